This is an optimization exercise on Yosys and OpenROAD, whose aim is small area, not a production implementation. At most, simulation tests tie the RTL to the original design; equivalence was not proved. The runs stand in the order in which they began. Some may have run side by side, so a run need not build on the results above it, and the first need not be the original design. Not every run is shown, and edits may drop behaviour that the tests do not exercise. No functional check of the RTL was part of runs 4 to 10, 14 to 16 and 21. In runs 11 to 23 the design's own scripts or RTL, not TritonCTS, make the clock network. The clock port is modelled as an ideal driver, which makes a skipped or thinned clock tree look cheaper than it is; a real chip needs a root buffer or a tree. Power is estimated from default activity; no workload was simulated.

--- flow/config.mk ---
export PLATFORM = sky130hd
export DESIGN_NAME = qspi_fsm
export DESIGN_NICKNAME = qspi_fsm
export VERILOG_FILES = /design/flow/design.v
export SDC_FILE = /design/flow/constraint.sdc
export NUM_CORES = 4
export LEC_CHECK = 0
export CAP_MARGIN = 20
export CORE_MARGIN = 2
export CORE_UTILIZATION = 40
export PLACE_DENSITY = 0.6
export SLEW_MARGIN = 20
--- flow/constraint.sdc ---
create_clock -name core_clock -period 5.0 [get_ports {clk}]
set_input_delay 1.0000 -clock core_clock [delete_from_list [all_inputs] [get_ports {clk}]]
set_output_delay 1.0000 -clock core_clock [all_outputs]
set_load 0.01 [all_outputs]
--- flow/design.v ---
module qspi_fsm #( 
  parameter ADDR_W = 32 )
(
  input               clk,
  input               rst_n,
  input      [2:0]    clk_div,     
  input               cs_auto,     
  input               cs_level,    
  input               quad_en,     
  input               cpol,        
  input               cpha,        
  input               lsb_first,   
  input               start,
  input      [15:0]   cmd_cfg,     
  input      [15:0]   cmd_op,      
  input      [ADDR_W-1:0] cmd_addr,
  input      [7:0]    cmd_dummy,
  input      [31:0]   cmd_len,
  output              done,
  input               tx_ren,           
  input      [7:0]    tx_data_fifo,
  output reg          tx_empty,
  output reg          rx_wen,
  output reg [7:0]    rx_data_fifo,
  input               rx_full,
  output              sclk,
  output reg          cs_n,
  output reg [3:0]    io_o,        
  output reg [3:0]    io_oe,       
  input      [3:0]    io_i         
);
  wire [7:0] opcode    = cmd_op[7:0];
  wire [7:0] mode_bits = cmd_op[15:8];
  wire is_cmd_wrdi = (opcode == 8'h04);  
  wire is_cmd_rdsr = (opcode == 8'h05);  
  wire is_cmd_rdid = (opcode == 8'h9F);  
  wire [1:0] cmd_lanes_raw  = cmd_cfg[1:0];
  wire [1:0] addr_lanes_raw = cmd_cfg[3:2];
  wire [1:0] data_lanes_raw = cmd_cfg[5:4];
  wire [1:0] eff_cmd_lanes  = (is_cmd_wrdi|is_cmd_rdsr|is_cmd_rdid) ? 2'd0 : cmd_lanes_raw;
  wire [1:0] eff_addr_lanes = (is_cmd_wrdi|is_cmd_rdsr|is_cmd_rdid) ? 2'd0
                           : (quad_en ? 2'd2 : addr_lanes_raw);
  wire [1:0] eff_data_lanes = (is_cmd_wrdi|is_cmd_rdsr|is_cmd_rdid) ? 2'd0
                           : (quad_en ? 2'd2 : data_lanes_raw);
  function [2:0] lane_w; input [1:0] code; begin
    case (code)
      2'd0: lane_w = 3'd1;
      2'd1: lane_w = 3'd2;
      default: lane_w = 3'd4;
    endcase
  end endfunction
  wire [2:0] w_cmd  = lane_w(eff_cmd_lanes);
  wire [2:0] w_addr = lane_w(eff_addr_lanes);
  wire [2:0] w_data = lane_w(eff_data_lanes);
  wire [2:0] w_mode = w_addr;  
  wire [1:0] addr_bytes_sel = cmd_cfg[7:6];
  reg  [2:0] addr_bytes_raw;
  always @(*) begin
    case (addr_bytes_sel)
      2'd1: addr_bytes_raw = 3'd3;
      2'd2: addr_bytes_raw = 3'd4;
      default: addr_bytes_raw = 3'd0;
    endcase
  end
  wire [2:0] addr_bytes = (is_cmd_wrdi|is_cmd_rdsr|is_cmd_rdid) ? 3'd0 : addr_bytes_raw;
  wire       mode_en_raw   = cmd_cfg[8];
  wire [3:0] dummy_cfg     = cmd_cfg[12:9];
  wire       dir_read_raw  = cmd_cfg[13];
  wire       mode_en   = (is_cmd_wrdi|is_cmd_rdsr|is_cmd_rdid) ? 1'b0 : mode_en_raw;
  wire [7:0] total_dummy_raw = {4'b0, dummy_cfg} + cmd_dummy;
  wire [7:0] total_dummy = (is_cmd_wrdi|is_cmd_rdsr|is_cmd_rdid) ? 8'd0 : total_dummy_raw;
  wire       dir_read = is_cmd_rdid ? 1'b1 :
                        is_cmd_rdsr ? 1'b1 :
                        dir_read_raw;
  wire [31:0] cmd_len_eff =
      is_cmd_wrdi ? 32'd0 :
      is_cmd_rdid ? ((cmd_len==32'd0) ? 32'd3 : cmd_len) :
      is_cmd_rdsr ? ((cmd_len==32'd0) ? 32'd1 : cmd_len) :
                    cmd_len;
  reg [7:0] div_cnt;
  reg       sclk_int, sclk_en;
  wire [7:0] div_mask = (clk_div==3'd0) ? 8'd1 : (8'd1 << clk_div);
  always @(posedge clk or negedge rst_n) begin
    if (!rst_n) begin
      div_cnt  <= 8'd0;
      sclk_int <= 1'b0;
    end else if (sclk_en) begin
      div_cnt <= div_cnt + 8'd1;
      if (div_cnt == (div_mask - 1)) begin
        div_cnt  <= 8'd0;
        sclk_int <= ~sclk_int;
      end
    end else begin
      div_cnt  <= 8'd0;
      sclk_int <= 1'b0;
    end
  end
  assign sclk = sclk_en ? (cpol ^ sclk_int) : cpol;
  reg sclk_int_d;
  always @(posedge clk or negedge rst_n) begin
    if (!rst_n) sclk_int_d <= 1'b0;
    else        sclk_int_d <= sclk_int;
  end
  wire sclk_rise =  sclk_int & ~sclk_int_d;
  wire sclk_fall = ~sclk_int &  sclk_int_d;
  wire strobe_shift  = cpha ? sclk_rise : sclk_fall;
  wire strobe_sample = cpha ? sclk_fall : sclk_rise;
  localparam ST_IDLE   = 4'd0,
             ST_CS_ON  = 4'd1,
             ST_OPCODE = 4'd2,
             ST_ADDR   = 4'd3,
             ST_MODE   = 4'd4,
             ST_DUMMY  = 4'd5,
             ST_DATA_W = 4'd6,
             ST_DATA_R = 4'd7,
             ST_CS_OFF = 4'd8,
             ST_DONE   = 4'd9;
  reg [3:0] state, nstate;
  reg [7:0] out_byte, in_byte;
  reg [2:0] group_ptr;            
  reg [31:0] bytes_left;
  reg [2:0] addr_idx;
  reg [7:0] dummy_left;
  reg       done_r; assign done = done_r;
  reg       lsb_first_q;
  reg       have_tx;
  reg [7:0] tx_lat;
  reg start_d; always @(posedge clk or negedge rst_n) if (!rst_n) start_d<=1'b0; else start_d<=start;
  wire start_pulse = start & ~start_d;
  function group_done; input [2:0] w; reg [2:0] thr; begin
    if (w==3'd1) thr = 3'd7;      
    else if (w==3'd2) thr = 3'd6;  
    else thr = 3'd4;              
    group_done = (group_ptr >= thr);
  end endfunction
  always @(posedge clk or negedge rst_n) begin
    if (!rst_n) state <= ST_IDLE;
    else        state <= nstate;
  end
  always @(*) begin
    nstate = state;
    case (state)
      ST_IDLE   : nstate = start_pulse ? ST_CS_ON : ST_IDLE;
      ST_CS_ON  : nstate = ST_OPCODE;
      ST_OPCODE : if (strobe_shift && group_done(w_cmd)) begin
                    if (addr_bytes!=0)                    nstate = ST_ADDR;
                    else if (mode_en)                     nstate = ST_MODE;
                    else if (total_dummy!=0)              nstate = ST_DUMMY;
                    else if (cmd_len_eff!=0 && !dir_read) nstate = ST_DATA_W;
                    else if (cmd_len_eff!=0 &&  dir_read) nstate = ST_DATA_R;
                    else                                  nstate = ST_CS_OFF;
                  end
      ST_ADDR   : if (strobe_shift && group_done(w_addr)) begin
                    if (addr_idx == (addr_bytes-1)) begin
                      if (mode_en)                         nstate = ST_MODE;
                      else if (total_dummy!=0)             nstate = ST_DUMMY;
                      else if (cmd_len_eff!=0 && !dir_read)nstate = ST_DATA_W;
                      else if (cmd_len_eff!=0 &&  dir_read)nstate = ST_DATA_R;
                      else                                 nstate = ST_CS_OFF;
                    end
                  end
      ST_MODE   : if (strobe_shift && group_done(w_mode)) begin
                    if (total_dummy!=0)                    nstate = ST_DUMMY;
                    else if (cmd_len_eff!=0 && !dir_read)  nstate = ST_DATA_W;
                    else if (cmd_len_eff!=0 &&  dir_read)  nstate = ST_DATA_R;
                    else                                   nstate = ST_CS_OFF;
                  end
      ST_DUMMY  : if (strobe_sample && (dummy_left==8'd0))
                    nstate = (cmd_len_eff!=0) ? (dir_read ? ST_DATA_R : ST_DATA_W) : ST_CS_OFF;
      ST_DATA_W : if (strobe_shift && group_done(w_data)) begin
                    if (bytes_left==32'd1) nstate = ST_CS_OFF;
                  end
      ST_DATA_R : if (strobe_shift && group_done(w_data)) begin
                    if (bytes_left==32'd1) nstate = ST_CS_OFF;
                  end
      ST_CS_OFF : nstate = ST_DONE;
      ST_DONE   : nstate = ST_IDLE;
      default   : nstate = ST_IDLE;
    endcase
  end
  always @(posedge clk or negedge rst_n) begin
    if (!rst_n) begin
      sclk_en<=1'b0; cs_n<=1'b1; io_oe<=4'b0000; io_o<=4'b0000;
      out_byte<=8'h00; in_byte<=8'h00; group_ptr<=3'd0; bytes_left<=32'd0;
      addr_idx<=3'd0; dummy_left<=8'd0; have_tx<=1'b0; tx_lat<=8'h00;
      tx_empty<=1'b1; rx_wen<=1'b0; rx_data_fifo<=8'h00; done_r<=1'b0;
      lsb_first_q<=1'b0;
    end else begin
      rx_wen<=1'b0; done_r<=1'b0;
      case (state)
        ST_IDLE:   begin sclk_en<=1'b0; cs_n <= (cs_auto ? 1'b1 : cs_level); end
        ST_CS_ON,
        ST_OPCODE, ST_ADDR, ST_MODE, ST_DUMMY, ST_DATA_W, ST_DATA_R:
                   begin sclk_en<=1'b1; cs_n<=1'b0; end
        ST_CS_OFF: begin sclk_en<=1'b1; cs_n <= (cs_auto ? 1'b1 : cs_level); end
        ST_DONE:   begin sclk_en<=1'b0; cs_n <= (cs_auto ? 1'b1 : cs_level); done_r<=1'b1; end
      endcase
      if (state==ST_IDLE && start_pulse) begin
        lsb_first_q <= lsb_first;                
        group_ptr   <= 3'd0;
        out_byte    <= opcode;
        bytes_left  <= cmd_len_eff;
        addr_idx    <= 3'd0;
        dummy_left  <= total_dummy;
        tx_empty    <= (cmd_len_eff==0) || dir_read;
        have_tx     <= 1'b0;
      end
      if (state==ST_CS_ON && nstate==ST_OPCODE) begin
        out_byte  <= opcode; group_ptr <= 3'd0;
      end
      else if (state==ST_OPCODE && strobe_shift && group_done(w_cmd)) begin
        group_ptr <= 3'd0;
        if (addr_bytes!=0)        out_byte <= pick_addr_byte(cmd_addr, addr_bytes, 3'd0);
        else if (mode_en)         out_byte <= mode_bits;    
      end
      else if (state==ST_ADDR && strobe_shift && group_done(w_addr)) begin
        group_ptr <= 3'd0;
        if (addr_idx < addr_bytes-1) out_byte <= pick_addr_byte(cmd_addr, addr_bytes, addr_idx+1);
        else if (mode_en)            out_byte <= mode_bits;  
      end
      else if (state==ST_MODE && strobe_shift && group_done(w_mode)) begin
        group_ptr <= 3'd0;
      end
      else if (state==ST_DATA_W && strobe_shift && group_done(w_data)) begin
        group_ptr <= 3'd0;
      end
      else if (state==ST_DATA_R && strobe_shift && group_done(w_data)) begin
        group_ptr <= 3'd0;
      end
      if (state==ST_ADDR && strobe_shift && group_done(w_addr))
        addr_idx <= addr_idx + 3'd1;
      if ((state==ST_OPCODE && nstate==ST_DUMMY) ||
          (state==ST_ADDR   && nstate==ST_DUMMY) ||
          (state==ST_MODE   && nstate==ST_DUMMY)) begin
        dummy_left <= total_dummy;
      end else if (state==ST_DUMMY && strobe_sample && dummy_left!=8'd0) begin
        dummy_left <= dummy_left - 8'd1;
      end
      if (tx_ren) begin tx_lat <= tx_data_fifo; have_tx <= 1'b0; have_tx <= 1'b1; end
      if (state==ST_DATA_W && strobe_shift && group_done(w_data)) begin
        if (bytes_left!=0) bytes_left <= bytes_left - 32'd1;
        tx_empty <= (bytes_left<=32'd1);
        have_tx  <= 1'b0;
      end
      if (state==ST_DATA_R && strobe_shift && group_done(w_data))
        if (bytes_left!=0) bytes_left <= bytes_left - 32'd1;
      io_oe <= 4'b0000; io_o <= 4'b0000;
      if (state==ST_OPCODE)      {io_oe, io_o} <= drive_group(w_cmd , out_byte, group_ptr, lsb_first_q);
      else if (state==ST_ADDR)   {io_oe, io_o} <= drive_group(w_addr, out_byte, group_ptr, lsb_first_q);
      else if (state==ST_MODE)   {io_oe, io_o} <= drive_group(w_mode, out_byte, group_ptr, lsb_first_q);
      else if (state==ST_DATA_W) {io_oe, io_o} <= drive_group(w_data, (have_tx ? tx_lat : 8'h00), group_ptr, lsb_first_q);
      if (strobe_shift) begin
        if (state==ST_OPCODE)      group_ptr <= group_ptr + w_cmd;
        else if (state==ST_ADDR)   group_ptr <= group_ptr + w_addr;
        else if (state==ST_MODE)   group_ptr <= group_ptr + w_mode;
        else if (state==ST_DATA_W || state==ST_DATA_R)
                                   group_ptr <= group_ptr + w_data;
      end
      if (state==ST_DATA_R && strobe_sample)
        in_byte <= sample_group(w_data, in_byte, lsb_first_q, io_i);  
      if (state==ST_DATA_R && strobe_shift && group_done(w_data)) begin
        if (!rx_full) begin rx_data_fifo <= in_byte; rx_wen <= 1'b1; end
        in_byte <= 8'h00;
      end
    end
  end
  function [7:0] pick_addr_byte;
    input [31:0] a; input [2:0] nbytes; input [2:0] idx;
    begin
      if (nbytes==3) begin
        case (idx)
          3'd0: pick_addr_byte = a[23:16];
          3'd1: pick_addr_byte = a[15:8];
          default: pick_addr_byte = a[7:0];
        endcase
      end else begin
        case (idx)
          3'd0: pick_addr_byte = a[31:24];
          3'd1: pick_addr_byte = a[23:16];
          3'd2: pick_addr_byte = a[15:8];
          default: pick_addr_byte = a[7:0];
        endcase
      end
    end
  endfunction
  function [7:0] drive_group;
    input  [2:0] w;               
    input  [7:0] byte_val;
    input  [2:0] ptr;             
    input        lsb_first_t;
    reg [3:0] oe_r, o_r;
    reg b0,b1,b2,b3;
    integer idx;
    begin
      oe_r = 4'b0000; o_r = 4'b0000;
      case (w)
        3'd1: begin
          oe_r = 4'b0001;
          idx  = lsb_first_t ? ptr : (7 - ptr);
          b0   = byte_val[idx];
          o_r  = {3'b000, b0};                  
        end
        3'd2: begin
          oe_r = 4'b0011;
          if (lsb_first_t) begin
            b1 = byte_val[ptr+1]; b0 = byte_val[ptr];
          end else begin
            b1 = byte_val[7 - ptr    ];
            b0 = byte_val[7 - (ptr+1)];
          end
          o_r = {2'b00, b1, b0};                
        end
        default: begin  
          oe_r = 4'b1111;
          if (lsb_first_t) begin
            b3 = byte_val[ptr+3];
            b2 = byte_val[ptr+2];
            b1 = byte_val[ptr+1];
            b0 = byte_val[ptr  ];
          end else begin
            b3 = byte_val[7 - ptr    ];
            b2 = byte_val[7 - (ptr+1)];
            b1 = byte_val[7 - (ptr+2)];
            b0 = byte_val[7 - (ptr+3)];
          end
          o_r = {b3,b2,b1,b0};                  
        end
      endcase
      drive_group = {oe_r, o_r};
    end
  endfunction
  function [7:0] sample_group;
    input  [2:0] w;
    input  [7:0] byte_accum;
    input        lsb_first_t;
    input  [3:0] lanes_in;  
    reg b0,b1,b2,b3;
    begin
      b0 = lanes_in[0]; b1 = lanes_in[1]; b2 = lanes_in[2]; b3 = lanes_in[3];
      case (w)
        3'd1: begin
          if (!lsb_first_t)  sample_group = {byte_accum[6:0], b1};
          else               sample_group = {b1, byte_accum[7:1]};
        end
        3'd2: begin
          if (!lsb_first_t)  sample_group = {byte_accum[5:0], b1, b0};
          else               sample_group = {b1, b0, byte_accum[7:2]};
        end
        default: begin  
          if (!lsb_first_t)  sample_group = {byte_accum[3:0], b3, b2, b1, b0};
          else               sample_group = {b3, b2, b1, b0, byte_accum[7:4]};
        end
      endcase
    end
  endfunction
endmodule
--- flow/run.sh ---
#!/bin/bash
# synth_recipe.tcl (not shown) runs the flow's synth.tcl, then flattens the netlist and writes it again
# the make line also repeats each setting of config.mk as NAME=value (left out here)
make -C /OpenROAD-flow-scripts/flow DESIGN_CONFIG=/design/flow/config.mk WORK_HOME=/design/flow/orfs CLKGATE_MAP_FILE= SYNTH_SCRIPT=/design/flow/synth_recipe.tcl finish
==> summary.md, run 1 <==
| Metric | Value |
|---|---|
| Post-Synthesis Cells | roughly 1100 |
| Avg Vias per Cell | ~6.0 |
| Worst min path class | reg -> reg |
| TritonCTS Buffers | 9 |
| H-tree levels | 3 |
| Most Crowded Layer GR | met2 |
| Max Slew Vio Count | 0 |
| Final Power | around 5100 uW |
| Cell taking the most area after synthesis | dfrtp_1 |
| Area contributors post-synth | dfrtp_1, a21oi_1, nand2_1 |
| CP Cell Sequence | clkdlybuf4s50_1 -> nor4_1 -> buf_4 -> a21o_1 -> nand2_1 -> buf_12 -> o21ai_1 -> nand2_1 -> inv_1 -> ha_1 -> nand2b_1 -> a21oi_1 -> nor2_2 -> buf_4 -> nand2_1 -> a21o_1 -> nand2_1 -> buf_4 -> a21oi_1 -> a311oi_1 |
| Die X-Extent | 153.5 um |
| #FFs+latches synth | 107 |
| Setup crit start | cmd_op[4] |
| CP top delay family | buffers and inverters |
| Root buf cell | clkbuf_16 |
| Worst setup SP type | input port |
| Post-Route WL | 27.07 mm |
| Rel. slew slack | 28.84% |
| All-Layer GR Usage | 22.85% |
| CP max stage delay | 0.48 ns |
| Register area share after synthesis | 30.00% |
| WHS Endpoint | bytes_left[12]$_DFF_PN0_ |
| Vias in the first global route | 8616 |
| Commonest cells after routing, fill and taps aside | clkdlybuf4s50_1, nand2_1, a21oi_1 |
| Synth top area share | between 20% and 30% |
| Mux contribution to synthesized area | 8.556% |
| Area of the die | 23550 um^2 |
| Placement Rows | 54 |
| Status | complete, no violations |
| Worst Tran Pin Value | ~1.1 ns |
| Post-synth EDFFs | 0 |
| Ys async rst share | 100.0% |
| DP Worst Slack | -0.01711 ns |
| Final hold vios | 0 |
| Share of layout cells above drive strength 1 | 9.539% |
| Slowest cell on crit path | clkdlybuf4s50_1 |
| Reg2reg path depth | 10 |
| WL per Instance | 17.84 um |
| Fin nets | 1398 |
| VDD IR max | 0.1747 mV |
| CP required | approximately 5.2 ns |
| Arrival @ worst endpoint | slightly below 5 ns |
| Mean post-synth cell area | 8.160 um^2 |
| Synth Area in XOR/XNOR | between 2 and 2.5% |
| Port bufs | 148 |
| Vias | about 9000 |
| CTS tree | done |
| Synth-to-Final Area Change | 24.83% |
| First-pass GRT wire length | 44.64 mm |
| GR Layer Usage met2 | a little under two fifths |
| Reported max-cap violation count | 0 |
| Routed Antenna Nets | 0 |
| CORE AREA | 21890 um^2 |
| Deepest clock path buffer count | 2 |
| Synth Area in Simple Gates | 22.48% |
| Final Worst Setup Slack | 0.3075 ns |
| Synth warnings | 1 |
| Top_reg_cell synth | dfrtp_1 |
| CP Buf/Inv Count | 6 |
| Fin crit share | between 90% and 100% |
| Commonest non-fill, non-tap cell in the layout | clkdlybuf4s50_1 |
| R2r endpoint | dummy_left[0]$_DFFE_PN0P_ |
| Clock sinks | 107 |
| Residual DRC count | 0 |
| Chip Height | approximately 150 um |
| FMAX | between 200 and 250 MHz |
| Clock slew at reported path FFs | 0.08 ns |
| Largest family of logic cells by synthesized area | compound AO/OA/AOI/OAI gates |
| Synth Area in Adders | under 10% |
| Final HPWL DP | between 20 and 25 mm |
| DR pass1 iterations | 5 |
| Syn nets | 1261 |
| Routability Congestion | 0.8885 |
| Setup bufs post-CTS | 0 |
| R2R setup slack | 1.76 ns |
| Initial Util | 40.82% |
| Most frequent CP cell | nand2_1 |
| Grt met3 use | 3.771% |
| M1 GR Usage | 32.65% |
| # IOs | 151 |
| Reg2reg start | bytes_left[16]$_DFF_PN0_ |
| Overflow after GRT | 0 |
| Final instance area | 11150 um^2 |
| Initial antenna violation count | 0 |
| LEAKAGE | 0.004338 uW |
| Post-synthesis compound-gate area fraction | 27.15% |
| Number of diodes | 0 |
| Min-Delay Path Depth | 1 |
| RSZ-0062 raised after global routing | no |
| Largest net degree at the start of global routing | 51 |
| Syn Std Cell Area | 8935 um^2 |
| Placed Instance Area | 10830 um^2 |
| Setup Skew | 0.009596 ns |
| Fin crit period | 4.693 ns |
| Final setup fails | 0 |
| Endpoint type of the worst setup path | flop |
| Hold path startpoint | bytes_left[12]$_DFF_PN0_ |
| Setup Crit Path Kind | in -> reg |
| Worst-Skew Late Latency | between 0.3 and 0.4 ns |
| Power Dens Cells | 461.0 nW/um^2 |
| Synth unique cells | 77 |
| CP max FO | 19 |
| Detailed Route Iter0 Violations | 561 |
layout make-up:
| type | instances | area, um^2 |
|---|---|---|
| fill | 2163 | 10740 |
| multi-input combinational | 890 | 5891 |
| sequential | 107 | 2680 |
| timing repair buffer | 186 | 1777 |
| tap | 280 | 350.3 |
| clock buffer | 10 | 229.0 |
| inverter | 38 | 142.6 |
| clock inverter | 6 | 83.83 |
worst register-to-register path: stages (launching register included):
cell      delay, ns
dfrtp_1        0.47
nor4_1         0.47
nand3_1        0.37
nor4_4         0.39
nand2_1        0.15
a311oi_1       0.29
o221a_2        0.24
nor3_2         0.06
buf_4          0.18
or4_1          0.46
o221ai_1       0.08
metal layers:
metal | part of all wire (%) | vias up
met5 | 0 | -
met4 | 0.71 | 0
met3 | 6.1 | 15
met2 | 46 | 298
met1 | 47 | 4300
li1 | - | 4433
how the worst max path moves through the flow:
stage | cells past startpoint | slack, ns | end
after floorplan | 16 | 0.49 | dummy_left[5]$_DFFE_PN0P_
after global placement | 21 | 0.06 | bytes_left[20]$_DFF_PN0_
after detailed placement | 17 | -0.02 | dummy_left[0]$_DFFE_PN0P_
after CTS | 17 | 0.35 | dummy_left[0]$_DFFE_PN0P_
after global routing | 20 | 0.02 | bytes_left[22]$_DFF_PN0_
final | 20 | 0.31 | bytes_left[14]$_DFF_PN0_
logic make-up (layout without fill, tap and decap cells):
logic type | Yosys count | count (layout)
AND/OR/NAND/NOR | 400 | 400
flip-flops | 107 | 107
buffers and inverters | 98 | 240
AO/OA/AOI/OAI | 373 | 373
multiplexers | 59 | 59
XOR/XNOR | 22 | 22
adder cells (fa/ha/maj) | 36 | 36
what timing repair did:
action / CTS / global route
hold buffers: 0 / 0
setup endpoints to repair: 0 / 3
gates resized for setup: 0 / 2
through the flow:
| stage | cells | hold slack (ns) | TNS (ns) | utilization [%] |
|---|---|---|---|---|
| global placement | 1501 | 0.4778 | 0 | 49.45 |
| detailed placement | 1501 | 0.4796 | -0.01711 | 49.45 |
| finish | 1517 | 0.4924 | 0 | 50.95 |
| CTS | 1517 | 0.4930 | 0 | 50.88 |
| floorplan | 1095 | 0.4509 | 0 | - |
| global route | 1517 | 0.5064 | 0 | 50.95 |
registers in the layout (all words and copies together) (netlist names), 4 cells and up:
signal / count
bytes_left: 32
div_cnt: 8
dummy_left: 8
in_byte: 8
io_o: 4
out_byte: 8
rx_data_fifo: 8
state: 4
tx_lat: 8
power by group:
group,internal (uW),total [uW],switching [uW]
clock,401,769,368
sequential,1170,1580,414
combinational,1320,2790,1470
total,2890,5140,2250
synthesized netlist by cell type, drive strengths merged (5+ instances only):
master / count
a21o: 6
mux4: 11
nand4: 5
ha: 32
a32o: 5
nor2: 89
dfrtp: 105
nand3b: 8
and2: 9
and3: 8
or3: 13
inv: 36
a222oi: 8
nand2: 116
or2: 9
o21ai: 68
nand2b: 29
o31ai: 11
xnor2: 14
o22ai: 18
xor2: 8
a31oi: 20
mux2: 29
nand3: 35
mux2i: 19
a211oi: 19
clkbuf: 51
a22oi: 12
nor4: 19
o221ai: 7
a221oi: 11
buf: 9
nor2b: 8
a21oi: 117
nor3: 31
nor3b: 8
a311oi: 24
o211ai: 17
==> run 2, diff against run 1 <==
==> flow/design.v (replaced) <==
module qspi_fsm #(
  parameter ADDR_W = 32 )
(
  input               clk,
  input               rst_n,
  input      [2:0]    clk_div,
  input               cs_auto,
  input               cs_level,
  input               quad_en,
  input               cpol,
  input               cpha,
  input               lsb_first,
  input               start,
  input      [15:0]   cmd_cfg,
  input      [15:0]   cmd_op,
  input      [ADDR_W-1:0] cmd_addr,
  input      [7:0]    cmd_dummy,
  input      [31:0]   cmd_len,
  output              done,
  input               tx_ren,
  input      [7:0]    tx_data_fifo,
  output reg          tx_empty,
  output reg          rx_wen,
  output     [7:0]    rx_data_fifo,
  input               rx_full,
  output              sclk,
  output reg          cs_n,
  output reg [3:0]    io_o,
  output reg [3:0]    io_oe,
  input      [3:0]    io_i
);
  wire [7:0] opcode  = cmd_op[7:0];
  wire is_wrdi = (opcode == 8'h04);
  wire is_rdsr = (opcode == 8'h05);
  wire is_rdid = (opcode == 8'h9F);
  wire special = is_wrdi | is_rdsr | is_rdid;
  wire [1:0] cl = special ? 2'd0 : cmd_cfg[1:0];
  wire [1:0] al = special ? 2'd0 : (quad_en ? 2'd2 : cmd_cfg[3:2]);
  wire [1:0] dl = special ? 2'd0 : (quad_en ? 2'd2 : cmd_cfg[5:4]);
  wire       has_addr  = ~special & (cmd_cfg[7] ^ cmd_cfg[6]);
  wire       nb4       = cmd_cfg[7];
  wire       mode_en   = ~special & cmd_cfg[8];
  wire [7:0] td        = {4'd0, cmd_cfg[12:9]} + cmd_dummy;
  wire       has_dummy = ~special & (td != 8'd0);
  wire       rd        = is_rdid | is_rdsr | cmd_cfg[13];
  wire       len_zero  = (cmd_len == 32'd0);
  wire       has_data  = ~is_wrdi & (~len_zero | is_rdid | is_rdsr);
  wire [31:0] len_eff  = {cmd_len[31:2],
                          cmd_len[1] | (len_zero & is_rdid),
                          cmd_len[0] | (len_zero & (is_rdid | is_rdsr))};
  localparam S_IDLE  = 4'b0000,
             S_IDLED = 4'b0001,    
             S_CSOFF = 4'b0100,
             S_DONE  = 4'b0101,
             S_CSON  = 4'b0110,
             S_DUMMY = 4'b0111,
             S_OP    = 4'b1000,
             S_DATA  = 4'b1001,
             S_ADDR  = 4'b1010,
             S_MODE  = 4'b1011;
  reg  [3:0] state, nstate;
  wire idle      = (state[3:1] == 3'b000);
  wire byte_ph   = state[3];
  wire in_dummy  = (state == S_DUMMY);
  wire in_data   = (state == S_DATA);
  wire sclk_en   = byte_ph | in_dummy | (state == S_CSOFF) | (state == S_DONE);
  assign done = (state == S_IDLED);
  reg [6:0] div_cnt;
  reg       sclk_int, sclk_int_d;
  wire [6:0] div_care = ~(7'h7f << clk_div);
  wire       tick = &(div_cnt | ~div_care);
  always @(posedge clk) begin
    div_cnt    <= sclk_en ? div_cnt + 7'd1 : 7'd0;
    sclk_int   <= sclk_en & (sclk_int ^ tick);
    sclk_int_d <= sclk_int;
  end
  assign sclk = cpol ^ (sclk_en & sclk_int);
  wire sedge  = sclk_int ^ sclk_int_d;
  wire shift  = sedge & (sclk_int ~^ cpha);
  wire sample = sedge & (sclk_int ^ cpha);
  reg  [1:0] pl;
  always @(*) begin
    case (state)
      S_OP:          pl = cl;
      S_ADDR, S_MODE: pl = al;
      default:       pl = dl;
    endcase
  end
  wire w2 = (pl == 2'd1);
  wire w4 = pl[1];
  reg  [2:0] ptr;
  wire gd       = ptr[2] & (w4 | (ptr[1] & (w2 | ptr[0])));
  wire byte_end = byte_ph & shift & gd;
  always @(posedge clk)
    ptr <= byte_ph ? ptr + ({w4, w2, ~(w2 | w4)} & {3{shift}}) : 3'd0;
  reg  [31:0] cnt;
  wire addr_last  = (cnt[1:0] == 2'd0);
  wire dummy_last = (cnt[7:0] == 8'd0);
  wire data_last  = (cnt == 32'd1);
  wire [3:0] after_dummy = has_data  ? S_DATA  : S_CSOFF;
  wire [3:0] after_mode  = has_dummy ? S_DUMMY : after_dummy;
  wire [3:0] after_addr  = mode_en   ? S_MODE  : after_mode;
  wire [3:0] after_op    = has_addr  ? S_ADDR  : after_addr;
  reg start_d;
  wire start_pulse = start & ~start_d;
  always @(*) begin
    nstate = state;
    case (state)
      S_IDLE, S_IDLED: nstate = start_pulse ? S_CSON : S_IDLE;
      S_CSON:  nstate = S_OP;
      S_OP:    if (byte_end) nstate = after_op;
      S_ADDR:  if (byte_end & addr_last) nstate = after_addr;
      S_MODE:  if (byte_end) nstate = after_mode;
      S_DUMMY: if (sample & dummy_last) nstate = after_dummy;
      S_DATA:  if (byte_end & data_last) nstate = S_CSOFF;
      S_CSOFF: nstate = S_DONE;
      S_DONE:  nstate = S_IDLED;
      default: nstate = S_IDLE;
    endcase
  end
  always @(posedge clk or negedge rst_n) begin
    if (!rst_n) begin
      state   <= S_IDLE;
      start_d <= 1'b0;
    end else begin
      state   <= nstate;
      start_d <= start;
    end
  end
  wire enter  = (nstate != state);
  wire ld_addr  = enter & (nstate == S_ADDR);
  wire ld_dummy = enter & (nstate == S_DUMMY);
  wire ld_data  = enter & (nstate == S_DATA);
  wire dec      = byte_end | (in_dummy & sample);
  wire [31:0] cnt_dec = cnt - {31'd0, dec};
  always @(posedge clk) begin
    cnt[31:8] <= ld_data ? len_eff[31:8] : cnt_dec[31:8];
    cnt[7:2]  <= ld_data ? len_eff[7:2] : ld_dummy ? td[7:2] : cnt_dec[7:2];
    cnt[1:0]  <= ld_data ? len_eff[1:0] : ld_dummy ? td[1:0] :
                 ld_addr ? {1'b1, nb4} : cnt_dec[1:0];
  end
  reg [7:0] rb;
  assign rx_data_fifo = rb;
  reg [7:0] rb_smp;
  always @(*) begin
    if (dl == 2'd0)
      rb_smp = lsb_first ? {io_i[1], rb[7:1]} : {rb[6:0], io_i[1]};
    else if (dl == 2'd1)
      rb_smp = lsb_first ? {io_i[1:0], rb[7:2]} : {rb[5:0], io_i[1:0]};
    else
      rb_smp = lsb_first ? {io_i, rb[7:4]} : {rb[3:0], io_i};
  end
  always @(posedge clk) begin
    if (rd) begin
      if (in_data) begin
        if (sample) rb <= rb_smp;
      end else
        rb <= 8'h00;
    end else begin
      if (tx_ren & ~(in_data & byte_end)) rb <= tx_data_fifo;
      else if (idle | (in_data & byte_end)) rb <= 8'h00;
    end
  end
  reg [7:0] bv;
  always @(*) begin
    case (state)
      S_OP:   bv = cmd_op[7:0];
      S_MODE: bv = cmd_op[15:8];
      S_ADDR: case (cnt[1:0])
                2'd0: bv = cmd_addr[7:0];
                2'd1: bv = cmd_addr[15:8];
                2'd2: bv = cmd_addr[23:16];
                default: bv = cmd_addr[31:24];
              endcase
      default: bv = rb;
    endcase
  end
  wire [2:0] inv = {3{~lsb_first}};
  wire [1:0] wm1 = {w4, w4 | w2};           
  wire [2:0] i0 = (ptr | {1'b0, lsb_first ? 2'd0 : wm1}) ^ inv;
  wire [2:0] i1 = (ptr | {1'b0, lsb_first ? 2'd1 : (w4 ? 2'd2 : 2'd0)}) ^ inv;
  wire [2:0] i2 = (ptr | {1'b0, lsb_first ? 2'd2 : 2'd1}) ^ inv;
  wire [2:0] i3 = (ptr | {1'b0, lsb_first ? 2'd3 : 2'd0}) ^ inv;
  wire drive = byte_ph & ~(in_data & rd);
  always @(posedge clk) io_o <= {bv[i3], bv[i2], bv[i1], bv[i0]};
  always @(posedge clk or negedge rst_n) begin
    if (!rst_n) begin
      io_oe    <= 4'b0000;
      cs_n     <= 1'b1;
      rx_wen   <= 1'b0;
      tx_empty <= 1'b1;
    end else begin
      io_oe    <= {w4, w4, w4 | w2, 1'b1} & {4{drive}};
      cs_n     <= (~byte_ph & ~(state[2] & state[1])) & (cs_auto | cs_level);
      rx_wen   <= in_data & rd & byte_end & ~rx_full;
      if (idle & start_pulse)
        tx_empty <= ~has_data | rd;
      else if (in_data & ~rd & byte_end & data_last)
        tx_empty <= 1'b1;
    end
  end
endmodule
==> run 2 against run 1 <==
  * Synthesized cell count down 42%
  * Setup slack better by 0.097 ns
  * Sequential power down 35%
  * Clock skew about the same
  * Routed wire length down 38%
  * Critical endpoint is now cnt[8]$_DFF_P_
  * Maximum frequency up 2.1%
  * Count of clock-buffer cells in the layout up 4
==> summary.md, run 2 <==
| Metric | Value |
|---|---|
| Status | complete, no violations (unchanged) |
| Setup Skew | 0.009225 ns (was 0.009596 ns) |
| Reg2reg start | state[3]$_DFF_PN0_ (was bytes_left[16]$_DFF_PN0_) |
| Top_reg_cell synth | dfxtp_1 (was dfrtp_1) |
| Synth warnings | 1 (unchanged) |
| Residual DRC count | 0 (unchanged) |
| Root buf cell | clkbuf_16 (unchanged) |
| Deepest clock path buffer count | 2 (unchanged) |
| Grt met3 use | 3.897% (was 3.771%) |
| Fillers | 1184 (was 2163) |
| CTS tree | done (unchanged) |
| Final Power | 3063 uW (was 5142 uW) |
| Max FFs per register | 32 (unchanged) |
| Port bufs | 148 (unchanged) |
| FF/Latch Area | 1479 um^2 (was 2680 um^2) |
| Final hold vios | 0 (unchanged) |
| M1 GR Usage | 32.09% (was 32.65%) |
| Clock slew at reported path FFs | 0.05 ns (was 0.08 ns) |
| Area contributors post-synth | dfxtp_1, mux4_2, nand2_1 (was dfrtp_1, a21oi_1, nand2_1) |
| Endpoint type of the worst setup path | flop (unchanged) |
| Area of the die | 14290 um^2 (was 23550 um^2) |
| Vias in the first global route | 5223 (was 8616) |
| Worst min path class | reg -> reg (unchanged) |
| WL per Instance | 17.61 um (was 17.84 um) |
| Die X-Extent | 119.5 um (was 153.5 um) |
| Synth top cells by count | nand2_1, nor2_1, dfxtp_1, a21oi_1, o21ai_0 (was a21oi_1, nand2_1, dfrtp_1, nor2_1, o21ai_0) |
| Synth top area share | 18.00% (was 29.41%) |
| Post-route setup TNS | 0 ns (unchanged) |
| Area of the multi-input gates | 3657 um^2 (was 5891 um^2) |
| Post-Synthesis Cells | 630 (was 1095) |
| Fin crit period | 4.596 ns (was 4.693 ns) |
| Cts hold-fix bufs | 0 (unchanged) |
| Fin nets | 916 (was 1398) |
| TritonCTS Buffers | 9 (unchanged) |
| All-Layer GR Usage | 23.64% (was 22.85%) |
| Avg Vias per Cell | 5.685 (was 5.963) |
| Reg2reg path depth | 12 (was 10) |
| CP max FO | 16 (was 19) |
| Power Dens Cells | 420.1 nW/um^2 (was 461.0 nW/um^2) |
| Rel. slew slack | 37.74% (was 28.84%) |
| First-pass GRT wire length | 27.08 mm (was 44.64 mm) |
| GR Layer Usage met2 | 38.50% (was 37.10%) |
| Most Crowded Layer GR | met2 (unchanged) |
| Post-synth EDFFs | 8 (was 0) |
| Ys async rst share | 16.42% (was 100.0%) |
| Worst-Skew Late Latency | 0.34 ns (was 0.36 ns) |
| Mean post-synth cell area | 8.474 um^2 (was 8.160 um^2) |
| Syn Std Cell Area | 5339 um^2 (was 8935 um^2) |
| Synth unique cells | 78 (was 77) |
| Final HPWL DP | 13.02 mm (was 20.26 mm) |
| Clock sinks | 67 (was 107) |
| DR pass1 iterations | 5 (unchanged) |
| Reported max-cap violation count | 0 (unchanged) |
| Largest net degree at the start of global routing | 33 (was 51) |
| Worst setup SP type | input port (unchanged) |
| Final setup fails | 0 (unchanged) |
| Overflow after GRT | 0 (unchanged) |
| Cts repair resizes | 0 (unchanged) |
| Routability Congestion | 0.9889 (was 0.8885) |
| Post-route core utilization | 55.50% (was 50.95%) |
| Min-Delay Path Depth | 0 (was 1) |
| Setup Crit Path Kind | in -> reg (unchanged) |
| LEAKAGE | 0.002822 uW (was 0.004338 uW) |
| Commonest non-fill, non-tap cell in the layout | clkdlybuf4s50_1 (unchanged) |
| Register area share after synthesis | 27.70% (was 30.00%) |
| Share of layout cells above drive strength 1 | 10.24% (was 9.539%) |
| Setup bufs post-CTS | 0 (unchanged) |
| Largest regs | cnt: 32 flops, rb: 8 flops, div_cnt: 7 flops |
| Post-Route WL | 16.86 mm (was 27.07 mm) |
| CP required | 5.22 ns (was 5.23 ns) |
| R2R setup slack | 1.02 ns (was 1.76 ns) |
| Arrival @ worst endpoint | 4.81 ns (was 4.92 ns) |
| Synth-to-Final Area Change | 36.56% (was 24.83%) |
| WHS Endpoint | sclk_int_d$_DFF_P_ (was bytes_left[12]$_DFF_PN0_) |
| RSZ-0062 raised after global routing | no (unchanged) |
| FMAX | 217.6 MHz (was 213.1 MHz) |
| Chip Height | 119.5 um (was 153.5 um) |
| Max Slew Vio Count | 0 (unchanged) |
| Count leader, synth | nand2_1 (was a21oi_1) |
| H-tree levels | 3 (unchanged) |
| Register name with the most flops | cnt (was bytes_left) |
| Number of diodes | 0 (unchanged) |
| Commonest cells after routing, fill and taps aside | clkdlybuf4s50_1, nand2_1, nor2_1 (was clkdlybuf4s50_1, nand2_1, a21oi_1) |
| Worst Tran Pin Value | 0.9339 ns (was 1.065 ns) |
| # IOs | 151 (unchanged) |
| Hold path startpoint | sclk_int$_DFF_P_ (was bytes_left[12]$_DFF_PN0_) |
| Syn nets | 770 (was 1261) |
| R2r endpoint | cnt[8]$_DFF_P_ (was dummy_left[0]$_DFFE_PN0P_) |
| VDD IR max | 0.2117 mV (was 0.1747 mV) |
| Cell taking the most area after synthesis | dfxtp_1 (was dfrtp_1) |
| Fin crit share | 91.92% (was 93.85%) |
| Initial Util | 40.64% (was 40.82%) |
| Vias | 5441 (was 9046) |
| #FFs+latches synth | 67 (was 107) |
| Placement Rows | 42 (was 54) |
| Initial antenna violation count | 0 (unchanged) |
| Detailed Route Iter0 Violations | 442 (was 561) |
| Routed Antenna Nets | 0 (unchanged) |
| CORE AREA | 13140 um^2 (was 21890 um^2) |
==> run 2: changes by cell type after synthesis, sizes merged, moves of 33 or more <==
cell,change
o21ai,-37
a21oi,-82
nor2,-33
dfxtp,+48
clkbuf,-33
nand2,-46
dfrtp,-96
==> run 2: cells by family after synthesis <==
group	Yosys count	share of synthesized area, %
simple gates	266	25.08
fa+ha+maj	10	2.625
flops	67	27.70
xor+xnor	45	7.382
compound gates	147	18.94
mux	49	14.25
buf+inv	46	4.031
==> run 2: through the flow <==
stage / setup slack (ns) / cells / area (um^2) / hold slack, ns
after global placement: 0.1080 / 940 / 6994 / 0.4188
after CTS: 0.3773 / 956 / 7278 / 0.4448
after floorplan: 0.6168 / 630 / 5339 / 0.3950
after global routing: 0.03922 / 957 / 7291 / 0.4533
final: 0.4040 / 957 / 7291 / 0.4374
after detailed placement: 0.06777 / 940 / 6994 / 0.4414
==> run 2: how the worst max path moves through the flow <==
| stage | start | end | cells past startpoint |
|---|---|---|---|
| floorplan | cmd_cfg[10] | cnt[10]$_DFF_P_ | 14 |
| finish | cmd_cfg[9] | cnt[8]$_DFF_P_ | 13 |
| detailed placement | cmd_cfg[10] | cnt[8]$_DFF_P_ | 13 |
| CTS | cmd_cfg[10] | cnt[8]$_DFF_P_ | 13 |
| global placement | cmd_cfg[10] | cnt[9]$_DFF_P_ | 13 |
| global route | cmd_cfg[9] | cnt[9]$_DFF_P_ | 13 |
==> run 2: layout make-up <==
| type | instances | area share [%] |
|---|---|---|
| Tap cell | 176 | 3.020 |
| Timing Repair Buffer | 161 | 21.66 |
| Inverter | 19 | 0.9782 |
| Sequential cell | 67 | 20.28 |
| Multi-Input combinational cell | 518 | 50.16 |
| Clock inverter | 2 | 0.1373 |
| Clock buffer | 14 | 3.758 |
==> run 2: metal layers <==
metal  up-vias  part of all wire [%]  wire [um]
met5         -                     0          0
met4         0                   1.7        281
li1       2663                     -          -
met3        20                   6.4       1078
met2       192                    46       7676
met1      2566                    46       7820
==> run 2: critical path, cell delays in order <==
cell and delay [ns]:
clkdlybuf4s50_1 0.40, ha_1 0.25, fa_1 0.43, xor2_1 0.19, nor3_1 0.19, o221ai_1 0.21
nor3_1 0.42, o2111ai_1 0.19, a21oi_1 0.35, a21o_1 0.19, o31a_1 0.23, and2_4 0.38
mux2_2 0.37
==> run 2: power breakdown <==
group | internal (uW) | total, uW | switching, uW
combinational | 742 | 1440 | 697
clock | 375 | 606 | 232
sequential | 757 | 1020 | 261
==> run 3, diff against run 2 <==
==> flow/flow/run.sh (new file) <==
#!/bin/bash
# Standard ORFS layout, with the I/O port buffers made of the smallest buffer cell.
set -euo pipefail
bash standard.sh synth > synth.log 2>&1
bash standard.sh "BUFFER_PORTS_ARGS=-buffer_cell sky130_fd_sc_hd__buf_1" finish > layout.log 2>&1
==> flow/standard.sh (new file) <==
#!/bin/bash
# synth_recipe.tcl (not shown) runs the flow's synth.tcl, then flattens the netlist and writes it again
# the make line also repeats each setting of config.mk as NAME=value (left out here)
make -C /OpenROAD-flow-scripts/flow DESIGN_CONFIG=/design/flow/config.mk WORK_HOME=/design/flow/orfs CLKGATE_MAP_FILE= SYNTH_SCRIPT=/design/flow/synth_recipe.tcl "${@:-finish}"
--- a/flow/config.mk
+++ b/flow/config.mk
@@ -8,5 +8,6 @@
 export CAP_MARGIN = 20
 export CORE_MARGIN = 2
 export CORE_UTILIZATION = 40
+export CTS_BUF_LIST = sky130_fd_sc_hd__clkbuf_4
 export PLACE_DENSITY = 0.6
 export SLEW_MARGIN = 20
removed: flow/run.sh
==> run 3 against run 2 <==
  * Still clean
  * Count of clock-buffer cells in the layout shrank 3
  * Global-route usage shrank 1.0 points
  * Sequential share of layout area grew 3.6 points
==> summary.md, run 3 <==
| Metric | Value |
|---|---|
| Most Crowded Layer GR | met2 (unchanged) |
| Reported max-cap violation count | 0 (unchanged) |
| Fin nets | 916 (unchanged) |
| #FFs+latches synth | 67 (unchanged) |
| Ys async rst share | 16.42% (unchanged) |
| Placement Rows | 42 (unchanged) |
| Register area share after synthesis | 27.70% (unchanged) |
| Detailed Route Iter0 Violations | 461 (was 442) |
| Worst-Skew Late Latency | 0.45 ns (was 0.34 ns) |
| Grt met3 use | 3.992% (was 3.897%) |
| Synth top cells by count | nand2_1, nor2_1, dfxtp_1, a21oi_1, o21ai_0 (unchanged) |
| Max Slew Vio Count | 0 (unchanged) |
| Setup Skew | 0.02643 ns (was 0.009225 ns) |
| Count leader, synth | nand2_1 (unchanged) |
| # IOs | 151 (unchanged) |
| RSZ-0062 raised after global routing | no (unchanged) |
| Routed Antenna Nets | 0 (unchanged) |
| Layout Cells excl Fill | 957 (unchanged) |
| Cts repair resizes | 0 (unchanged) |
| Mean post-synth cell area | 8.474 um^2 (unchanged) |
| Share of layout cells above drive strength 1 | 9.987% (was 10.24%) |
| Worst setup SP type | input port (unchanged) |
| Vias | 5483 (was 5441) |
| Arrival @ worst endpoint | 4.44 ns (was 4.81 ns) |
| Overflow after GRT | 0 (unchanged) |
| CP max FO | 32 (was 16) |
| Post-Synthesis Cells | 630 (unchanged) |
| Max FFs per register | 32 (unchanged) |
| Chip Height | 119.5 um (unchanged) |
| Worst Tran Pin Value | 0.9808 ns (was 0.9339 ns) |
| Root buf cell | clkbuf_4 (was clkbuf_16) |
| CP required | 5.34 ns (was 5.22 ns) |
| Largest regs | cnt: 32 flops, rb: 8 flops, div_cnt: 7 flops (unchanged) |
| Post-Route WL | 16.16 mm (was 16.86 mm) |
| Synth top area share | 18.00% (unchanged) |
| Fin Hold WS | 0.4334 ns (was 0.4374 ns) |
| Final hold vios | 0 (unchanged) |
| GR Layer Usage met2 | 38.04% (was 38.50%) |
| Routability Congestion | 0.9370 (was 0.9889) |
| M1 GR Usage | 29.25% (was 32.09%) |
| Port bufs | 148 (unchanged) |
| Commonest non-fill, non-tap cell in the layout | buf_1 (was clkdlybuf4s50_1) |
| Deepest clock path buffer count | 2 (unchanged) |
| Area of the die | 14290 um^2 (unchanged) |
| Area contributors post-synth | dfxtp_1, mux4_2, nand2_1 (unchanged) |
| Setup Crit Path Kind | in -> reg (unchanged) |
| Post-synth EDFFs | 8 (unchanged) |
| LEAKAGE | 0.002345 uW (was 0.002822 uW) |
| Syn Std Cell Area | 5339 um^2 (unchanged) |
| Rel. slew slack | 34.62% (was 37.74%) |
| Synth-to-Final Area Change | 15.75% (was 36.56%) |
| Setup bufs post-CTS | 0 (unchanged) |
| Top_reg_cell synth | dfxtp_1 (unchanged) |
| Fin crit share | 82.04% (was 91.92%) |
| CTS tree | done (unchanged) |
| TritonCTS Buffers | 9 (unchanged) |
| VDD IR max | 0.1537 mV (was 0.2117 mV) |
| Die X-Extent | 119.5 um (unchanged) |
| Largest net degree at the start of global routing | 33 (unchanged) |
| DR pass1 iterations | 6 (was 5) |
| Endpoint type of the worst setup path | flop (unchanged) |
| WL per Instance | 16.89 um (was 17.61 um) |
| Final Worst Setup Slack | 0.8979 ns (was 0.4040 ns) |
| Avg Vias per Cell | 5.729 (was 5.685) |
| Status | complete, no violations (unchanged) |
| Post-route core utilization | 47.04% (was 55.50%) |
| Commonest cells after routing, fill and taps aside | buf_1, nand2_1, nor2_1 (was clkdlybuf4s50_1, nand2_1, nor2_1) |
| Vias in the first global route | 5272 (was 5223) |
| Synth warnings | 1 (unchanged) |
| Post-route setup TNS | 0 ns (unchanged) |
| Final HPWL DP | 12.61 mm (was 13.02 mm) |
| Power Dens Cells | 425.8 nW/um^2 (was 420.1 nW/um^2) |
| Placed cells | 941 (was 940) |
| All-Layer GR Usage | 22.61% (was 23.64%) |
| H-tree levels | 3 (unchanged) |
| Cts hold-fix bufs | 0 (unchanged) |
| Register name with the most flops | cnt (unchanged) |
| Syn nets | 770 (unchanged) |
| CORE AREA | 13140 um^2 (unchanged) |
| Synth unique cells | 78 (unchanged) |
| Initial antenna violation count | 0 (unchanged) |
| Worst min path class | reg -> reg (unchanged) |
| Initial Util | 40.64% (unchanged) |
| Clock sinks | 67 (unchanged) |
| Number of diodes | 0 (unchanged) |
| FMAX | 243.8 MHz (was 217.6 MHz) |
| Clock slew at reported path FFs | 0.11 ns (was 0.05 ns) |
| Residual DRC count | 0 (unchanged) |
| First-pass GRT wire length | 25.89 mm (was 27.08 mm) |
| Final setup fails | 0 (unchanged) |
| DP Worst Slack | 0.4640 ns (was 0.06777 ns) |
| Fin crit period | 4.102 ns (was 4.596 ns) |
| Cell taking the most area after synthesis | dfxtp_1 (unchanged) |
run 3: cell counts after synthesis:
Identical to the previous run, type by type.
run 3: power by group:
part           total [uW]  leakage [uW]  internal [uW]  switching (uW)
registers             984      0.000631            755             229
logic                1330       0.00165            624             710
clock network         313     0.0000631            107             206
run 3: critical path, cell delays in order:
cell,delay [ns]
buf_1,0.11
ha_1,0.31
a211oi_1,0.34
nor2_1,0.15
o311ai_0,0.40
buf_4,0.21
o21ai_0,0.12
a21oi_1,0.20
a22oi_1,0.16
a211oi_1,0.36
o31a_1,0.21
and2_4,0.45
mux2_2,0.39
run 3: layout make-up:
type,instances,area [um^2]
multi-input cells,517,3645
clock inverters,5,21.27
flip-flops and latches,67,1479
inverters,19,71.32
clock buffers,11,82.58
well taps,176,220.2
fillers,1392,6958
repair buffers,162,660.6
run 3: cells by family after synthesis:
| group | count (synthesis) | share of synthesized area (%) |
|---|---|---|
| mux | 49 | 14.25 |
| buf+inv | 46 | 4.031 |
| simple gates | 266 | 25.08 |
| flops | 67 | 27.70 |
| compound gates | 147 | 18.94 |
| xor+xnor | 45 | 7.382 |
| fa+ha+maj | 10 | 2.625 |
run 3: worst paths after layout:
check,startpoint,end,slack (ns),cells after the start
max in group asynchronous,rst_n,state[2]$_DFF_PN0_,4.08,1
min,sclk_int$_DFF_P_,sclk_int_d$_DFF_P_,0.43,0
max reg2reg,state[0]$_DFF_PN0_,cnt[12]$_DFF_P_,1.00,12
max,cmd_cfg[10],cnt[8]$_DFF_P_,0.90,13
min in group asynchronous,rst_n,io_oe[0]$_DFF_PN0_,0.50,1
min reg2reg,sclk_int$_DFF_P_,sclk_int_d$_DFF_P_,0.43,0
run 3: stage by stage:
step	power (uW)	area (um^2)
6_report	2631	6180
3_5_place_dp	2319	6076
2_1_floorplan	1962	5339
4_1_cts	2642	6180
3_3_place_gp	2289	6076
5_1_grt	2848	6180
run 3: metal layers:
metal / up-vias / share of wire [%]
met3: 27 / 6.1
li1: 2658 / -
met4: 0 / 1.9
met5: - / 0
met1: 2600 / 44
met2: 198 / 47
==> run 4, diff against run 3 <==
--- a/flow/design.v
+++ b/flow/design.v
@@ -175,14 +175,16 @@
       default: bv = rb;
     endcase
   end
-  wire [2:0] inv = {3{~lsb_first}};
-  wire [1:0] wm1 = {w4, w4 | w2};           
-  wire [2:0] i0 = (ptr | {1'b0, lsb_first ? 2'd0 : wm1}) ^ inv;
-  wire [2:0] i1 = (ptr | {1'b0, lsb_first ? 2'd1 : (w4 ? 2'd2 : 2'd0)}) ^ inv;
-  wire [2:0] i2 = (ptr | {1'b0, lsb_first ? 2'd2 : 2'd1}) ^ inv;
-  wire [2:0] i3 = (ptr | {1'b0, lsb_first ? 2'd3 : 2'd0}) ^ inv;
+  wire [2:0] idx = ptr ^ {3{~lsb_first}};
+  wire [2:0] s0  = {idx[2], idx[1] & ~w4, idx[0] & ~(w4 | w2)};
+  wire [1:0] s1  = {idx[2], idx[1] & ~w4};
+  wire [3:0] lane;
+  assign lane[0] = bv[s0];
+  assign lane[1] = bv[{s1, 1'b1}];
+  assign lane[2] = bv[{idx[2], 2'b10}];
+  assign lane[3] = bv[{idx[2], 2'b11}];
   wire drive = byte_ph & ~(in_data & rd);
-  always @(posedge clk) io_o <= {bv[i3], bv[i2], bv[i1], bv[i0]};
+  always @(posedge clk) io_o <= lane;
   always @(posedge clk or negedge rst_n) begin
     if (!rst_n) begin
       io_oe    <= 4'b0000;
==> flow/flow/run.sh (replaced) <==
#!/bin/bash
# Standard ORFS synthesis, then an area-oriented re-mapping of its combinational
# logic (flip-flops untouched), then the standard ORFS layout with the I/O port
# buffers made of the smallest buffer cell.
set -euo pipefail
here=$(pwd)
res=$here/orfs/results/$FLOW_PLATFORM/qspi_fsm/base
bash standard.sh synth > synth.log 2>&1
cp $res/1_2_yosys.v $here/standard_synth.v
REABC_IN=$here/standard_synth.v REABC_OUT=$res/1_2_yosys.v REABC_SCRIPT=$here/flow/area.abc \
  yosys -c $here/flow/reabc.tcl > reabc.log 2>&1
rm -f $res/1_synth.odb $res/1_synth.sdc
bash standard.sh "BUFFER_PORTS_ARGS=-buffer_cell sky130_fd_sc_hd__buf_1" finish > layout.log 2>&1
==> flow/flow/area.abc (new file) <==
strash
&get -n
&st
&syn2
&dch -f
&nf -a
&put
==> flow/flow/reabc.tcl (new file) <==
# Re-map the combinational logic of the standard synthesis netlist for area.
# The flip-flops are kept as they are (same instances, names and cells).
yosys -import
set lib $::env(FLOW_HOME)/platforms/sky130hd/lib/sky130_fd_sc_hd__tt_025C_1v80.lib
read_liberty -ignore_miss_func $lib
read_verilog $::env(REABC_IN)
hierarchy -top $::env(FLOW_TOP)
setattr -mod -set keep_hierarchy 1 sky130_fd_sc_hd__df* sky130_fd_sc_hd__edf*
flatten
opt_clean -purge
abc -liberty $lib -dont_use sky130_fd_sc_hd__probe_p_8 -dont_use sky130_fd_sc_hd__probec_p_8 -dont_use sky130_fd_sc_hd__lpflow_bleeder_1 -dont_use sky130_fd_sc_hd__lpflow_clkbufkapwr_1 -dont_use sky130_fd_sc_hd__lpflow_clkbufkapwr_16 -dont_use sky130_fd_sc_hd__lpflow_clkbufkapwr_2 -dont_use sky130_fd_sc_hd__lpflow_clkbufkapwr_4 -dont_use sky130_fd_sc_hd__lpflow_clkbufkapwr_8 -dont_use sky130_fd_sc_hd__lpflow_clkinvkapwr_1 -dont_use sky130_fd_sc_hd__lpflow_clkinvkapwr_16 -dont_use sky130_fd_sc_hd__lpflow_clkinvkapwr_2 -dont_use sky130_fd_sc_hd__lpflow_clkinvkapwr_4 -dont_use sky130_fd_sc_hd__lpflow_clkinvkapwr_8 -dont_use sky130_fd_sc_hd__lpflow_decapkapwr_12 -dont_use sky130_fd_sc_hd__lpflow_decapkapwr_3 -dont_use sky130_fd_sc_hd__lpflow_decapkapwr_4 -dont_use sky130_fd_sc_hd__lpflow_decapkapwr_6 -dont_use sky130_fd_sc_hd__lpflow_decapkapwr_8 -dont_use sky130_fd_sc_hd__lpflow_inputiso0n_1 -dont_use sky130_fd_sc_hd__lpflow_inputiso0p_1 -dont_use sky130_fd_sc_hd__lpflow_inputiso1n_1 -dont_use sky130_fd_sc_hd__lpflow_inputiso1p_1 -dont_use sky130_fd_sc_hd__lpflow_inputisolatch_1 -dont_use sky130_fd_sc_hd__lpflow_isobufsrc_1 -dont_use sky130_fd_sc_hd__lpflow_isobufsrc_16 -dont_use sky130_fd_sc_hd__lpflow_isobufsrc_2 -dont_use sky130_fd_sc_hd__lpflow_isobufsrc_4 -dont_use sky130_fd_sc_hd__lpflow_isobufsrc_8 -dont_use sky130_fd_sc_hd__lpflow_isobufsrckapwr_16 -dont_use sky130_fd_sc_hd__lpflow_lsbuf_lh_hl_isowell_tap_1 -dont_use sky130_fd_sc_hd__lpflow_lsbuf_lh_hl_isowell_tap_2 -dont_use sky130_fd_sc_hd__lpflow_lsbuf_lh_hl_isowell_tap_4 -dont_use sky130_fd_sc_hd__lpflow_lsbuf_lh_isowell_4 -dont_use sky130_fd_sc_hd__lpflow_lsbuf_lh_isowell_tap_1 -dont_use sky130_fd_sc_hd__lpflow_lsbuf_lh_isowell_tap_2 -dont_use sky130_fd_sc_hd__lpflow_lsbuf_lh_isowell_tap_4  -script $::env(REABC_SCRIPT) -D 5000
opt_clean -purge
hilomap -singleton -hicell sky130_fd_sc_hd__conb_1 HI -locell sky130_fd_sc_hd__conb_1 LO
insbuf -buf sky130_fd_sc_hd__buf_4 A X
splitnets
opt_clean -purge
select $::env(FLOW_TOP)
stat -liberty $lib
write_verilog -noattr -noexpr -nohex -nodec -selected $::env(REABC_OUT)
--- a/flow/config.mk
+++ b/flow/config.mk
@@ -8,6 +8,6 @@
 export CAP_MARGIN = 20
 export CORE_MARGIN = 2
 export CORE_UTILIZATION = 40
-export CTS_BUF_LIST = sky130_fd_sc_hd__clkbuf_4
+export CTS_BUF_LIST = sky130_fd_sc_hd__clkbuf_4 sky130_fd_sc_hd__clkbuf_8
 export PLACE_DENSITY = 0.6
 export SLEW_MARGIN = 20
==> run 4 against run 3 <==
  * First-iteration DRC count decreased by 36%
  * Synthesized cell count decreased by 10%
  * Critical path depth decreased by 2
==> summary.md, run 4 <==
| Metric | Value |
|---|---|
| Status | complete, no violations (unchanged) |
| Reg2reg start | state[1]$_DFF_PN0_ (was state[0]$_DFF_PN0_) |
| TritonCTS Buffers | 9 (unchanged) |
| Commonest cells after routing, fill and taps aside | buf_1, nor2_1, nand2_1 (was buf_1, nand2_1, nor2_1) |
| Routability Congestion | 0.8952 (was 0.9370) |
| Commonest non-fill, non-tap cell in the layout | buf_1 (unchanged) |
| DR pass1 iterations | 5 (was 6) |
| CP required | 5.23 ns (was 5.34 ns) |
| Worst-Skew Late Latency | 0.35 ns (was 0.45 ns) |
| Largest regs | cnt: 32 flops, rb: 8 flops, div_cnt: 7 flops (unchanged) |
| Largest net degree at the start of global routing | 40 (was 33) |
| Register name with the most flops | cnt (unchanged) |
| Reg2reg path depth | 11 (was 12) |
| All-Layer GR Usage | 22.59% (was 22.61%) |
| Final hold vios | 0 (unchanged) |
| CORE AREA | 10980 um^2 (was 13140 um^2) |
| Power Dens Cells | 501.0 nW/um^2 (was 425.8 nW/um^2) |
| Routed Antenna Nets | 0 (unchanged) |
| Detailed Route Iter0 Violations | 296 (was 461) |
| Clock sinks | 67 (unchanged) |
| Residual DRC count | 0 (unchanged) |
| # IOs | 151 (unchanged) |
| Reported max-cap violation count | 0 (unchanged) |
| Post-Route WL | 13.81 mm (was 16.16 mm) |
| Clock slew at reported path FFs | 0.07 ns (was 0.11 ns) |
| RSZ-0062 raised after global routing | no (unchanged) |
| Fin nets | 860 (was 916) |
| Fin crit share | 90.23% (was 82.04%) |
| Final Worst Setup Slack | 0.4887 ns (was 0.8979 ns) |
| Post-route setup TNS | 0 ns (unchanged) |
| Final HPWL DP | 10.89 mm (was 12.61 mm) |
| CTS tree | done (unchanged) |
| Fin crit period | 4.511 ns (was 4.102 ns) |
| Avg Vias per Cell | 5.695 (was 5.729) |
| Mean post-synth cell area | 8.065 um^2 (was 8.474 um^2) |
| Overflow after GRT | 0 (unchanged) |
| Port bufs | 148 (unchanged) |
| R2R setup slack | 0.49 ns (was 1.00 ns) |
| Syn nets | 695 (was 770) |
| Area of the die | 12260 um^2 (was 14290 um^2) |
| Synth-to-Final Area Change | 21.39% (was 15.75%) |
| Final setup fails | 0 (unchanged) |
| Number of diodes | 0 (unchanged) |
| Endpoint type of the worst setup path | flop (unchanged) |
| Post-Synthesis Cells | 565 (was 630) |
| Vias | 4983 (was 5483) |
| Initial antenna violation count | 0 (unchanged) |
| Cts hold-fix bufs | 0 (unchanged) |
| Fillers | 1084 (was 1392) |
| First-pass GRT wire length | 22.91 mm (was 25.89 mm) |
| LEAKAGE | 0.001939 uW (was 0.002345 uW) |
| Fin Hold WS | 0.4490 ns (was 0.4334 ns) |
| Area of the multi-input gates | 3009 um^2 (was 3645 um^2) |
| Share of layout cells above drive strength 1 | 5.442% (was 9.987%) |
| R2r endpoint | cnt[1]$_DFF_P_ (was cnt[12]$_DFF_P_) |
| Hold path startpoint | sclk_int$_DFF_P_ (unchanged) |
| CP max FO | 25 (was 32) |
| Root buf cell | clkbuf_8 (was clkbuf_4) |
| Setup Crit Path Kind | reg -> reg (was in -> reg) |
| H-tree levels | 3 (unchanged) |
| Setup bufs post-CTS | 0 (unchanged) |
| Max FFs per register | 32 (unchanged) |
| Worst min path class | reg -> reg (unchanged) |
| DP Worst Slack | 0.4641 ns (was 0.4640 ns) |
| Synth warnings | 1 (unchanged) |
| WL per Instance | 15.78 um (was 16.89 um) |
| VDD IR max | 0.2526 mV (was 0.1537 mV) |
| Die X-Extent | 110.7 um (was 119.5 um) |
| Cts repair resizes | 0 (unchanged) |
| Chip Height | 110.7 um (was 119.5 um) |
| Placed cells | 859 (was 941) |
| WHS Endpoint | sclk_int_d$_DFF_P_ (unchanged) |
| Setup Skew | 0.008697 ns (was 0.02643 ns) |
| Initial Util | 41.49% (was 40.64%) |
| FMAX | 221.7 MHz (was 243.8 MHz) |
| Deepest clock path buffer count | 2 (unchanged) |
| Vias in the first global route | 4729 (was 5272) |
| Worst setup SP type | flop (was input port) |
| Arrival @ worst endpoint | 4.74 ns (was 4.44 ns) |
| Worst Tran Pin Value | 0.8694 ns (was 0.9808 ns) |
| Rel. slew slack | 40.54% (was 34.62%) |
| Max Slew Vio Count | 0 (unchanged) |
| Placement Rows | 38 (was 42) |
| FF/Latch Area | 1479 um^2 (unchanged) |
| Layout Cells excl Fill | 875 (was 957) |
| Min-Delay Path Depth | 0 (unchanged) |
| Syn Std Cell Area | 4557 um^2 (was 5339 um^2) |
==> run 4: through the flow <==
stage / instance area (um^2) / total power [uW] / util, %
after floorplan: 4572 / 1940 / -
after global placement: 5348 / 2318 / 48.69
after detailed placement: 5348 / 2355 / 48.69
after CTS: 5525 / 2781 / 50.31
after global routing: 5532 / 3010 / 50.36
final: 5532 / 2771 / 50.36
==> run 4: per-layer routing <==
| layer | vias to the layer above | part of all wire (%) | global-route usage, % | routed length [um] |
|---|---|---|---|---|
| met3 | 27 | 8.1 | 5.030 | 1119 |
| met5 | - | 0 | 0 | 0 |
| met4 | 0 | 1.9 | 8.083 | 269 |
| li1 | 2468 | - | - | - |
| met2 | 218 | 46 | 37.59 | 6326 |
| met1 | 2270 | 44 | 28.84 | 6096 |
==> run 4: cell type report <==
type                       instances  share of cell area (%)
inverter                           4                  0.2714
timing repair buffer             164                   12.21
multi-input combinational        484                   54.40
clock buffer                      12                   2.760
tap                              140                   3.167
clock inverter                     4                  0.4524
sequential                        67                   26.74
==> run 4: power by group <==
group,switching [uW],total (uW),leakage (uW),internal (uW)
clock network,209,413,0.0000975,204
registers,237,1030,0.000620,792
logic,750,1330,0.00122,579
total,1200,2770,0.00194,1580
==> run 4: worst max path at each step <==
stage / cells past startpoint / start / end / slack [ns]
after floorplan: 9 / cmd_op[6] / cnt[0]$_DFF_P_ / 0.39
final: 11 / state[1]$_DFF_PN0_ / cnt[1]$_DFF_P_ / 0.49
after CTS: 11 / state[1]$_DFF_PN0_ / cnt[1]$_DFF_P_ / 0.56
after detailed placement: 12 / cmd_op[3] / cnt[1]$_DFF_P_ / 0.46
after global placement: 12 / cmd_op[3] / cnt[1]$_DFF_P_ / 0.51
after global routing: 11 / state[1]$_DFF_PN0_ / cnt[1]$_DFF_P_ / 0.07
==> run 4: worst max-delay path, stage by stage, from the launching register on <==
cell and delay (ns):
dfrtp_1 0.59, or2_0 0.56, nor3_1 0.13, a2111oi_0 0.80, o2111ai_1 0.23, or2_0 0.39
o311ai_0 0.59, buf_4 0.23, or4b_1 0.44, buf_4 0.23, o22ai_1 0.13, a31oi_1 0.05
==> run 5, diff against run 4 <==
--- a/flow/design.v
+++ b/flow/design.v
@@ -141,19 +141,19 @@
   end
   reg [7:0] rb;
   assign rx_data_fifo = rb;
-  reg [7:0] rb_smp;
-  always @(*) begin
-    if (dl == 2'd0)
-      rb_smp = lsb_first ? {io_i[1], rb[7:1]} : {rb[6:0], io_i[1]};
-    else if (dl == 2'd1)
-      rb_smp = lsb_first ? {io_i[1:0], rb[7:2]} : {rb[5:0], io_i[1:0]};
-    else
-      rb_smp = lsb_first ? {io_i, rb[7:4]} : {rb[3:0], io_i};
-  end
+  wire [2:0] idx = ptr ^ {3{~lsb_first}};
+  wire w1 = ~(w4 | w2);
+  wire [7:0] hit;
+  wire [7:0] din;
+  genvar k;
+  generate for (k = 0; k < 8; k = k + 1) begin : g_rx
+    assign hit[k] = (idx[2] == k[2]) & (w4 | ((idx[1] == k[1]) & (w2 | (idx[0] == k[0]))));
+    assign din[k] = w1 ? io_i[1] : w2 ? io_i[k % 2] : io_i[k % 4];
+  end endgenerate
   always @(posedge clk) begin
     if (rd) begin
       if (in_data) begin
-        if (sample) rb <= rb_smp;
+        if (sample) rb <= (din & hit) | (rb & ~hit);
       end else
         rb <= 8'h00;
     end else begin
@@ -175,7 +175,6 @@
       default: bv = rb;
     endcase
   end
-  wire [2:0] idx = ptr ^ {3{~lsb_first}};
   wire [2:0] s0  = {idx[2], idx[1] & ~w4, idx[0] & ~(w4 | w2)};
   wire [1:0] s1  = {idx[2], idx[1] & ~w4};
   wire [3:0] lane;
==> flow/flow/area.abc (replaced) <==
strash
&get -n
&st
&deepsyn -T 60
&dch -f
&nf -a -R 1000
&put
mfs3 -a
strash
&get -n
&st
&dc2
&syn2
&dch -f
&nf -a -R 1000
&put
mfs3 -a
==> run 5 against run 4 <==
  * Sequential power barely moved
  * Clock power rose by 25%
  * Critical path depth rose by 7
  * Flip-flop and latch count did not move
  * Sequential share of layout area rose by 2.7 points
  * Utilization rose by 1.3 points
  * Clock skew rose by 0.0050 ns
  * Power rose by 4.7%
  * Register-to-register slack improved by 0.13 ns
  * Synthesized cell count fell by 9.7%
  * Largest cell class unchanged
==> summary.md, run 5 <==
| Metric | Value |
|---|---|
| Setup crit start | cmd_op[2] (was state[1]$_DFF_PN0_) |
| FMAX | 226.7 MHz (was 221.7 MHz) |
| Fin crit period | 4.410 ns (was 4.511 ns) |
| Placement Rows | 36 (was 38) |
| RSZ-0062 raised after global routing | no (unchanged) |
| Initial Util | 41.18% (was 41.49%) |
| Reg2reg path depth | 20 (was 11) |
| Status | complete, no violations (unchanged) |
| Largest regs | cnt: 32 flops, rb: 8 flops, div_cnt: 7 flops (unchanged) |
| Overflow after GRT | 0 (unchanged) |
| Cts repair resizes | 0 (unchanged) |
| CORE AREA | 9729 um^2 (was 10980 um^2) |
| All-Layer GR Usage | 23.18% (was 22.59%) |
| Post-Route WL | 12.76 mm (was 13.81 mm) |
| Commonest cells after routing, fill and taps aside | buf_1, nor2_1, a21oi_1 (was buf_1, nor2_1, nand2_1) |
| Power Dens Cells | 576.9 nW/um^2 (was 501.0 nW/um^2) |
| Detailed Route Iter0 Violations | 265 (was 296) |
| Avg Vias per Cell | 5.457 (was 5.695) |
| Setup Crit Path Kind | in -> reg (was reg -> reg) |
| Final setup fails | 0 (unchanged) |
| Vias | 4442 (was 4983) |
| Clock sinks | 67 (unchanged) |
| Routed Antenna Nets | 0 (unchanged) |
| Arrival @ worst endpoint | 4.70 ns (was 4.74 ns) |
| LEAKAGE | 0.001825 uW (was 0.001939 uW) |
| Clock slew at reported path FFs | 0.08 ns (was 0.07 ns) |
| First-pass GRT wire length | 20.36 mm (was 22.91 mm) |
| Placed cells | 798 (was 859) |
| VDD IR max | 0.1854 mV (was 0.2526 mV) |
| Worst setup SP type | input port (was flop) |
| Fin nets | 806 (was 860) |
| TritonCTS Buffers | 9 (unchanged) |
| Largest net degree at the start of global routing | 52 (was 40) |
| Worst Tran Pin Value | 0.9861 ns (was 0.8694 ns) |
| Root buf cell | clkbuf_8 (unchanged) |
| Rel. slew slack | 33.96% (was 40.54%) |
| Worst min path class | reg -> reg (unchanged) |
| Reg2reg start | state[2]$_DFF_PN0_ (was state[1]$_DFF_PN0_) |
| # IOs | 151 (unchanged) |
| Endpoint type of the worst setup path | flop (unchanged) |
| Crit path to | cnt[31]$_DFF_P_ (was cnt[1]$_DFF_P_) |
| Setup Skew | 0.01367 ns (was 0.008697 ns) |
| Post-route setup TNS | 0 ns (unchanged) |
| Final HPWL DP | 10.18 mm (was 10.89 mm) |
| CTS tree | done (unchanged) |
| Initial antenna violation count | 0 (unchanged) |
| Post-Synthesis Cells | 510 (was 565) |
| Syn nets | 640 (was 695) |
| H-tree levels | 3 (unchanged) |
| Commonest non-fill, non-tap cell in the layout | buf_1 (unchanged) |
| Residual DRC count | 0 (unchanged) |
| Final instance area | 5029 um^2 (was 5532 um^2) |
| CP max FO | 8 (was 25) |
| R2r endpoint | cnt[31]$_DFF_P_ (was cnt[1]$_DFF_P_) |
| Area of the die | 10830 um^2 (was 12260 um^2) |
| Vias in the first global route | 4242 (was 4729) |
| Fillers | 1024 (was 1084) |
| WL per Instance | 15.67 um (was 15.78 um) |
| Cts hold-fix bufs | 0 (unchanged) |
| Register name with the most flops | cnt (unchanged) |
| Die X-Extent | 104.1 um (was 110.7 um) |
| Synth warnings | 1 (unchanged) |
| Number of diodes | 0 (unchanged) |
| Setup bufs post-CTS | 0 (unchanged) |
| Worst-Skew Late Latency | 0.36 ns (was 0.35 ns) |
| Synth-to-Final Area Change | 25.52% (was 21.39%) |
| Syn Std Cell Area | 4006 um^2 (was 4557 um^2) |
| Routability Congestion | 0.9064 (was 0.8952) |
| Min-Delay Path Depth | 0 (unchanged) |
| Fin crit share | 88.21% (was 90.23%) |
| CP required | 5.29 ns (was 5.23 ns) |
| Deepest clock path buffer count | 2 (unchanged) |
| Max FFs per register | 32 (unchanged) |
| Share of layout cells above drive strength 1 | 5.580% (was 5.442%) |
| Final hold vios | 0 (unchanged) |
| Port bufs | 148 (unchanged) |
| Chip Height | 104.1 um (was 110.7 um) |
| R2R setup slack | 0.62 ns (was 0.49 ns) |
| Max Slew Vio Count | 0 (unchanged) |
| Reported max-cap violation count | 0 (unchanged) |
| Post-route core utilization | 51.68% (was 50.36%) |
| DR pass1 iterations | 6 (was 5) |
| Mean post-synth cell area | 7.856 um^2 (was 8.065 um^2) |
| Final Power | 2901 uW (was 2771 uW) |
| Layout Cells excl Fill | 814 (was 875) |
| Placed Instance Area | 4802 um^2 (was 5348 um^2) |
[run 5: per-stage QoR]
step           hold WS [ns]  setup slack [ns]
2_1_floorplan        0.4072          0.005962
3_3_place_gp         0.4264            0.3516
3_5_place_dp         0.4412            0.2592
4_1_cts              0.4522            0.6088
5_1_grt              0.4645            0.2344
6_report             0.4461            0.5896
[run 5: worst min-delay path by stage]
stage	start	end
detailed placement	sclk_int$_DFF_P_	sclk_int_d$_DFF_P_
finish	sclk_int$_DFF_P_	sclk_int_d$_DFF_P_
floorplan	sclk_int$_DFF_P_	sclk_int_d$_DFF_P_
global route	sclk_int$_DFF_P_	sclk_int_d$_DFF_P_
global placement	sclk_int$_DFF_P_	sclk_int_d$_DFF_P_
CTS	sclk_int$_DFF_P_	sclk_int_d$_DFF_P_
[run 5: final cells by class]
class | count | area [um^2] | share of cell area (%)
clock buffer | 10 | 137.6 | 2.737
clock inverter | 6 | 88.84 | 1.767
inverter | 16 | 61.31 | 1.219
multi-input combinational | 417 | 2400 | 47.72
sequential | 67 | 1479 | 29.41
tap | 133 | 166.4 | 3.309
timing repair buffer | 165 | 695.7 | 13.83
[run 5: worst max-delay path, stage by stage]
cell and delay [ns]:
buf_1 0.08, nor3b_1 0.16, nand3_1 0.08, and4b_1 0.23
a21o_1 0.20, or3_1 0.37, a21oi_1 0.18, and2_1 0.17
a22o_1 0.23, nand3_1 0.11, or3_1 0.34, or3_1 0.34
nor3_1 0.21, nand2b_1 0.11, or2_0 0.36, nand2b_1 0.23
xor2_1 0.16, a21oi_1 0.13
[run 5: power by group]
part / total (uW) / leakage [uW] / internal (uW) / switching (uW)
registers: 1030 / 0.000614 / 821 / 208
clock network: 518 / 0.000108 / 294 / 224
logic: 1350 / 0.00110 / 559 / 796
total: 2900 / 0.00183 / 1670 / 1230
[run 5: metal layers]
metal  share of wire, %  up-vias  wire length (um)  global-route usage (%)
li1                   -     2198                 -                       -
met3                6.4       12               816                   4.825
met4                1.3        0               167                   6.564
met5                  0        -                 0                       0
met1                 45     2078              5740                   30.30
met2                 47      154              6034                   38.77
==> run 6, diff against run 5 <==
--- a/flow/config.mk
+++ b/flow/config.mk
@@ -7,7 +7,7 @@
 export LEC_CHECK = 0
 export CAP_MARGIN = 20
 export CORE_MARGIN = 2
-export CORE_UTILIZATION = 40
-export CTS_BUF_LIST = sky130_fd_sc_hd__clkbuf_4 sky130_fd_sc_hd__clkbuf_8
-export PLACE_DENSITY = 0.6
+export CORE_UTILIZATION = 60
+export CTS_BUF_LIST = sky130_fd_sc_hd__clkbuf_4
+export PLACE_DENSITY = 0.7
 export SLEW_MARGIN = 20
==> run 6 against run 5 <==
  * Power down 6.5%
  * Die area down 32%
  * Synthesized area unchanged
  * Via count up 0.14%
  * Hold slack better by 0.0017 ns
  * Combinational power down 4%
  * Clock skew up 0.0025 ns
  * Critical path type is now reg -> reg
  * Highest routed layer unchanged
==> summary.md, run 6 <==
| Metric | Value |
|---|---|
| Clock share of power | 13.4% (was 17.9%) |
| R2R setup slack | 0.50 ns (was 0.62 ns) |
| Port bufs | 148 (unchanged) |
| Final HPWL DP | 9.325 mm (was 10.18 mm) |
| Fin nets | 798 (was 806) |
| Fin Hold WS | 0.4479 ns (was 0.4461 ns) |
| Reported max-cap violation count | 0 (unchanged) |
| CORE AREA | 6386 um^2 (was 9729 um^2) |
| Rel. slew slack | 36.20% (was 33.96%) |
| CP Cell Sequence | nand2b_1 -> clkinv_1 -> nand2_1 -> o21ai_0 -> nand2b_1 -> a21oi_1 -> o21ai_0 -> a21oi_1 -> and2_1 -> a22o_1 -> nand3_1 -> or3_1 -> or3_1 -> nor3_1 -> nand2b_1 -> or2_0 -> nand2b_1 -> xor2_1 -> a21oi_1 (was buf_1 -> nor3b_1 -> nand3_1 -> and4b_1 -> a21o_1 -> or3_1 -> a21oi_1 -> and2_1 -> a22o_1 -> nand3_1 -> or3_1 -> or3_1 -> nor3_1 -> nand2b_1 -> or2_0 -> nand2b_1 -> xor2_1 -> a21oi_1) |
| Syn nets | 640 (unchanged) |
| WHS Endpoint | sclk_int_d$_DFF_P_ (unchanged) |
| Overflow after GRT | 0 (unchanged) |
| Placement Rows | 29 (was 36) |
| Critical Path Stages | 19 (was 18) |
| # IOs | 151 (unchanged) |
| Endpoint type of the worst setup path | flop (unchanged) |
| Max Slew Vio Count | 0 (unchanged) |
| Post-route core utilization | 75.29% (was 51.68%) |
| Worst Tran Pin Value | 0.9538 ns (was 0.9861 ns) |
| Clock sinks | 67 (unchanged) |
| Register name with the most flops | cnt (unchanged) |
| Syn Std Cell Area | 4006 um^2 (unchanged) |
| DR pass1 iterations | 6 (unchanged) |
| Setup bufs post-CTS | 0 (unchanged) |
| Vias | 4448 (was 4442) |
| Reg2reg path depth | 19 (was 20) |
| Fin crit share | 89.90% (was 88.21%) |
| Number of diodes | 0 (unchanged) |
| Commonest cells after routing, fill and taps aside | buf_1, nor2_1, a21oi_1 (unchanged) |
| Residual DRC count | 0 (unchanged) |
| Worst-Skew Late Latency | 0.44 ns (was 0.36 ns) |
| TritonCTS Buffers | 9 (unchanged) |
| Chip Height | 85.72 um (was 104.1 um) |
| CP required | 5.37 ns (was 5.29 ns) |
| Status | complete, no violations (unchanged) |
| Routability Congestion | 0.9992 (was 0.9064) |
| Final setup fails | 0 (unchanged) |
| Hold path startpoint | sclk_int$_DFF_P_ (unchanged) |
| Min-Delay Path Depth | 0 (unchanged) |
| H-tree levels | 3 (unchanged) |
| Worst min path class | reg -> reg (unchanged) |
| Initial antenna violation count | 0 (unchanged) |
| Clock slew at reported path FFs | 0.11 ns (was 0.08 ns) |
| Routed Antenna Nets | 0 (unchanged) |
| Gate power share | 47.9% (was 46.7%) |
| Die X-Extent | 85.72 um (was 104.1 um) |
| Switch share | 44.04% (was 42.31%) |
| Final instance area | 4808 um^2 (was 5029 um^2) |
| Cts repair resizes | 0 (unchanged) |
| CP top delay family | simple AND/OR/NAND/NOR gates (unchanged) |
| Commonest non-fill, non-tap cell in the layout | buf_1 (unchanged) |
| Switch Pwr | 1195 uW (was 1228 uW) |
| CP max FO | 10 (was 8) |
| Post-Route WL | 11.81 mm (was 12.76 mm) |
| Vias in the first global route | 3947 (was 4242) |
| First-pass GRT wire length | 18.41 mm (was 20.36 mm) |
| Arrival @ worst endpoint | 4.86 ns (was 4.70 ns) |
| CTS tree | done (unchanged) |
| Avg Vias per Cell | 5.931 (was 5.457) |
| Fin crit period | 4.495 ns (was 4.410 ns) |
| CP max stage delay | 0.51 ns (was 0.37 ns) |
| R2r endpoint | cnt[31]$_DFF_P_ (unchanged) |
| FMAX | 222.5 MHz (was 226.7 MHz) |
| Synth warnings | 1 (unchanged) |
| Detailed Route Iter0 Violations | 267 (was 265) |
| Reg2reg start | state[3]$_DFF_PN0_ (was state[2]$_DFF_PN0_) |
| RSZ-0062 raised after global routing | no (unchanged) |
| Reg power frac | 38.7% (was 35.4%) |
| Power Dens Cells | 564.4 nW/um^2 (was 576.9 nW/um^2) |
| Share of layout cells above drive strength 1 | 4.458% (was 5.580%) |
| Setup Crit Path Kind | reg -> reg (was in -> reg) |
| Placed Instance Area | 4672 um^2 (was 4802 um^2) |
| Mean post-synth cell area | 7.856 um^2 (unchanged) |
| Initial Util | 62.74% (was 41.18%) |
| Max FFs per register | 32 (unchanged) |
| Most frequent CP cell | nand2b_1 (was or3_1) |
| Worst setup SP type | flop (was input port) |
| Power Internal | 1519 uW (was 1674 uW) |
| Root buf cell | clkbuf_4 (was clkbuf_8) |
| Slowest cell on crit path | dfrtp_1 (was or3_1) |
| VDD IR max | 0.3897 mV (was 0.1854 mV) |
| Synth-to-Final Area Change | 20.02% (was 25.52%) |
| CP Buf/Inv Count | 1 (unchanged) |
| Deepest clock path buffer count | 2 (unchanged) |
| Post-route setup TNS | 0 ns (unchanged) |
| Setup Skew | 0.01619 ns (was 0.01367 ns) |
| LEAKAGE | 0.001760 uW (was 0.001825 uW) |
| Area of the die | 7347 um^2 (was 10830 um^2) |
| Largest net degree at the start of global routing | 52 (unchanged) |
| Final hold vios | 0 (unchanged) |
| WL per Instance | 15.74 um (was 15.67 um) |
| Cts hold-fix bufs | 0 (unchanged) |
| All-Layer GR Usage | 31.86% (was 23.18%) |
| Post-Synthesis Cells | 510 (unchanged) |
| Largest regs | cnt: 32 flops, rb: 8 flops, div_cnt: 7 flops (unchanged) |
[run 6: worst register-to-register path, delay by kind of cell (launching register included)]
kind,cells,cell delay [ns]
simple gates,11,2.48
compound gates,6,1.18
flops,1,0.51
xor+xnor,1,0.15
buf+inv,1,0.13
[run 6: layout make-up]
class | instances | area [um^2]
Tap cell | 77 | 96.34
Timing Repair Buffer | 157 | 635.6
Fill cell | 526 | 1578
Inverter | 16 | 61.31
Multi-Input combinational cell | 417 | 2400
Sequential cell | 67 | 1479
Clock buffer | 11 | 82.58
Clock inverter | 5 | 53.80
[run 6: worst max-delay path by stage]
| stage | startpoint | endpoint | slack [ns] |
|---|---|---|---|
| floorplan | cmd_op[2] | cnt[7]$_DFF_P_ | 0.006 |
| global placement | cmd_op[2] | cnt[30]$_DFF_P_ | 0.25 |
| CTS | state[3]$_DFF_PN0_ | cnt[31]$_DFF_P_ | 0.54 |
| detailed placement | cmd_op[2] | cnt[28]$_DFF_P_ | 0.15 |
| finish | state[3]$_DFF_PN0_ | cnt[31]$_DFF_P_ | 0.50 |
| global route | state[3]$_DFF_PN0_ | cnt[31]$_DFF_P_ | 0.06 |
[run 6: power groups by stage]
| stage | clock network [uW] | registers [uW] | logic [uW] |
|---|---|---|---|
| detailed placement | 0 | 1060 | 1280 |
| global placement | 0 | 1040 | 1250 |
| floorplan | 0 | 1010 | 966 |
| CTS | 365 | 1040 | 1290 |
| finish | 363 | 1050 | 1300 |
| global route | 392 | 1080 | 1440 |
[run 6: metrics by stage]
| stage | power [uW] | worst slack [ns] | std cells |
|---|---|---|---|
| after CTS | 2700 | 0.5361 | 750 |
| final | 2714 | 0.5048 | 750 |
| after global placement | 2287 | 0.2490 | 734 |
| after floorplan | 1976 | 0.005962 | 510 |
| after detailed placement | 2332 | 0.1510 | 734 |
| after global routing | 2912 | 0.05962 | 750 |
[run 6: per-layer routing]
layer | part of all wire [%] | wire, um | global-route usage, %
met1 | 42 | 4966 | 41.68
met2 | 47 | 5576 | 52.49
met3 | 9.2 | 1081 | 7.315
met4 | 1.6 | 184 | 10.10
met5 | 0 | 0 | 0
==> run 7, diff against run 6 <==
==> flow/flow/area.abc (replaced) <==
strash
&get -n
&st
&dc2
&syn2
&dch -f
&nf -a -R 1000
&put
mfs3 -a
strash
&get -n
&st
&dc2
&syn2
&dch -f
&nf -a -R 1000
&put
mfs3 -a
--- a/flow/config.mk
+++ b/flow/config.mk
@@ -8,6 +8,7 @@
 export CAP_MARGIN = 20
 export CORE_MARGIN = 2
 export CORE_UTILIZATION = 60
-export CTS_BUF_LIST = sky130_fd_sc_hd__clkbuf_4
+export CTS_BUF_LIST = sky130_fd_sc_hd__clkbuf_4 sky130_fd_sc_hd__clkbuf_8
+export CTS_CLUSTER_SIZE = 20
 export PLACE_DENSITY = 0.7
 export SLEW_MARGIN = 20
==> run 7 against run 6 <==
  * Still clean
  * Final area up 4.4%
  * Synthesized cell count is 2.4% higher
  * Utilization shrank 0.56 points
  * Count of clock-buffer cells in the layout rose by 1
  * Synthesized area up 2.8%
  * Critical path depth increased by 3
  * Largest power group unchanged
==> summary.md, run 7 <==
| Metric | Value |
|---|---|
| Status | complete, no violations (unchanged) |
| All-Layer GR Usage | 32.79% (was 31.86%) |
| TritonCTS Buffers | 9 (unchanged) |
| Final instance area | 5021 um^2 (was 4808 um^2) |
| Reported max-cap violation count | 0 (unchanged) |
| RSZ-0062 raised after global routing | no (unchanged) |
| Cts hold-fix bufs | 0 (unchanged) |
| Max FFs per register | 32 (unchanged) |
| Hold path startpoint | sclk_int$_DFF_P_ (unchanged) |
| Fillers | 580 (was 526) |
| Clock sinks | 67 (unchanged) |
| # IOs | 151 (unchanged) |
| Setup Crit Path Kind | in -> reg (was reg -> reg) |
| Final HPWL DP | 9.661 mm (was 9.325 mm) |
| Reg power frac | 37.1% (was 38.7%) |
| Worst min path class | reg -> reg (unchanged) |
| Area of the die | 7546 um^2 (was 7347 um^2) |
| Endpoint type of the worst setup path | flop (unchanged) |
| Commonest cells after routing, fill and taps aside | buf_1, nand2_1, nor2_1 (was buf_1, nor2_1, a21oi_1) |
| Die X-Extent | 86.87 um (was 85.72 um) |
| Power Dens Cells | 540.1 nW/um^2 (was 564.4 nW/um^2) |
| Arrival @ worst endpoint | 4.95 ns (was 4.86 ns) |
| Register name with the most flops | cnt (unchanged) |
| Vias in the first global route | 4332 (was 3947) |
| LEAKAGE | 0.001839 uW (was 0.001760 uW) |
| Fin crit period | 4.674 ns (was 4.495 ns) |
| WL per Instance | 16.24 um (was 15.74 um) |
| Grt met3 use | 5.877% (was 7.315%) |
| Final setup fails | 0 (unchanged) |
| Placed Instance Area | 4812 um^2 (was 4672 um^2) |
| M1 GR Usage | 40.65% (was 41.68%) |
| Synth warnings | 1 (unchanged) |
| Min-Delay Path Depth | 0 (unchanged) |
| Root buf cell | clkbuf_8 (was clkbuf_4) |
| Placed cells | 753 (was 734) |
| R2R setup slack | 0.46 ns (was 0.50 ns) |
| Final hold vios | 0 (unchanged) |
| Placement Rows | 30 (was 29) |
| FF/Latch Area | 1479 um^2 (unchanged) |
| Syn nets | 652 (was 640) |
| Detailed Route Iter0 Violations | 345 (was 267) |
| Overflow after GRT | 0 (unchanged) |
| Fin nets | 814 (was 798) |
| Initial antenna violation count | 0 (unchanged) |
| H-tree levels | 3 (unchanged) |
| First-pass GRT wire length | 19.62 mm (was 18.41 mm) |
| Chip Height | 86.87 um (was 85.72 um) |
| Reg2reg path depth | 21 (was 19) |
| Routed Antenna Nets | 0 (unchanged) |
| Largest regs | cnt: 32 flops, rb: 8 flops, div_cnt: 7 flops (unchanged) |
| Post-Synthesis Cells | 522 (was 510) |
| Switch share | 41.67% (was 44.04%) |
| Most Crowded Layer GR | met2 (unchanged) |
| Area of the multi-input gates | 2511 um^2 (was 2400 um^2) |
| Commonest non-fill, non-tap cell in the layout | buf_1 (unchanged) |
| Gate power share | 45.8% (was 47.9%) |
| Worst setup SP type | input port (was flop) |
| Max Slew Vio Count | 0 (unchanged) |
| Mean post-synth cell area | 7.893 um^2 (was 7.856 um^2) |
| WHS Endpoint | sclk_int_d$_DFF_P_ (unchanged) |
| Worst-Skew Late Latency | 0.34 ns (was 0.44 ns) |
| Power Internal | 1582 uW (was 1519 uW) |
| CORE AREA | 6719 um^2 (was 6386 um^2) |
| Switch Pwr | 1130 uW (was 1195 uW) |
| Deepest clock path buffer count | 2 (unchanged) |
| Share of layout cells above drive strength 1 | 6.096% (was 4.458%) |
| GR Layer Usage met2 | 57.04% (was 52.49%) |
| CP max FO | 11 (was 10) |
| CP required | 5.27 ns (was 5.37 ns) |
| Clock share of power | 17.1% (was 13.4%) |
| Rel. slew slack | 39.66% (was 36.20%) |
| Fin crit share | 93.47% (was 89.90%) |
| Initial Util | 61.32% (was 62.74%) |
| Avg Vias per Cell | 6.029 (was 5.931) |
| Port bufs | 148 (unchanged) |
| R2r endpoint | cnt[3]$_DFF_P_ (was cnt[31]$_DFF_P_) |
| Post-Route WL | 12.49 mm (was 11.81 mm) |
| Routability Congestion | 0.9950 (was 0.9992) |
| Number of diodes | 0 (unchanged) |
| Reg2reg start | state[2]$_DFF_PN0_ (was state[3]$_DFF_PN0_) |
| VDD IR max | 0.3337 mV (was 0.3897 mV) |
| Setup Skew | 0.01049 ns (was 0.01619 ns) |
| DR pass1 iterations | 5 (was 6) |
| FMAX | 214.0 MHz (was 222.5 MHz) |
| Post-route setup TNS | 0 ns (unchanged) |
| Synth-to-Final Area Change | 21.86% (was 20.02%) |
| CTS tree | done (unchanged) |
| Layout Cells excl Fill | 769 (was 750) |
| Largest net degree at the start of global routing | 38 (was 52) |
| Residual DRC count | 0 (unchanged) |
| Clock slew at reported path FFs | 0.08 ns (was 0.11 ns) |
| Worst Tran Pin Value | 0.9008 ns (was 0.9538 ns) |
| Vias | 4636 (was 4448) |
| Syn Std Cell Area | 4120 um^2 (was 4006 um^2) |
## run 7: changes by cell type in the layout (fill, tap and decap cells not counted), moves of 9 or more
cell	change
clkbuf_4	-9
o21ai_0	+33
nor2_1	-20
clkbuf_8	+10
nand2_1	+28
a21oi_1	-34
## run 7: through the flow
stage	total power (uW)	utilization [%]	hold slack (ns)	setup WS [ns]
after global placement	2173	71.62	0.4045	0.08217
final	2712	74.73	0.4489	0.3263
after floorplan	1826	-	0.3894	0.09393
after global routing	2915	74.73	0.4817	0.04880
after detailed placement	2223	71.62	0.4269	-0.04413
after CTS	2695	74.62	0.4529	0.2079
## run 7: how the worst max path moves through the flow
stage                           endpoint  cells past startpoint         start  slack, ns
after floorplan           cnt[2]$_DFF_P_                     18   cmd_cfg[10]       0.09
after CTS                 cnt[3]$_DFF_P_                     22   cmd_cfg[10]       0.21
after global routing      cnt[3]$_DFF_P_                     22   cmd_cfg[10]       0.05
final                     cnt[3]$_DFF_P_                     22  cmd_dummy[1]       0.33
after detailed placement  cnt[3]$_DFF_P_                     22   cmd_cfg[10]      -0.04
after global placement    cnt[3]$_DFF_P_                     22   cmd_cfg[10]       0.08
## run 7: layer usage
layer  vias to the layer above  wire (um)
met5                         -          0
met4                         0        320
met3                        37       1090
met2                       267       6091
met1                      2102       4985
li1                       2230          -
## run 7: area by class of cell
class	count	share of cell area (%)
inverters	17	1.271
clock buffers	12	3.040
well taps	80	1.994
flip-flops and latches	67	29.45
repair buffers	161	13.26
multi-input cells	428	50.01
clock inverters	4	0.9718
## run 7: repair_timing
item	CTS	global route
setup buffers	0	0
setup endpoints to repair	0	7
resized for setup	0	2
hold endpoints to repair	0	0
## run 7: worst max-delay path, stage by stage
cell	delay, ns
buf_1	0.10
nor2_1	0.06
a21oi_1	0.16
a21oi_1	0.13
maj3_1	0.41
maj3_1	0.42
and2_0	0.21
nand3_1	0.14
o41ai_1	0.11
nand3_1	0.14
nand2_1	0.08
and2_0	0.16
o31ai_1	0.27
nand3_1	0.14
a211oi_2	0.30
o311a_1	0.22
and2_0	0.23
nand2_2	0.17
buf_4	0.21
nand3_1	0.07
o21ai_0	0.08
o21ai_0	0.14
## run 7: power groups by stage
| stage | Clock, uW | Combinational (uW) | Sequential (uW) |
|---|---|---|---|
| after floorplan | 0 | 849 | 977 |
| after global placement | 0 | 1180 | 996 |
| after detailed placement | 0 | 1210 | 1010 |
| after CTS | 467 | 1230 | 1000 |
| after global routing | 484 | 1390 | 1040 |
| final | 464 | 1240 | 1010 |
==> run 8, diff against run 7 <==
--- a/flow/config.mk
+++ b/flow/config.mk
@@ -8,7 +8,8 @@
 export CAP_MARGIN = 20
 export CORE_MARGIN = 2
 export CORE_UTILIZATION = 60
-export CTS_BUF_LIST = sky130_fd_sc_hd__clkbuf_4 sky130_fd_sc_hd__clkbuf_8
-export CTS_CLUSTER_SIZE = 20
+export CTS_BUF_LIST = sky130_fd_sc_hd__clkbuf_8
+export CTS_CLUSTER_DIAMETER = 100
+export CTS_CLUSTER_SIZE = 30
 export PLACE_DENSITY = 0.7
 export SLEW_MARGIN = 20
==> run 8 against run 7 <==
  * Global-route usage fell by 0.11 points
  * Sequential share of layout area barely moved
  * Routed wire length fell by 0.61%
  * Final area fell by 0.15%
  * Maximum frequency rose by 0.13%
  * Die area did not move
  * Synthesized area did not move
  * Flip-flop and latch count did not move
  * First-iteration DRC count rose by 2.6%
  * Clock power fell by 3%
  * Critical endpoint unchanged
==> summary.md, run 8 <==
| Metric | Value |
|---|---|
| Fillers | 579 (was 580) |
| VDD IR max | 0.3477 mV (was 0.3337 mV) |
| Clock slew at reported path FFs | 0.08 ns (about the same) |
| RSZ-0062 raised after global routing | no (unchanged) |
| Power Dens Cells | 538.6 nW/um^2 (was 540.1 nW/um^2) |
| Avg Vias per Cell | 6.018 (was 6.029) |
| DR pass1 iterations | 5 (unchanged) |
| Largest net degree at the start of global routing | 38 (unchanged) |
| FMAX | 214.2 MHz (was 214.0 MHz) |
| Register name with the most flops | cnt (unchanged) |
| CTS tree | done (unchanged) |
| Placement Rows | 30 (unchanged) |
| Post-Route WL | 12.41 mm (was 12.49 mm) |
| Deepest clock path buffer count | 2 (unchanged) |
| Final Power | 2700 uW (was 2712 uW) |
| WL per Instance | 16.14 um (was 16.24 um) |
| Number of diodes | 0 (unchanged) |
| Max Slew Vio Count | 0 (unchanged) |
| TritonCTS Buffers | 9 (unchanged) |
| Syn nets | 652 (unchanged) |
| Min-Delay Path Depth | 0 (unchanged) |
| Endpoint type of the worst setup path | flop (unchanged) |
| Worst-Skew Late Latency | 0.34 ns (about the same) |
| Commonest non-fill, non-tap cell in the layout | buf_1 (unchanged) |
| Reg2reg path depth | 21 (unchanged) |
| Final Worst Setup Slack | 0.3323 ns (was 0.3263 ns) |
| Worst Tran Pin Value | 0.9040 ns (was 0.9008 ns) |
| CORE AREA | 6719 um^2 (unchanged) |
| Rel. slew slack | 39.45% (was 39.66%) |
| Fin nets | 814 (unchanged) |
| DP Worst Slack | -0.04413 ns (unchanged) |
| Setup Skew | 0.01096 ns (was 0.01049 ns) |
| Syn Std Cell Area | 4120 um^2 (unchanged) |
| Mean post-synth cell area | 7.893 um^2 (unchanged) |
| LEAKAGE | 0.001841 uW (was 0.001839 uW) |
| Final hold vios | 0 (unchanged) |
| Worst min path class | reg -> reg (unchanged) |
| Die X-Extent | 86.87 um (unchanged) |
| Final setup fails | 0 (unchanged) |
| Post-Synthesis Cells | 522 (unchanged) |
| Vias | 4628 (was 4636) |
| Overflow after GRT | 0 (unchanged) |
| Setup bufs post-CTS | 0 (unchanged) |
| Clock sinks | 67 (unchanged) |
| Port bufs | 148 (unchanged) |
| Initial Util | 61.32% (unchanged) |
| Chip Height | 86.87 um (unchanged) |
| Fin crit period | 4.668 ns (was 4.674 ns) |
| First-pass GRT wire length | 19.59 mm (was 19.62 mm) |
| Final HPWL DP | 9.661 mm (unchanged) |
| Post-route setup TNS | 0 ns (unchanged) |
| R2R setup slack | 0.48 ns (was 0.46 ns) |
| Initial antenna violation count | 0 (unchanged) |
| All-Layer GR Usage | 32.68% (was 32.79%) |
| # IOs | 151 (unchanged) |
| Post-route core utilization | 74.62% (was 74.73%) |
| Synth warnings | 1 (unchanged) |
| Status | complete, no violations (unchanged) |
| Vias in the first global route | 4340 (was 4332) |
| Largest regs | cnt: 32 flops, rb: 8 flops, div_cnt: 7 flops (unchanged) |
| Setup Crit Path Kind | in -> reg (unchanged) |
| Root buf cell | clkbuf_8 (unchanged) |
| Fin crit share | 93.35% (was 93.47%) |
| Routed Antenna Nets | 0 (unchanged) |
| Commonest cells after routing, fill and taps aside | buf_1, nand2_1, nor2_1 (unchanged) |
| Area of the die | 7546 um^2 (unchanged) |
| Synth-to-Final Area Change | 21.68% (was 21.86%) |
| Worst setup SP type | input port (unchanged) |
| Share of layout cells above drive strength 1 | 5.806% (was 6.096%) |
| CP max FO | 11 (unchanged) |
| Detailed Route Iter0 Violations | 354 (was 345) |
| Reported max-cap violation count | 0 (unchanged) |
| Residual DRC count | 0 (unchanged) |
| Arrival @ worst endpoint | 4.94 ns (was 4.95 ns) |
| H-tree levels | 3 (unchanged) |
| Routability Congestion | 0.9950 (unchanged) |
| CP required | 5.27 ns (about the same) |
| Max FFs per register | 32 (unchanged) |
==> run 8: worst max-delay path, stage by stage <==
cell	delay [ns]
buf_1	0.10
nor2_1	0.06
a21oi_1	0.16
a21oi_1	0.13
maj3_1	0.41
maj3_1	0.42
and2_0	0.21
nand3_1	0.14
o41ai_1	0.11
nand3_1	0.14
nand2_1	0.08
and2_0	0.16
o31ai_1	0.28
nand3_1	0.14
a211oi_2	0.30
o311a_1	0.22
and2_0	0.22
nand2_2	0.17
buf_4	0.21
nand3_1	0.07
o21ai_0	0.08
o21ai_0	0.14
==> run 8: area by class of cell <==
| cell class | count | area, um^2 | share of cell area [%] |
|---|---|---|---|
| repair buffers | 161 | 665.6 | 13.28 |
| multi-input cells | 428 | 2511 | 50.09 |
| inverters | 17 | 63.81 | 1.273 |
| clock buffers | 10 | 137.6 | 2.745 |
| clock inverters | 6 | 56.30 | 1.123 |
| flip-flops and latches | 67 | 1479 | 29.50 |
| well taps | 80 | 100.1 | 1.997 |
==> run 8: power breakdown <==
group / switching, uW / leakage, uW / internal (uW) / total [uW]
Sequential: 217 / 0.000630 / 788 / 1000
Clock: 209 / 0.000105 / 240 / 449
Combinational: 708 / 0.00111 / 539 / 1250
Total: 1130 / 0.00184 / 1570 / 2700
==> run 8: path summary, 6_finish.rpt <==
path / startpoint / end
setup / recovery: cmd_dummy[1] / cnt[3]$_DFF_P_
hold / removal: sclk_int$_DFF_P_ / sclk_int_d$_DFF_P_
setup reg to reg: state[2]$_DFF_PN0_ / cnt[3]$_DFF_P_
hold reg to reg: sclk_int$_DFF_P_ / sclk_int_d$_DFF_P_
max in group asynchronous: rst_n / state[0]$_DFF_PN0_
min in group asynchronous: rst_n / state[2]$_DFF_PN0_
==> run 8: layer usage <==
layer  part of all wire (%)  GRT usage, %  vias to the layer above  routed length (um)
li1                       -             -                     2231                   -
met1                     40         40.68                     2091                4997
met2                     49         56.84                      268                6024
met3                    8.6         5.592                       38                1070
met4                    2.6         11.65                        0                 320
met5                      0             0                        -                   0
==> run 8: per-stage QoR <==
stage / cell area, um^2 / cells / hold slack, ns
after detailed placement: 4812 / 753 / 0.4269
after floorplan: 4121 / 522 / 0.3894
after global routing: 5014 / 769 / 0.4722
after global placement: 4812 / 753 / 0.4045
after CTS: 5006 / 769 / 0.4402
final: 5014 / 769 / 0.4328
==> run 8: what timing repair did <==
| item | in CTS | in global routing |
|---|---|---|
| setup endpoints to repair | 0 | 7 |
| hold buffers | 0 | 0 |
| resized for setup | 0 | 2 |
==> run 9, diff against run 8 <==
--- a/flow/design.v
+++ b/flow/design.v
@@ -19,7 +19,7 @@
   output              done,
   input               tx_ren,
   input      [7:0]    tx_data_fifo,
-  output reg          tx_empty,
+  output              tx_empty,
   output reg          rx_wen,
   output     [7:0]    rx_data_fifo,
   input               rx_full,
@@ -65,6 +65,8 @@
   wire in_data   = (state == S_DATA);
   wire sclk_en   = byte_ph | in_dummy | (state == S_CSOFF) | (state == S_DONE);
   assign done = (state == S_IDLED);
+  wire pre_csoff = byte_ph | (state == S_CSON) | in_dummy;
+  assign tx_empty = ~(pre_csoff & has_data & ~rd);
   reg [6:0] div_cnt;
   reg       sclk_int, sclk_int_d;
   wire [6:0] div_care = ~(7'h7f << clk_div);
@@ -189,15 +191,10 @@
       io_oe    <= 4'b0000;
       cs_n     <= 1'b1;
       rx_wen   <= 1'b0;
-      tx_empty <= 1'b1;
     end else begin
       io_oe    <= {w4, w4, w4 | w2, 1'b1} & {4{drive}};
       cs_n     <= (~byte_ph & ~(state[2] & state[1])) & (cs_auto | cs_level);
       rx_wen   <= in_data & rd & byte_end & ~rx_full;
-      if (idle & start_pulse)
-        tx_empty <= ~has_data | rd;
-      else if (in_data & ~rd & byte_end & data_last)
-        tx_empty <= 1'b1;
     end
   end
 endmodule
==> flow/flow/run.sh (replaced) <==
#!/bin/bash
# Layout flow:
#  1. the standard synthesis (standard.sh synth), unchanged;
#  2. the combinational logic of that netlist is re-mapped for area with a few
#     ABC scripts (flow/area*.abc, each run in its own Yosys, log reabc_N.log);
#     the flip-flops are left as they are, and the smallest netlist is kept;
#  3. the standard ORFS layout of that netlist (standard.sh finish), with the
#     I/O port buffers made of the smallest buffer cell.
set -uo pipefail
here=$(pwd)
res=$here/orfs/results/$FLOW_PLATFORM/qspi_fsm/base
bash standard.sh synth > synth.log 2>&1 || exit 1
cp $res/1_2_yosys.v $here/standard_synth.v

flops() { grep -cE '^ *sky130_fd_sc_hd__(df|edf|sdf|dl)[a-z0-9_]* ' "$1"; }
nflops=$(flops $here/standard_synth.v)
pids=()
for s in $here/flow/area*.abc; do
  n=$(basename $s .abc)
  REABC_IN=$here/standard_synth.v REABC_OUT=$here/reabc_$n.v REABC_SCRIPT=$s \
    yosys -c $here/flow/reabc.tcl > reabc_$n.log 2>&1 &
  pids+=($!)
done
for p in "${pids[@]}"; do wait $p; done

best=""; bestarea=""
for s in $here/flow/area*.abc; do
  n=$(basename $s .abc)
  [[ -s $here/reabc_$n.v ]] || continue
  a=$(grep 'Chip area' reabc_$n.log | tail -1 | awk '{print $NF}')
  [[ -n "$a" ]] || continue
  [[ $(flops $here/reabc_$n.v) == "$nflops" ]] || continue
  if [[ -z "$best" ]] || awk "BEGIN{exit !($a < $bestarea)}"; then best=$n; bestarea=$a; fi
done
echo "standard synthesis: $(grep 'Chip area' orfs/reports/$FLOW_PLATFORM/qspi_fsm/base/synth_stat.txt)" > reabc_choice.log
echo "chosen: ${best:-standard netlist} ${bestarea}" >> reabc_choice.log
if [[ -n "$best" ]]; then
  cp $here/reabc_$best.v $res/1_2_yosys.v
  rm -f $res/1_synth.odb $res/1_synth.sdc
fi
bash standard.sh "BUFFER_PORTS_ARGS=-buffer_cell sky130_fd_sc_hd__buf_1" finish > layout.log 2>&1
==> flow/flow/area1.abc (new file) <==
strash
&get -n
&st
&deepsyn -T 100
&dch -f
&nf -a -R 1000
&put
mfs3 -a
==> flow/flow/area2.abc (new file) <==
strash
&get -n
&st
&dc2
&syn2
&dch -f
&nf -a -R 1000
&put
mfs3 -a
==> flow/flow/area3.abc (new file) <==
strash
&get -n
&st
&dc2
&syn2
&dch -f
&nf -a -R 1000
&put
strash
&get -n
&st
&dc2
&syn2
&dch -f
&nf -a -R 1000
&put
==> flow/flow/area4.abc (new file) <==
strash
&get -n
&st
&deepsyn -T 100 -S 7
&dch -f
&nf -a -R 1000
&put
mfs3 -a
--- a/flow/config.mk
+++ b/flow/config.mk
@@ -8,8 +8,6 @@
 export CAP_MARGIN = 20
 export CORE_MARGIN = 2
 export CORE_UTILIZATION = 60
-export CTS_BUF_LIST = sky130_fd_sc_hd__clkbuf_8
-export CTS_CLUSTER_DIAMETER = 100
-export CTS_CLUSTER_SIZE = 30
+export CTS_BUF_LIST = sky130_fd_sc_hd__clkbuf_4
 export PLACE_DENSITY = 0.7
 export SLEW_MARGIN = 20
removed: flow/flow/area.abc
==> run 9 against run 8 <==
  * Synthesized area is 4.5% lower
  * Power decreased by 15%
  * Maximum frequency increased by 1.5%
  * Clock skew grew 0.0073 ns
  * Flip-flop and latch count shrank 1
  * Largest cell class unchanged
  * Routed wire length is 8.7% lower
  * Highest routed layer unchanged
  * Still clean on timing, DRC and antenna
  * Via count decreased by 5.4%
==> summary.md, run 9 <==
| Metric | Value |
|---|---|
| Most frequent CP cell | or3_4 (was nand3_1) |
| Syn nets | 622 (was 652) |
| Deepest clock path buffer count | 2 (unchanged) |
| TritonCTS Buffers | 9 (unchanged) |
| Slowest cell on crit path | or3_4 (was maj3_1) |
| Setup Crit Path Kind | in -> reg (unchanged) |
| Reg power frac | 41.7% (was 37.2%) |
| Share of layout cells above drive strength 1 | 8.846% (was 5.806%) |
| Endpoint type of the worst setup path | flop (unchanged) |
| Fin crit period | 4.599 ns (was 4.668 ns) |
| Overflow after GRT | 0 (unchanged) |
| Synth warnings | 1 (unchanged) |
| Status | complete, no violations (unchanged) |
| Placement Rows | 29 (was 30) |
| Switch Pwr | 950.1 uW (was 1134 uW) |
| RSZ-0062 raised after global routing | no (unchanged) |
| Worst min path class | reg -> reg (unchanged) |
| Residual DRC count | 0 (unchanged) |
| Cts hold-fix bufs | 0 (unchanged) |
| Routability Congestion | 0.9615 (was 0.9950) |
| Synth-to-Final Area Change | 25.16% (was 21.68%) |
| Post-Route WL | 11.33 mm (was 12.41 mm) |
| Avg Vias per Cell | 5.886 (was 6.018) |
| Final Worst Setup Slack | 0.4007 ns (was 0.3323 ns) |
| Switch share | 41.61% (was 41.98%) |
| Fillers | 491 (was 579) |
| Clock sinks | 66 (was 67) |
| Gate power share | 42.5% (was 46.2%) |
| CTS tree | done (unchanged) |
| All-Layer GR Usage | 31.76% (was 32.68%) |
| Commonest cells after routing, fill and taps aside | buf_1, nand2_1, nor2_1 (unchanged) |
| Initial antenna violation count | 0 (unchanged) |
| Worst Tran Pin Value | 0.8141 ns (was 0.9040 ns) |
| Fin crit share | 91.99% (was 93.35%) |
| Worst setup SP type | input port (unchanged) |
| Clock share of power | 15.8% (was 16.6%) |
| DP Worst Slack | -0.03403 ns (was -0.04413 ns) |
| Chip Height | 84.97 um (was 86.87 um) |
| Port bufs | 148 (unchanged) |
| Max FFs per register | 32 (unchanged) |
| CORE AREA | 6350 um^2 (was 6719 um^2) |
| Commonest non-fill, non-tap cell in the layout | buf_1 (unchanged) |
| Post-route core utilization | 77.54% (was 74.62%) |
| VDD IR max | 0.2699 mV (was 0.3477 mV) |
| Rel. slew slack | 45.73% (was 39.45%) |
| CP max FO | 4 (was 11) |
| Worst-Skew Late Latency | 0.42 ns (was 0.34 ns) |
| Fin Hold WS | 0.4307 ns (was 0.4328 ns) |
| Arrival @ worst endpoint | 4.87 ns (was 4.94 ns) |
| Placed cells | 728 (was 753) |
| Detailed Route Iter0 Violations | 242 (was 354) |
| # IOs | 151 (unchanged) |
| WL per Instance | 15.23 um (was 16.14 um) |
| Largest net degree at the start of global routing | 38 (unchanged) |
| Area of the multi-input gates | 2440 um^2 (was 2511 um^2) |
| Final HPWL DP | 8.860 mm (was 9.661 mm) |
| Post-Synthesis Cells | 492 (was 522) |
| H-tree levels | 3 (unchanged) |
| Final instance area | 4923 um^2 (was 5014 um^2) |
| CP Buf/Inv Count | 4 (was 2) |
| CP required | 5.27 ns (about the same) |
| Initial Util | 61.95% (was 61.32%) |
| Setup Skew | 0.01822 ns (was 0.01096 ns) |
| Placed Instance Area | 4786 um^2 (was 4812 um^2) |
| Area of the die | 7220 um^2 (was 7546 um^2) |
| Register name with the most flops | cnt (unchanged) |
| Number of diodes | 0 (unchanged) |
| Mean post-synth cell area | 7.995 um^2 (was 7.893 um^2) |
| Routed Antenna Nets | 0 (unchanged) |
| LEAKAGE | 0.001783 uW (was 0.001841 uW) |
| Syn Std Cell Area | 3934 um^2 (was 4120 um^2) |
| Final hold vios | 0 (unchanged) |
| Reported max-cap violation count | 0 (unchanged) |
| Die X-Extent | 84.97 um (was 86.87 um) |
| First-pass GRT wire length | 18.64 mm (was 19.59 mm) |
| FMAX | 217.4 MHz (was 214.2 MHz) |
| Clock slew at reported path FFs | 0.10 ns (was 0.08 ns) |
| CP max stage delay | 0.41 ns (was 0.42 ns) |
| Fin nets | 792 (was 814) |
| Largest regs | cnt: 32 flops, rb: 8 flops, div_cnt: 7 flops (unchanged) |
| FF/Latch Area | 1453 um^2 (was 1479 um^2) |
| Vias in the first global route | 4140 (was 4340) |
| Layout Cells excl Fill | 744 (was 769) |
| CP top delay family | simple AND/OR/NAND/NOR gates (was compound AO/OA/AOI/OAI gates) |
| Final setup fails | 0 (unchanged) |
| Power Dens Cells | 463.7 nW/um^2 (was 538.6 nW/um^2) |
| Root buf cell | clkbuf_4 (was clkbuf_8) |
| Vias | 4379 (was 4628) |
| DR pass1 iterations | 5 (unchanged) |
| Max Slew Vio Count | 0 (unchanged) |
| Power Internal | 1333 uW (was 1567 uW) |
run 9: layout make-up:
type | instances | share of cell area (%)
inverters | 21 | 1.753
clock buffers | 12 | 1.830
well taps | 77 | 1.957
repair buffers | 169 | 14.49
clock inverters | 4 | 0.9149
flip-flops and latches | 66 | 29.50
multi-input cells | 395 | 49.56
run 9: final timing paths:
| path | from | to | slack, ns | depth (start not counted) |
|---|---|---|---|---|
| worst max register to register | state[2]$_DFF_PN0_ | cnt[31]$_DFF_P_ | 0.46 | 25 |
| min in group asynchronous | rst_n | io_oe[0]$_DFF_PN0_ | 0.54 | 1 |
| worst min-delay path | sclk_int$_DFF_P_ | sclk_int_d$_DFF_P_ | 0.43 | 0 |
| max in group asynchronous | rst_n | io_oe[1]$_DFF_PN0_ | 4.06 | 1 |
| worst max-delay path | cmd_op[7] | cnt[31]$_DFF_P_ | 0.40 | 26 |
| worst min register to register | sclk_int$_DFF_P_ | sclk_int_d$_DFF_P_ | 0.43 | 0 |
run 9: metal layers:
metal	wire [um]	vias to the layer above	track usage, %
met5	0	-	0
met4	236	0	11.26
met3	906	26	4.669
met2	5312	218	52.27
met1	4872	1981	42.74
li1	-	2154	-
run 9: repair_timing:
action / 4_1_cts / 5_1_grt
endpoints found under the setup margin: 0 / 1
resized for setup: 0 / 1
buffers inserted: 0 / 0
run 9: power by group through the flow:
stage          registers, uW  logic, uW  clock network, uW
5_1_grt                  982       1080                380
2_1_floorplan            938        687                  0
3_3_place_gp             948        928                  0
4_1_cts                  949        959                361
3_5_place_dp             961        952                  0
6_report                 952        971                361
run 9: metrics by stage:
stage / total power (uW) / setup TNS [ns]
after floorplan: 1625 / 0
after global placement: 1876 / 0
after detailed placement: 1913 / -0.04610
after CTS: 2270 / 0
after global routing: 2440 / 0
final: 2283 / 0
==> run 10, diff against run 9 <==
--- a/flow/config.mk
+++ b/flow/config.mk
@@ -5,9 +5,9 @@
 export SDC_FILE = /design/flow/constraint.sdc
 export NUM_CORES = 4
 export LEC_CHECK = 0
-export CAP_MARGIN = 20
+export CAP_MARGIN = 0
 export CORE_MARGIN = 2
 export CORE_UTILIZATION = 60
 export CTS_BUF_LIST = sky130_fd_sc_hd__clkbuf_4
 export PLACE_DENSITY = 0.7
-export SLEW_MARGIN = 20
+export SLEW_MARGIN = 0
==> run 10 against run 9 <==
  * Die area unchanged
  * Final cell count unchanged
  * Still clean
  * Power unchanged
  * Critical endpoint unchanged
  * Sequential power about the same
  * First-iteration DRC count unchanged
==> summary.md, run 10 <==
| Metric | Value |
|---|---|
| Status | complete, no violations (unchanged) |
| Reg2reg start | state[2]$_DFF_PN0_ (unchanged) |
| Routability Congestion | 0.9615 (unchanged) |
| CP required | 5.27 ns (about the same) |
| Overflow after GRT | 0 (unchanged) |
| CTS tree | done (unchanged) |
| Clock sinks | 66 (unchanged) |
| Post-route core utilization | 77.54% (unchanged) |
| Final HPWL DP | 8.860 mm (unchanged) |
| Setup crit start | cmd_op[7] (unchanged) |
| H-tree levels | 3 (unchanged) |
| CP max FO | 4 (unchanged) |
| Reg2reg path depth | 25 (unchanged) |
| Final hold vios | 0 (unchanged) |
| Initial Util | 61.95% (unchanged) |
| Area of the die | 7220 um^2 (unchanged) |
| Worst Tran Pin Value | 0.8141 ns (unchanged) |
| # IOs | 151 (unchanged) |
| Commonest non-fill, non-tap cell in the layout | buf_1 (unchanged) |
| Crit path to | cnt[31]$_DFF_P_ (unchanged) |
| VDD IR max | 0.2699 mV (unchanged) |
| RSZ-0062 raised after global routing | no (unchanged) |
| DR pass1 iterations | 5 (unchanged) |
| Min-Delay Path Depth | 0 (unchanged) |
| Post-Synthesis Cells | 492 (unchanged) |
| Commonest cells after routing, fill and taps aside | buf_1, nand2_1, nor2_1 (unchanged) |
| LEAKAGE | 0.001783 uW (unchanged) |
| CORE AREA | 6350 um^2 (unchanged) |
| Worst-Skew Late Latency | 0.42 ns (about the same) |
| Syn Std Cell Area | 3934 um^2 (unchanged) |
| Final setup fails | 0 (unchanged) |
| Max FFs per register | 32 (unchanged) |
| Root buf cell | clkbuf_4 (unchanged) |
| TritonCTS Buffers | 9 (unchanged) |
| Max Slew Vio Count | 0 (unchanged) |
| Share of layout cells above drive strength 1 | 8.846% (unchanged) |
| Port bufs | 148 (unchanged) |
| Avg Vias per Cell | 5.886 (unchanged) |
| All-Layer GR Usage | 31.76% (unchanged) |
| Rel. slew slack | 45.73% (unchanged) |
| Setup Skew | 0.01822 ns (unchanged) |
| Chip Height | 84.97 um (unchanged) |
| Number of diodes | 0 (unchanged) |
| Largest regs | cnt: 32 flops, rb: 8 flops, div_cnt: 7 flops (unchanged) |
| Cts hold-fix bufs | 0 (unchanged) |
| Endpoint type of the worst setup path | flop (unchanged) |
| Initial antenna violation count | 0 (unchanged) |
| FMAX | 217.4 MHz (unchanged) |
| Synth warnings | 1 (unchanged) |
| WL per Instance | 15.23 um (unchanged) |
| Clock slew at reported path FFs | 0.10 ns (about the same) |
| Die X-Extent | 84.97 um (unchanged) |
| Vias | 4379 (unchanged) |
| Synth-to-Final Area Change | 25.16% (unchanged) |
| Detailed Route Iter0 Violations | 242 (unchanged) |
| Arrival @ worst endpoint | 4.87 ns (about the same) |
| Worst setup SP type | input port (unchanged) |
| Mean post-synth cell area | 7.995 um^2 (unchanged) |
| DP Worst Slack | -0.03403 ns (unchanged) |
| Power Dens Cells | 463.7 nW/um^2 (unchanged) |
| Fin crit share | 91.99% (unchanged) |
| Final Worst Setup Slack | 0.4007 ns (unchanged) |
| Reported max-cap violation count | 0 (unchanged) |
| Routed Antenna Nets | 0 (unchanged) |
| Vias in the first global route | 4140 (unchanged) |
| Post-Route WL | 11.33 mm (unchanged) |
| Setup Crit Path Kind | in -> reg (unchanged) |
| Largest net degree at the start of global routing | 38 (unchanged) |
| Register name with the most flops | cnt (unchanged) |
| Worst min path class | reg -> reg (unchanged) |
| Fin crit period | 4.599 ns (unchanged) |
| Deepest clock path buffer count | 2 (unchanged) |
| R2R setup slack | 0.46 ns (about the same) |
| Placement Rows | 29 (unchanged) |
| R2r endpoint | cnt[31]$_DFF_P_ (unchanged) |
| Residual DRC count | 0 (unchanged) |
| Fin nets | 792 (unchanged) |
| First-pass GRT wire length | 18.64 mm (unchanged) |
| Syn nets | 622 (unchanged) |
run 10: layout make-up:
class | count | area [um^2]
inverters | 21 | 86.33
clock inverters | 4 | 45.04
well taps | 77 | 96.34
multi-input cells | 395 | 2440
clock buffers | 12 | 90.09
fillers | 491 | 1426
flip-flops and latches | 66 | 1453
repair buffers | 169 | 713.2
run 10: routing by layer:
metal  global-route usage [%]  vias up  wire length (um)
met3                    4.669       26               906
met5                        0        -                 0
li1                         -     2154                 -
met2                    52.27      218              5312
met1                    42.74     1981              4872
met4                    11.26        0               236
run 10: worst max-delay path, stage by stage:
cell and delay, ns:
buf_1 0.10, nor3_1 0.20, o211ai_1 0.11, a21o_1 0.22, o221ai_2 0.11, clkinv_2 0.12
nor2_4 0.10, nand2_2 0.08, o21ai_2 0.20, nor3_2 0.06, nor2_1 0.12, nand2_1 0.11
clkinv_2 0.06, a22o_4 0.14, nand2_4 0.04, or3_4 0.34, nand2b_4 0.17, clkinv_4 0.08
nand3_4 0.07, or3_4 0.41, nor4_4 0.23, nand2b_1 0.13, or3_4 0.37, nor2_4 0.10
xnor2_1 0.12, a21oi_1 0.09
run 10: how the worst min path moves through the flow:
stage	start	end	slack, ns
3_3_place_gp	sclk_int$_DFF_P_	sclk_int_d$_DFF_P_	0.40
2_1_floorplan	sclk_int$_DFF_P_	sclk_int_d$_DFF_P_	0.38
3_5_place_dp	sclk_int$_DFF_P_	sclk_int_d$_DFF_P_	0.41
6_report	sclk_int$_DFF_P_	sclk_int_d$_DFF_P_	0.43
4_1_cts	sclk_int$_DFF_P_	sclk_int_d$_DFF_P_	0.42
5_1_grt	sclk_int$_DFF_P_	sclk_int_d$_DFF_P_	0.45
run 10: report_power, final:
group          switching (uW)  total [uW]  internal (uW)  leakage [uW]
Clock                     194         361            167     0.0000811
Sequential                193         952            759      0.000618
Combinational             563         971            407       0.00108
run 10: repair_timing:
action	in CTS	in global routing
gates resized for setup	0	1
buffers inserted	0	0
setup endpoints to repair	0	1
run 10: metrics by stage:
stage               std cells  instance area [um^2]  TNS (ns)  hold slack, ns  total power [uW]
floorplan                 492                  4045         0          0.3830              1625
global placement          728                  4786         0          0.3981              1876
detailed placement        728                  4786  -0.04610          0.4081              1913
CTS                       744                  4921         0          0.4248              2270
global route              744                  4923         0          0.4452              2440
finish                    744                  4923         0          0.4307              2283
==> run 11, diff against run 10 <==
--- a/flow/design.v
+++ b/flow/design.v
@@ -134,7 +134,12 @@
   wire ld_dummy = enter & (nstate == S_DUMMY);
   wire ld_data  = enter & (nstate == S_DATA);
   wire dec      = byte_end | (in_dummy & sample);
-  wire [31:0] cnt_dec = cnt - {31'd0, dec};
+  reg         borrow;
+  wire [7:0]  lo_dec = cnt[7:0] - {7'd0, dec};
+  wire [23:0] hi_dec = cnt[31:8] - {23'd0, borrow};
+  always @(posedge clk)
+    borrow <= dec & (cnt[7:0] == 8'd0) & ~ld_data;
+  wire [31:0] cnt_dec = {hi_dec, lo_dec};
   always @(posedge clk) begin
     cnt[31:8] <= ld_data ? len_eff[31:8] : cnt_dec[31:8];
     cnt[7:2]  <= ld_data ? len_eff[7:2] : ld_dummy ? td[7:2] : cnt_dec[7:2];
@@ -152,17 +157,12 @@
     assign hit[k] = (idx[2] == k[2]) & (w4 | ((idx[1] == k[1]) & (w2 | (idx[0] == k[0]))));
     assign din[k] = w1 ? io_i[1] : w2 ? io_i[k % 2] : io_i[k % 4];
   end endgenerate
-  always @(posedge clk) begin
-    if (rd) begin
-      if (in_data) begin
-        if (sample) rb <= (din & hit) | (rb & ~hit);
-      end else
-        rb <= 8'h00;
-    end else begin
-      if (tx_ren & ~(in_data & byte_end)) rb <= tx_data_fifo;
-      else if (idle | (in_data & byte_end)) rb <= 8'h00;
-    end
-  end
+  wire       bew   = in_data & byte_end;
+  wire [7:0] rx_ld = {8{rd & in_data & sample}} & hit;
+  wire [7:0] tx_ld = {8{~rd & tx_ren & ~bew}};
+  wire [7:0] kp    = rd ? ({8{in_data}} & ~rx_ld) : ({8{~(idle | bew)}} & ~tx_ld);
+  always @(posedge clk)
+    rb <= (rx_ld & din) | (tx_ld & tx_data_fifo) | (kp & rb);
   reg [7:0] bv;
   always @(*) begin
     case (state)
--- a/flow/flow/run.sh
+++ b/flow/flow/run.sh
@@ -4,8 +4,10 @@
 #  2. the combinational logic of that netlist is re-mapped for area with a few
 #     ABC scripts (flow/area*.abc, each run in its own Yosys, log reabc_N.log);
 #     the flip-flops are left as they are, and the smallest netlist is kept;
-#  3. the standard ORFS layout of that netlist (standard.sh finish), with the
-#     I/O port buffers made of the smallest buffer cell.
+#  3. the standard ORFS layout of that netlist (standard.sh finish, log
+#     layout.log), with two changes: the I/O port buffers are made of the
+#     smallest buffer cell, and the clock tree is built by flow/cts.tcl
+#     (4 leaf buffers driven by the clock port) in place of TritonCTS.
 set -uo pipefail
 here=$(pwd)
 res=$here/orfs/results/$FLOW_PLATFORM/qspi_fsm/base
@@ -38,4 +40,5 @@
   cp $here/reabc_$best.v $res/1_2_yosys.v
   rm -f $res/1_synth.odb $res/1_synth.sdc
 fi
-bash standard.sh "BUFFER_PORTS_ARGS=-buffer_cell sky130_fd_sc_hd__buf_1" finish > layout.log 2>&1
+bash standard.sh "BUFFER_PORTS_ARGS=-buffer_cell sky130_fd_sc_hd__buf_1" \
+  "PRE_CTS_TCL=$here/flow/cts.tcl" finish > layout.log 2>&1
==> flow/flow/cts.tcl (new file) <==
# Clock tree made by hand: the clock port drives a few leaf buffers, each of
# which drives the clock pins of one cluster of flip-flops (k-means on the
# flip-flop locations).
proc my_leaf_cts { net_name ncl buf } {
  set block [ord::get_db_block]
  set net [$block findNet $net_name]
  set sinks {}
  foreach it [$net getITerms] {
    if { [$it isOutputSignal] } { continue }
    set inst [$it getInst]
    set bb [$inst getBBox]
    set x [expr { ([$bb xMin] + [$bb xMax]) / 2.0 }]
    set y [expr { ([$bb yMin] + [$bb yMax]) / 2.0 }]
    lappend sinks [list [$inst getName] [[$it getMTerm] getName] $x $y]
  }
  set n [llength $sinks]
  # initial centers: spread along sorted x+y
  set sorted [lsort -real -index 2 $sinks]
  set centers {}
  for { set k 0 } { $k < $ncl } { incr k } {
    set s [lindex $sorted [expr { int(($k + 0.5) * $n / $ncl) }]]
    lappend centers [list [lindex $s 2] [lindex $s 3]]
  }
  # capacity-limited k-means: each cluster takes at most ceil(n / ncl) sinks
  set cap [expr { int(ceil(double($n) / $ncl)) }]
  for { set iter 0 } { $iter < 30 } { incr iter } {
    # all (distance, sink, cluster) pairs, nearest first
    set pairs {}
    set i 0
    foreach s $sinks {
      for { set k 0 } { $k < $ncl } { incr k } {
        set c [lindex $centers $k]
        lappend pairs [list [expr { abs([lindex $s 2] - [lindex $c 0]) + abs([lindex $s 3] - [lindex $c 1]) }] $i $k]
      }
      incr i
    }
    set pairs [lsort -real -index 0 $pairs]
    set assign [lrepeat $n -1]
    set fill [lrepeat $ncl 0]
    foreach pr $pairs {
      lassign $pr d i k
      if { [lindex $assign $i] >= 0 || [lindex $fill $k] >= $cap } { continue }
      lset assign $i $k
      lset fill $k [expr { [lindex $fill $k] + 1 }]
    }
    set newc {}
    for { set k 0 } { $k < $ncl } { incr k } {
      set sx 0; set sy 0; set m 0
      foreach s $sinks a $assign { if { $a == $k } { set sx [expr { $sx + [lindex $s 2] }]; set sy [expr { $sy + [lindex $s 3] }]; incr m } }
      if { $m > 0 } { lappend newc [list [expr { $sx / $m }] [expr { $sy / $m }]] } else { lappend newc [lindex $centers $k] }
    }
    set centers $newc
  }
  set dbu [$block getDbUnitsPerMicron]
  for { set k 0 } { $k < $ncl } { incr k } {
    set pins {}
    foreach s $sinks a $assign { if { $a == $k } { lappend pins [get_pins "[lindex $s 0]/[lindex $s 1]"] } }
    if { [llength $pins] == 0 } { continue }
    set c [lindex $centers $k]
    insert_buffer -buffer_cell $buf -net $net_name -load_pins $pins \
      -location [list [expr { [lindex $c 0] / $dbu }] [expr { [lindex $c 1] / $dbu }]] \
      -buffer_name clkleaf_$k -net_name clknet_leaf_$k
    puts "clock leaf $k: [llength $pins] sinks"
  }
}


# Worst slew over the flip-flop clock pins, with placement parasitics.
proc my_worst_clk_slew { } {
  set worst 0
  foreach p [get_pins -hierarchical */CLK] {
    foreach pr { slew_max_rise slew_max_fall } {
      set s [get_property $p $pr]
      if { $s > $worst } { set worst $s }
    }
  }
  return $worst
}

# Replaces TritonCTS (called by ORFS's cts.tcl through this PRE_CTS hook):
# the clock port drives 4 leaf buffers, one per cluster of flip-flops; the
# leaves are made bigger if the clock pin slew is high.
proc clock_tree_synthesis { args } {
  set ncl 4
  my_leaf_cts clk $ncl sky130_fd_sc_hd__buf_8
  set_propagated_clock [all_clocks]
  estimate_parasitics -placement
  set s [my_worst_clk_slew]
  puts "bench cts: worst clock pin slew with buf_8 leaves: $s"
  foreach cell { sky130_fd_sc_hd__buf_12 sky130_fd_sc_hd__buf_16 } {
    if { $s <= 0.100 } { break }
    for { set k 0 } { $k < $ncl } { incr k } {
      set inst [get_cells -quiet clkleaf_$k]
      if { $inst != "" } { replace_cell $inst $cell }
    }
    estimate_parasitics -placement
    set s [my_worst_clk_slew]
    puts "bench cts: worst clock pin slew with $cell leaves: $s"
  }
}
==> flow/config.mk (replaced) <==
export PLATFORM = sky130hd
export DESIGN_NAME = qspi_fsm
export DESIGN_NICKNAME = qspi_fsm
export VERILOG_FILES = /design/flow/design.v
export SDC_FILE = /design/flow/constraint.sdc
export NUM_CORES = 4
export LEC_CHECK = 0
export CAP_MARGIN = 20
export CORE_MARGIN = 2
export CORE_UTILIZATION = 60
export PLACE_DENSITY = 0.7
export SLEW_MARGIN = 20
==> run 11 against run 10 <==
  * Still clean
  * Clock power shrank 35%
  * Combinational power down 23%
  * Sequential share of layout area is 0.71 points higher
  * Synthesized cell count grew 2.2%
  * Via count is 0.34% higher
  * Sequential power decreased by 6.3%
  * Utilization down 4.5 points
  * Power shrank 18%
  * Flip-flop and latch count increased by 1
  * Final cell count is 1.7% lower
  * Clock skew is 0.0081 ns lower
  * Final area is 6.4% lower
  * Critical endpoint is now cnt[12]$_DFF_P_
  * Largest cell class unchanged
  * Largest power group is now registers
  * Highest routed layer unchanged
==> summary.md, run 11 <==
| Metric | Value |
|---|---|
| Status | complete, no violations (unchanged) |
| Initial antenna violation count | 0 (unchanged) |
| Largest net degree at the start of global routing | 18 (was 38) |
| Reported max-cap violation count | 0 (unchanged) |
| Endpoint type of the worst setup path | flop (unchanged) |
| Clock slew at reported path FFs | 0.10 ns (about the same) |
| Fin nets | 786 (was 792) |
| CORE AREA | 6314 um^2 (was 6350 um^2) |
| Initial Util | 61.53% (was 61.95%) |
| # IOs | 151 (unchanged) |
| Chip Height | 84.47 um (was 84.97 um) |
| Power Dens Cells | 406.1 nW/um^2 (was 463.7 nW/um^2) |
| Max FFs per register | 32 (unchanged) |
| RSZ-0062 raised after global routing | no (unchanged) |
| Number of diodes | 0 (unchanged) |
| VDD IR max | 0.2945 mV (was 0.2699 mV) |
| Post-route core utilization | 73.01% (was 77.54%) |
| LEAKAGE | 0.001590 uW (was 0.001783 uW) |
| Worst min path class | reg -> reg (unchanged) |
| Syn Std Cell Area | 3885 um^2 (was 3934 um^2) |
| Worst-Skew Late Latency | 0.13 ns (was 0.42 ns) |
| Fin Hold WS | 0.4183 ns (was 0.4307 ns) |
| Synth warnings | 1 (unchanged) |
| Port bufs | 148 (unchanged) |
| All-Layer GR Usage | 31.64% (was 31.76%) |
| Most frequent CP cell | a21oi_1 (was or3_4) |
| Worst setup SP type | input port (unchanged) |
| Min-Delay Path Depth | 0 (unchanged) |
| FMAX | 219.2 MHz (was 217.4 MHz) |
| Avg Vias per Cell | 6.011 (was 5.886) |
| Final HPWL DP | 9.443 mm (was 8.860 mm) |
| Placement Rows | 29 (unchanged) |
| Share of layout cells above drive strength 1 | 3.211% (was 8.846%) |
| Routed Antenna Nets | 0 (unchanged) |
| CP max FO | 17 (was 4) |
| Max Slew Vio Count | 0 (unchanged) |
| WL per Instance | 15.90 um (was 15.23 um) |
| Die X-Extent | 84.47 um (was 84.97 um) |
| Setup Skew | 0.01013 ns (was 0.01822 ns) |
| Rel. slew slack | 49.39% (was 45.73%) |
| Commonest non-fill, non-tap cell in the layout | buf_1 (unchanged) |
| Slowest cell on crit path | a32oi_2 (was or3_4) |
| Residual DRC count | 0 (unchanged) |
| Fin crit share | 91.26% (was 91.99%) |
| Setup bufs post-CTS | 0 (unchanged) |
| Area of the die | 7134 um^2 (was 7220 um^2) |
| Overflow after GRT | 0 (unchanged) |
| Vias | 4394 (was 4379) |
| Routability Congestion | 0.9129 (was 0.9615) |
| CP max stage delay | 0.39 ns (was 0.41 ns) |
| Fin crit period | 4.563 ns (was 4.599 ns) |
| Post-route setup TNS | 0 ns (unchanged) |
| Post-Synthesis Cells | 503 (was 492) |
| Detailed Route Iter0 Violations | 339 (was 242) |
| Critical Path Stages | 20 (was 26) |
| Worst Tran Pin Value | 0.7592 ns (was 0.8141 ns) |
| Synth-to-Final Area Change | 18.65% (was 25.16%) |
| Syn nets | 633 (was 622) |
| CP top delay family | compound AO/OA/AOI/OAI gates (was simple AND/OR/NAND/NOR gates) |
| CP required | 5.06 ns (was 5.27 ns) |
| DR pass1 iterations | 5 (unchanged) |
| Mean post-synth cell area | 7.724 um^2 (was 7.995 um^2) |
| Final hold vios | 0 (unchanged) |
| Final setup fails | 0 (unchanged) |
| Arrival @ worst endpoint | 4.62 ns (was 4.87 ns) |
| Setup Crit Path Kind | in -> reg (unchanged) |
| Reg2reg path depth | 19 (was 25) |
| Vias in the first global route | 4009 (was 4140) |
| Post-Route WL | 11.62 mm (was 11.33 mm) |
| First-pass GRT wire length | 18.62 mm (was 18.64 mm) |
| CP Buf/Inv Count | 3 (was 4) |
| Largest regs | cnt: 32 flops, rb: 8 flops, div_cnt: 7 flops (unchanged) |
| Commonest cells after routing, fill and taps aside | buf_1, nor2_1, dfxtp_1 (was buf_1, nand2_1, nor2_1) |
| Register name with the most flops | cnt (unchanged) |
| CP Cell Sequence | buf_1 -> nor3_1 -> o211ai_1 -> a21oi_1 -> clkinv_1 -> o221ai_1 -> o21a_1 -> nand2_1 -> o21ai_0 -> a21oi_1 -> a32oi_2 -> a211oi_1 -> a21oi_1 -> nand2_1 -> a21oi_1 -> a21oi_1 -> nand2_2 -> buf_4 -> nor2_1 -> a31oi_1 |
## run 11: cell types whose count changed in the layout (fill, tap and decap cells not counted), moves of 9 or more
cell | previous run | this run
dfxtp_1 | 48 | 57
clkbuf_4 | 12 | 0
o22ai_1 | 11 | 23
a21oi_1 | 37 | 46
buf_4 | 21 | 9
nor2_1 | 51 | 61
## run 11: per-layer routing
| layer | GRT usage, % | routed length (um) | share of wire [%] | up-vias |
|---|---|---|---|---|
| met5 | 0 | 0 | 0 | - |
| met4 | 8.081 | 306 | 2.6 | 0 |
| met3 | 3.245 | 1129 | 9.7 | 30 |
| met2 | 53.75 | 5312 | 46 | 242 |
| met1 | 43.51 | 4873 | 42 | 1979 |
| li1 | - | - | - | 2143 |
## run 11: worst register-to-register path: cells and delay by family (launching register included)
| family | cells | cell delay [ns] |
|---|---|---|
| buffers and inverters | 2 | 0.46 |
| and+or+nand+nor | 7 | 1.29 |
| AOI/OAI and AO/OA | 10 | 2.08 |
| DFF | 1 | 0.56 |
## run 11: worst paths after layout
| check | from | slack [ns] | end |
|---|---|---|---|
| hold reg to reg | sclk_int$_DFF_P_ | 0.42 | sclk_int_d$_DFF_P_ |
| min in group asynchronous | rst_n | 0.82 | rx_wen$_DFF_PN0_ |
| max in group asynchronous | rst_n | 3.81 | cs_n$_DFF_PN1_ |
| hold / removal | sclk_int$_DFF_P_ | 0.42 | sclk_int_d$_DFF_P_ |
| setup / recovery | cmd_op[7] | 0.44 | cnt[12]$_DFF_P_ |
| setup reg to reg | state[3]$_DFF_PN0_ | 0.55 | cnt[12]$_DFF_P_ |
## run 11: metrics by stage
| step | power, uW | instances | setup WS (ns) | instance area [um^2] |
|---|---|---|---|---|
| 6_report | 1872 | 731 | 0.4372 | 4609 |
| 5_1_grt | 2004 | 731 | 0.08698 | 4609 |
| 3_5_place_dp | 1627 | 727 | 0.2287 | 4532 |
| 2_1_floorplan | 1377 | 503 | 0.2969 | 3887 |
| 4_1_cts | 1855 | 731 | 0.2757 | 4592 |
| 3_3_place_gp | 1601 | 727 | 0.3446 | 4532 |
## run 11: report_power, final
group / switching, uW / internal (uW)
registers: 176 / 716
logic: 435 / 312
clock network: 141 / 91.9
## run 11: timing repair
item,in CTS,in global routing
hold buffers,0,0
hold endpoints to repair,0,0
endpoints found under the setup margin,0,34
gates resized for setup,0,5
## run 11: area by class of cell, without the clock buffers
cell class	count	area (um^2)
Fill cell	552	1704
Inverter	20	75.07
Multi-Input combinational cell	406	2362
Sequential cell	67	1393
Tap cell	77	96.34
Timing Repair Buffer	157	623.1
==> run 12, diff against run 11 <==
--- a/flow/flow/cts.tcl
+++ b/flow/flow/cts.tcl
@@ -88,11 +88,8 @@
   set s [my_worst_clk_slew]
   puts "bench cts: worst clock pin slew with buf_8 leaves: $s"
   foreach cell { sky130_fd_sc_hd__buf_12 sky130_fd_sc_hd__buf_16 } {
-    if { $s <= 0.100 } { break }
-    for { set k 0 } { $k < $ncl } { incr k } {
-      set inst [get_cells -quiet clkleaf_$k]
-      if { $inst != "" } { replace_cell $inst $cell }
-    }
+    if { $s <= 0.118 } { break }
+    foreach inst [get_cells clkleaf_*] { replace_cell $inst $cell }
     estimate_parasitics -placement
     set s [my_worst_clk_slew]
     puts "bench cts: worst clock pin slew with $cell leaves: $s"
==> run 12 against run 11 <==
  * Still clean on timing, DRC and antenna
  * Sequential share of layout area stayed put
  * Register-to-register slack hardly changed
  * Final area stayed put
  * Setup slack stayed put
  * Die area stayed put
  * Utilization stayed put
  * Clock power hardly changed
  * Hold slack stayed put
  * Final cell count stayed put
  * Sequential power hardly changed
  * First-iteration DRC count stayed put
  * Synthesized area stayed put
  * Critical endpoint unchanged
  * Largest cell class unchanged
  * Highest routed layer unchanged
==> summary.md, run 12 <==
| Metric | Value |
|---|---|
| Final instance area | 4609 um^2 (unchanged) |
| Reg2reg path depth | 19 (unchanged) |
| Initial Util | 61.53% (unchanged) |
| Min-Delay Path Depth | 0 (unchanged) |
| Avg Vias per Cell | 6.011 (unchanged) |
| Syn Std Cell Area | 3885 um^2 (unchanged) |
| Max Slew Vio Count | 0 (unchanged) |
| FMAX | 219.2 MHz (unchanged) |
| CP Buf/Inv Count | 3 (unchanged) |
| Hold path startpoint | sclk_int$_DFF_P_ (unchanged) |
| Placed Instance Area | 4532 um^2 (unchanged) |
| Fin crit share | 91.26% (unchanged) |
| Chip Height | 84.47 um (unchanged) |
| CP max stage delay | 0.39 ns (about the same) |
| Final setup fails | 0 (unchanged) |
| Syn nets | 633 (unchanged) |
| Share of layout cells above drive strength 1 | 3.211% (unchanged) |
| WL per Instance | 15.90 um (unchanged) |
| First-pass GRT wire length | 18.62 mm (unchanged) |
| RSZ-0062 raised after global routing | no (unchanged) |
| Endpoint type of the worst setup path | flop (unchanged) |
| CP max FO | 17 (unchanged) |
| Worst Tran Pin Value | 0.7592 ns (unchanged) |
| Reg power frac | 47.6% (about the same) |
| R2r endpoint | cnt[12]$_DFF_P_ (unchanged) |
| Post-Synthesis Cells | 503 (unchanged) |
| LEAKAGE | 0.001590 uW (unchanged) |
| Power Internal | 1120 uW (unchanged) |
| Setup Crit Path Kind | in -> reg (unchanged) |
| Placement Rows | 29 (unchanged) |
| Worst-Skew Late Latency | 0.13 ns (about the same) |
| Clock share of power | 12.4% (about the same) |
| Largest net degree at the start of global routing | 18 (unchanged) |
| Reg2reg start | state[3]$_DFF_PN0_ (unchanged) |
| Synth-to-Final Area Change | 18.65% (unchanged) |
| Most frequent CP cell | a21oi_1 (unchanged) |
| Vias | 4394 (unchanged) |
| Fin nets | 786 (unchanged) |
| Detailed Route Iter0 Violations | 339 (unchanged) |
| Port bufs | 148 (unchanged) |
| CP Cell Sequence | buf_1 -> nor3_1 -> o211ai_1 -> a21oi_1 -> clkinv_1 -> o221ai_1 -> o21a_1 -> nand2_1 -> o21ai_0 -> a21oi_1 -> a32oi_2 -> a211oi_1 -> a21oi_1 -> nand2_1 -> a21oi_1 -> a21oi_1 -> nand2_2 -> buf_4 -> nor2_1 -> a31oi_1 (unchanged) |
| Post-route setup TNS | 0 ns (unchanged) |
| Commonest cells after routing, fill and taps aside | buf_1, nor2_1, dfxtp_1 (unchanged) |
| Gate power share | 39.9% (about the same) |
| Fin Hold WS | 0.4183 ns (unchanged) |
| Initial antenna violation count | 0 (unchanged) |
| WHS Endpoint | sclk_int_d$_DFF_P_ (unchanged) |
| Post-Route WL | 11.62 mm (unchanged) |
| Area of the die | 7134 um^2 (unchanged) |
| Final hold vios | 0 (unchanged) |
| Routability Congestion | 0.9129 (unchanged) |
| DR pass1 iterations | 5 (unchanged) |
| Die X-Extent | 84.47 um (unchanged) |
| CP top delay family | compound AO/OA/AOI/OAI gates (unchanged) |
| Worst setup SP type | input port (unchanged) |
| Final Power | 1872 uW (unchanged) |
| Worst min path class | reg -> reg (unchanged) |
| Layout Cells excl Fill | 731 (unchanged) |
| Register name with the most flops | cnt (unchanged) |
| Mean post-synth cell area | 7.724 um^2 (unchanged) |
| Placed cells | 727 (unchanged) |
| Power Dens Cells | 406.1 nW/um^2 (unchanged) |
| Fin crit period | 4.563 ns (unchanged) |
| Rel. slew slack | 49.39% (unchanged) |
| All-Layer GR Usage | 31.64% (unchanged) |
| CP required | 5.06 ns (about the same) |
| VDD IR max | 0.2945 mV (unchanged) |
| CORE AREA | 6314 um^2 (unchanged) |
| Overflow after GRT | 0 (unchanged) |
| Number of diodes | 0 (unchanged) |
| R2R setup slack | 0.55 ns (about the same) |
| # IOs | 151 (unchanged) |
| Synth warnings | 1 (unchanged) |
| Switch share | 40.18% (unchanged) |
| Setup Skew | 0.01013 ns (unchanged) |
| Arrival @ worst endpoint | 4.62 ns (about the same) |
| Slowest cell on crit path | a32oi_2 (unchanged) |
| Clock slew at reported path FFs | 0.10 ns (about the same) |
| Max FFs per register | 32 (unchanged) |
| Final HPWL DP | 9.443 mm (unchanged) |
| Status | complete, no violations (unchanged) |
| Vias in the first global route | 4009 (unchanged) |
| Largest regs | cnt: 32 flops, rb: 8 flops, div_cnt: 7 flops (unchanged) |
| Switch Pwr | 752.1 uW (unchanged) |
| Commonest non-fill, non-tap cell in the layout | buf_1 (unchanged) |
| Reported max-cap violation count | 0 (unchanged) |
| Residual DRC count | 0 (unchanged) |
| Routed Antenna Nets | 0 (unchanged) |
## run 12: per-layer routing
metal | vias to the layer above | routed length [um] | track usage [%]
met3 | 30 | 1129 | 3.245
met4 | 0 | 306 | 8.081
met1 | 1979 | 4873 | 43.51
met2 | 242 | 5312 | 53.75
met5 | - | 0 | 0
li1 | 2143 | - | -
## run 12: worst max path at each step
stage	start	cells after the start	slack, ns	endpoint
final	cmd_op[7]	20	0.44	cnt[12]$_DFF_P_
after global routing	cmd_op[7]	20	0.09	cnt[15]$_DFF_P_
after CTS	state[3]$_DFF_PN0_	15	0.28	cnt[1]$_DFF_P_
after detailed placement	cmd_op[7]	16	0.23	cnt[1]$_DFF_P_
after global placement	cmd_op[7]	16	0.34	cnt[1]$_DFF_P_
after floorplan	cmd_op[3]	14	0.30	cnt[31]$_DFF_P_
## run 12: power by group through the flow
stage	clock network, uW	registers, uW	logic, uW
after CTS	234	886	734
after global routing	254	916	834
final	233	892	748
after detailed placement	0	897	731
after floorplan	0	866	511
after global placement	0	890	711
## run 12: worst register-to-register path, cell delays in order, from the launching register on
cell and delay [ns]:
dfrtp_1 0.56, nor2b_2 0.32, nand2_1 0.18, nand2_2 0.22, clkinv_1 0.18, a222oi_1 0.23
o21a_1 0.29, nand2_1 0.12, o21ai_0 0.27, a21oi_1 0.14, a32oi_2 0.39, a211oi_1 0.10
a21oi_1 0.13, nand2_1 0.07, a21oi_1 0.24, a21oi_1 0.14, nand2_2 0.32, buf_4 0.28
nor2_1 0.06, a31oi_1 0.15
## run 12: stage by stage
stage | setup WS, ns | util (%)
3_3_place_gp | 0.3446 | 71.78
2_1_floorplan | 0.2969 | -
5_1_grt | 0.08698 | 73.01
6_report | 0.4372 | 73.01
4_1_cts | 0.2757 | 72.73
3_5_place_dp | 0.2287 | 71.78
## run 12: final cells by class, without the clock buffers
class | instances | area, um^2
timing repair buffer | 157 | 623.1
multi-input combinational | 406 | 2362
inverter | 20 | 75.07
tap | 77 | 96.34
fill | 552 | 1704
sequential | 67 | 1393
## run 12: repair_timing
action | CTS | global route
hold endpoints to repair | 0 | 0
hold buffers | 0 | 0
resized for setup | 0 | 5
setup endpoints to repair | 0 | 34
buffers inserted | 0 | 0
==> run 13, diff against run 12 <==
==> flow/flow/area_fast.abc (new file) <==
strash
&get -n
&st
&dc2
&syn2
&dch -f
&nf -a -R 1000
&put
mfs3 -a
==> flow/flow/area_s0.abc (new file) <==
strash
&get -n
&st
&deepsyn -T 150 -S 0
&dch -f
&nf -a -R 1000
&put
mfs3 -a
==> flow/flow/area_s21.abc (new file) <==
strash
&get -n
&st
&deepsyn -T 150 -S 21
&dch -f
&nf -a -R 1000
&put
mfs3 -a
==> flow/flow/area_s42.abc (new file) <==
strash
&get -n
&st
&deepsyn -T 150 -S 42
&dch -f
&nf -a -R 1000
&put
mfs3 -a
==> flow/flow/area_s7.abc (new file) <==
strash
&get -n
&st
&deepsyn -T 150 -S 7
&dch -f
&nf -a -R 1000
&put
mfs3 -a
removed: flow/flow/area1.abc
removed: flow/flow/area2.abc
removed: flow/flow/area3.abc
removed: flow/flow/area4.abc
==> run 13 against run 12 <==
  * Still clean
  * Setup slack better by 0.042 ns
  * Maximum frequency up 0.92%
  * Combinational power grew 68%
  * Hold slack improved by 0.012 ns
  * Power increased by 34%
  * First-iteration DRC count up 0.29%
  * Global-route usage down 2.1 points
  * Final area down 1.2%
  * Sequential share of layout area grew 0.40 points
  * Critical path type unchanged
  * Largest cell class unchanged
==> summary.md, run 13 <==
| Metric | Value |
|---|---|
| Status | complete, no violations (unchanged) |
| Share of layout cells above drive strength 1 | 2.462% (was 3.211%) |
| Number of diodes | 0 (unchanged) |
| Arrival @ worst endpoint | 4.53 ns (was 4.62 ns) |
| Residual DRC count | 0 (unchanged) |
| Setup Crit Path Kind | in -> reg (unchanged) |
| Placed Instance Area | 4479 um^2 (was 4532 um^2) |
| Avg Vias per Cell | 5.880 (was 6.011) |
| Metal-1 WL | 5.056 mm (was 4.873 mm) |
| Worst min path class | reg -> reg (unchanged) |
| Synth-to-Final Area Change | 18.26% (was 18.65%) |
| Power Dens Cells | 548.9 nW/um^2 (was 406.1 nW/um^2) |
| Post-route setup TNS | 0 ns (unchanged) |
| Final hold vios | 0 (unchanged) |
| Largest net degree at the start of global routing | 45 (was 18) |
| Max Slew Vio Count | 0 (unchanged) |
| Clock slew at reported path FFs | 0.11 ns (was 0.10 ns) |
| Vias in the first global route | 3842 (was 4009) |
| VDD IR max | 0.3319 mV (was 0.2945 mV) |
| First-pass GRT wire length | 17.67 mm (was 18.62 mm) |
| Commonest non-fill, non-tap cell in the layout | buf_1 (unchanged) |
| CP max FO | 8 (was 17) |
| Met3 WL | 986 um (was 1.129 mm) |
| CP Buf/Inv Count | 2 (was 3) |
| WL per Instance | 15.20 um (was 15.90 um) |
| Slowest cell on crit path | a221oi_1 (was a32oi_2) |
| Worst setup SP type | input port (unchanged) |
| Fin Hold WS | 0.4299 ns (was 0.4183 ns) |
| DR pass1 iterations | 5 (unchanged) |
| Die X-Extent | 84.11 um (was 84.47 um) |
| Initial antenna violation count | 0 (unchanged) |
| Synth warnings | 1 (unchanged) |
| Initial Util | 61.33% (was 61.53%) |
| CP top delay family | compound AO/OA/AOI/OAI gates (unchanged) |
| Max FFs per register | 32 (unchanged) |
| Final setup fails | 0 (unchanged) |
| Chip Height | 84.11 um (was 84.47 um) |
| Routed Antenna Nets | 0 (unchanged) |
| Area of the die | 7074 um^2 (was 7134 um^2) |
| Highest Signal Layer | met4 (unchanged) |
| Worst Tran Pin Value | 0.6846 ns (was 0.7592 ns) |
| Final HPWL DP | 8.855 mm (was 9.443 mm) |
| CP Cell Sequence | buf_1 -> nor3_1 -> o211ai_1 -> a21oi_1 -> a211o_1 -> o21ai_0 -> o21ai_0 -> a21oi_1 -> nand2_1 -> nor3_1 -> o31ai_1 -> a221oi_1 -> nor2_1 -> nor2_1 -> o21ai_0 -> nand2b_1 -> clkinv_1 -> nor2_2 -> a21oi_1 (was buf_1 -> nor3_1 -> o211ai_1 -> a21oi_1 -> clkinv_1 -> o221ai_1 -> o21a_1 -> nand2_1 -> o21ai_0 -> a21oi_1 -> a32oi_2 -> a211oi_1 -> a21oi_1 -> nand2_1 -> a21oi_1 -> a21oi_1 -> nand2_2 -> buf_4 -> nor2_1 -> a31oi_1) |
| CORE AREA | 6277 um^2 (was 6314 um^2) |
| Fin crit period | 4.521 ns (was 4.563 ns) |
| Fin nets | 782 (was 786) |
| Register name with the most flops | cnt (unchanged) |
| Port bufs | 148 (unchanged) |
| Largest regs | cnt: 32 flops, rb: 8 flops, div_cnt: 7 flops (unchanged) |
| Worst-Skew Late Latency | 0.14 ns (was 0.13 ns) |
| Detailed Route Iter0 Violations | 340 (was 339) |
| Syn Std Cell Area | 3850 um^2 (was 3885 um^2) |
| # IOs | 151 (unchanged) |
| Placement Rows | 29 (unchanged) |
| Syn nets | 631 (was 633) |
| All-Layer GR Usage | 29.57% (was 31.64%) |
| RSZ-0062 raised after global routing | no (unchanged) |
| Routability Congestion | 1.025 (was 0.9129) |
| CP required | 5.01 ns (was 5.06 ns) |
| Setup Skew | 0.02236 ns (was 0.01013 ns) |
| Reported max-cap violation count | 0 (unchanged) |
| Commonest cells after routing, fill and taps aside | buf_1, nand2_1, dfxtp_1 (was buf_1, nor2_1, dfxtp_1) |
| CP max stage delay | 0.48 ns (was 0.39 ns) |
| Post-Route WL | 11.05 mm (was 11.62 mm) |
| LEAKAGE | 0.001552 uW (was 0.001590 uW) |
| Rel. slew slack | 54.36% (was 49.39%) |
| Final instance area | 4553 um^2 (was 4609 um^2) |
| Post-Synthesis Cells | 501 (was 503) |
| Mean post-synth cell area | 7.685 um^2 (was 7.724 um^2) |
| Endpoint type of the worst setup path | flop (unchanged) |
| Overflow after GRT | 0 (unchanged) |
| Vias | 4275 (was 4394) |
| Met2 Routed Length | 4.880 mm (was 5.312 mm) |
| FMAX | 221.2 MHz (was 219.2 MHz) |
| Fin crit share | 90.42% (was 91.26%) |
## run 13: cell count changes in the layout (fill, tap and decap cells not counted), sizes merged, moves of 5 or more
cell / delta
o21ai: +23
a21oi: -16
nand2: +14
nor2: -14
nor3: +12
o22ai: -9
o21a: +8
a31oi: -6
o211ai: -5
## run 13: path summary, 6_finish.rpt
check,from,endpoint,depth (start not counted),slack [ns]
worst max-delay path,cmd_op[3],cnt[5]$_DFF_P_,19,0.48
worst min-delay path,sclk_int$_DFF_P_,sclk_int_d$_DFF_P_,0,0.43
worst max register to register,state[3]$_DFF_PN0_,cnt[5]$_DFF_P_,19,0.49
worst min register to register,sclk_int$_DFF_P_,sclk_int_d$_DFF_P_,0,0.43
max in group asynchronous,rst_n,cs_n$_DFF_PN1_,1,3.83
min in group asynchronous,rst_n,rx_wen$_DFF_PN0_,1,0.80
## run 13: metal layers
metal  global-route usage [%]  vias to the layer above
li1                         -                     2129
met5                        0                        -
met4                    4.399                        0
met3                    3.561                       17
met1                    43.56                     1928
met2                    47.76                      201
## run 13: stage by stage
stage	total power (uW)	cells	setup slack [ns]	util, %
2_1_floorplan	1883	501	0.2080	-
3_3_place_gp	2178	723	0.4519	71.36
3_5_place_dp	2235	723	0.3057	71.36
4_1_cts	2471	727	0.4020	72.31
5_1_grt	2703	727	0.06604	72.53
6_report	2499	727	0.4788	72.53
## run 13: layout make-up, without the clock buffers
type,count,area (um^2)
inverters,20,75.07
fillers,560,1724
repair buffers,155,608.1
flip-flops and latches,67,1394
well taps,77,96.34
multi-input cells,404,2320
## run 13: repair_timing
| item | CTS | global route |
|---|---|---|
| setup endpoints to repair | 0 | 10 |
| hold buffers | 0 | 0 |
| gates resized for setup | 0 | 4 |
| buffers inserted | 0 | 0 |
## run 13: report_power, final
group / total, uW / switching [uW] / internal (uW) / leakage [uW]
clock: 241 / 149 / 91.9 / 0.0000297
combinational: 1260 / 749 / 516 / 0.000936
sequential: 993 / 206 / 787 / 0.000586
==> run 14, diff against run 13 <==
--- a/flow/design.v
+++ b/flow/design.v
@@ -26,7 +26,7 @@
   output              sclk,
   output reg          cs_n,
   output reg [3:0]    io_o,
-  output reg [3:0]    io_oe,
+  output     [3:0]    io_oe,
   input      [3:0]    io_i
 );
   wire [7:0] opcode  = cmd_op[7:0];
@@ -185,14 +185,16 @@
   assign lane[2] = bv[{idx[2], 2'b10}];
   assign lane[3] = bv[{idx[2], 2'b11}];
   wire drive = byte_ph & ~(in_data & rd);
+  reg [1:0] oe_code;
+  assign io_oe = {{2{&oe_code}}, oe_code[1], |oe_code};
   always @(posedge clk) io_o <= lane;
   always @(posedge clk or negedge rst_n) begin
     if (!rst_n) begin
-      io_oe    <= 4'b0000;
+      oe_code  <= 2'd0;
       cs_n     <= 1'b1;
       rx_wen   <= 1'b0;
     end else begin
-      io_oe    <= {w4, w4, w4 | w2, 1'b1} & {4{drive}};
+      oe_code  <= {drive & (w4 | w2), drive & ~w2};
       cs_n     <= (~byte_ph & ~(state[2] & state[1])) & (cs_auto | cs_level);
       rx_wen   <= in_data & rd & byte_end & ~rx_full;
     end
--- a/flow/flow/cts.tcl
+++ b/flow/flow/cts.tcl
@@ -77,21 +77,34 @@
   return $worst
 }
 
+# Worst slew over the clock pins driven by one leaf buffer.
+proc my_leaf_slew { inst } {
+  set worst 0
+  set out [get_pins -of_objects $inst -filter "direction==output"]
+  foreach p [get_pins -of_objects [get_nets -of_objects $out] -filter "direction==input"] {
+    foreach pr { slew_max_rise slew_max_fall } {
+      set s [get_property $p $pr]
+      if { $s > $worst } { set worst $s }
+    }
+  }
+  return $worst
+}
+
 # Replaces TritonCTS (called by ORFS's cts.tcl through this PRE_CTS hook):
-# the clock port drives 4 leaf buffers, one per cluster of flip-flops; the
-# leaves are made bigger if the clock pin slew is high.
+# the clock port drives 4 leaf buffers, one per cluster of flip-flops; a leaf
+# is made bigger while the slew at its clock pins is high.
 proc clock_tree_synthesis { args } {
-  set ncl 4
-  my_leaf_cts clk $ncl sky130_fd_sc_hd__buf_8
+  my_leaf_cts clk 4 sky130_fd_sc_hd__buf_8
   set_propagated_clock [all_clocks]
   estimate_parasitics -placement
-  set s [my_worst_clk_slew]
-  puts "bench cts: worst clock pin slew with buf_8 leaves: $s"
-  foreach cell { sky130_fd_sc_hd__buf_12 sky130_fd_sc_hd__buf_16 } {
-    if { $s <= 0.118 } { break }
-    foreach inst [get_cells clkleaf_*] { replace_cell $inst $cell }
-    estimate_parasitics -placement
-    set s [my_worst_clk_slew]
-    puts "bench cts: worst clock pin slew with $cell leaves: $s"
+  foreach inst [get_cells clkleaf_*] {
+    foreach cell { sky130_fd_sc_hd__buf_12 sky130_fd_sc_hd__buf_16 } {
+      set s [my_leaf_slew $inst]
+      puts "bench cts: [get_full_name $inst] [get_property $inst ref_name] slew $s"
+      if { $s <= 0.100 } { break }
+      replace_cell $inst $cell
+      estimate_parasitics -placement
+    }
   }
+  puts "bench cts: worst clock pin slew [my_worst_clk_slew]"
 }
==> run 14 against run 13 <==
  * Still clean on timing, DRC and antenna
  * Synthesized cell count down 3.0%
  * Register-to-register slack worse by 0.02 ns
  * Sequential share of layout area is 0.56 points lower
  * Die area fell by 0.69%
  * Critical path depth down 1
  * Combinational power decreased by 43%
  * Hold slack worse by 0.014 ns
  * Clock skew down 0.017 ns
  * Flip-flop and latch count decreased by 1
  * Sequential power fell by 13%
  * Global-route usage grew 0.36 points
  * Critical endpoint is now cnt[17]$_DFF_P_
==> summary.md, run 14 <==
| Metric | Value |
|---|---|
| Power Internal | 1103 uW (was 1395 uW) |
| Worst Tran Pin Value | 0.6702 ns (was 0.6846 ns) |
| Port bufs | 148 (unchanged) |
| Placed cells | 710 (was 723) |
| Slowest cell on crit path | dfrtp_1 (was a221oi_1) |
| Largest net degree at the start of global routing | 35 (was 45) |
| Area of the die | 7025 um^2 (was 7074 um^2) |
| Power Dens Cells | 397.2 nW/um^2 (was 548.9 nW/um^2) |
| Register name with the most flops | cnt (unchanged) |
| Post-route setup TNS | 0 ns (unchanged) |
| Synth-to-Final Area Change | 19.05% (was 18.26%) |
| Switch share | 38.98% (was 44.20%) |
| Worst min path class | reg -> reg (unchanged) |
| Routed Antenna Nets | 0 (unchanged) |
| VDD IR max | 0.2523 mV (was 0.3319 mV) |
| Setup Skew | 0.005280 ns (was 0.02236 ns) |
| Fillers | 561 (was 560) |
| WL per Instance | 15.23 um (was 15.20 um) |
| R2R setup slack | 0.47 ns (was 0.49 ns) |
| Final instance area | 4551 um^2 (was 4553 um^2) |
| LEAKAGE | 0.001561 uW (was 0.001552 uW) |
| CP Cell Sequence | nand2b_1 -> clkinv_1 -> nand2_1 -> clkinvlp_4 -> o21ai_0 -> o31ai_2 -> nor2_1 -> nor2_1 -> a21oi_1 -> nand2_1 -> a311oi_1 -> nor2_1 -> o22ai_1 -> a21boi_1 -> and2_0 -> buf_4 -> a21oi_1 -> a21o_1 (was buf_1 -> nor3_1 -> o211ai_1 -> a21oi_1 -> a211o_1 -> o21ai_0 -> o21ai_0 -> a21oi_1 -> nand2_1 -> nor3_1 -> o31ai_1 -> a221oi_1 -> nor2_1 -> nor2_1 -> o21ai_0 -> nand2b_1 -> clkinv_1 -> nor2_2 -> a21oi_1) |
| Final HPWL DP | 8.780 mm (was 8.855 mm) |
| Synth warnings | 1 (unchanged) |
| Gate power share | 40.0% (was 50.6%) |
| Clock share of power | 12.4% (was 9.6%) |
| Initial antenna violation count | 0 (unchanged) |
| Rel. slew slack | 55.32% (was 54.36%) |
| Syn nets | 616 (was 631) |
| Fin crit share | 90.55% (was 90.42%) |
| Endpoint type of the worst setup path | flop (unchanged) |
| Largest regs | cnt: 32 flops, rb: 8 flops, div_cnt: 7 flops (unchanged) |
| Fin crit period | 4.527 ns (was 4.521 ns) |
| Layout Cells excl Fill | 714 (was 727) |
| Detailed Route Iter0 Violations | 234 (was 340) |
| Post-Synthesis Cells | 486 (was 501) |
| Share of layout cells above drive strength 1 | 3.140% (was 2.462%) |
| Final Power | 1807 uW (was 2499 uW) |
| Chip Height | 83.82 um (was 84.11 um) |
| Reg power frac | 47.6% (was 39.7%) |
| Cts hold-fix bufs | 0 (unchanged) |
| Most frequent CP cell | nor2_1 |
| Post-Route WL | 10.88 mm (was 11.05 mm) |
| CP top delay family | compound AO/OA/AOI/OAI gates (unchanged) |
| RSZ-0062 raised after global routing | no (unchanged) |
| CP max FO | 34 (was 8) |
| Die X-Extent | 83.82 um (was 84.11 um) |
| Worst-Skew Late Latency | 0.12 ns (was 0.14 ns) |
| Overflow after GRT | 0 (unchanged) |
| CP max stage delay | 0.49 ns (was 0.48 ns) |
| Reported max-cap violation count | 0 (unchanged) |
| CORE AREA | 6241 um^2 (was 6277 um^2) |
| All-Layer GR Usage | 29.93% (was 29.57%) |
| CP Buf/Inv Count | 3 (was 2) |
| Vias | 4240 (was 4275) |
| Switch Pwr | 704.5 uW (was 1105 uW) |
| Number of diodes | 0 (unchanged) |
| Setup Crit Path Kind | reg -> reg (was in -> reg) |
| Max Slew Vio Count | 0 (unchanged) |
| Worst setup SP type | flop (was input port) |
| Vias in the first global route | 3947 (was 3842) |
| Arrival @ worst endpoint | 4.56 ns (was 4.53 ns) |
| Status | complete, no violations (unchanged) |
| Avg Vias per Cell | 5.938 (was 5.880) |
| Routability Congestion | 0.9838 (was 1.025) |
| Mean post-synth cell area | 7.865 um^2 (was 7.685 um^2) |
| DR pass1 iterations | 6 (was 5) |
| FMAX | 220.9 MHz (was 221.2 MHz) |
| Commonest cells after routing, fill and taps aside | buf_1, nor2_1, dfxtp_1 (was buf_1, nand2_1, dfxtp_1) |
| Syn Std Cell Area | 3822 um^2 (was 3850 um^2) |
| Max FFs per register | 32 (unchanged) |
| Placement Rows | 29 (unchanged) |
| Final setup fails | 0 (unchanged) |
| # IOs | 151 (unchanged) |
| Final hold vios | 0 (unchanged) |
| Fin nets | 769 (was 782) |
| CP required | 5.03 ns (was 5.01 ns) |
| Clock slew at reported path FFs | 0.09 ns (was 0.11 ns) |
| Residual DRC count | 0 (unchanged) |
| Initial Util | 61.25% (was 61.33%) |
| Commonest non-fill, non-tap cell in the layout | buf_1 (unchanged) |
| First-pass GRT wire length | 17.79 mm (was 17.67 mm) |
| Placed Instance Area | 4467 um^2 (was 4479 um^2) |
[run 14: final cells by class, without the clock buffers]
class	count	area [um^2]	area share [%]
inverters	18	71.32	1.567
multi-input cells	392	2332	51.25
repair buffers	157	623.1	13.69
well taps	77	96.34	2.117
flip-flops and latches	66	1368	30.05
[run 14: power by group through the flow]
stage	sequential, uW	clock (uW)	combinational, uW
after floorplan	851	0	482
after CTS	859	228	706
after detailed placement	870	0	700
final	860	225	723
after global placement	861	0	676
after global routing	890	245	795
[run 14: path summary, 6_finish.rpt]
| check | depth (start not counted) | start | to |
|---|---|---|---|
| hold reg to reg | 0 | sclk_int$_DFF_P_ | sclk_int_d$_DFF_P_ |
| min in group asynchronous | 1 | rst_n | state[0]$_DFF_PN0_ |
| hold / removal | 0 | sclk_int$_DFF_P_ | sclk_int_d$_DFF_P_ |
| setup / recovery | 18 | state[3]$_DFF_PN0_ | cnt[17]$_DFF_P_ |
| setup reg to reg | 18 | state[3]$_DFF_PN0_ | cnt[17]$_DFF_P_ |
| max in group asynchronous | 1 | rst_n | cs_n$_DFF_PN1_ |
[run 14: worst reg2reg max path, delay by kind of cell, from the launching register on]
kind | cells | cell delay [ns]
flops | 1 | 0.49
buf+inv | 3 | 0.73
simple gates | 7 | 1.58
compound gates | 8 | 1.63
[run 14: timing repair]
action,4_1_cts,5_1_grt
resized for setup,0,8
setup endpoints to repair,0,27
buffers inserted,0,0
[run 14: through the flow]
step                      setup slack (ns)  hold WS [ns]  utilization (%)
after floorplan                     0.2783        0.3830                -
after global placement              0.3903        0.3989            71.57
after detailed placement            0.2743        0.4098            71.57
after CTS                           0.2714        0.4227            72.53
after global routing               0.02117        0.4519            72.91
final                               0.4725        0.4160            72.91
[run 14: metal layers]
| metal | up-vias | track usage (%) | part of all wire, % |
|---|---|---|---|
| li1 | 2102 | - | - |
| met1 | 1880 | 40.25 | 43 |
| met2 | 229 | 52.00 | 47 |
| met3 | 29 | 3.858 | 8.4 |
| met4 | 0 | 5.718 | 2.1 |
| met5 | - | 0 | 0 |
==> run 15, diff against run 14 <==
--- a/flow/config.mk
+++ b/flow/config.mk
@@ -8,5 +8,6 @@
 export CAP_MARGIN = 20
 export CORE_MARGIN = 2
 export CORE_UTILIZATION = 60
+export GPL_TIMING_DRIVEN = 0
 export PLACE_DENSITY = 0.7
 export SLEW_MARGIN = 20
==> run 15 against run 14 <==
  * Register-to-register slack lost 0.097 ns
  * Critical endpoint is now cnt[29]$_DFF_P_
  * Global-route usage grew 1.4 points
  * Combinational power grew 3%
  * Sequential power grew 2%
  * Flip-flop and latch count is the same
  * Highest routed layer unchanged
==> summary.md, run 15 <==
| Metric | Value |
|---|---|
| Fin crit period | 4.625 ns (was 4.527 ns) |
| RSZ-0062 raised after global routing | no (unchanged) |
| VDD IR max | 0.2865 mV (was 0.2523 mV) |
| Fillers | 528 (was 561) |
| All-Layer GR Usage | 31.29% (was 29.93%) |
| Post-Synthesis Cells | 486 (unchanged) |
| Setup Skew | 0.006320 ns (was 0.005280 ns) |
| Worst Tran Pin Value | 0.8587 ns (was 0.6702 ns) |
| Area of the multi-input gates | 2385 um^2 (was 2332 um^2) |
| Clock slew at reported path FFs | 0.09 ns (about the same) |
| Commonest non-fill, non-tap cell in the layout | buf_1 (unchanged) |
| Cts hold-fix bufs | 0 (unchanged) |
| Worst-Skew Late Latency | 0.12 ns (about the same) |
| Routability Congestion | 0.9881 (was 0.9838) |
| Residual DRC count | 0 (unchanged) |
| Initial Util | 61.25% (unchanged) |
| Syn Std Cell Area | 3822 um^2 (unchanged) |
| Worst min path class | reg -> reg (unchanged) |
| Register name with the most flops | cnt (unchanged) |
| FMAX | 216.2 MHz (was 220.9 MHz) |
| Synth warnings | 1 (unchanged) |
| Setup Crit Path Kind | reg -> reg (unchanged) |
| Final Worst Setup Slack | 0.3754 ns (was 0.4725 ns) |
| Number of diodes | 0 (unchanged) |
| Detailed Route Iter0 Violations | 252 (was 234) |
| Largest regs | cnt: 32 flops, rb: 8 flops, div_cnt: 7 flops (unchanged) |
| Endpoint type of the worst setup path | flop (unchanged) |
| LEAKAGE | 0.001618 uW (was 0.001561 uW) |
| DR pass1 iterations | 7 (was 6) |
| Vias | 4399 (was 4240) |
| Post-Route WL | 11.55 mm (was 10.88 mm) |
| Die X-Extent | 83.82 um (unchanged) |
| Worst setup SP type | flop (unchanged) |
| CP required | 5.02 ns (was 5.03 ns) |
| Routed Antenna Nets | 0 (unchanged) |
| WL per Instance | 16.07 um (was 15.23 um) |
| Initial antenna violation count | 0 (unchanged) |
| Port bufs | 148 (unchanged) |
| DP Worst Slack | -0.1129 ns (was 0.2743 ns) |
| Power Dens Cells | 401.6 nW/um^2 (was 397.2 nW/um^2) |
| Avg Vias per Cell | 6.118 (was 5.938) |
| Vias in the first global route | 3989 (was 3947) |
| Mean post-synth cell area | 7.865 um^2 (unchanged) |
| Max FFs per register | 32 (unchanged) |
| Commonest cells after routing, fill and taps aside | buf_1, nor2_1, dfxtp_1 (unchanged) |
| FF/Latch Area | 1369 um^2 (was 1368 um^2) |
| Chip Height | 83.82 um (unchanged) |
| Fin nets | 774 (was 769) |
| Overflow after GRT | 0 (unchanged) |
| Reported max-cap violation count | 0 (unchanged) |
| Layout Cells excl Fill | 719 (was 714) |
| Largest net degree at the start of global routing | 27 (was 35) |
| Max Slew Vio Count | 0 (unchanged) |
| Rel. slew slack | 42.13% (was 55.32%) |
| Arrival @ worst endpoint | 4.64 ns (was 4.56 ns) |
| Placed cells | 712 (was 710) |
| # IOs | 151 (unchanged) |
| First-pass GRT wire length | 18.55 mm (was 17.79 mm) |
| Fin crit share | 92.49% (was 90.55%) |
| Syn nets | 616 (unchanged) |
| CORE AREA | 6241 um^2 (unchanged) |
| CP max FO | 5 (was 34) |
| Area of the die | 7025 um^2 (unchanged) |
| Final setup fails | 0 (unchanged) |
| Share of layout cells above drive strength 1 | 5.763% (was 3.140%) |
| Placement Rows | 29 (unchanged) |
| Final HPWL DP | 9.071 mm (was 8.780 mm) |
| Final hold vios | 0 (unchanged) |
| Status | complete, no violations (unchanged) |
| Synth-to-Final Area Change | 22.00% (was 19.05%) |
## run 15: what timing repair did
item	in CTS	in global routing
setup endpoints to repair	14	33
resized for setup	4	19
setup buffers	0	3
## run 15: metal layers
layer  GRT usage (%)  share of wire, %  up-vias
li1                -                 -     2114
met4           4.106               1.5        0
met1           41.73                41     2036
met2           55.56                48      233
met5               0                 0        -
met3           4.154               8.7       16
## run 15: area by class of cell, without the clock buffers
cell class	instances	share of cell area, %
buffer	10	1.610
timing repair buffer	152	12.72
tap	77	2.066
inverter	18	1.610
multi-input combinational	392	51.14
sequential	66	29.35
## run 15: final timing paths
path                                  start                 end  slack [ns]  cells past startpoint
setup / recovery             cnt[8]$_DFF_P_     cnt[29]$_DFF_P_        0.38                     15
hold / removal             sclk_int$_DFF_P_  sclk_int_d$_DFF_P_        0.42                      0
setup reg to reg             cnt[8]$_DFF_P_     cnt[29]$_DFF_P_        0.38                     15
hold reg to reg            sclk_int$_DFF_P_  sclk_int_d$_DFF_P_        0.42                      0
max in group asynchronous             rst_n  state[1]$_DFF_PN0_        3.84                      1
min in group asynchronous             rst_n   start_d$_DFF_PN0_        0.80                      1
## run 15: where the power goes
| part | switching [uW] | internal [uW] |
|---|---|---|
| Combinational | 425 | 317 |
| Sequential | 170 | 708 |
| Clock | 141 | 111 |
| Total | 737 | 1140 |
## run 15: worst max-delay path, stage by stage, from the launching register on
cell and delay (ns):
dfxtp_1 0.34, nand2b_1 0.22, nor4_1 0.46, nand2b_1 0.20, nor3_1 0.38, nand2b_1 0.17
or3_1 0.40, or3_1 0.36, or2_0 0.30, nor3_1 0.30, nand2b_1 0.14, nor2_1 0.26
nand2_1 0.18, or3_1 0.39, xnor2_1 0.15, mux2_1 0.28
## run 15: per-stage QoR
step / TNS (ns) / utilization (%) / hold WS, ns / area [um^2] / total power (uW)
floorplan: 0 / - / 0.3830 / 3822 / 1333
global placement: -14.34 / 71.69 / 0.4044 / 4474 / 1537
detailed placement: -0.7197 / 72.05 / 0.4057 / 4497 / 1577
CTS: 0 / 73.32 / 0.4198 / 4576 / 1830
global route: 0 / 74.72 / 0.4370 / 4663 / 1997
finish: 0 / 74.72 / 0.4208 / 4663 / 1873
==> run 16, diff against run 15 <==
--- a/flow/design.v
+++ b/flow/design.v
@@ -99,24 +99,32 @@
   wire addr_last  = (cnt[1:0] == 2'd0);
   wire dummy_last = (cnt[7:0] == 8'd0);
   wire data_last  = (cnt == 32'd1);
-  wire [3:0] after_dummy = has_data  ? S_DATA  : S_CSOFF;
-  wire [3:0] after_mode  = has_dummy ? S_DUMMY : after_dummy;
-  wire [3:0] after_addr  = mode_en   ? S_MODE  : after_mode;
-  wire [3:0] after_op    = has_addr  ? S_ADDR  : after_addr;
   reg start_d;
   wire start_pulse = start & ~start_d;
+  wire in_op     = (state == S_OP);
+  wire in_addr   = (state == S_ADDR);
+  wire in_mode   = (state == S_MODE);
+  wire op_end    = in_op & byte_end;
+  wire to_mode   = (op_end & ~has_addr | in_addr & byte_end & addr_last);
+  wire to_dummy  = (to_mode & ~mode_en) | (in_mode & byte_end);
+  wire ld_addr   = op_end & has_addr;
+  wire ld_dummy  = to_dummy & has_dummy;
+  wire ld_data   = ((to_dummy & ~has_dummy) | (in_dummy & sample & dummy_last)) & has_data;
   always @(*) begin
-    nstate = state;
     case (state)
       S_IDLE, S_IDLED: nstate = start_pulse ? S_CSON : S_IDLE;
       S_CSON:  nstate = S_OP;
-      S_OP:    if (byte_end) nstate = after_op;
-      S_ADDR:  if (byte_end & addr_last) nstate = after_addr;
-      S_MODE:  if (byte_end) nstate = after_mode;
-      S_DUMMY: if (sample & dummy_last) nstate = after_dummy;
-      S_DATA:  if (byte_end & data_last) nstate = S_CSOFF;
       S_CSOFF: nstate = S_DONE;
       S_DONE:  nstate = S_IDLED;
+      S_OP, S_ADDR, S_MODE, S_DUMMY, S_DATA:
+        if (ld_addr)                     nstate = S_ADDR;
+        else if (to_mode & mode_en)      nstate = S_MODE;
+        else if (ld_dummy)               nstate = S_DUMMY;
+        else if (ld_data)                nstate = S_DATA;
+        else if (to_dummy | (in_dummy & sample & dummy_last) |
+                 (in_data & byte_end & data_last))
+                                         nstate = S_CSOFF;
+        else                             nstate = state;
       default: nstate = S_IDLE;
     endcase
   end
@@ -129,10 +137,6 @@
       start_d <= start;
     end
   end
-  wire enter  = (nstate != state);
-  wire ld_addr  = enter & (nstate == S_ADDR);
-  wire ld_dummy = enter & (nstate == S_DUMMY);
-  wire ld_data  = enter & (nstate == S_DATA);
   wire dec      = byte_end | (in_dummy & sample);
   reg         borrow;
   wire [7:0]  lo_dec = cnt[7:0] - {7'd0, dec};
--- a/flow/config.mk
+++ b/flow/config.mk
@@ -8,6 +8,5 @@
 export CAP_MARGIN = 20
 export CORE_MARGIN = 2
 export CORE_UTILIZATION = 60
-export GPL_TIMING_DRIVEN = 0
 export PLACE_DENSITY = 0.7
 export SLEW_MARGIN = 20
==> run 16 against run 15 <==
  * Still clean
  * Routed wire length increased by 0.31%
  * Setup slack lost 0.071 ns
  * Hold slack better by 0.041 ns
  * Combinational power decreased by 9.3%
  * Power decreased by 2.7%
  * Die area is 1.6% lower
  * Critical path depth up 4
  * Maximum frequency shrank 1.5%
  * Sequential share of layout area up 0.67 points
  * Final cell count fell by 1.4%
==> summary.md, run 16 <==
| Metric | Value |
|---|---|
| Status | complete, no violations (unchanged) |
| Detailed Route Iter0 Violations | 310 (was 252) |
| Max FFs per register | 32 (unchanged) |
| Largest regs | cnt: 32 flops, rb: 8 flops, div_cnt: 7 flops (unchanged) |
| Fin crit share | 93.92% (was 92.49%) |
| Post-Route WL | 11.59 mm (was 11.55 mm) |
| Reg2reg start | state[1]$_DFFE_PN0P_ (was cnt[8]$_DFF_P_) |
| Fillers | 493 (was 528) |
| Gate power share | 37.0% (was 39.7%) |
| Vias | 4380 (was 4399) |
| Area of the die | 6913 um^2 (was 7025 um^2) |
| Reg power frac | 48.9% (was 46.9%) |
| Initial antenna violation count | 0 (unchanged) |
| Worst setup SP type | input port (was flop) |
| Routability Congestion | 0.9589 (was 0.9881) |
| Worst-Skew Late Latency | 0.13 ns (was 0.12 ns) |
| Final HPWL DP | 9.214 mm (was 9.071 mm) |
| Worst min path class | reg -> reg (unchanged) |
| Reported max-cap violation count | 0 (unchanged) |
| Largest net degree at the start of global routing | 27 (unchanged) |
| Synth warnings | 1 (unchanged) |
| Clock share of power | 14.1% (was 13.5%) |
| Initial Util | 62.74% (was 61.25%) |
| Commonest non-fill, non-tap cell in the layout | buf_1 (unchanged) |
| Number of diodes | 0 (unchanged) |
| Max Slew Vio Count | 0 (unchanged) |
| # IOs | 151 (unchanged) |
| R2R setup slack | 0.47 ns (was 0.38 ns) |
| Syn Std Cell Area | 3759 um^2 (was 3822 um^2) |
| Cts hold-fix bufs | 0 (unchanged) |
| Port bufs | 148 (unchanged) |
| Min-Delay Path Depth | 0 (unchanged) |
| Post-Synthesis Cells | 476 (was 486) |
| RSZ-0062 raised after global routing | no (unchanged) |
| R2r endpoint | cnt[2]$_DFF_P_ (was cnt[29]$_DFF_P_) |
| CP required | 5.00 ns (was 5.02 ns) |
| Power Dens Cells | 399.9 nW/um^2 (was 401.6 nW/um^2) |
| Post-route setup TNS | 0 ns (unchanged) |
| VDD IR max | 0.2356 mV (was 0.2865 mV) |
| Worst Tran Pin Value | 0.9336 ns (was 0.8587 ns) |
| Final instance area | 4556 um^2 (was 4663 um^2) |
| Power Internal | 1109 uW (was 1136 uW) |
| LEAKAGE | 0.001573 uW (was 0.001618 uW) |
| Routed Antenna Nets | 0 (unchanged) |
| Die X-Extent | 83.15 um (was 83.82 um) |
| Residual DRC count | 0 (unchanged) |
| Placed Instance Area | 4466 um^2 (was 4497 um^2) |
| Rel. slew slack | 37.11% (was 42.13%) |
| CP Buf/Inv Count | 2 (was 0) |
| Share of layout cells above drive strength 1 | 4.732% (was 5.763%) |
| CORE AREA | 5991 um^2 (was 6241 um^2) |
| WL per Instance | 16.34 um (was 16.07 um) |
| Register name with the most flops | cnt (unchanged) |
| Cts repair resizes | 0 (was 4) |
| Syn nets | 606 (was 616) |
| Switch Pwr | 712.8 uW (was 736.7 uW) |
| Critical Path Stages | 19 (was 15) |
| CP max stage delay | 0.51 ns (was 0.46 ns) |
| Setup Crit Path Kind | in -> reg (was reg -> reg) |
| DR pass1 iterations | 7 (unchanged) |
| Switch share | 39.13% (was 39.34%) |
| Final setup fails | 0 (unchanged) |
| All-Layer GR Usage | 32.62% (was 31.29%) |
| Chip Height | 83.15 um (was 83.82 um) |
| Fin Hold WS | 0.4621 ns (was 0.4208 ns) |
| Fin crit period | 4.696 ns (was 4.625 ns) |
| Commonest cells after routing, fill and taps aside | buf_1, nor2_1, dfxtp_1 (unchanged) |
| CP max FO | 13 (was 5) |
| Clock slew at reported path FFs | 0.09 ns (about the same) |
| Endpoint type of the worst setup path | flop (unchanged) |
| Vias in the first global route | 4120 (was 3989) |
| Slowest cell on crit path | or3b_4 (was nor4_1) |
| Reg2reg path depth | 22 (was 15) |
| Avg Vias per Cell | 6.178 (was 6.118) |
| Setup Skew | 0.01866 ns (was 0.006320 ns) |
| WHS Endpoint | sclk_int_d$_DFF_P_ (unchanged) |
| Synth-to-Final Area Change | 21.21% (was 22.00%) |
| Fin nets | 766 (was 774) |
| Placement Rows | 28 (was 29) |
| Mean post-synth cell area | 7.896 um^2 (was 7.865 um^2) |
| Hold path startpoint | sclk_int$_DFF_P_ (unchanged) |
| First-pass GRT wire length | 19.00 mm (was 18.55 mm) |
| Final hold vios | 0 (unchanged) |
| Overflow after GRT | 0 (unchanged) |
| CP Cell Sequence | buf_1 -> and3_1 -> nand3_1 -> a21oi_1 -> buf_4 -> nor2_1 -> o21a_1 -> nand2_1 -> nor2_2 -> a41oi_1 -> or3_1 -> or3_1 -> or3_4 -> nor3_2 -> a21oi_1 -> or3b_4 -> and2_4 -> a22oi_1 -> o21ai_0 (was nand2b_1 -> nor4_1 -> nand2b_1 -> nor3_1 -> nand2b_1 -> or3_1 -> or3_1 -> or2_0 -> nor3_1 -> nand2b_1 -> nor2_1 -> nand2_1 -> or3_1 -> xnor2_1 -> mux2_1) |
| Arrival @ worst endpoint | 4.70 ns (was 4.64 ns) |
| Setup bufs post-CTS | 0 (unchanged) |
| FMAX | 212.9 MHz (was 216.2 MHz) |
| CP top delay family | simple AND/OR/NAND/NOR gates (unchanged) |
run 16: worst max-delay path by stage:
stage | endpoint | slack (ns) | from
2_1_floorplan | cnt[2]$_DFF_P_ | 0.05 | cmd_op[7]
3_3_place_gp | cnt[2]$_DFF_P_ | 0.16 | cmd_op[7]
3_5_place_dp | cnt[2]$_DFF_P_ | 0.09 | cmd_op[1]
4_1_cts | cnt[2]$_DFF_P_ | 0.20 | cmd_op[1]
5_1_grt | cnt[2]$_DFF_P_ | 0.03 | cmd_op[1]
6_report | cnt[2]$_DFF_P_ | 0.30 | cmd_op[1]
run 16: layer usage:
| metal | up-vias | track usage, % | part of all wire (%) |
|---|---|---|---|
| met5 | - | 0 | 0 |
| met4 | 0 | 9.240 | 2.8 |
| met3 | 35 | 4.374 | 10 |
| met2 | 252 | 56.30 | 48 |
| met1 | 1998 | 42.76 | 39 |
| li1 | 2095 | - | - |
run 16: power groups by stage:
stage	Sequential, uW	Combinational, uW	Clock [uW]
global placement	877	644	0
global route	915	755	281
finish	890	674	258
CTS	879	663	262
floorplan	857	446	0
detailed placement	889	657	0
run 16: final cells by class, without the clock buffers:
| type | instances | area (um^2) | area share [%] |
|---|---|---|---|
| inverters | 13 | 50.05 | 1.099 |
| multi-input cells | 387 | 2298 | 50.45 |
| flip-flops and latches | 66 | 1368 | 30.02 |
| well taps | 75 | 93.84 | 2.060 |
| repair buffers | 164 | 675.6 | 14.83 |
run 16: per-stage QoR:
step	util (%)	setup slack (ns)	total power (uW)	std cells
CTS	75.71	0.1964	1804	709
global route	76.04	0.03307	1951	709
global placement	74.54	0.1618	1521	705
finish	76.04	0.3039	1822	709
floorplan	-	0.04804	1302	476
detailed placement	74.54	0.08584	1546	705
==> run 17, diff against run 16 <==
--- a/flow/design.v
+++ b/flow/design.v
@@ -164,7 +164,7 @@
   wire       bew   = in_data & byte_end;
   wire [7:0] rx_ld = {8{rd & in_data & sample}} & hit;
   wire [7:0] tx_ld = {8{~rd & tx_ren & ~bew}};
-  wire [7:0] kp    = rd ? ({8{in_data}} & ~rx_ld) : ({8{~(idle | bew)}} & ~tx_ld);
+  wire [7:0] kp    = {8{~(idle | (bew & ~rd))}} & ~rx_ld & ~tx_ld;
   always @(posedge clk)
     rb <= (rx_ld & din) | (tx_ld & tx_data_fifo) | (kp & rb);
   reg [7:0] bv;
==> flow/flow/run.sh (replaced) <==
#!/bin/bash
# Layout flow:
#  1. the standard synthesis (standard.sh synth), unchanged;
#  2. the combinational logic of that netlist is re-mapped for area with a few
#     ABC scripts (flow/area*.abc, each run in its own Yosys, log reabc_N.log);
#     the flip-flops are left as they are;
#  3. the 3 smallest re-mapped netlists are each laid out by the standard ORFS
#     flow (standard.sh finish in its own work folder orfs_N, log layout_N.log),
#     with two changes: the I/O port buffers are made of the smallest buffer
#     cell, and the clock tree is built by flow/cts.tcl (4 leaf buffers driven
#     by the clock port) in place of TritonCTS;
#  4. the layout with the smallest cell area that meets timing is kept
#     (moved to orfs/, choice in layout_choice.log) and written to out/final.def.
set -uo pipefail
here=$(pwd)
sub=results/$FLOW_PLATFORM/qspi_fsm/base
bash standard.sh synth > synth.log 2>&1 || exit 1
cp orfs/$sub/1_2_yosys.v $here/standard_synth.v

flops() { grep -cE '^ *sky130_fd_sc_hd__(df|edf|sdf|dl)[a-z0-9_]* ' "$1"; }
nflops=$(flops $here/standard_synth.v)
pids=()
for s in $here/flow/area*.abc; do
  n=$(basename $s .abc)
  REABC_IN=$here/standard_synth.v REABC_OUT=$here/reabc_$n.v REABC_SCRIPT=$s \
    yosys -c $here/flow/reabc.tcl > reabc_$n.log 2>&1 &
  pids+=($!)
done
for p in "${pids[@]}"; do wait $p; done

: > reabc_choice.log
echo "standard synthesis: $(grep 'Chip area' orfs/reports/$FLOW_PLATFORM/qspi_fsm/base/synth_stat.txt)" >> reabc_choice.log
cands=()
for s in $here/flow/area*.abc; do
  n=$(basename $s .abc)
  [[ -s $here/reabc_$n.v ]] || continue
  a=$(grep 'Chip area' reabc_$n.log | tail -1 | awk '{print $NF}')
  [[ -n "$a" ]] || continue
  [[ $(flops $here/reabc_$n.v) == "$nflops" ]] || continue
  echo "$n $a" >> reabc_choice.log
  cands+=("$a $n")
done
# the 3 smallest netlists, or the standard one if re-mapping failed
mapfile -t top < <(printf '%s\n' "${cands[@]}" | sort -g | head -3 | awk '{print $2}')
[[ ${#top[@]} -gt 0 ]] || top=(standard)
echo "laid out: ${top[*]}" >> reabc_choice.log

pids=()
for n in "${top[@]}"; do
  rm -rf orfs_$n
  cp -a orfs orfs_$n
  if [[ $n != standard ]]; then
    cp $here/reabc_$n.v orfs_$n/$sub/1_2_yosys.v
    rm -f orfs_$n/$sub/1_synth.odb orfs_$n/$sub/1_synth.sdc
  fi
  bash standard.sh "WORK_HOME=$here/orfs_$n" \
    "BUFFER_PORTS_ARGS=-buffer_cell sky130_fd_sc_hd__buf_1" \
    "PRE_CTS_TCL=$here/flow/cts.tcl" finish > layout_$n.log 2>&1 &
  pids+=($!)
done
for p in "${pids[@]}"; do wait $p; done

best=""; bestarea=""
: > layout_choice.log
for n in "${top[@]}"; do
  rep=orfs_$n/logs/$FLOW_PLATFORM/qspi_fsm/base/6_report.json
  [[ -f orfs_$n/$sub/6_final.odb && -f $rep ]] || { echo "$n: no layout" >> layout_choice.log; continue; }
  read -r a ws < <(python3 -c "
import json,sys
d=json.load(open('$rep'))
a=d['finish__design__instance__area']-d.get('finish__design__instance__area__class:tap_cell',0)
print(a, d['finish__timing__setup__ws'])")
  echo "$n: cell area $a, setup ws $ws" >> layout_choice.log
  awk "BEGIN{exit !($ws > 0.05)}" || continue
  if [[ -z "$best" ]] || awk "BEGIN{exit !($a < $bestarea)}"; then best=$n; bestarea=$a; fi
done
if [[ -z "$best" ]]; then
  # none met timing with margin: take the first one that finished
  for n in "${top[@]}"; do [[ -f orfs_$n/$sub/6_final.odb ]] && { best=$n; break; }; done
fi
echo "chosen: $best" >> layout_choice.log
[[ -n "$best" ]] || exit 1
rm -rf orfs
mv orfs_$best orfs
: # left out here: write the final layout as DEF
==> run 17 against run 16 <==
  * Setup slack better by 0.053 ns
  * Power fell by 20%
  * Register-to-register slack lost 0.05 ns
  * First-iteration DRC count down 18%
  * Hold slack worse by 0.041 ns
  * Synthesized area up 1.7%
  * Maximum frequency is 1.1% higher
  * Utilization decreased by 3.1 points
  * Sequential share of layout area about the same
  * Global-route usage shrank 2.4 points
  * Critical path type unchanged
  * Critical endpoint is now cnt[5]$_DFF_P_
==> summary.md, run 17 <==
| Metric | Value |
|---|---|
| Worst setup SP type | input port (unchanged) |
| Final setup fails | 0 (unchanged) |
| CP max stage delay | 0.40 ns (was 0.51 ns) |
| DP Worst Slack | 0.2003 ns (was 0.08584 ns) |
| Number of diodes | 0 (unchanged) |
| # IOs | 151 (unchanged) |
| Fillers | 562 (was 493) |
| Syn Std Cell Area | 3821 um^2 (was 3759 um^2) |
| CP Buf/Inv Count | 3 (was 2) |
| Clock slew at reported path FFs | 0.10 ns (was 0.09 ns) |
| Layout Cells excl Fill | 731 (was 709) |
| Final Power | 1458 uW (was 1822 uW) |
| Fin crit period | 4.643 ns (was 4.696 ns) |
| Largest net degree at the start of global routing | 54 (was 27) |
| Die X-Extent | 83.81 um (was 83.15 um) |
| Residual DRC count | 0 (unchanged) |
| Mean post-synth cell area | 7.612 um^2 (was 7.896 um^2) |
| Most frequent CP cell | a21oi_1 |
| Register name with the most flops | cnt (unchanged) |
| Fin nets | 786 (was 766) |
| Largest regs | cnt: 32 flops, rb: 8 flops, div_cnt: 7 flops (unchanged) |
| Commonest cells after routing, fill and taps aside | buf_1, nor2_1, nand2_1 (was buf_1, nor2_1, dfxtp_1) |
| Final hold vios | 0 (unchanged) |
| Detailed Route Iter0 Violations | 253 (was 310) |
| CORE AREA | 6241 um^2 (was 5991 um^2) |
| Power Internal | 921.7 uW (was 1109 uW) |
| Port bufs | 148 (unchanged) |
| Routed Antenna Nets | 0 (unchanged) |
| R2R setup slack | 0.42 ns (was 0.47 ns) |
| DR pass1 iterations | 5 (was 7) |
| All-Layer GR Usage | 30.21% (was 32.62%) |
| Share of layout cells above drive strength 1 | 2.752% (was 4.732%) |
| Endpoint type of the worst setup path | flop (unchanged) |
| Rel. slew slack | 53.32% (was 37.11%) |
| Initial antenna violation count | 0 (unchanged) |
| Switch share | 36.76% (was 39.13%) |
| Reg power frac | 46.5% (was 48.9%) |
| Worst-Skew Late Latency | 0.13 ns (about the same) |
| Chip Height | 83.81 um (was 83.15 um) |
| Switch Pwr | 535.9 uW (was 712.8 uW) |
| Fin crit share | 92.86% (was 93.92%) |
| Vias in the first global route | 4110 (was 4120) |
| Worst Tran Pin Value | 0.6976 ns (was 0.9336 ns) |
| Placed cells | 727 (was 705) |
| LEAKAGE | 0.001607 uW (was 0.001573 uW) |
| Area of the die | 7023 um^2 (was 6913 um^2) |
| Overflow after GRT | 0 (unchanged) |
| Avg Vias per Cell | 5.877 (was 6.178) |
| Status | complete, no violations (unchanged) |
| VDD IR max | 0.2626 mV (was 0.2356 mV) |
| Setup Skew | 0.01005 ns (was 0.01866 ns) |
| Setup Crit Path Kind | in -> reg (unchanged) |
| CP Cell Sequence | buf_1 -> and3_1 -> nand3_1 -> a21oi_1 -> buf_4 -> a21oi_1 -> nor2_1 -> a21oi_1 -> o21ai_0 -> or2_0 -> clkinv_1 -> nand2_1 -> a21oi_1 -> o311ai_0 -> or2_0 -> a41o_1 -> a22o_2 -> nand2_2 -> and2_0 -> o21ai_0 -> o311ai_0 (was buf_1 -> and3_1 -> nand3_1 -> a21oi_1 -> buf_4 -> nor2_1 -> o21a_1 -> nand2_1 -> nor2_2 -> a41oi_1 -> or3_1 -> or3_1 -> or3_4 -> nor3_2 -> a21oi_1 -> or3b_4 -> and2_4 -> a22oi_1 -> o21ai_0) |
| Initial Util | 61.23% (was 62.74%) |
| Final HPWL DP | 8.995 mm (was 9.214 mm) |
| Vias | 4296 (was 4380) |
| WL per Instance | 15.16 um (was 16.34 um) |
| CP top delay family | compound AO/OA/AOI/OAI gates (was simple AND/OR/NAND/NOR gates) |
| Commonest non-fill, non-tap cell in the layout | buf_1 (unchanged) |
| Gate power share | 37.1% (was 37.0%) |
| Post-Route WL | 11.08 mm (was 11.59 mm) |
| Power Dens Cells | 320.3 nW/um^2 (was 399.9 nW/um^2) |
| Synth warnings | 1 (unchanged) |
| Cts hold-fix bufs | 0 (unchanged) |
| Syn nets | 632 (was 606) |
| Post-Synthesis Cells | 502 (was 476) |
| Worst min path class | reg -> reg (unchanged) |
| Final Worst Setup Slack | 0.3572 ns (was 0.3039 ns) |
| Max Slew Vio Count | 0 (unchanged) |
| RSZ-0062 raised after global routing | no (unchanged) |
| FMAX | 215.4 MHz (was 212.9 MHz) |
| Post-route setup TNS | 0 ns (unchanged) |
| Final instance area | 4551 um^2 (was 4556 um^2) |
| Placed Instance Area | 4476 um^2 (was 4466 um^2) |
| Slowest cell on crit path | and2_0 (was or3b_4) |
| Reported max-cap violation count | 0 (unchanged) |
| Arrival @ worst endpoint | 4.67 ns (was 4.70 ns) |
| Max FFs per register | 32 (unchanged) |
| First-pass GRT wire length | 18.04 mm (was 19.00 mm) |
| CP max FO | 10 (was 13) |
| Routability Congestion | 0.9819 (was 0.9589) |
| Synth-to-Final Area Change | 19.09% (was 21.21%) |
| Placement Rows | 29 (was 28) |
| CP required | 5.03 ns (was 5.00 ns) |
| Clock share of power | 16.3% (was 14.1%) |
## run 17: area by class of cell, without the clock buffers
| cell class | count | area [um^2] | share of cell area, % |
|---|---|---|---|
| inverters | 19 | 71.32 | 1.567 |
| multi-input cells | 407 | 2316 | 50.89 |
| flip-flops and latches | 66 | 1368 | 30.05 |
| well taps | 77 | 96.34 | 2.117 |
| repair buffers | 158 | 634.4 | 13.94 |
## run 17: path summary, 6_finish.rpt
kind / start / endpoint / cells after the start
min reg2reg: sclk_int$_DFF_P_ / sclk_int_d$_DFF_P_ / 0
max: cmd_op[7] / cnt[5]$_DFF_P_ / 21
max reg2reg: state[2]$_DFFE_PN0P_ / cnt[5]$_DFF_P_ / 22
max in group asynchronous: rst_n / cs_n$_DFF_PN1_ / 1
min: sclk_int$_DFF_P_ / sclk_int_d$_DFF_P_ / 0
min in group asynchronous: rst_n / state[0]$_DFFE_PN0P_ / 1
## run 17: per-layer routing
layer / wire length [um] / share of wire, % / global-route usage (%)
met1: 4510 / 41 / 37.25
met2: 5540 / 50 / 57.67
met3: 783 / 7.1 / 1.879
met4: 249 / 2.2 / 6.158
met5: 0 / 0 / 0
## run 17: power by group through the flow
stage,combinational [uW],clock (uW),sequential (uW)
2_1_floorplan,339,0,694
3_3_place_gp,517,0,683
3_5_place_dp,534,0,687
4_1_cts,537,243,676
5_1_grt,601,255,688
6_report,541,238,678
## run 17: stage by stage
stage | utilization [%] | hold slack, ns
6_report | 72.91 | 0.4213
3_3_place_gp | 71.71 | 0.3952
4_1_cts | 72.75 | 0.4219
5_1_grt | 72.91 | 0.4259
3_5_place_dp | 71.71 | 0.4108
2_1_floorplan | - | 0.3799
## run 17: repair_timing
item	4_1_cts	5_1_grt
setup endpoints to repair	0	8
setup buffers	0	0
endpoints found under the hold margin	0	0
resized for setup	0	3
==> run 18, diff against run 17 <==
--- a/flow/flow/run.sh
+++ b/flow/flow/run.sh
@@ -4,7 +4,7 @@
 #  2. the combinational logic of that netlist is re-mapped for area with a few
 #     ABC scripts (flow/area*.abc, each run in its own Yosys, log reabc_N.log);
 #     the flip-flops are left as they are;
-#  3. the 3 smallest re-mapped netlists are each laid out by the standard ORFS
+#  3. the 5 smallest re-mapped netlists are each laid out by the standard ORFS
 #     flow (standard.sh finish in its own work folder orfs_N, log layout_N.log),
 #     with two changes: the I/O port buffers are made of the smallest buffer
 #     cell, and the clock tree is built by flow/cts.tcl (4 leaf buffers driven
@@ -40,8 +40,8 @@
   echo "$n $a" >> reabc_choice.log
   cands+=("$a $n")
 done
-# the 3 smallest netlists, or the standard one if re-mapping failed
-mapfile -t top < <(printf '%s\n' "${cands[@]}" | sort -g | head -3 | awk '{print $2}')
+# the 5 smallest netlists, or the standard one if re-mapping failed
+mapfile -t top < <(printf '%s\n' "${cands[@]}" | sort -g | head -5 | awk '{print $2}')
 [[ ${#top[@]} -gt 0 ]] || top=(standard)
 echo "laid out: ${top[*]}" >> reabc_choice.log
 
==> flow/flow/area_s0.abc (replaced) <==
strash
&get -n
&st
&deepsyn -T 100 -S 0
&dch -f
&nf -a -R 1000
&put
==> flow/flow/area_s0m.abc (new file) <==
strash
&get -n
&st
&deepsyn -T 100 -S 0
&dch -f
&nf -a -R 1000
&put
mfs3 -a
==> flow/flow/area_s21.abc (replaced) <==
strash
&get -n
&st
&deepsyn -T 100 -S 21
&dch -f
&nf -a -R 1000
&put
==> flow/flow/area_s21m.abc (new file) <==
strash
&get -n
&st
&deepsyn -T 100 -S 21
&dch -f
&nf -a -R 1000
&put
mfs3 -a
==> flow/flow/area_s42.abc (replaced) <==
strash
&get -n
&st
&deepsyn -T 100 -S 42
&dch -f
&nf -a -R 1000
&put
==> flow/flow/area_s42m.abc (new file) <==
strash
&get -n
&st
&deepsyn -T 100 -S 42
&dch -f
&nf -a -R 1000
&put
mfs3 -a
==> flow/flow/area_s7.abc (replaced) <==
strash
&get -n
&st
&deepsyn -T 100 -S 7
&dch -f
&nf -a -R 1000
&put
==> flow/flow/area_s7m.abc (new file) <==
strash
&get -n
&st
&deepsyn -T 100 -S 7
&dch -f
&nf -a -R 1000
&put
mfs3 -a
==> run 18 against run 17 <==
  * Combinational power about the same
  * Hold slack unchanged
  * Maximum frequency unchanged
  * Setup slack unchanged
  * Highest routed layer unchanged
  * Global-route usage unchanged
  * Final area unchanged
  * Still clean
  * First-iteration DRC count unchanged
  * Register-to-register slack about the same
  * Sequential power about the same
  * Die area unchanged
==> summary.md, run 18 <==
| Metric | Value |
|---|---|
| Fin nets | 786 (unchanged) |
| Commonest cells after routing, fill and taps aside | buf_1, nor2_1, nand2_1 (unchanged) |
| Initial Util | 61.23% (unchanged) |
| Syn nets | 632 (unchanged) |
| Port bufs | 148 (unchanged) |
| Post-route setup TNS | 0 ns (unchanged) |
| Reported max-cap violation count | 0 (unchanged) |
| RSZ-0062 raised after global routing | no (unchanged) |
| CP max stage delay | 0.40 ns (about the same) |
| Number of diodes | 0 (unchanged) |
| Final HPWL DP | 8.995 mm (unchanged) |
| Initial antenna violation count | 0 (unchanged) |
| Largest regs | cnt: 32 flops, rb: 8 flops, div_cnt: 7 flops (unchanged) |
| Fin crit share | 92.86% (unchanged) |
| Detailed Route Iter0 Violations | 253 (unchanged) |
| Status | complete, no violations (unchanged) |
| Most Crowded Layer GR | met2 (unchanged) |
| Residual DRC count | 0 (unchanged) |
| Power Internal | 921.7 uW (unchanged) |
| Syn Std Cell Area | 3821 um^2 (unchanged) |
| Clock slew at reported path FFs | 0.10 ns (about the same) |
| CP max FO | 10 (unchanged) |
| Post-Synthesis Cells | 502 (unchanged) |
| Clock share of power | 16.3% (about the same) |
| M1 GR Usage | 37.25% (unchanged) |
| Overflow after GRT | 0 (unchanged) |
| Routability Congestion | 0.9819 (unchanged) |
| CP Cell Sequence | buf_1 -> and3_1 -> nand3_1 -> a21oi_1 -> buf_4 -> a21oi_1 -> nor2_1 -> a21oi_1 -> o21ai_0 -> or2_0 -> clkinv_1 -> nand2_1 -> a21oi_1 -> o311ai_0 -> or2_0 -> a41o_1 -> a22o_2 -> nand2_2 -> and2_0 -> o21ai_0 -> o311ai_0 (unchanged) |
| VDD IR max | 0.2626 mV (unchanged) |
| Post-route core utilization | 72.91% (unchanged) |
| Mean post-synth cell area | 7.612 um^2 (unchanged) |
| Commonest non-fill, non-tap cell in the layout | buf_1 (unchanged) |
| Reg power frac | 46.5% (about the same) |
| Max FFs per register | 32 (unchanged) |
| Worst Tran Pin Value | 0.6976 ns (unchanged) |
| Final hold vios | 0 (unchanged) |
| CP required | 5.03 ns (about the same) |
| Cts hold-fix bufs | 0 (unchanged) |
| Routed Antenna Nets | 0 (unchanged) |
| Area of the die | 7023 um^2 (unchanged) |
| Worst min path class | reg -> reg (unchanged) |
| Worst-Skew Late Latency | 0.13 ns (about the same) |
| Vias in the first global route | 4110 (unchanged) |
| CORE AREA | 6241 um^2 (unchanged) |
| First-pass GRT wire length | 18.04 mm (unchanged) |
| Chip Height | 83.81 um (unchanged) |
| DR pass1 iterations | 5 (unchanged) |
| Avg Vias per Cell | 5.877 (unchanged) |
| FMAX | 215.4 MHz (unchanged) |
| Worst setup SP type | input port (unchanged) |
| Fin crit period | 4.643 ns (unchanged) |
| Endpoint type of the worst setup path | flop (unchanged) |
| Setup Skew | 0.01005 ns (unchanged) |
| Gate power share | 37.1% (about the same) |
| LEAKAGE | 0.001607 uW (unchanged) |
| Slowest cell on crit path | and2_0 (unchanged) |
| Register name with the most flops | cnt (unchanged) |
| Synth warnings | 1 (unchanged) |
| Grt met3 use | 1.879% (unchanged) |
| Die X-Extent | 83.81 um (unchanged) |
| Rel. slew slack | 53.32% (unchanged) |
| Arrival @ worst endpoint | 4.67 ns (about the same) |
| Switch Pwr | 535.9 uW (unchanged) |
| Final Power | 1458 uW (unchanged) |
| Placement Rows | 29 (unchanged) |
| Final setup fails | 0 (unchanged) |
| Setup Crit Path Kind | in -> reg (unchanged) |
| Post-Route WL | 11.08 mm (unchanged) |
| Vias | 4296 (unchanged) |
| Most frequent CP cell | a21oi_1 (unchanged) |
| Share of layout cells above drive strength 1 | 2.752% (unchanged) |
| # IOs | 151 (unchanged) |
| Power Dens Cells | 320.3 nW/um^2 (unchanged) |
| Largest net degree at the start of global routing | 54 (unchanged) |
| All-Layer GR Usage | 30.21% (unchanged) |
| Switch share | 36.76% (unchanged) |
| WL per Instance | 15.16 um (unchanged) |
| GR Layer Usage met2 | 57.67% (unchanged) |
| Max Slew Vio Count | 0 (unchanged) |
| Synth-to-Final Area Change | 19.09% (unchanged) |
==> run 18: power by group through the flow <==
stage | clock, uW | sequential (uW) | combinational, uW
after floorplan | 0 | 694 | 339
after global placement | 0 | 683 | 517
after detailed placement | 0 | 687 | 534
after CTS | 243 | 676 | 537
after global routing | 255 | 688 | 601
final | 238 | 678 | 541
==> run 18: worst paths after layout <==
path,start,end,slack (ns),cells after the start
setup / recovery,cmd_op[7],cnt[5]$_DFF_P_,0.36,21
hold / removal,sclk_int$_DFF_P_,sclk_int_d$_DFF_P_,0.42,0
setup reg to reg,state[2]$_DFFE_PN0P_,cnt[5]$_DFF_P_,0.42,22
hold reg to reg,sclk_int$_DFF_P_,sclk_int_d$_DFF_P_,0.42,0
max in group asynchronous,rst_n,cs_n$_DFF_PN1_,3.87,1
min in group asynchronous,rst_n,state[0]$_DFFE_PN0P_,0.78,1
==> run 18: through the flow <==
step / setup WS, ns / hold slack (ns) / cell area (um^2) / std cells
final: 0.3572 / 0.4213 / 4551 / 731
after floorplan: 0.06408 / 0.3799 / 3824 / 502
after CTS: 0.3068 / 0.4219 / 4541 / 731
after global routing: 0.005683 / 0.4259 / 4551 / 731
after detailed placement: 0.2003 / 0.4108 / 4476 / 727
after global placement: 0.2609 / 0.3952 / 4476 / 727
==> run 18: critical path, delay by kind of cell <==
kind	cells	cell delay, ns
compound gates	10	1.78
simple gates	8	1.48
buf+inv	3	0.39
==> run 18: layout make-up, without the clock buffers <==
class	count	area, um^2
Tap cell	77	96.34
Timing Repair Buffer	158	634.4
Inverter	19	71.32
Multi-Input combinational cell	407	2316
Fill cell	562	1690
Sequential cell	66	1368
==> run 18: per-layer routing <==
layer	vias up	routed length [um]
met5	-	0
met2	192	5540
met3	25	783
met4	0	249
li1	2135	-
met1	1944	4510
==> run 18: repair_timing <==
item / CTS / global route
endpoints found under the hold margin: 0 / 0
gates resized for setup: 0 / 3
endpoints found under the setup margin: 0 / 8
buffers inserted: 0 / 0
==> run 19, diff against run 18 <==
--- a/flow/design.v
+++ b/flow/design.v
@@ -59,13 +59,13 @@
              S_ADDR  = 4'b1010,
              S_MODE  = 4'b1011;
   reg  [3:0] state, nstate;
-  wire idle      = (state[3:1] == 3'b000);
+  wire idle      = ~(state[3] | state[2]);
   wire byte_ph   = state[3];
-  wire in_dummy  = (state == S_DUMMY);
-  wire in_data   = (state == S_DATA);
-  wire sclk_en   = byte_ph | in_dummy | (state == S_CSOFF) | (state == S_DONE);
-  assign done = (state == S_IDLED);
-  wire pre_csoff = byte_ph | (state == S_CSON) | in_dummy;
+  wire in_dummy  = state[2] & state[1] & state[0];
+  wire in_data   = state[3] & ~state[1] & state[0];
+  wire sclk_en   = state[3] | (state[2] & ~(state[1] & ~state[0]));
+  assign done = idle & state[0];
+  wire pre_csoff = state[3] | (state[2] & state[1]);
   assign tx_empty = ~(pre_csoff & has_data & ~rd);
   reg [6:0] div_cnt;
   reg       sclk_int, sclk_int_d;
@@ -80,14 +80,7 @@
   wire sedge  = sclk_int ^ sclk_int_d;
   wire shift  = sedge & (sclk_int ~^ cpha);
   wire sample = sedge & (sclk_int ^ cpha);
-  reg  [1:0] pl;
-  always @(*) begin
-    case (state)
-      S_OP:          pl = cl;
-      S_ADDR, S_MODE: pl = al;
-      default:       pl = dl;
-    endcase
-  end
+  wire [1:0] pl = state[1] ? al : (state[0] ? dl : cl);    
   wire w2 = (pl == 2'd1);
   wire w4 = pl[1];
   reg  [2:0] ptr;
@@ -101,9 +94,9 @@
   wire data_last  = (cnt == 32'd1);
   reg start_d;
   wire start_pulse = start & ~start_d;
-  wire in_op     = (state == S_OP);
-  wire in_addr   = (state == S_ADDR);
-  wire in_mode   = (state == S_MODE);
+  wire in_op     = state[3] & ~state[1] & ~state[0];
+  wire in_addr   = state[3] & state[1] & ~state[0];
+  wire in_mode   = state[3] & state[1] & state[0];
   wire op_end    = in_op & byte_end;
   wire to_mode   = (op_end & ~has_addr | in_addr & byte_end & addr_last);
   wire to_dummy  = (to_mode & ~mode_en) | (in_mode & byte_end);
@@ -111,12 +104,11 @@
   wire ld_dummy  = to_dummy & has_dummy;
   wire ld_data   = ((to_dummy & ~has_dummy) | (in_dummy & sample & dummy_last)) & has_data;
   always @(*) begin
-    case (state)
-      S_IDLE, S_IDLED: nstate = start_pulse ? S_CSON : S_IDLE;
-      S_CSON:  nstate = S_OP;
-      S_CSOFF: nstate = S_DONE;
-      S_DONE:  nstate = S_IDLED;
-      S_OP, S_ADDR, S_MODE, S_DUMMY, S_DATA:
+    casez (state)
+      4'b00??: nstate = start_pulse ? S_CSON : S_IDLE;         
+      4'b010?: nstate = state[0] ? S_IDLED : S_DONE;           
+      4'b0110: nstate = S_OP;                                  
+      default:                                                 
         if (ld_addr)                     nstate = S_ADDR;
         else if (to_mode & mode_en)      nstate = S_MODE;
         else if (ld_dummy)               nstate = S_DUMMY;
@@ -125,7 +117,6 @@
                  (in_data & byte_end & data_last))
                                          nstate = S_CSOFF;
         else                             nstate = state;
-      default: nstate = S_IDLE;
     endcase
   end
   always @(posedge clk or negedge rst_n) begin
--- a/flow/flow/run.sh
+++ b/flow/flow/run.sh
@@ -4,7 +4,7 @@
 #  2. the combinational logic of that netlist is re-mapped for area with a few
 #     ABC scripts (flow/area*.abc, each run in its own Yosys, log reabc_N.log);
 #     the flip-flops are left as they are;
-#  3. the 5 smallest re-mapped netlists are each laid out by the standard ORFS
+#  3. the 6 smallest re-mapped netlists are each laid out by the standard ORFS
 #     flow (standard.sh finish in its own work folder orfs_N, log layout_N.log),
 #     with two changes: the I/O port buffers are made of the smallest buffer
 #     cell, and the clock tree is built by flow/cts.tcl (4 leaf buffers driven
@@ -40,8 +40,8 @@
   echo "$n $a" >> reabc_choice.log
   cands+=("$a $n")
 done
-# the 5 smallest netlists, or the standard one if re-mapping failed
-mapfile -t top < <(printf '%s\n' "${cands[@]}" | sort -g | head -5 | awk '{print $2}')
+# the 6 smallest netlists, or the standard one if re-mapping failed
+mapfile -t top < <(printf '%s\n' "${cands[@]}" | sort -g | head -6 | awk '{print $2}')
 [[ ${#top[@]} -gt 0 ]] || top=(standard)
 echo "laid out: ${top[*]}" >> reabc_choice.log
 
==> flow/flow/area_s11.abc (new file) <==
strash
&get -n
&st
&deepsyn -T 100 -S 11
&dch -f
&nf -a -R 1000
&put
==> flow/flow/area_s11m.abc (new file) <==
strash
&get -n
&st
&deepsyn -T 100 -S 11
&dch -f
&nf -a -R 1000
&put
mfs3 -a
==> flow/flow/area_s3.abc (new file) <==
strash
&get -n
&st
&deepsyn -T 100 -S 3
&dch -f
&nf -a -R 1000
&put
==> flow/flow/area_s3m.abc (new file) <==
strash
&get -n
&st
&deepsyn -T 100 -S 3
&dch -f
&nf -a -R 1000
&put
mfs3 -a
==> run 19 against run 18 <==
  * Clock power rose by 8.8%
  * Maximum frequency rose by 1.1%
  * Still clean
  * Synthesized cell count down 1.2%
==> summary.md, run 19 <==
| Metric | Value |
|---|---|
| All-Layer GR Usage | 32.14% (was 30.21%) |
| Grt met3 use | 2.485% (was 1.879%) |
| Vias | 4320 (was 4296) |
| Status | complete, no violations (unchanged) |
| Overflow after GRT | 0 (unchanged) |
| Commonest non-fill, non-tap cell in the layout | buf_1 (unchanged) |
| Initial antenna violation count | 0 (unchanged) |
| Final setup fails | 0 (unchanged) |
| Residual DRC count | 0 (unchanged) |
| Vias in the first global route | 4056 (was 4110) |
| Max FFs per register | 32 (unchanged) |
| Routability Congestion | 0.9402 (was 0.9819) |
| Synth warnings | 1 (unchanged) |
| Most Crowded Layer GR | met2 (unchanged) |
| Number of diodes | 0 (unchanged) |
| DR pass1 iterations | 5 (unchanged) |
| GR Layer Usage met2 | 55.94% (was 57.67%) |
| Mean post-synth cell area | 7.573 um^2 (was 7.612 um^2) |
| Placement Rows | 28 (was 29) |
| Fin crit share | 91.85% (was 92.86%) |
| CORE AREA | 5991 um^2 (was 6241 um^2) |
| Clock share of power | 11.1% (was 16.3%) |
| Reported max-cap violation count | 0 (unchanged) |
| Syn Std Cell Area | 3756 um^2 (was 3821 um^2) |
| Fin crit period | 4.592 ns (was 4.643 ns) |
| Synth-to-Final Area Change | 18.92% (was 19.09%) |
| VDD IR max | 0.3451 mV (was 0.2626 mV) |
| Die X-Extent | 83.12 um (was 83.81 um) |
| RSZ-0062 raised after global routing | no (unchanged) |
| Gate power share | 46.0% (was 37.1%) |
| Worst setup SP type | input port (unchanged) |
| Area of the die | 6909 um^2 (was 7023 um^2) |
| Routed Antenna Nets | 0 (unchanged) |
| LEAKAGE | 0.001573 uW (was 0.001607 uW) |
| Largest regs | cnt: 32 flops, rb: 8 flops, div_cnt: 7 flops (unchanged) |
| Power Dens Cells | 520.6 nW/um^2 (was 320.3 nW/um^2) |
| Avg Vias per Cell | 5.992 (was 5.877) |
| Post-Route WL | 11.46 mm (was 11.08 mm) |
| Final hold vios | 0 (unchanged) |
| CP max FO | 34 (was 10) |
| Post-route setup TNS | 0 ns (unchanged) |
| Reg power frac | 42.9% (was 46.5%) |
| Power Internal | 1313 uW (was 921.7 uW) |
| Setup Skew | 0.01381 ns (was 0.01005 ns) |
| Worst-Skew Late Latency | 0.13 ns (about the same) |
| Final HPWL DP | 9.150 mm (was 8.995 mm) |
| Max Slew Vio Count | 0 (unchanged) |
| Endpoint type of the worst setup path | flop (unchanged) |
| WL per Instance | 15.89 um (was 15.16 um) |
| Setup bufs post-CTS | 0 (unchanged) |
| Rel. slew slack | 33.72% (was 53.32%) |
| Switch share | 43.55% (was 36.76%) |
| Register name with the most flops | cnt (unchanged) |
| Arrival @ worst endpoint | 4.59 ns (was 4.67 ns) |
| Port bufs | 148 (unchanged) |
| First-pass GRT wire length | 18.77 mm (was 18.04 mm) |
| Detailed Route Iter0 Violations | 302 (was 253) |
| Commonest cells after routing, fill and taps aside | buf_1, nand2_1, nor2_1 (was buf_1, nor2_1, nand2_1) |
| Initial Util | 62.70% (was 61.23%) |
| Syn nets | 626 (was 632) |
| Switch Pwr | 1013 uW (was 535.9 uW) |
| # IOs | 151 (unchanged) |
| Chip Height | 83.12 um (was 83.81 um) |
| Placed cells | 717 (was 727) |
| M1 GR Usage | 43.53% (was 37.25%) |
| Fin nets | 778 (was 786) |
| Setup Crit Path Kind | in -> reg (unchanged) |
| CP required | 5.00 ns (was 5.03 ns) |
| Worst Tran Pin Value | 0.9838 ns (was 0.6976 ns) |
| Post-Synthesis Cells | 496 (was 502) |
| Clock slew at reported path FFs | 0.10 ns (about the same) |
| Share of layout cells above drive strength 1 | 2.322% (was 2.752%) |
| Worst min path class | reg -> reg (unchanged) |
| Layout Cells excl Fill | 721 (was 731) |
| Largest net degree at the start of global routing | 35 (was 54) |
| FMAX | 217.7 MHz (was 215.4 MHz) |
## run 19: metal layers
| metal | routed length (um) | vias up |
|---|---|---|
| li1 | - | 2120 |
| met1 | 4746 | 1942 |
| met2 | 5460 | 232 |
| met3 | 962 | 26 |
| met4 | 291 | 0 |
| met5 | 0 | - |
## run 19: worst paths after layout
kind	startpoint	endpoint	slack (ns)	cells past startpoint
setup / recovery	cmd_op[1]	cnt[2]$_DFF_P_	0.41	21
hold / removal	sclk_int$_DFF_P_	sclk_int_d$_DFF_P_	0.42	0
setup reg to reg	state[0]$_DFFE_PN0P_	cnt[7]$_DFF_P_	0.63	20
hold reg to reg	sclk_int$_DFF_P_	sclk_int_d$_DFF_P_	0.42	0
max in group asynchronous	rst_n	state[0]$_DFFE_PN0P_	3.79	1
min in group asynchronous	rst_n	start_d$_DFF_PN0_	0.82	1
## run 19: what timing repair did
item,CTS,global route
gates resized for setup,0,1
setup endpoints to repair,0,19
hold buffers,0,0
## run 19: cell type report, without the clock buffers
| class | instances | area, um^2 |
|---|---|---|
| inverters | 14 | 52.55 |
| repair buffers | 156 | 615.6 |
| fillers | 523 | 1524 |
| multi-input cells | 406 | 2267 |
| well taps | 75 | 93.84 |
| flip-flops and latches | 66 | 1368 |
## run 19: per-stage QoR
stage	area, um^2	setup WS (ns)	total power (uW)	hold slack [ns]	util (%)
finish	4467	0.4076	2325	0.4150	74.56
global route	4467	0.03766	2500	0.4429	74.56
CTS	4463	0.4145	2305	0.4138	74.50
detailed placement	4393	0.3135	2050	0.3995	73.33
global placement	4393	0.4564	1994	0.3948	73.33
floorplan	3759	0.3109	1729	0.3829	-
## run 19: worst max-delay path, stage by stage
cell      delay (ns)
buf_1           0.22
nor3_1          0.11
o211ai_1        0.20
a21oi_2         0.09
a21oi_1         0.21
o21ai_0         0.13
nor2_1          0.17
a21oi_1         0.10
and2_0          0.23
nand2_1         0.14
nor3_1          0.07
and3_1          0.23
nor2b_1         0.22
nand4_1         0.15
nor2_1          0.24
o21ai_0         0.18
buf_4           0.20
nor2b_2         0.16
buf_4           0.23
a22oi_1         0.20
o21ai_0         0.11
## run 19: power groups by stage
stage               clock network (uW)  registers [uW]  logic [uW]
floorplan                            0             954         776
global placement                     0             983        1010
detailed placement                   0             999        1050
CTS                                259             990        1060
global route                       274            1020        1200
finish                             259             997        1070
==> run 20, diff against run 19 <==
--- a/flow/flow/run.sh
+++ b/flow/flow/run.sh
@@ -4,7 +4,7 @@
 #  2. the combinational logic of that netlist is re-mapped for area with a few
 #     ABC scripts (flow/area*.abc, each run in its own Yosys, log reabc_N.log);
 #     the flip-flops are left as they are;
-#  3. the 6 smallest re-mapped netlists are each laid out by the standard ORFS
+#  3. the 8 smallest re-mapped netlists are each laid out by the standard ORFS
 #     flow (standard.sh finish in its own work folder orfs_N, log layout_N.log),
 #     with two changes: the I/O port buffers are made of the smallest buffer
 #     cell, and the clock tree is built by flow/cts.tcl (4 leaf buffers driven
@@ -40,8 +40,8 @@
   echo "$n $a" >> reabc_choice.log
   cands+=("$a $n")
 done
-# the 6 smallest netlists, or the standard one if re-mapping failed
-mapfile -t top < <(printf '%s\n' "${cands[@]}" | sort -g | head -6 | awk '{print $2}')
+# the 8 smallest netlists, or the standard one if re-mapping failed
+mapfile -t top < <(printf '%s\n' "${cands[@]}" | sort -g | head -8 | awk '{print $2}')
 [[ ${#top[@]} -gt 0 ]] || top=(standard)
 echo "laid out: ${top[*]}" >> reabc_choice.log
 
==> flow/flow/area_s5.abc (new file) <==
strash
&get -n
&st
&deepsyn -T 100 -S 5
&dch -f
&nf -a -R 1000
&put
==> flow/flow/area_s5m.abc (new file) <==
strash
&get -n
&st
&deepsyn -T 100 -S 5
&dch -f
&nf -a -R 1000
&put
mfs3 -a
==> flow/flow/area_s9.abc (new file) <==
strash
&get -n
&st
&deepsyn -T 100 -S 9
&dch -f
&nf -a -R 1000
&put
==> flow/flow/area_s9m.abc (new file) <==
strash
&get -n
&st
&deepsyn -T 100 -S 9
&dch -f
&nf -a -R 1000
&put
mfs3 -a
==> run 20 against run 19 <==
  * Die area is the same
  * Clock power is essentially flat
  * Utilization is the same
  * Routed wire length is the same
  * Synthesized area is the same
  * Synthesized cell count is the same
  * Final cell count is the same
  * First-iteration DRC count is the same
  * Critical path depth is the same
  * Setup slack is the same
  * Power is the same
  * Critical endpoint unchanged
  * Largest cell class unchanged
==> summary.md, run 20 <==
| Metric | Value |
|---|---|
| Status | complete, no violations (unchanged) |
| Fillers | 523 (unchanged) |
| Endpoint type of the worst setup path | flop (unchanged) |
| Number of diodes | 0 (unchanged) |
| Clock slew at reported path FFs | 0.10 ns (about the same) |
| Register name with the most flops | cnt (unchanged) |
| Placed Instance Area | 4393 um^2 (unchanged) |
| VDD IR max | 0.3451 mV (unchanged) |
| Final instance area | 4467 um^2 (unchanged) |
| Worst min path class | reg -> reg (unchanged) |
| Cts hold-fix bufs | 0 (unchanged) |
| Max FFs per register | 32 (unchanged) |
| Vias in the first global route | 4056 (unchanged) |
| CP required | 5.00 ns (about the same) |
| Avg Vias per Cell | 5.992 (unchanged) |
| Routed Antenna Nets | 0 (unchanged) |
| Area of the die | 6909 um^2 (unchanged) |
| CP max FO | 34 (unchanged) |
| Fin crit share | 91.85% (unchanged) |
| Reported max-cap violation count | 0 (unchanged) |
| Worst-Skew Late Latency | 0.13 ns (about the same) |
| Post-route setup TNS | 0 ns (unchanged) |
| RSZ-0062 raised after global routing | no (unchanged) |
| First-pass GRT wire length | 18.77 mm (unchanged) |
| Setup Crit Path Kind | in -> reg (unchanged) |
| Placement Rows | 28 (unchanged) |
| Share of layout cells above drive strength 1 | 2.322% (unchanged) |
| Syn nets | 626 (unchanged) |
| FF/Latch Area | 1368 um^2 (unchanged) |
| Synth warnings | 1 (unchanged) |
| Reg2reg path depth | 20 (unchanged) |
| Final hold vios | 0 (unchanged) |
| LEAKAGE | 0.001573 uW (unchanged) |
| Worst Tran Pin Value | 0.9838 ns (unchanged) |
| WL per Instance | 15.89 um (unchanged) |
| Mean post-synth cell area | 7.573 um^2 (unchanged) |
| CORE AREA | 5991 um^2 (unchanged) |
| Largest net degree at the start of global routing | 35 (unchanged) |
| Post-Route WL | 11.46 mm (unchanged) |
| Vias | 4320 (unchanged) |
| Routability Congestion | 0.9402 (unchanged) |
| R2R setup slack | 0.63 ns (about the same) |
| Commonest non-fill, non-tap cell in the layout | buf_1 (unchanged) |
| Synth-to-Final Area Change | 18.92% (unchanged) |
| Final setup fails | 0 (unchanged) |
| Worst setup SP type | input port (unchanged) |
| Min-Delay Path Depth | 0 (unchanged) |
| Largest regs | cnt: 32 flops, rb: 8 flops, div_cnt: 7 flops (unchanged) |
| Detailed Route Iter0 Violations | 302 (unchanged) |
| Post-Synthesis Cells | 496 (unchanged) |
| All-Layer GR Usage | 32.14% (unchanged) |
| Setup Skew | 0.01381 ns (unchanged) |
| DR pass1 iterations | 5 (unchanged) |
| Port bufs | 148 (unchanged) |
| Fin nets | 778 (unchanged) |
| Chip Height | 83.12 um (unchanged) |
| Final Power | 2325 uW (unchanged) |
| Area of the multi-input gates | 2267 um^2 (unchanged) |
| Fin crit period | 4.592 ns (unchanged) |
| Overflow after GRT | 0 (unchanged) |
| Power Dens Cells | 520.6 nW/um^2 (unchanged) |
| Arrival @ worst endpoint | 4.59 ns (about the same) |
| Rel. slew slack | 33.72% (unchanged) |
| # IOs | 151 (unchanged) |
| Die X-Extent | 83.12 um (unchanged) |
| Final HPWL DP | 9.150 mm (unchanged) |
| Residual DRC count | 0 (unchanged) |
| FMAX | 217.7 MHz (unchanged) |
| Max Slew Vio Count | 0 (unchanged) |
| Syn Std Cell Area | 3756 um^2 (unchanged) |
| Initial antenna violation count | 0 (unchanged) |
| Commonest cells after routing, fill and taps aside | buf_1, nand2_1, nor2_1 (unchanged) |
| Initial Util | 62.70% (unchanged) |
## run 20: final timing paths
kind	startpoint	end
max	cmd_op[1]	cnt[2]$_DFF_P_
min	sclk_int$_DFF_P_	sclk_int_d$_DFF_P_
max reg2reg	state[0]$_DFFE_PN0P_	cnt[7]$_DFF_P_
min reg2reg	sclk_int$_DFF_P_	sclk_int_d$_DFF_P_
max in group asynchronous	rst_n	state[0]$_DFFE_PN0P_
min in group asynchronous	rst_n	start_d$_DFF_PN0_
## run 20: critical path: stages
cell,delay (ns)
buf_1,0.22
nor3_1,0.11
o211ai_1,0.20
a21oi_2,0.09
a21oi_1,0.21
o21ai_0,0.13
nor2_1,0.17
a21oi_1,0.10
and2_0,0.23
nand2_1,0.14
nor3_1,0.07
and3_1,0.23
nor2b_1,0.22
nand4_1,0.15
nor2_1,0.24
o21ai_0,0.18
buf_4,0.20
nor2b_2,0.16
buf_4,0.23
a22oi_1,0.20
o21ai_0,0.11
## run 20: routing by layer
layer / track usage, % / share of wire, % / wire [um]
met1: 43.53 / 41 / 4746
met5: 0 / 0 / 0
met3: 2.485 / 8.4 / 962
met4: 7.601 / 2.5 / 291
met2: 55.94 / 48 / 5460
## run 20: stage by stage
step	hold WS [ns]	utilization [%]	instances	setup slack (ns)
6_report	0.4150	74.56	721	0.4076
5_1_grt	0.4429	74.56	721	0.03766
4_1_cts	0.4138	74.50	721	0.4145
3_5_place_dp	0.3995	73.33	717	0.3135
3_3_place_gp	0.3948	73.33	717	0.4564
2_1_floorplan	0.3829	-	496	0.3109
## run 20: cell type report, without the clock buffers
| cell class | count | share of cell area, % |
|---|---|---|
| inverters | 14 | 1.176 |
| multi-input cells | 406 | 50.76 |
| flip-flops and latches | 66 | 30.62 |
| well taps | 75 | 2.101 |
| repair buffers | 156 | 13.78 |
## run 20: power by group
part	internal, uW	switching [uW]
logic	431	638
registers	771	226
clock network	111	148
total	1310	1010
## run 20: repair_timing
action | CTS | global route
endpoints found under the setup margin | 0 | 19
gates resized for setup | 0 | 1
buffers inserted | 0 | 0
==> run 21, diff against run 20 <==
--- a/flow/design.v
+++ b/flow/design.v
@@ -100,7 +100,7 @@
   wire op_end    = in_op & byte_end;
   wire to_mode   = (op_end & ~has_addr | in_addr & byte_end & addr_last);
   wire to_dummy  = (to_mode & ~mode_en) | (in_mode & byte_end);
-  wire ld_addr   = op_end & has_addr;
+  wire ld_addr   = state[2] & state[1] & ~state[0];    
   wire ld_dummy  = to_dummy & has_dummy;
   wire ld_data   = ((to_dummy & ~has_dummy) | (in_dummy & sample & dummy_last)) & has_data;
   always @(*) begin
@@ -109,7 +109,7 @@
       4'b010?: nstate = state[0] ? S_IDLED : S_DONE;           
       4'b0110: nstate = S_OP;                                  
       default:                                                 
-        if (ld_addr)                     nstate = S_ADDR;
+        if (op_end & has_addr)           nstate = S_ADDR;
         else if (to_mode & mode_en)      nstate = S_MODE;
         else if (ld_dummy)               nstate = S_DUMMY;
         else if (ld_data)                nstate = S_DATA;
@@ -128,7 +128,7 @@
       start_d <= start;
     end
   end
-  wire dec      = byte_end | (in_dummy & sample);
+  wire dec      = (byte_end & ~in_op) | (in_dummy & sample);
   reg         borrow;
   wire [7:0]  lo_dec = cnt[7:0] - {7'd0, dec};
   wire [23:0] hi_dec = cnt[31:8] - {23'd0, borrow};
--- a/flow/flow/run.sh
+++ b/flow/flow/run.sh
@@ -4,7 +4,7 @@
 #  2. the combinational logic of that netlist is re-mapped for area with a few
 #     ABC scripts (flow/area*.abc, each run in its own Yosys, log reabc_N.log);
 #     the flip-flops are left as they are;
-#  3. the 8 smallest re-mapped netlists are each laid out by the standard ORFS
+#  3. the 6 smallest re-mapped netlists are each laid out by the standard ORFS
 #     flow (standard.sh finish in its own work folder orfs_N, log layout_N.log),
 #     with two changes: the I/O port buffers are made of the smallest buffer
 #     cell, and the clock tree is built by flow/cts.tcl (4 leaf buffers driven
@@ -40,8 +40,8 @@
   echo "$n $a" >> reabc_choice.log
   cands+=("$a $n")
 done
-# the 8 smallest netlists, or the standard one if re-mapping failed
-mapfile -t top < <(printf '%s\n' "${cands[@]}" | sort -g | head -8 | awk '{print $2}')
+# the 6 smallest netlists, or the standard one if re-mapping failed
+mapfile -t top < <(printf '%s\n' "${cands[@]}" | sort -g | head -6 | awk '{print $2}')
 [[ ${#top[@]} -gt 0 ]] || top=(standard)
 echo "laid out: ${top[*]}" >> reabc_choice.log
 
removed: flow/flow/area_s5.abc
removed: flow/flow/area_s5m.abc
removed: flow/flow/area_s9.abc
removed: flow/flow/area_s9m.abc
==> run 21 against run 20 <==
  * First-iteration DRC count up 36%
  * Routed wire length down 0.12%
  * Final area about the same
  * Die area grew 0.80%
  * Critical path depth down 2
  * Final cell count is the same
  * Clock power is about 10% lower
  * Highest routed layer unchanged
  * Setup slack better by 0.0070 ns
  * Register-to-register slack better by 0.05 ns
  * Clock skew hardly changed
==> summary.md, run 21 <==
| Metric | Value |
|---|---|
| Syn Std Cell Area | 3787 um^2 (was 3756 um^2) |
| Commonest non-fill, non-tap cell in the layout | buf_1 (unchanged) |
| Placement Rows | 28 (unchanged) |
| Reported max-cap violation count | 0 (unchanged) |
| Gate power share | 45.0% (was 46.0%) |
| Power Dens Cells | 454.7 nW/um^2 (was 520.6 nW/um^2) |
| Setup crit start | cmd_op[1] (unchanged) |
| Cts repair resizes | 0 (unchanged) |
| First-pass GRT wire length | 18.32 mm (was 18.77 mm) |
| Largest regs | cnt: 32 flops, rb: 8 flops, div_cnt: 7 flops (unchanged) |
| Crit path to | cnt[7]$_DFF_P_ (was cnt[2]$_DFF_P_) |
| Synth warnings | 1 (unchanged) |
| Worst Tran Pin Value | 0.7418 ns (was 0.9838 ns) |
| Reg2reg path depth | 18 (was 20) |
| Die X-Extent | 83.45 um (was 83.12 um) |
| Clock share of power | 11.5% (was 11.1%) |
| Max FFs per register | 32 (unchanged) |
| R2R setup slack | 0.68 ns (was 0.63 ns) |
| Rel. slew slack | 50.44% (was 33.72%) |
| Reg2reg start | state[0]$_DFFE_PN0P_ (unchanged) |
| Largest net degree at the start of global routing | 41 (was 35) |
| Synth-to-Final Area Change | 18.04% (was 18.92%) |
| Slowest cell on crit path | or3_1 (was nor2_1) |
| RSZ-0062 raised after global routing | no (unchanged) |
| Final hold vios | 0 (unchanged) |
| Fin nets | 778 (unchanged) |
| Post-route core utilization | 74.19% (was 74.56%) |
| Port bufs | 148 (unchanged) |
| CP max FO | 6 (was 34) |
| Avg Vias per Cell | 6.143 (was 5.992) |
| Worst min path class | reg -> reg (unchanged) |
| # IOs | 151 (unchanged) |
| Vias | 4429 (was 4320) |
| Routed Antenna Nets | 0 (unchanged) |
| Routability Congestion | 0.9465 (was 0.9402) |
| Chip Height | 83.45 um (was 83.12 um) |
| Number of diodes | 0 (unchanged) |
| Setup Crit Path Kind | in -> reg (unchanged) |
| Post-Route WL | 11.45 mm (was 11.46 mm) |
| Area of the die | 6964 um^2 (was 6909 um^2) |
| Arrival @ worst endpoint | 4.59 ns (about the same) |
| Register name with the most flops | cnt (unchanged) |
| Switch share | 42.69% (was 43.55%) |
| Setup bufs post-CTS | 0 (unchanged) |
| VDD IR max | 0.3211 mV (was 0.3451 mV) |
| Reg power frac | 43.5% (was 42.9%) |
| Final setup fails | 0 (unchanged) |
| CP max stage delay | 0.37 ns (was 0.24 ns) |
| Overflow after GRT | 0 (unchanged) |
| Min-Delay Path Depth | 0 (unchanged) |
| Initial antenna violation count | 0 (unchanged) |
| Worst-Skew Late Latency | 0.13 ns (about the same) |
| Mean post-synth cell area | 7.605 um^2 (was 7.573 um^2) |
| Fin crit share | 91.71% (was 91.85%) |
| Power Internal | 1165 uW (was 1313 uW) |
| FMAX | 218.1 MHz (was 217.7 MHz) |
| Share of layout cells above drive strength 1 | 1.858% (was 2.322%) |
| Fin crit period | 4.585 ns (was 4.592 ns) |
| All-Layer GR Usage | 30.75% (was 32.14%) |
| LEAKAGE | 0.001510 uW (was 0.001573 uW) |
| Max Slew Vio Count | 0 (unchanged) |
| Final HPWL DP | 9.073 mm (was 9.150 mm) |
| Detailed Route Iter0 Violations | 411 (was 302) |
| Initial Util | 62.85% (was 62.70%) |
| R2r endpoint | cnt[7]$_DFF_P_ (unchanged) |
| Fillers | 518 (was 523) |
| Residual DRC count | 0 (unchanged) |
| CP required | 5.01 ns (was 5.00 ns) |
| Post-route setup TNS | 0 ns (unchanged) |
| Setup Skew | 0.01428 ns (was 0.01381 ns) |
| Post-Synthesis Cells | 498 (was 496) |
| DR pass1 iterations | 7 (was 5) |
| Status | complete, no violations (unchanged) |
| Cts hold-fix bufs | 0 (unchanged) |
| CORE AREA | 6026 um^2 (was 5991 um^2) |
| Switch Pwr | 867.8 uW (was 1013 uW) |
| Worst setup SP type | input port (unchanged) |
| Clock slew at reported path FFs | 0.11 ns (was 0.10 ns) |
| Commonest cells after routing, fill and taps aside | buf_1, nand2_1, dfxtp_1 (was buf_1, nand2_1, nor2_1) |
| Vias in the first global route | 4098 (was 4056) |
| CP Cell Sequence | buf_1 -> nor3_1 -> o211ai_1 -> a21oi_1 -> nor2_1 -> nor2_1 -> clkinv_1 -> o21ai_0 -> nor2_1 -> a21oi_1 -> and2_0 -> nand2_1 -> o21bai_1 -> nand2_1 -> or3_1 -> or2_0 -> or3_1 -> nand2_1 -> a31oi_1 (was buf_1 -> nor3_1 -> o211ai_1 -> a21oi_2 -> a21oi_1 -> o21ai_0 -> nor2_1 -> a21oi_1 -> and2_0 -> nand2_1 -> nor3_1 -> and3_1 -> nor2b_1 -> nand4_1 -> nor2_1 -> o21ai_0 -> buf_4 -> nor2b_2 -> buf_4 -> a22oi_1 -> o21ai_0) |
| Syn nets | 628 (was 626) |
| WL per Instance | 15.88 um (was 15.89 um) |
| Endpoint type of the worst setup path | flop (unchanged) |
==> run 21: per-layer routing <==
layer | track usage [%] | part of all wire, % | vias up
met5 | 0 | 0 | -
met4 | 6.305 | 2.6 | 0
met3 | 3.066 | 7.4 | 29
met2 | 55.65 | 47 | 244
met1 | 40.03 | 43 | 2021
li1 | - | - | 2135
==> run 21: metrics by stage <==
| stage | hold slack [ns] | power (uW) | instances | setup slack [ns] | cell area (um^2) |
|---|---|---|---|---|---|
| after global routing | 0.4337 | 2181 | 721 | 0.02509 | 4471 |
| final | 0.4218 | 2033 | 721 | 0.4146 | 4471 |
| after floorplan | 0.3809 | 1514 | 498 | 0.1804 | 3791 |
| after detailed placement | 0.4068 | 1785 | 717 | 0.2958 | 4410 |
| after global placement | 0.3909 | 1751 | 717 | 0.4973 | 4410 |
| after CTS | 0.4204 | 2014 | 721 | 0.4334 | 4471 |
==> run 21: how the worst min path moves through the flow <==
stage                                 from            endpoint  slack, ns
after floorplan           sclk_int$_DFF_P_  sclk_int_d$_DFF_P_       0.38
after global placement    sclk_int$_DFF_P_  sclk_int_d$_DFF_P_       0.39
after detailed placement  sclk_int$_DFF_P_  sclk_int_d$_DFF_P_       0.41
after CTS                 sclk_int$_DFF_P_  sclk_int_d$_DFF_P_       0.42
after global routing      sclk_int$_DFF_P_  sclk_int_d$_DFF_P_       0.43
final                     sclk_int$_DFF_P_  sclk_int_d$_DFF_P_       0.42
==> run 21: power groups by stage <==
| stage | combinational, uW | sequential, uW | clock [uW] |
|---|---|---|---|
| floorplan | 654 | 860 | 0 |
| global placement | 871 | 880 | 0 |
| detailed placement | 895 | 890 | 0 |
| CTS | 903 | 878 | 233 |
| global route | 1020 | 909 | 250 |
| finish | 915 | 885 | 233 |
==> run 21: final cells by class, without the clock buffers <==
| cell class | instances | area [um^2] | area share [%] |
|---|---|---|---|
| inverter | 15 | 56.30 | 1.259 |
| multi-input combinational | 407 | 2292 | 51.27 |
| sequential | 66 | 1368 | 30.59 |
| tap | 75 | 93.84 | 2.099 |
| timing repair buffer | 154 | 600.6 | 13.43 |
==> run 21: worst max-delay path: cells and delay by family <==
kind | cells | cell delay, ns
buffers and inverters | 2 | 0.20
AO/OA/AOI/OAI | 6 | 1.14
AND/OR/NAND/NOR | 11 | 2.25
==> run 22, diff against run 21 <==
--- a/flow/design.v
+++ b/flow/design.v
@@ -100,7 +100,7 @@
   wire op_end    = in_op & byte_end;
   wire to_mode   = (op_end & ~has_addr | in_addr & byte_end & addr_last);
   wire to_dummy  = (to_mode & ~mode_en) | (in_mode & byte_end);
-  wire ld_addr   = state[2] & state[1] & ~state[0];    
+  wire ld_addr   = op_end & has_addr;
   wire ld_dummy  = to_dummy & has_dummy;
   wire ld_data   = ((to_dummy & ~has_dummy) | (in_dummy & sample & dummy_last)) & has_data;
   always @(*) begin
@@ -109,7 +109,7 @@
       4'b010?: nstate = state[0] ? S_IDLED : S_DONE;           
       4'b0110: nstate = S_OP;                                  
       default:                                                 
-        if (op_end & has_addr)           nstate = S_ADDR;
+        if (ld_addr)                     nstate = S_ADDR;
         else if (to_mode & mode_en)      nstate = S_MODE;
         else if (ld_dummy)               nstate = S_DUMMY;
         else if (ld_data)                nstate = S_DATA;
@@ -128,7 +128,7 @@
       start_d <= start;
     end
   end
-  wire dec      = (byte_end & ~in_op) | (in_dummy & sample);
+  wire dec      = byte_end | (in_dummy & sample);
   reg         borrow;
   wire [7:0]  lo_dec = cnt[7:0] - {7'd0, dec};
   wire [23:0] hi_dec = cnt[31:8] - {23'd0, borrow};
--- a/flow/flow/run.sh
+++ b/flow/flow/run.sh
@@ -3,8 +3,10 @@
 #  1. the standard synthesis (standard.sh synth), unchanged;
 #  2. the combinational logic of that netlist is re-mapped for area with a few
 #     ABC scripts (flow/area*.abc, each run in its own Yosys, log reabc_N.log);
-#     the flip-flops are left as they are;
-#  3. the 6 smallest re-mapped netlists are each laid out by the standard ORFS
+#     the flip-flops are left as they are; the 3 smallest results are
+#     re-mapped once more with the scripts flow/r2_*.abc2 (reabc_N_r2_M.log);
+#  3. the 5 smallest re-mapped netlists and the 2 smallest of the first round
+#     are each laid out by the standard ORFS
 #     flow (standard.sh finish in its own work folder orfs_N, log layout_N.log),
 #     with two changes: the I/O port buffers are made of the smallest buffer
 #     cell, and the clock tree is built by flow/cts.tcl (4 leaf buffers driven
@@ -40,8 +42,33 @@
   echo "$n $a" >> reabc_choice.log
   cands+=("$a $n")
 done
-# the 6 smallest netlists, or the standard one if re-mapping failed
-mapfile -t top < <(printf '%s\n' "${cands[@]}" | sort -g | head -6 | awk '{print $2}')
+# second round on the 3 smallest netlists
+mapfile -t r1 < <(printf '%s\n' "${cands[@]}" | sort -g | head -3 | awk '{print $2}')
+pids=()
+for n in "${r1[@]}"; do
+  for s in $here/flow/r2_*.abc2; do
+    m=${n}_r2_$(basename $s .abc2)
+    REABC_IN=$here/reabc_$n.v REABC_OUT=$here/reabc_$m.v REABC_SCRIPT=$s \
+      yosys -c $here/flow/reabc.tcl > reabc_$m.log 2>&1 &
+    pids+=($!)
+  done
+done
+for p in "${pids[@]}"; do wait $p; done
+for n in "${r1[@]}"; do
+  for s in $here/flow/r2_*.abc2; do
+    m=${n}_r2_$(basename $s .abc2)
+    [[ -s $here/reabc_$m.v ]] || continue
+    a=$(grep 'Chip area' reabc_$m.log | tail -1 | awk '{print $NF}')
+    [[ -n "$a" ]] || continue
+    [[ $(flops $here/reabc_$m.v) == "$nflops" ]] || continue
+    echo "$m $a" >> reabc_choice.log
+    cands+=("$a $m")
+  done
+done
+# the 5 smallest netlists and the 2 smallest of the first round, or the
+# standard one if re-mapping failed
+mapfile -t top < <( { printf '%s\n' "${cands[@]}" | sort -g | head -5 | awk '{print $2}'; \
+  printf '%s\n' "${r1[@]}" | head -2; } | awk 'NF && !seen[$0]++')
 [[ ${#top[@]} -gt 0 ]] || top=(standard)
 echo "laid out: ${top[*]}" >> reabc_choice.log
 
==> flow/flow/r2_s1.abc2 (new file) <==
strash
&get -n
&st
&deepsyn -T 60 -S 1
&dch -f
&nf -a -R 1000
&put
mfs3 -a
==> flow/flow/r2_s2.abc2 (new file) <==
strash
&get -n
&st
&deepsyn -T 60 -S 2
&dch -f
&nf -a -R 1000
&put
mfs3 -a
==> flow/flow/r2_s4.abc2 (new file) <==
strash
&get -n
&st
&deepsyn -T 60 -S 4
&dch -f
&nf -a -R 1000
&put
mfs3 -a
==> run 22 against run 21 <==
  * Power up 14%
  * Sequential share of layout area about the same
  * Final area is essentially flat
  * Global-route usage up 1.4 points
  * Final cell count unchanged
  * Hold slack worse by 0.0068 ns
  * Register-to-register slack got worse by 0.05 ns
  * Utilization increased by 0.37 points
  * Synthesized area decreased by 0.83%
==> summary.md, run 22 <==
| Metric | Value |
|---|---|
| Reg2reg start | state[0]$_DFFE_PN0P_ (unchanged) |
| Final hold vios | 0 (unchanged) |
| Routability Congestion | 0.9402 (was 0.9465) |
| Switch Pwr | 1013 uW (was 867.8 uW) |
| Initial antenna violation count | 0 (unchanged) |
| CP Buf/Inv Count | 3 (was 2) |
| Max Slew Vio Count | 0 (unchanged) |
| Setup Crit Path Kind | in -> reg (unchanged) |
| Hold path startpoint | sclk_int$_DFF_P_ (unchanged) |
| Register name with the most flops | cnt (unchanged) |
| Vias | 4320 (was 4429) |
| CP top delay family | simple AND/OR/NAND/NOR gates (unchanged) |
| CORE AREA | 5991 um^2 (was 6026 um^2) |
| Detailed Route Iter0 Violations | 302 (was 411) |
| Residual DRC count | 0 (unchanged) |
| Final HPWL DP | 9.150 mm (was 9.073 mm) |
| CP max FO | 34 (was 6) |
| Endpoint type of the worst setup path | flop (unchanged) |
| R2r endpoint | cnt[7]$_DFF_P_ (unchanged) |
| Placed cells | 717 (unchanged) |
| CP Cell Sequence | buf_1 -> nor3_1 -> o211ai_1 -> a21oi_2 -> a21oi_1 -> o21ai_0 -> nor2_1 -> a21oi_1 -> and2_0 -> nand2_1 -> nor3_1 -> and3_1 -> nor2b_1 -> nand4_1 -> nor2_1 -> o21ai_0 -> buf_4 -> nor2b_2 -> buf_4 -> a22oi_1 -> o21ai_0 (was buf_1 -> nor3_1 -> o211ai_1 -> a21oi_1 -> nor2_1 -> nor2_1 -> clkinv_1 -> o21ai_0 -> nor2_1 -> a21oi_1 -> and2_0 -> nand2_1 -> o21bai_1 -> nand2_1 -> or3_1 -> or2_0 -> or3_1 -> nand2_1 -> a31oi_1) |
| Reg2reg path depth | 20 (was 18) |
| Routed Antenna Nets | 0 (unchanged) |
| Rel. slew slack | 33.72% (was 50.44%) |
| Worst min path class | reg -> reg (unchanged) |
| All-Layer GR Usage | 32.14% (was 30.75%) |
| Fin nets | 778 (unchanged) |
| Area of the die | 6909 um^2 (was 6964 um^2) |
| Fin Hold WS | 0.4150 ns (was 0.4218 ns) |
| Commonest cells after routing, fill and taps aside | buf_1, nand2_1, nor2_1 (was buf_1, nand2_1, dfxtp_1) |
| Reported max-cap violation count | 0 (unchanged) |
| Arrival @ worst endpoint | 4.59 ns (about the same) |
| Status | complete, no violations (unchanged) |
| Fin crit share | 91.85% (was 91.71%) |
| Worst-Skew Late Latency | 0.13 ns (about the same) |
| Placement Rows | 28 (unchanged) |
| Fillers | 523 (was 518) |
| Power Dens Cells | 520.6 nW/um^2 (was 454.7 nW/um^2) |
| Min-Delay Path Depth | 0 (unchanged) |
| First-pass GRT wire length | 18.77 mm (was 18.32 mm) |
| CP max stage delay | 0.24 ns (was 0.37 ns) |
| R2R setup slack | 0.63 ns (was 0.68 ns) |
| Initial Util | 62.70% (was 62.85%) |
| Worst setup SP type | input port (unchanged) |
| Most frequent CP cell | o21ai_0 |
| Syn nets | 626 (was 628) |
| Port bufs | 148 (unchanged) |
| # IOs | 151 (unchanged) |
| Switch share | 43.55% (was 42.69%) |
| Number of diodes | 0 (unchanged) |
| Overflow after GRT | 0 (unchanged) |
| Gate power share | 46.0% (was 45.0%) |
| Largest net degree at the start of global routing | 35 (was 41) |
| CP required | 5.00 ns (was 5.01 ns) |
| Synth warnings | 1 (unchanged) |
| Slowest cell on crit path | nor2_1 (was or3_1) |
| Commonest non-fill, non-tap cell in the layout | buf_1 (unchanged) |
| Setup Skew | 0.01381 ns (was 0.01428 ns) |
| FMAX | 217.7 MHz (was 218.1 MHz) |
| VDD IR max | 0.3451 mV (was 0.3211 mV) |
| WHS Endpoint | sclk_int_d$_DFF_P_ (unchanged) |
| Worst Tran Pin Value | 0.9838 ns (was 0.7418 ns) |
| Layout Cells excl Fill | 721 (unchanged) |
| Chip Height | 83.12 um (was 83.45 um) |
| Clock slew at reported path FFs | 0.10 ns (was 0.11 ns) |
| Mean post-synth cell area | 7.573 um^2 (was 7.605 um^2) |
| Max FFs per register | 32 (unchanged) |
| Fin crit period | 4.592 ns (was 4.585 ns) |
| Post-Synthesis Cells | 496 (was 498) |
| Post-route setup TNS | 0 ns (unchanged) |
| Largest regs | cnt: 32 flops, rb: 8 flops, div_cnt: 7 flops (unchanged) |
| Setup bufs post-CTS | 0 (unchanged) |
| Power Internal | 1313 uW (was 1165 uW) |
| Cts repair resizes | 0 (unchanged) |
| Die X-Extent | 83.12 um (was 83.45 um) |
| Cts hold-fix bufs | 0 (unchanged) |
| WL per Instance | 15.89 um (was 15.88 um) |
| Share of layout cells above drive strength 1 | 2.322% (was 1.858%) |
| Syn Std Cell Area | 3756 um^2 (was 3787 um^2) |
| LEAKAGE | 0.001573 uW (was 0.001510 uW) |
| Final setup fails | 0 (unchanged) |
| RSZ-0062 raised after global routing | no (unchanged) |
| Avg Vias per Cell | 5.992 (was 6.143) |
| DR pass1 iterations | 5 (was 7) |
| Synth-to-Final Area Change | 18.92% (was 18.04%) |
| Clock share of power | 11.1% (was 11.5%) |
| Reg power frac | 42.9% (was 43.5%) |
| Vias in the first global route | 4056 (was 4098) |
| Post-Route WL | 11.46 mm (was 11.45 mm) |
-- run 22: metrics by stage --
stage | setup WS (ns) | util, % | instance area (um^2) | total power, uW
after CTS | 0.4145 | 74.50 | 4463 | 2305
after detailed placement | 0.3135 | 73.33 | 4393 | 2050
after global routing | 0.03766 | 74.56 | 4467 | 2500
final | 0.4076 | 74.56 | 4467 | 2325
after global placement | 0.4564 | 73.33 | 4393 | 1994
after floorplan | 0.3109 | - | 3759 | 1729
-- run 22: power groups by stage --
stage               Combinational (uW)  Clock, uW  Sequential (uW)
global route                      1200        274             1020
detailed placement                1050          0              999
finish                            1070        259              997
CTS                               1060        259              990
floorplan                          776          0              954
global placement                  1010          0              983
-- run 22: worst max path at each step --
stage,startpoint,endpoint,cells after the start
after floorplan,cmd_op[1],cnt[1]$_DFF_P_,18
after global placement,cmd_op[1],cnt[4]$_DFF_P_,21
after detailed placement,cmd_op[1],cnt[7]$_DFF_P_,21
after CTS,cmd_op[1],cnt[7]$_DFF_P_,21
after global routing,cmd_op[1],cnt[4]$_DFF_P_,21
final,cmd_op[1],cnt[2]$_DFF_P_,21
-- run 22: layout make-up, without the clock buffers --
class	instances	area [um^2]	area share (%)
tap	75	93.84	2.101
sequential	66	1368	30.62
multi-input combinational	406	2267	50.76
inverter	14	52.55	1.176
timing repair buffer	156	615.6	13.78
-- run 22: per-layer routing --
metal / routed length (um) / vias to the layer above / GRT usage (%)
met2: 5460 / 232 / 55.94
met4: 291 / 0 / 7.601
met3: 962 / 26 / 2.485
met5: 0 / - / 0
met1: 4746 / 1942 / 43.53
li1: - / 2120 / -
==> run 23, diff against run 22 <==
--- a/flow/flow/run.sh
+++ b/flow/flow/run.sh
@@ -3,7 +3,7 @@
 #  1. the standard synthesis (standard.sh synth), unchanged;
 #  2. the combinational logic of that netlist is re-mapped for area with a few
 #     ABC scripts (flow/area*.abc, each run in its own Yosys, log reabc_N.log);
-#     the flip-flops are left as they are; the 3 smallest results are
+#     the flip-flops are left as they are; the 2 smallest results are
 #     re-mapped once more with the scripts flow/r2_*.abc2 (reabc_N_r2_M.log);
 #  3. the 5 smallest re-mapped netlists and the 2 smallest of the first round
 #     are each laid out by the standard ORFS
@@ -42,8 +42,8 @@
   echo "$n $a" >> reabc_choice.log
   cands+=("$a $n")
 done
-# second round on the 3 smallest netlists
-mapfile -t r1 < <(printf '%s\n' "${cands[@]}" | sort -g | head -3 | awk '{print $2}')
+# second round on the 2 smallest netlists
+mapfile -t r1 < <(printf '%s\n' "${cands[@]}" | sort -g | head -2 | awk '{print $2}')
 pids=()
 for n in "${r1[@]}"; do
   for s in $here/flow/r2_*.abc2; do
==> flow/flow/r2_s2.abc2 (replaced) <==
strash
&get -n
&st
&deepsyn -T 120 -S 2
&dch -f
&nf -a -R 1000
&put
mfs3 -a
==> flow/flow/r2_s4.abc2 (replaced) <==
strash
&get -n
&st
&deepsyn -T 120 -S 4
&dch -f
&nf -a -R 1000
&put
mfs3 -a
removed: flow/flow/r2_s1.abc2
==> run 23 against run 22 <==
  * Power unchanged
  * Setup slack unchanged
  * Synthesized area unchanged
  * Clock skew unchanged
  * Hold slack unchanged
  * Clock power about the same
  * Largest cell class unchanged
==> summary.md, run 23 <==
| Metric | Value |
|---|---|
| First-pass GRT wire length | 18.77 mm (unchanged) |
| All-Layer GR Usage | 32.14% (unchanged) |
| Worst-Skew Late Latency | 0.13 ns (about the same) |
| RSZ-0062 raised after global routing | no (unchanged) |
| R2r endpoint | cnt[7]$_DFF_P_ (unchanged) |
| Final setup fails | 0 (unchanged) |
| Largest regs | cnt: 32 flops, rb: 8 flops, div_cnt: 7 flops (unchanged) |
| Number of diodes | 0 (unchanged) |
| WHS Endpoint | sclk_int_d$_DFF_P_ (unchanged) |
| Fin crit period | 4.592 ns (unchanged) |
| Detailed Route Iter0 Violations | 302 (unchanged) |
| Rel. slew slack | 33.72% (unchanged) |
| Fin nets | 778 (unchanged) |
| Reported max-cap violation count | 0 (unchanged) |
| Reg2reg start | state[0]$_DFFE_PN0P_ (unchanged) |
| Port bufs | 148 (unchanged) |
| Overflow after GRT | 0 (unchanged) |
| Worst setup SP type | input port (unchanged) |
| Synth-to-Final Area Change | 18.92% (unchanged) |
| Cts hold-fix bufs | 0 (unchanged) |
| Avg Vias per Cell | 5.992 (unchanged) |
| Mean post-synth cell area | 7.573 um^2 (unchanged) |
| Most frequent CP cell | o21ai_0 (unchanged) |
| R2R setup slack | 0.63 ns (about the same) |
| Routed Antenna Nets | 0 (unchanged) |
| Slowest cell on crit path | nor2_1 (unchanged) |
| Worst min path class | reg -> reg (unchanged) |
| Die X-Extent | 83.12 um (unchanged) |
| Reg2reg path depth | 20 (unchanged) |
| Min-Delay Path Depth | 0 (unchanged) |
| Max FFs per register | 32 (unchanged) |
| Status | complete, no violations (unchanged) |
| # IOs | 151 (unchanged) |
| Vias in the first global route | 4056 (unchanged) |
| Initial Util | 62.70% (unchanged) |
| Fin Hold WS | 0.4150 ns (unchanged) |
| Chip Height | 83.12 um (unchanged) |
| Fin crit share | 91.85% (unchanged) |
| Arrival @ worst endpoint | 4.59 ns (about the same) |
| Layout Cells excl Fill | 721 (unchanged) |
| Hold path startpoint | sclk_int$_DFF_P_ (unchanged) |
| Clock slew at reported path FFs | 0.10 ns (about the same) |
| Syn Std Cell Area | 3756 um^2 (unchanged) |
| CP max FO | 34 (unchanged) |
| LEAKAGE | 0.001573 uW (unchanged) |
| Residual DRC count | 0 (unchanged) |
| Placed Instance Area | 4393 um^2 (unchanged) |
| Fillers | 523 (unchanged) |
| Synth warnings | 1 (unchanged) |
| Largest net degree at the start of global routing | 35 (unchanged) |
| FMAX | 217.7 MHz (unchanged) |
| Final instance area | 4467 um^2 (unchanged) |
| Endpoint type of the worst setup path | flop (unchanged) |
| Commonest non-fill, non-tap cell in the layout | buf_1 (unchanged) |
| Routability Congestion | 0.9402 (unchanged) |
| CORE AREA | 5991 um^2 (unchanged) |
| Power Dens Cells | 520.6 nW/um^2 (unchanged) |
| Commonest cells after routing, fill and taps aside | buf_1, nand2_1, nor2_1 (unchanged) |
| CP Cell Sequence | buf_1 -> nor3_1 -> o211ai_1 -> a21oi_2 -> a21oi_1 -> o21ai_0 -> nor2_1 -> a21oi_1 -> and2_0 -> nand2_1 -> nor3_1 -> and3_1 -> nor2b_1 -> nand4_1 -> nor2_1 -> o21ai_0 -> buf_4 -> nor2b_2 -> buf_4 -> a22oi_1 -> o21ai_0 (unchanged) |
| Placement Rows | 28 (unchanged) |
| Register name with the most flops | cnt (unchanged) |
| Placed cells | 717 (unchanged) |
| Final hold vios | 0 (unchanged) |
| Setup Crit Path Kind | in -> reg (unchanged) |
| VDD IR max | 0.3451 mV (unchanged) |
| Syn nets | 626 (unchanged) |
| Area of the die | 6909 um^2 (unchanged) |
| Vias | 4320 (unchanged) |
| WL per Instance | 15.89 um (unchanged) |
| Final HPWL DP | 9.150 mm (unchanged) |
| Share of layout cells above drive strength 1 | 2.322% (unchanged) |
| Post-route setup TNS | 0 ns (unchanged) |
| Setup Skew | 0.01381 ns (unchanged) |
| Max Slew Vio Count | 0 (unchanged) |
| Initial antenna violation count | 0 (unchanged) |
| CP max stage delay | 0.24 ns (about the same) |
| Post-Route WL | 11.46 mm (unchanged) |
| DR pass1 iterations | 5 (unchanged) |
| Post-Synthesis Cells | 496 (unchanged) |
| CP required | 5.00 ns (about the same) |
| Worst Tran Pin Value | 0.9838 ns (unchanged) |
-- run 23: layer usage --
layer / global-route usage [%] / part of all wire [%] / vias up
met4: 7.601 / 2.5 / 0
li1: - / - / 2120
met3: 2.485 / 8.4 / 26
met2: 55.94 / 48 / 232
met1: 43.53 / 41 / 1942
met5: 0 / 0 / -
-- run 23: how the worst max path moves through the flow --
stage / cells after the start / end / start / slack (ns)
2_1_floorplan: 18 / cnt[1]$_DFF_P_ / cmd_op[1] / 0.31
3_3_place_gp: 21 / cnt[4]$_DFF_P_ / cmd_op[1] / 0.46
3_5_place_dp: 21 / cnt[7]$_DFF_P_ / cmd_op[1] / 0.31
4_1_cts: 21 / cnt[7]$_DFF_P_ / cmd_op[1] / 0.41
5_1_grt: 21 / cnt[4]$_DFF_P_ / cmd_op[1] / 0.04
6_report: 21 / cnt[2]$_DFF_P_ / cmd_op[1] / 0.41
-- run 23: per-stage QoR --
stage,utilization [%],worst slack [ns],total power (uW)
after global placement,73.33,0.4564,1994
after detailed placement,73.33,0.3135,2050
after global routing,74.56,0.03766,2500
after CTS,74.50,0.4145,2305
after floorplan,-,0.3109,1729
final,74.56,0.4076,2325
-- run 23: worst max-delay path: cells and delay by family --
kind            cells  cell delay (ns)
simple gates       10             1.72
buf+inv             3             0.65
compound gates      8             1.22
-- run 23: what timing repair did --
action | 4_1_cts | 5_1_grt
buffers inserted | 0 | 0
gates resized for setup | 0 | 1
setup endpoints to repair | 0 | 19
-- run 23: layout make-up, without the clock buffers --
class / count / area (um^2) / share of cell area (%)
well taps: 75 / 93.84 / 2.101
multi-input cells: 406 / 2267 / 50.76
repair buffers: 156 / 615.6 / 13.78
inverters: 14 / 52.55 / 1.176
flip-flops and latches: 66 / 1368 / 30.62
-- run 23: power breakdown --
group / internal, uW / total (uW) / leakage [uW] / switching (uW)
sequential: 771 / 997 / 0.000583 / 226
clock: 111 / 259 / 0.0000336 / 148
combinational: 431 / 1070 / 0.000956 / 638

[re-timing with driven ports]
The results above use ideal ports. As a check the final layouts listed here were re-extracted and re-timed, cells and wires unchanged. Step 1, drivers: a clkbuf_16 drives clk and a buf_2 each remaining input, both assumed. Step 2 moves the port delays by t, midway between the first and last clock arrival at a register: inputs arrive t later, outputs are due t later. That takes back most of the time a late clock gives input paths. Three values: ideal ports, drivers, drivers and shift; two values: the first two.
| run | t (ns) | slack for setup (ns) | latest minus earliest clock arrival (ns) | worst slew at a driven data input, ns |
|---|---|---|---|---|
| run 1 | 0.404 | 0.307 / 0.319 / -0.086 | 0.011 / 0.011 | 0.07 |
| run 2 | 0.374 | 0.404 / 0.424 / 0.050 | 0.010 / 0.009 | 0.07 |
| run 3 | 0.469 | 0.898 / 0.908 / 0.440 | 0.026 / 0.027 | 0.05 |
| run 4 | 0.382 | 0.489 / 0.489 / 0.335 | 0.008 / 0.009 | 0.06 |
| run 5 | 0.382 | 0.590 / 0.599 / 0.217 | 0.014 / 0.014 | 0.05 |
| run 6 | 0.458 | 0.505 / 0.505 / 0.062 | 0.016 / 0.016 | 0.05 |
| run 7 | 0.367 | 0.326 / 0.335 / -0.032 | 0.010 / 0.010 | 0.05 |
| run 8 | 0.366 | 0.332 / 0.341 / -0.025 | 0.011 / 0.011 | 0.06 |
| run 9 | 0.446 | 0.401 / 0.411 / -0.035 | 0.019 / 0.018 | 0.05 |
| run 10 | 0.446 | 0.401 / 0.411 / -0.035 | 0.019 / 0.018 | 0.05 |
| run 11 | 0.201 | 0.437 / 0.491 / 0.290 | 0.011 / 0.010 | 0.06 |
| run 12 | 0.201 | 0.437 / 0.491 / 0.290 | 0.011 / 0.010 | 0.06 |
| run 13 | 0.208 | 0.479 / 0.495 / 0.325 | 0.022 / 0.022 | 0.05 |
| run 14 | 0.195 | 0.473 / 0.472 / 0.368 | 0.006 / 0.006 | 0.04 |
| run 15 | 0.197 | 0.375 / 0.375 / 0.373 | 0.008 / 0.008 | 0.06 |
| run 16 | 0.198 | 0.304 / 0.359 / 0.161 | 0.018 / 0.019 | 0.04 |
| run 17 | 0.193 | 0.357 / 0.408 / 0.215 | 0.010 / 0.011 | 0.04 |
| run 18 | 0.193 | 0.357 / 0.408 / 0.215 | 0.010 / 0.011 | 0.04 |
| run 19 | 0.198 | 0.408 / 0.459 / 0.261 | 0.014 / 0.014 | 0.06 |
| run 20 | 0.198 | 0.408 / 0.459 / 0.261 | 0.014 / 0.014 | 0.06 |
| run 21 | 0.195 | 0.415 / 0.455 / 0.260 | 0.015 / 0.014 | 0.05 |
| run 22 | 0.198 | 0.408 / 0.459 / 0.261 | 0.014 / 0.014 | 0.06 |
| run 23 | 0.198 | 0.408 / 0.459 / 0.261 | 0.014 / 0.014 | 0.06 |
Met with ideal ports but missed after step 2: setup timing in 5 of these runs. The setup slack of run 3, which loses most, moves by +0.010 ns with the drivers and by -0.458 ns with both steps.
